Source: an optimization exercise on an open RTL-to-GDS flow (aim: small area, a short achievable clock period and few clock cycles). Production flows keep margins and buffers that such runs may drop.
At most, simulation tests tie the RTL to the original design; equivalence was not proved.
The runs stand in the order in which they began. Some may have run side by side, so a run need not build on the results above it, and the first need not be the original design.
Not every run is shown, and edits may drop behaviour that the tests do not exercise.
The RTL of runs 2 to 4, 6 to 13, 17, 20 and 21 was laid out without a check of its function.
Power figures rest on the tool's default switching activity, not on a simulated workload.

==> design/flow/design.v <==
`timescale 1ns / 1ps
module seq_core(
    input 		rst,    
    input		clk,
    output reg [(10)-1:0] pc,
    input  [(16)-1:0] instruction,
    output reg read,   
    output reg write,  
    output reg[(10)-1:0]	address,
    input wire[(32)-1:0]	data_in,
    output reg[(32)-1:0] data_out,
    output halted   
);
reg [(32)-1:0] reg_block [0:(8)-1];
wire [(32)-1:0] mem_buff = data_in;
assign halted = (instruction[15:9] == (7'b1111111));
always @(posedge clk) begin
    if (1'b0 == rst) begin
        pc <= 1'd0;
        reg_block[0] <= 0;
        reg_block[1] <= 0;
        reg_block[2] <= 0;
        reg_block[3] <= 0;
        reg_block[4] <= 0;
        reg_block[5] <= 0;
        reg_block[6] <= 0;
        reg_block[7] <= 0;
    end
    else begin    
        if (instruction[15:9] != (7'b1111111)) begin
            pc <= pc + 10'd1;
        end
        casex(instruction[15:9])
        (7'b0000000):       ;
        (7'b0000001):       reg_block[instruction[8:6]] <= reg_block[instruction[5:3]] + reg_block[instruction[2:0]];
        (7'b0000010):      reg_block[instruction[8:6]] <= reg_block[instruction[5:3]] + reg_block[instruction[2:0]];
        (7'b0000011):       reg_block[instruction[8:6]] <= reg_block[instruction[5:3]] - reg_block[instruction[2:0]];
        (7'b0000100):      reg_block[instruction[8:6]] <= reg_block[instruction[5:3]] - reg_block[instruction[2:0]];
        (7'b0000101):       reg_block[instruction[8:6]] <= reg_block[instruction[5:3]] & reg_block[instruction[2:0]];
        (7'b0000110):        reg_block[instruction[8:6]] <= reg_block[instruction[5:3]] | reg_block[instruction[2:0]];
        (7'b0000111):       reg_block[instruction[8:6]] <= reg_block[instruction[5:3]] ^ reg_block[instruction[2:0]];
        (7'b0001000):      reg_block[instruction[8:6]] <= ~(reg_block[instruction[5:3]] & reg_block[instruction[2:0]]);
        (7'b0001001):       reg_block[instruction[8:6]] <= ~(reg_block[instruction[5:3]] | reg_block[instruction[2:0]]);
        (7'b0001010):      reg_block[instruction[8:6]] <= ~(reg_block[instruction[5:3]] ^ reg_block[instruction[2:0]]);
        (7'b0001011):    reg_block[instruction[8:6]] <= reg_block[instruction[8:6]] >> instruction[5:0];
        (7'b0001100):   reg_block[instruction[8:6]] <= $signed(reg_block[instruction[8:6]]) >>> instruction[5:0]; 
        (7'b0001101):    reg_block[instruction[8:6]] <= reg_block[instruction[8:6]] << instruction[5:0];
        (7'b0101xxx):       pc <= reg_block[instruction[2:0]];
        (7'b0110xxx):      pc <= pc + instruction[5:0];
        (7'b0111xxx):   case (instruction[11:9])
                        (3'b000): if (1'b1 == reg_block[instruction[8:6]][(32)-1]) begin
                            pc <= reg_block[instruction[2:0]];
                            end
                        (3'b001): if (1'b0 == reg_block[instruction[8:6]][(32)-1]) begin
                            pc <= reg_block[instruction[2:0]];
                            end
                        (3'b010): if (reg_block[instruction[8:6]] == 0) begin
                            pc <= reg_block[instruction[2:0]];
                            end
                        (3'b011): if (reg_block[instruction[8:6]] != 0) begin
                             pc <= reg_block[instruction[2:0]];
                             end            
                    endcase
        (7'b1000xxx):  case (instruction[11:9])
                        (3'b000): if (1'b1 == reg_block[instruction[8:6]][(32)-1]) begin
                            pc <= pc + instruction[5:0];
                            end
                        (3'b001): if (1'b0 == reg_block[instruction[8:6]][(32)-1]) begin
                            pc <= pc + instruction[5:0];
                            end
                         (3'b010): if (reg_block[instruction[8:6]] == 0) begin
                             pc <= pc + instruction[5:0];
                             end
                         (3'b011): if (reg_block[instruction[8:6]] != 0) begin
                              pc <= pc + instruction[5:0];
                              end            
                    endcase
         (7'b00111xx):     reg_block[instruction[10:8]] <= mem_buff;
         (7'b01000xx):    begin
                    reg_block[instruction[10:8]] <= {reg_block[instruction[10:8]][(32) - 1:0], instruction[7:0]};
                    end
         (7'b1111111):     pc <= pc;
        endcase
    end
end
always @(*) begin 
    read     = (1'b0);
    write    = (1'b0);
    address  = reg_block[instruction[2:0]][(10) - 1:0];
    data_out = reg_block[instruction[2:0]];
    casex(instruction[15:9]) 
       (7'b00111xx): begin
              read    = (1'b1);
              write   = (1'b0);
              address = reg_block[instruction[2:0]][(10) - 1:0];
              end
       (7'b01001xx): begin
               read     = (1'b0);
               write    = (1'b1);
               address  = reg_block[instruction[10:8]][(10) - 1:0];
               data_out = reg_block[instruction[2:0]];
               end
    endcase
end
endmodule
==> design/flow/run.sh <==
#!/bin/bash
# synth_recipe.tcl (not shown) runs the flow's synth.tcl, then flattens the netlist and writes it again
# the make line also repeats each setting of config.mk as NAME=value (left out here)
make -C /OpenROAD-flow-scripts/flow DESIGN_CONFIG=/design/flow/config.mk WORK_HOME=/design/flow/orfs CLKGATE_MAP_FILE= SYNTH_SCRIPT=/design/flow/synth_recipe.tcl finish
==> design/flow/config.mk <==
export PLATFORM = sky130hd
export DESIGN_NAME = seq_core
export DESIGN_NICKNAME = seq_core
export VERILOG_FILES = /design/flow/design.v
export SDC_FILE = /design/flow/constraint.sdc
export NUM_CORES = 4
export LEC_CHECK = 0
export CAP_MARGIN = 20
export CORE_MARGIN = 2
export CORE_UTILIZATION = 40
export PLACE_DENSITY = 0.6
export SLEW_MARGIN = 20
==> design/flow/constraint.sdc <==
create_clock -name core_clock -period 8.5 [get_ports {clk}]
set_input_delay 1.7000 -clock core_clock [delete_from_list [all_inputs] [get_ports {clk}]]
set_output_delay 1.7000 -clock core_clock [all_outputs]
set_load 0.01 [all_outputs]
==> results of run 1 <==
## cells by family after synthesis
group	count (synthesis)
simple gates	1160
compound gates	880
mux	497
buf+inv	394
flops	266
fa+ha+maj	105
xor+xnor	42
## cells in the final DEF (no fill, tap or decap), drive strengths merged, types with 84 or more instances in the layout
master         netlist  routed
a21oi              228     228
buf                107     123
clkdlybuf4s50        0      93
edfxtp             256     256
ha                 102     102
inv                116     120
mux2i              194     194
mux4               242     242
nand2              307     307
nor2               523     523
nor3                84      84
o21ai              186     186
## flip-flops by register name (all words and copies together) (netlist names)
name	flops
reg_block	256
pc	10
## worst min path at each step
stage / endpoint / slack, ps / cells past startpoint / startpoint
5_1_grt: pc[4] / 640 / 1 / pc[4]
4_1_cts: pc[4] / 600 / 1 / pc[4]
6_report: pc[4] / 600 / 1 / pc[4]
3_5_place_dp: pc[4] / 580 / 1 / pc[4]
2_1_floorplan: pc[5] / 600 / 2 / pc[5]
3_3_place_gp: pc[4] / 590 / 1 / pc[4]
## routing by layer
layer  vias up  part of all wire  routed length [um]
met3       451              0.14               22070
li1      12780                 -                   -
met4        10             0.061                9344
met1     15430              0.38               57420
met5         -           0.00033                  51
met2      2666              0.42               63930
## final cells by class
type | instances | area (um^2) | share of cell area
Clock buffer | 39 | 890.9 | 0.02657
Sequential cell | 266 | 7888 | 0.2353
Multi-Input combinational cell | 2684 | 20860 | 0.6222
Antenna cell | 4 | 10.01 | 0.0002986
Tap cell | 969 | 1212 | 0.03616
Timing Repair Buffer | 216 | 1963 | 0.05855
Clock inverter | 22 | 262.8 | 0.007837
Inverter | 117 | 439.2 | 0.01310
## metrics by stage
| step | util | power [uW] |
|---|---|---|
| finish | 0.4481 | 5365 |
| global route | 0.4480 | 5498 |
| CTS | 0.4479 | 5259 |
| detailed placement | 0.4325 | 3741 |
| global placement | 0.4325 | 3754 |
| floorplan | - | 2898 |
## worst max-delay path, stage by stage
cell and delay (ps):
buf_6 330, mux4_2 560, mux2i_1 460, ha_1 300, inv_1 80, fa_1 440
nand2b_1 100, a221oi_1 140, o311ai_0 840, nand3b_1 330, mux2i_1 270, mux2i_1 210
a222oi_1 100, o21ai_0 590, a2111oi_0 350, nor2_1 710, nor2_1 80
## power by group through the flow
stage	registers, uW	logic (uW)	clock network [uW]
2_1_floorplan	1560	1340	0
3_3_place_gp	1590	2170	0
3_5_place_dp	1590	2150	0
4_1_cts	1560	2160	1530
5_1_grt	1570	2350	1580
6_report	1570	2280	1520
==> summary.md, run 1 <==
| Metric | Value |
|---|---|
| TritonCTS clock tree | `built` |
| Synth warn | `1` |
| Post-synth EDFFs | `~260` |
| Vias | `31340` |
| Slew headroom | `0.2247` |
| Layout area overhead | `10.52%` |
| Status | `finished clean` |
| Nets | `3474` |
| Fillers | `about 7300` |
| Fmax achieved | `between 100 and 150 MHz` |
| M3 GR Usage | `0.1269` |
| CP required | `slightly below 9000 ps` |
| Initial drt markers | `approximately 5600` |
| R2R setup slack | `between 2000 and 2500 ps` |
| Mux share of post-synthesis cell area | `0.2674` |
| First-pass GRT wire length | `215900 um` |
| Routability Congestion | `around 1.0` |
| HPWL after DPL | `approximately 110000 um` |
| Worst Hold Class | `reg -> reg` |
| Clock share of power | `0.284` |
| Reported max-cap violation count | `0` |
| Worst vdd rail ir drop | `0.1192 mV` |
| Largest family of logic cells by synthesized area | `multiplexers` |
| Drt pass-1 iters | `8` |
| Clock buffer depth | `3` |
| Layout cell share with drive strength beyond 1 | `0.1630` |
| Adder-cell share of the synthesized area | `0.04405` |
| CORE AREA | `between 0.07 and 0.08 mm^2` |
| Cell Int Power | `roughly 3200 uW` |
| Switching power | `approximately 2200 uW` |
| Setup_tns | `0 ps` |
| Most common cell in the netlist | `nor2_1` |
| Primary FF master, synth | `edfxtp_1` |
| Syn nets | `3499` |
| Cell area after layout | `roughly 0.034 mm^2` |
| Met2 GRT Util | `0.5546` |
| Die area | `just under 0.08 mm^2` |
| Avg Inst Size Synth | `roughly 9.1 um^2` |
| Largest net degree at the start of global routing | `80` |
| Combinational power share | `0.424` |
| Reg2Reg Capture Point | `reg_block[0][14]` |
| Non-filler cells, final | `4317` |
| Grt total ovfl | `0` |
| Ports | `between 100 and 150` |
| Die Ht | `around 280 um` |
| Vias in the first global route | `between 20000 and 30000` |
| Critical Path Source Type | `primary input` |
| Final wirelength | `around 150000 um` |
| Post-Synth XOR/XNOR Area | `0.01237` |
| Post-CTS sizing | `0` |
| Placed insts | `about 4300` |
| Row cnt | `100` |
| Reg-to-reg critical path startpoint | `reg_block[7][0]` |
| Final Setup Violations | `0` |
| Initial antenna violation count | `8` |
| CTS buffer count | `34` |
| Post-CTS setup buffers | `0` |
| Post-cts hold buffer count | `0` |
| Crit path arrival time | `roughly 7700 ps` |
| GRT Total Usage | `0.3822` |
| CP startpoint | `instruction[3]` |
| Period utilization | `0.8715` |
| Latest clock arrival within the worst-skew pair | `560 ps` |
| Worst-margin pin slew | `around 1200 ps` |
| Slew Limit Fails | `0` |
| CTS sink cnt | `around 270` |
| Post-synth cell types | `just over 100` |
| Post-synthesis cell count | `3344` |
| Die Wd | `approximately 280 um` |
| CP endpoint kind | `register` |
| Simple-gate share of the synthesized area | `0.1678` |
| CTS clock-pin slew for the worst setup and hold paths | `~60 ps` |
| Number of vias per cell | `about 7.3` |
| Reg2Reg Depth | `16` |
| Busiest layer in global routing | `met2` |
| Initial cell density of the core | `0.4055` |
| Synthesized area | `about 0.030 mm^2` |
| Synth top area cells | `edfxtp_1 25%, mux4_2 18%, nor2_1 6.4%` |
| Placed cell area | `~0.032 mm^2` |
| RSZ-0062 raised after global routing | `no` |
| Clock skew | `about 30 ps` |
| Pwr dens | `roughly 160 mW/mm^2` |
| Place WS | `885.2 ps` |
| Commonest cells post-synth | `521 x nor2_1, 307 x nand2_1, 256 x edfxtp_1` |
| Final ANT Viol Nets | `0` |
| Synth area leader | `edfxtp_1` |
| Worst Setup Slack, final | `roughly 1100 ps` |
| Minimum hold slack | `between 500 and 600 ps` |
| Flops & latches, synth | `approximately 270` |
| Post-route minimum period | `about 7400 ps` |
| Fin. Hold Viols | `0` |
| Wire per inst | `around 35 um` |
| # DRC | `0` |
| Switching Share | `0.4102` |
| Routing usage on met1 | `0.5081` |
| H-tree depth | `2` |
| Post-synthesis sequential area ratio | `0.2600` |
| Worst-path fanout max | `27` |
| LEAKAGE | `0.01255 uW` |
| Reg power frac | `0.292` |
| Worst Path Class, Setup | `in -> reg` |
| Post-synthesis compound-gate area fraction | `0.1936` |
| End point of the critical path | `reg_block[0][14]` |
| Root Buffer | `clkbuf_16` |
| Yosys top cell area share | `0.2534` |
| Post-synth ARST share | `0` |
| I/O Buffers | `between 100 and 150` |
==> inputs of run 2 (changes only) <==
==> design/flow/design.v (replaced) <==
`timescale 1ns / 1ps
module seq_core(
    input              rst,    
    input              clk,
    output reg [(10)-1:0] pc,
    input  [(16)-1:0] instruction,
    output             read,
    output             write,
    output [(10)-1:0] address,
    input  [(32)-1:0] data_in,
    output [(32)-1:0] data_out,
    output             halted
);
reg [31:0] rf [0:7];
reg [7:0]  rvalid;
reg [15:0] ir;
reg [9:0]  ir_pc;
reg        e_valid;
reg        e_pred;
reg [7:0]  a_sel, b_sel;    
reg [7:0]  wen;             
reg        e_store, e_load, e_halt;
wire [6:0] f_op = instruction[15:9];
wire f_load  = (f_op[6:2] == 5'b00111);
wire f_loadc = (f_op[6:2] == 5'b01000);
wire f_store = (f_op[6:2] == 5'b01001);
wire f_alu   = (f_op >= 7'd1) && (f_op <= 7'd10);
wire f_shift = (f_op >= 7'd11) && (f_op <= 7'd13);
wire f_jmp   = (f_op[6:3] == 4'b0101);
wire f_jc    = (f_op[6:3] == 4'b0111);
wire f_halt  = (f_op == 7'h7f);
reg [2:0] f_aidx;
always @(*) begin
    if (f_load)                f_aidx = instruction[2:0];
    else if (f_loadc | f_store) f_aidx = instruction[10:8];
    else if (f_alu)            f_aidx = instruction[5:3];
    else                       f_aidx = instruction[8:6];
end
wire [2:0] f_didx = (f_alu | f_shift) ? instruction[8:6] : instruction[10:8];
wire       f_we   = f_alu | f_shift | f_load | f_loadc;
wire [7:0] f_a1h = 8'd1 << f_aidx;
wire [7:0] f_b1h = 8'd1 << instruction[2:0];
wire [7:0] f_d1h = 8'd1 << f_didx;
wire [7:0] rvalid_next = rvalid | wen;
reg [9:0] f_tgt;
integer k;
always @(*) begin
    f_tgt = 10'd0;
    for (k = 0; k < 8; k = k + 1)
        f_tgt = f_tgt | ({10{f_b1h[k] & rvalid[k]}} & rf[k][9:0]);
end
wire f_hazard = |(f_b1h & wen);
wire f_pred   = (f_jmp | (f_jc & instruction[9] & ~instruction[11])) & ~f_hazard;
reg [31:0] A, B;
always @(*) begin
    A = 32'd0;
    B = 32'd0;
    for (k = 0; k < 8; k = k + 1) begin
        A = A | ({32{a_sel[k]}} & rf[k]);
        B = B | ({32{b_sel[k]}} & rf[k]);
    end
end
wire [6:0] e_op = ir[15:9];
wire e_arith = (e_op >= 7'd1) && (e_op <= 7'd4);
wire e_logic = (e_op >= 7'd5) && (e_op <= 7'd10);
wire e_shift = (e_op >= 7'd11) && (e_op <= 7'd13);
wire e_loadc = (e_op[6:2] == 5'b01000);
wire e_jmp   = (e_op[6:3] == 4'b0101);
wire e_jmpr  = (e_op[6:3] == 4'b0110);
wire e_jc    = (e_op[6:3] == 4'b0111);
wire e_jrc   = (e_op[6:3] == 4'b1000);
wire        sub = (e_op == 7'd3) || (e_op == 7'd4);
wire [31:0] sum = A + (B ^ {32{sub}}) + {31'd0, sub};
reg [31:0] lres;
always @(*) begin
    case (e_op)
        7'd5, 7'd8:  lres = A & B;
        7'd6, 7'd9:  lres = A | B;
        default:     lres = A ^ B;
    endcase
    if (e_op == 7'd8 || e_op == 7'd9 || e_op == 7'd10) lres = ~lres;
end
wire        sh_left  = (e_op == 7'd13);
wire        sh_fill  = (e_op == 7'd12) & A[31];
reg  [31:0] sh_in;
always @(*) for (k = 0; k < 32; k = k + 1) sh_in[k] = sh_left ? A[31-k] : A[k];
wire [63:0] sh_ext = {{32{sh_fill}}, sh_in};
wire [31:0] sh_r   = ir[5] ? {32{sh_fill}} : sh_ext[ir[4:0] +: 32];
reg  [31:0] sres;
always @(*) for (k = 0; k < 32; k = k + 1) sres[k] = sh_left ? sh_r[31-k] : sh_r[k];
reg [31:0] result;
always @(*) begin
    if (e_load)       result = data_in;
    else if (e_loadc) result = {A[23:0], ir[7:0]};
    else if (e_shift) result = sres;
    else if (e_logic) result = lres;
    else              result = sum;
end
reg cond;
always @(*) begin
    case (ir[11:9])
        3'b000:  cond = A[31];
        3'b001:  cond = ~A[31];
        3'b010:  cond = (A == 32'd0);
        3'b011:  cond = (A != 32'd0);
        default: cond = 1'b0;
    endcase
end
wire       taken    = e_jmp | e_jmpr | ((e_jc | e_jrc) & cond);
wire       redirect = e_valid & (taken ^ e_pred);
wire       e_rel    = e_jmpr | e_jrc;
wire [9:0] e_inc    = ir_pc + ((taken & e_rel) ? {4'd0, ir[5:0]} : 10'd1);
wire [9:0] r_tgt    = (taken & ~e_rel) ? B[9:0] : e_inc;
assign read     = e_load;
assign write    = e_store;
assign address  = A[9:0];
assign data_out = B;
assign halted   = e_halt;
always @(posedge clk) begin
    for (k = 0; k < 8; k = k + 1)
        if (wen[k]) rf[k] <= result;
end
always @(posedge clk) begin
    ir    <= instruction;
    ir_pc <= pc;
    a_sel <= f_a1h & rvalid_next;
    b_sel <= f_b1h & rvalid_next;
    if (1'b0 == rst) begin
        pc      <= 10'd0;
        rvalid  <= 8'd0;
        e_valid <= 1'b0;
        e_pred  <= 1'b0;
        wen     <= 8'd0;
        e_store <= 1'b0;
        e_load  <= 1'b0;
        e_halt  <= 1'b0;
    end else begin
        rvalid  <= rvalid_next;
        e_valid <= ~redirect;
        e_pred  <= f_pred;
        wen     <= (f_we & ~redirect) ? f_d1h : 8'd0;
        e_store <= f_store & ~redirect;
        e_load  <= f_load & ~redirect;
        e_halt  <= f_halt & ~redirect;
        if (redirect)    pc <= r_tgt;
        else if (f_halt) pc <= pc;
        else if (f_pred) pc <= f_tgt;
        else             pc <= pc + 10'd1;
    end
end
endmodule
==> run 2 against run 1 <==
  * Fmax is 18% higher
  * Still clean
  * Sequential share of layout area is 14 points higher
  * Non-clock buffer count is 48 lower
  * Combinational power is 74% lower
  * Register-to-register slack worse by 100 ps
  * Cell area is 28% lower
  * Routed wire length is 40% lower
  * Power is 29% lower
  * Sequential cell count is 62 higher
  * Final cell count is 34% lower
  * Worst hold slack worse by 180 ps
==> summary.md, run 2 <==
| Metric | Value |
|---|---|
| Routability Congestion | `approximately 1.0` |
| Die area | `approximately 0.055 mm^2` |
| LEAKAGE | `0.008346 uW` |
| Worst-margin pin slew | `between 1000 and 1500 ps` |
| Max FFs per register | `about 260` |
| # diodes | `0` |
| Post-synthesis cell count | `2086` |
| Clock buffer depth | `3` |
| Most common cell in the netlist | `a22oi_1` |
| Row cnt | `84` |
| Regs by FF count | `rf x256, ir x15` |
| Latest clock arrival within the worst-skew pair | `590 ps` |
| CP required | `between 8000 and 9000 ps` |
| CP max stage delay | `approximately 810 ps` |
| Synth area leader | `edfxtp_1` |
| Worst Hold Class | `reg -> reg` |
| HPWL after DPL | `about 63000 um` |
| Syn nets | `2239` |
| Die Ht | `between 200 and 250 um` |
| Drt pass-1 iters | `7` |
| Vias | `between 15000 and 20000` |
| Pwr dens | `around 160 mW/mm^2` |
| Initial antenna violation count | `1` |
| Biggest register | `rf` |
| Fin. Hold Viols | `0` |
| Grt total ovfl | `0` |
| GRT Total Usage | `0.3184` |
| Final Setup Violations | `0` |
| CP endpoint kind | `register` |
| Post-CTS sizing | `0` |
| H-tree depth | `1` |
| Critical Path Source Type | `register` |
| Post-synth ARST share | `0` |
| Worst vdd rail ir drop | `between 0.15 and 0.2 mV` |
| Post-cts hold buffer count | `0` |
| Critical path buffer and inverter count | `1` |
| Cell area after layout | `around 0.024 mm^2` |
| Layout cell share with drive strength beyond 1 | `0.1035` |
| Post-synthesis sequential area ratio | `0.4269` |
| Slew headroom | `0.1678` |
| Most frequent cells in the layout | `287 x a22oi_1, 256 x edfxtp_1, 162 x nor2_1` |
| Die Wd | `between 200 and 250 um` |
| Crit path arrival time | `about 6500 ps` |
| Area of the multi-input gates | `0.01136 mm^2` |
| Root Buffer | `clkbuf_16` |
| Fillers | `4827` |
| Largest net degree at the start of global routing | `between 40 and 50` |
| Yosys top cell area share | `0.3595` |
| RSZ-0062 raised after global routing | `no` |
| Ports | `approximately 110` |
| Worst Path Class, Setup | `reg -> reg` |
| Synth top area cells | `edfxtp_1 36%, a22oi_1 10%, dfxtp_1 6.7%` |
| CP max stage cell | `a221oi_1` |
| Avg Inst Size Synth | `between 10 and 15 um^2` |
| Slew Limit Fails | `0` |
| Crit-path cells | `buf_4, a22oi_1, nand4_1, xnor2_1, ha_1, a21oi_1, nand3b_1, o2111a_1, a31oi_1, o211ai_1, a311oi_1, o311ai_1, nor2_1, a2111oi_1, a221oi_1` |
| Vias in the first global route | `18830` |
| Clock skew | `21.34 ps` |
| Flops & latches, synth | `roughly 330` |
| CORE AREA | `approximately 0.053 mm^2` |
| Post-synth cell types | `85` |
| Number of vias per cell | `between 6 and 7` |
| Post-CTS setup buffers | `0` |
| Post-synth EDFFs | `256` |
| I/O Buffers | `roughly 100` |
| Setup_tns | `0 ps` |
| Most common cell after layout, fill and taps aside | `a22oi_1` |
| Synthesized area | `roughly 0.021 mm^2` |
| Status | `finished clean` |
| Worst-path fanout max | `19` |
| Wire per inst | `between 30 and 40 um` |
| Fmax achieved | `about 160 MHz` |
| Critical path's top delay family | `compound AO/OA/AOI/OAI gates` |
| CTS buffer count | `30` |
| CTS sink cnt | `328` |
| Post-route minimum period | `approximately 6300 ps` |
| Reported max-cap violation count | `0` |
| Placed cell area | `approximately 0.023 mm^2` |
| R2R setup slack | `around 2200 ps` |
| Final wirelength | `91750 um` |
| Nets | `roughly 2300` |
| First-pass GRT wire length | `~130000 um` |
| TritonCTS clock tree | `built` |
| Synth warn | `2` |
| # DRC | `0` |
| Primary FF master, synth | `edfxtp_1` |
| CTS clock-pin slew for the worst setup and hold paths | `roughly 70 ps` |
| Layout area overhead | `13.44%` |
| Final ANT Viol Nets | `0` |
| Commonest cells post-synth | `287 x a22oi_1, 256 x edfxtp_1, 163 x nor2_1` |
| Initial cell density of the core | `0.4053` |
| Period utilization | `0.7381` |
| Register area | `0.009140 mm^2` |
| Initial drt markers | `~3500` |
| Final core occ | `0.4598` |
## run 2: kinds of logic (layout without fill, tap and decap cells)
group,count (synthesis),count (layout),share of synthesized area
XOR/XNOR,96,96,0.03932
multiplexers,88,88,0.06424
AO/OA/AOI/OAI,715,715,0.2374
buffers and inverters,236,315,0.04552
AND/OR/NAND/NOR,520,520,0.1257
flip-flops,328,328,0.4269
adder cells (fa/ha/maj),103,103,0.06096
## run 2: power breakdown
part,internal (uW),switching [uW],leakage [uW],total [uW]
Combinational,199,385,0.00488,584
Clock,795,597,0.000500,1390
Sequential,1800,37.7,0.00296,1830
Total,2790,1020,0.00835,3810
## run 2: area by class of cell
cell class | count | area share
Multi-Input combinational cell | 1522 | 0.4685
Sequential cell | 328 | 0.3768
Timing Repair Buffer | 168 | 0.06272
Tap cell | 688 | 0.03548
Clock buffer | 38 | 0.03476
Inverter | 92 | 0.01423
Clock inverter | 17 | 0.007582
## run 2: per-layer routing
| layer | vias to the layer above | wire length, um | part of all wire | GRT usage |
|---|---|---|---|---|
| met5 | - | 0 | 0 | 0 |
| met4 | 0 | 5476 | 0.060 | 0.1579 |
| met3 | 331 | 11440 | 0.12 | 0.07727 |
| met2 | 1586 | 39790 | 0.43 | 0.4911 |
| met1 | 9666 | 35050 | 0.38 | 0.4190 |
| li1 | 8341 | - | - | - |
## run 2: path summary, 6_finish.rpt
check,from,end,depth (start not counted)
hold / removal,pc[7],ir_pc[7],0
setup reg to reg,b_sel[3],rf[1][30],15
setup / recovery,b_sel[3],rf[1][30],15
hold reg to reg,pc[7],ir_pc[7],0
## run 2: stage by stage
stage	total power, uW	setup WS (ps)	instances	hold WS, ps
floorplan	2176	3894	2086	400.8
global placement	2423	2672	2798	415.1
detailed placement	2425	2541	2798	420.1
CTS	3799	2476	2853	429.1
global route	3919	2075	2853	433.3
finish	3810	2226	2853	421.1
## run 2: worst reg2reg max path, stage by stage, from the launching register on
cell	delay, ps
dfxtp_1	560
buf_4	380
a22oi_1	260
nand4_1	620
xnor2_1	490
ha_1	370
a21oi_1	260
nand3b_1	150
o2111a_1	340
a31oi_1	410
o211ai_1	290
a311oi_1	560
o311ai_1	250
nor2_1	150
a2111oi_1	60
a221oi_1	810
==> inputs of run 3 (changes only) <==
--- a/design/flow/config.mk
+++ b/design/flow/config.mk
@@ -5,8 +5,10 @@
 export SDC_FILE = /design/flow/constraint.sdc
 export NUM_CORES = 4
 export LEC_CHECK = 0
+export ABC_CLOCK_PERIOD_IN_PS = 3000
 export CAP_MARGIN = 20
 export CORE_MARGIN = 2
 export CORE_UTILIZATION = 40
 export PLACE_DENSITY = 0.6
+export SETUP_SLACK_MARGIN = 5
 export SLEW_MARGIN = 20
==> run 3 against run 2 <==
  * Still clean on timing, DRC and antenna
  * Die area is the same
  * Global-route usage grew 5.8 points
  * Non-clock buffer count grew 356
  * Area after synthesis is the same
  * Cell area grew 28%
  * Critical path depth grew 5
  * Clock-buffer cell count grew 4
  * Routed wire length grew 21%
  * Largest cell class unchanged
==> summary.md, run 3 <==
| Metric | Value |
|---|---|
| RSZ-0062 raised after global routing | `yes` |
| Total power | `4203 uW` |
| GRT Total Usage | `0.3762` |
| Setup_tns | `0 ps` |
| Regs by FF count | `rf x256, ir x15` |
| CP endpoint kind | `register` |
| CTS buffer count | `34` |
| Synthesized area | `0.02139 mm^2` |
| Initial drt markers | `between 4000 and 5000` |
| Ports | `~110` |
| Worst Setup Slack, final | `3925 ps` |
| Period utilization | `0.5383` |
| Latest clock arrival within the worst-skew pair | `around 550 ps` |
| Commonest cells post-synth | `287 x a22oi_1, 256 x edfxtp_1, 163 x nor2_1` |
| CTS clock-pin slew for the worst setup and hold paths | `around 60 ps` |
| Final ANT Viol Nets | `0` |
| Wire per inst | `~34 um` |
| CP required | `approximately 8900 ps` |
| Layout cell share with drive strength beyond 1 | `0.4053` |
| Flops & latches, synth | `328` |
| LEAKAGE | `roughly 0.011 uW` |
| Initial antenna violation count | `3` |
| Yosys top cell area share | `0.3595` |
| Worst Path Class, Setup | `reg -> reg` |
| Largest net degree at the start of global routing | `35` |
| Syn nets | `about 2200` |
| Max FFs per register | `around 260` |
| Most frequent cells in the layout | `266 x buf_4, 256 x edfxtp_1, 152 x nor2_1` |
| Pwr dens | `135.5 mW/mm^2` |
| Slew Limit Fails | `0` |
| Drt pass-1 iters | `9` |
| Final wirelength | `around 110000 um` |
| Nets | `2656` |
| Crit path arrival time | `4990 ps` |
| Final Setup Violations | `0` |
| Fin. Hold Viols | `0` |
| Post-synthesis sequential area ratio | `0.4269` |
| Most common cell after layout, fill and taps aside | `buf_4` |
| # DRC | `0` |
| Vias | `22990` |
| Synth warn | `2` |
| Worst Hold Class | `reg -> reg` |
| Die Wd | `roughly 240 um` |
| Die area | `approximately 0.055 mm^2` |
| Register area | `just over 0.009 mm^2` |
| Avg Inst Size Synth | `roughly 10 um^2` |
| Worst-path fanout max | `8` |
| Root Buffer | `clkbuf_16` |
| CTS sink cnt | `328` |
| Number of vias per cell | `between 7 and 8` |
| Post-synth ARST share | `0` |
| Slew headroom | `0.1533` |
| Post-synth EDFFs | `around 260` |
| Area of the multi-input gates | `~0.014 mm^2` |
| Vias in the first global route | `21640` |
| Post-route minimum period | `4575 ps` |
| Routability Congestion | `between 1 and 1.5` |
| Post-cts hold buffer count | `0` |
| First-pass GRT wire length | `~150000 um` |
| Biggest register | `rf` |
| Clock skew | `between 30 and 40 ps` |
| Row cnt | `84` |
| Reported max-cap violation count | `0` |
| Most common cell in the netlist | `a22oi_1` |
| Critical Path Source Type | `register` |
| Synth top area cells | `edfxtp_1 36%, a22oi_1 10%, dfxtp_1 6.7%` |
| Worst vdd rail ir drop | `around 0.12 mV` |
| Post-synthesis cell count | `between 2000 and 2500` |
| I/O Buffers | `~100` |
| Place WS | `~3200 ps` |
| TritonCTS clock tree | `built` |
| Grt total ovfl | `0` |
| Synth area leader | `edfxtp_1` |
| Fmax achieved | `~220 MHz` |
| Primary FF master, synth | `edfxtp_1` |
| HPWL after DPL | `about 62000 um` |
| Post-synth cell types | `85` |
| Fillers | `just over 4000` |
| Clock buffer depth | `3` |
| Worst-margin pin slew | `1265 ps` |
| Layout area overhead | `44.99%` |
| H-tree depth | `2` |
| CORE AREA | `0.05276 mm^2` |
| Initial cell density of the core | `0.4053` |
| Status | `finished clean` |
| Die Ht | `between 200 and 250 um` |
==> run 3: cell counts after synthesis <==
Identical to the previous run, type by type.
==> run 3: cell type report <==
cell class                      count  share of cell area
Clock inverter                     20            0.006941
Multi-Input combinational cell   1523              0.4417
Inverter                           92             0.01324
Clock buffer                       42             0.03010
Tap cell                          688             0.02776
Antenna cell                        2           0.0001614
Timing Repair Buffer              524              0.1825
Sequential cell                   328              0.2976
==> run 3: where the power goes <==
| part | internal, uW | leakage, uW | switching [uW] |
|---|---|---|---|
| combinational | 342 | 0.00771 | 481 |
| clock | 883 | 0.000553 | 665 |
| sequential | 1790 | 0.00298 | 42.6 |
| total | 3010 | 0.0112 | 1190 |
==> run 3: worst max-delay path, cell delays in order, from the launching register on <==
cell	delay, ps
dfxtp_4	420
buf_12	180
a22oi_2	180
and4_4	310
clkinvlp_4	270
nor4_4	230
nand4_1	170
or3_4	420
nand3_4	110
a32oi_4	120
or3_1	350
ha_2	200
fa_2	360
a21oi_2	150
o21bai_1	90
a21o_1	200
a21oi_2	170
xor2_1	170
nor2_1	60
a21oi_1	170
a21oi_1	90
==> run 3: per-stage QoR <==
stage	util	cell area (um^2)	cells	hold slack, ps
after floorplan	-	21910	2086	400.8
after global placement	0.4423	23330	2786	409.2
after detailed placement	0.4423	23330	2786	405.9
after CTS	0.5580	29440	3137	415.4
after global routing	0.5876	31000	3217	424.4
final	0.5877	31010	3219	414.6
==> run 3: layer usage <==
layer,share of wire,vias to the layer above,track usage,routed length (um)
met5,0.00012,-,0,13
met4,0.089,2,0.2552,9880
met3,0.15,622,0.1221,16200
met2,0.42,2135,0.5683,47010
met1,0.34,11130,0.4584,37560
li1,-,9102,-,-
==> run 3: timing repair <==
action,4_1_cts,5_1_grt
buffers inserted,271,77
pin swaps,130,116
endpoints found under the setup margin,329,328
gates resized for setup,675,191
cloned,18,3
==> run 3: cell families (layout without fill, tap and decap cells) <==
kind of cell               count (synthesis)  in the layout  share of synthesized area
adders and majority gates                103            103                    0.06096
muxes                                     88             88                    0.06424
AOI/OAI and AO/OA                        715            715                     0.2374
xor gates and xnor gates                  96             96                    0.03932
other                                      0              2                          0
DFF                                      328            328                     0.4269
buffers and inverters                    236            678                    0.04552
and+or+nand+nor                          520            521                     0.1257
==> run 3: path summary, 6_finish.rpt <==
path,startpoint,end,slack [ps],depth (start not counted)
worst max register to register,a_sel[4],pc[6],3920,20
worst max-delay path,a_sel[4],pc[6],3920,20
worst min register to register,pc[9],ir_pc[9],410,0
worst min-delay path,pc[9],ir_pc[9],410,0
==> inputs of run 4 (changes only) <==
==> design/flow/design.v (replaced) <==
`timescale 1ns / 1ps
module seq_core(
    input              rst,    
    input              clk,
    output reg [(10)-1:0] pc,
    input  [(16)-1:0] instruction,
    output             read,
    output             write,
    output [(10)-1:0] address,
    input  [(32)-1:0] data_in,
    output [(32)-1:0] data_out,
    output             halted
);
integer k;
reg [31:0] rf [0:7];
reg [7:0]  rvalid;
reg [1:0]  bt_v;
reg [9:0]  bt_pc [0:1];
reg [9:0]  bt_tg [0:1];
reg        bt_victim;
reg        d_valid;
reg [9:0]  d_pc;
reg [1:0]  d_hit;
reg [15:0] d_ir;
reg        e_valid;
reg [9:0]  e_pc;
reg [1:0]  e_hit;
reg [7:0]  e_ir;
reg [2:0]  e_cc;
reg [31:0] A, B;
reg [7:0]  e_wen;
reg        e_halt, e_load, e_store, e_jmp, e_jmpr, e_jc, e_jrc;
reg        e_sub, e_and, e_or, e_inv, e_shl, e_shr, e_ashr;
reg        e_arith, e_logic, e_loadc;
reg        e_ntok, e_relok;    
reg        h_r;
reg        upd_r, upd_t;       
wire [31:0] sum  = A + (B ^ {32{e_sub}}) + {31'd0, e_sub};
wire [31:0] lres = {32{e_inv}} ^ (e_and ? (A & B) : e_or ? (A | B) : (A ^ B));
wire        sh_fill = e_ashr & A[31];
wire [63:0] sh_ext  = {{32{sh_fill}}, A};
wire [31:0] sh_r    = e_ir[5] ? {32{sh_fill}} : sh_ext[e_ir[4:0] +: 32];
reg  [31:0] sh_rev;
always @(*) for (k = 0; k < 32; k = k + 1) sh_rev[k] = sh_r[31-k];
wire [31:0] result = ({32{e_load}}  & data_in)
                   | ({32{e_loadc}} & {A[23:0], e_ir[7:0]})
                   | ({32{e_shr}}   & sh_r)
                   | ({32{e_shl}}   & sh_rev)
                   | ({32{e_logic}} & lres)
                   | ({32{e_arith}} & sum);
reg cond;
always @(*) begin
    case (e_cc)
        3'b000:  cond = A[31];
        3'b001:  cond = ~A[31];
        3'b010:  cond = (A == 32'd0);
        3'b011:  cond = (A != 32'd0);
        default: cond = 1'b0;
    endcase
end
wire       e_rel    = e_jmpr | e_jrc;
wire       taken    = e_jmp | e_jmpr | ((e_jc | e_jrc) & cond);
wire [9:0] e_pc1    = e_pc + 10'd1;
wire [9:0] e_pcrel  = e_pc + {4'd0, e_ir[5:0]};
wire [9:0] e_tgt    = e_rel ? e_pcrel : B[9:0];
wire       ok_t     = e_rel ? e_relok : (d_pc == B[9:0]);
wire       redirect = e_valid & (taken ? ~ok_t : ~e_ntok);
wire [9:0] r_tgt    = taken ? e_tgt : e_pc1;
wire       stop     = h_r | (e_valid & e_halt);
assign read     = e_valid & e_load;
assign write    = e_valid & e_store;
assign address  = A[9:0];
assign data_out = B;
assign halted   = stop;
wire [6:0] op      = d_ir[15:9];
wire       i_load  = (op[6:2] == 5'b00111);
wire       i_loadc = (op[6:2] == 5'b01000);
wire       i_store = (op[6:2] == 5'b01001);
wire       i_alu   = (op >= 7'd1) && (op <= 7'd10);
wire       i_shift = (op >= 7'd11) && (op <= 7'd13);
reg [2:0] aidx;
always @(*) begin
    if (i_load)                 aidx = d_ir[2:0];
    else if (i_loadc | i_store) aidx = d_ir[10:8];
    else if (i_alu)             aidx = d_ir[5:3];
    else                        aidx = d_ir[8:6];
end
wire [2:0] didx = (i_alu | i_shift) ? d_ir[8:6] : d_ir[10:8];
wire       we   = i_alu | i_shift | i_load | i_loadc;
wire [7:0] a1h  = (8'd1 << aidx) & rvalid;
wire [7:0] b1h  = (8'd1 << d_ir[2:0]) & rvalid;
wire       abyp = |((8'd1 << aidx) & e_wen);
wire       bbyp = |((8'd1 << d_ir[2:0]) & e_wen);
reg [31:0] ra, rb;
always @(*) begin
    ra = 32'd0;
    rb = 32'd0;
    for (k = 0; k < 8; k = k + 1) begin
        ra = ra | ({32{a1h[k]}} & rf[k]);
        rb = rb | ({32{b1h[k]}} & rf[k]);
    end
end
wire        i_shl = (op == 7'd13);
wire [31:0] a_in  = abyp ? result : ra;
reg  [31:0] a_rev;
always @(*) for (k = 0; k < 32; k = k + 1) a_rev[k] = a_in[31-k];
wire        go    = d_valid & ~redirect & ~stop;
wire       hit0   = bt_v[0] & (bt_pc[0] == pc);
wire       hit1   = bt_v[1] & (bt_pc[1] == pc);
wire [9:0] pc_inc = pc + 10'd1;
always @(posedge clk) begin
    for (k = 0; k < 8; k = k + 1)
        if (e_wen[k]) rf[k] <= result;
end
always @(posedge clk) begin
    d_pc    <= pc;
    d_hit   <= {hit1 & ~hit0, hit0};
    d_ir    <= instruction;
    if (~redirect) begin
        e_pc  <= d_pc;
        e_hit <= d_hit;
    end
    e_ntok  <= (pc == d_pc + 10'd1);
    e_relok <= (pc == d_pc + {4'd0, d_ir[5:0]});
    e_ir    <= d_ir[7:0];
    e_cc    <= d_ir[11:9];
    A       <= i_shl ? a_rev : a_in;
    B       <= bbyp ? result : rb;
    e_halt  <= (op == 7'h7f);
    e_load  <= i_load;
    e_store <= i_store;
    e_jmp   <= (op[6:3] == 4'b0101);
    e_jmpr  <= (op[6:3] == 4'b0110);
    e_jc    <= (op[6:3] == 4'b0111);
    e_jrc   <= (op[6:3] == 4'b1000);
    e_sub   <= (op == 7'd3) | (op == 7'd4);
    e_and   <= (op == 7'd5) | (op == 7'd8);
    e_or    <= (op == 7'd6) | (op == 7'd9);
    e_inv   <= (op == 7'd8) | (op == 7'd9) | (op == 7'd10);
    e_shl   <= i_shl;
    e_shr   <= (op == 7'd11) | (op == 7'd12);
    e_ashr  <= (op == 7'd12);
    e_arith <= (op >= 7'd1) && (op <= 7'd4);
    e_logic <= (op >= 7'd5) && (op <= 7'd10);
    e_loadc <= i_loadc;
    if (1'b0 == rst) begin
        pc        <= 10'd0;
        rvalid    <= 8'd0;
        bt_v      <= 2'd0;
        bt_victim <= 1'b0;
        d_valid   <= 1'b0;
        e_valid   <= 1'b0;
        e_wen     <= 8'd0;
        h_r       <= 1'b0;
        upd_r     <= 1'b0;
    end else begin
        rvalid  <= rvalid | e_wen;
        h_r     <= stop;
        d_valid <= ~redirect;
        e_valid <= go;
        e_wen   <= (go & we) ? (8'd1 << didx) : 8'd0;
        if (redirect)  pc <= r_tgt;
        else if (hit0) pc <= bt_tg[0];
        else if (hit1) pc <= bt_tg[1];
        else           pc <= pc_inc;
        upd_r <= redirect;
        upd_t <= taken;
        if (upd_r) begin
            if (upd_t) begin
                if (e_hit[0] | (~e_hit[1] & ~bt_victim)) begin
                    bt_v[0] <= 1'b1; bt_pc[0] <= e_pc; bt_tg[0] <= pc;
                end else begin
                    bt_v[1] <= 1'b1; bt_pc[1] <= e_pc; bt_tg[1] <= pc;
                end
                if (e_hit == 2'b00) bt_victim <= ~bt_victim;
            end else begin
                if (e_hit[0]) bt_v[0] <= 1'b0;
                if (e_hit[1]) bt_v[1] <= 1'b0;
            end
        end
    end
end
endmodule
--- a/design/flow/config.mk
+++ b/design/flow/config.mk
@@ -5,7 +5,6 @@
 export SDC_FILE = /design/flow/constraint.sdc
 export NUM_CORES = 4
 export LEC_CHECK = 0
-export ABC_CLOCK_PERIOD_IN_PS = 3000
 export CAP_MARGIN = 20
 export CORE_MARGIN = 2
 export CORE_UTILIZATION = 40
==> run 4 against run 3 <==
  * Synthesized cell count rose by 27%
  * Critical endpoint is now A[30]
  * Power rose by 43%
  * Still clean
  * Clock power rose by 53%
  * Area after synthesis rose by 29%
  * Core utilization fell by 11 points
==> summary.md, run 4 <==
| Metric | Value |
|---|---|
| Ports | `105` |
| Post-synth ARST share | `0` |
| Worst Path Class, Setup | `reg -> reg` |
| Largest net degree at the start of global routing | `65` |
| # diodes | `0` |
| I/O Buffers | `around 100` |
| CP endpoint kind | `register` |
| Most common cell after layout, fill and taps aside | `edfxtp_1` |
| Setup_tns | `0 ps` |
| Layout area overhead | `19.57%` |
| CTS clock-pin slew for the worst setup and hold paths | `~70 ps` |
| Critical path's top delay family | `compound AO/OA/AOI/OAI gates` |
| Wire per inst | `30.31 um` |
| CP max stage delay | `about 380 ps` |
| Reported max-cap violation count | `0` |
| Post-synth cell types | `96` |
| Nets | `around 2900` |
| First-pass GRT wire length | `between 150000 and 200000 um` |
| Fin. Hold Viols | `0` |
| Critical path buffer and inverter count | `2` |
| Most common cell in the netlist | `edfxtp_1` |
| CTS buffer count | `~50` |
| Drt pass-1 iters | `6` |
| Number of vias per cell | `approximately 6.7` |
| Pwr dens | `183.2 mW/mm^2` |
| Slew Limit Fails | `0` |
| Final ANT Viol Nets | `0` |
| Critical Path Source Type | `register` |
| Reg2Reg Capture Point | `A[30]` |
| LEAKAGE | `0.01205 uW` |
| CORE AREA | `around 0.068 mm^2` |
| Yosys top cell area share | `0.3373` |
| Initial antenna violation count | `4` |
| Post-route minimum period | `roughly 3500 ps` |
| Initial drt markers | `between 3000 and 4000` |
| Crit path arrival time | `4040 ps` |
| Met3 wire len | `12890 um` |
| Fillers | `just over 6000` |
| Initial cell density of the core | `0.4025` |
| Met1 wire length | `about 42000 um` |
| HPWL after DPL | `between 60000 and 70000 um` |
| Met2 wire len | `49560 um` |
| Biggest register | `rf` |
| Die Ht | `between 200 and 300 um` |
| Primary FF master, synth | `edfxtp_1` |
| Minimum hold slack | `roughly 400 ps` |
| Placed cell area | `0.02926 mm^2` |
| Die Wd | `~270 um` |
| Crit-path cells | `bufbuf_16, xor2_1, ha_1, a21oi_1, o21ai_0, a21oi_2, a31oi_4, buf_12, a2111oi_4, nor3_1, a211oi_4, a21oi_1, mux2_2` |
| Clock skew | `between 20 and 30 ps` |
| Grt total ovfl | `0` |
| Vias | `roughly 24000` |
| Post-synthesis sequential area ratio | `0.4501` |
| GRT Total Usage | `0.3061` |
| CP max stage cell | `dfxtp_4` |
| Post-cts hold buffer count | `0` |
| End point of the critical path | `A[30]` |
| Most frequent cells in the layout | `309 x edfxtp_1, 163 x nand2_1, 155 x a21oi_1` |
| Row cnt | `96` |
| Final wirelength | `111300 um` |
| Final Setup Violations | `0` |
| Worst-path fanout max | `16` |
| Final core occ | `0.4813` |
| RSZ-0062 raised after global routing | `yes` |
| Fmax achieved | `roughly 280 MHz` |
| Worst Setup Slack, final | `a little under 5000 ps` |
| Cell area after layout | `0.03290 mm^2` |
| Reg2Reg Depth | `13` |
| Commonest cells post-synth | `309 x edfxtp_1, 170 x a21oi_1, 168 x nand2_1` |
| Syn nets | `2817` |
| Period utilization | `0.4173` |
| Regs by FF count | `rf x256, A x32, B x32` |
| Place WS | `3174 ps` |
| DR top layer | `met5` |
| Max FFs per register | `~260` |
| Latest clock arrival within the worst-skew pair | `between 600 and 700 ps` |
| Synth area leader | `edfxtp_1` |
| Root Buffer | `clkbuf_16` |
| # DRC | `0` |
| Synth warn | `4` |
| H-tree depth | `2` |
| Synthesized area | `around 0.028 mm^2` |
| Worst-margin pin slew | `around 1100 ps` |
| Post-synthesis cell count | `around 2700` |
| Clock buffer depth | `3` |
| Avg Inst Size Synth | `10.36 um^2` |
| Layout cell share with drive strength beyond 1 | `0.1839` |
| CTS sink cnt | `464` |
| Die area | `0.07089 mm^2` |
| Worst vdd rail ir drop | `between 0.15 and 0.2 mV` |
| Vias in the first global route | `approximately 24000` |
| Worst Hold Class | `reg -> reg` |
| Slew headroom | `0.2668` |
| Routability Congestion | `between 0.9 and 1` |
| R2R setup slack | `~5000 ps` |
| Hold path startpoint | `d_ir[3]` |
| CP required | `approximately 9000 ps` |
| Post-synth EDFFs | `309` |
| Cell mode on critical path | `a21oi_1` |
| Reg-to-reg critical path startpoint | `e_sub` |
| Synth top area cells | `edfxtp_1 34%, dfxtp_1 11%, ha_1 5.0%` |
| Flops & latches, synth | `around 460` |
| Crit. path cell count | `13` |
| Status | `finished clean` |
| CP startpoint | `e_sub` |
| TritonCTS clock tree | `built` |
[run 4: cell types whose count changed in the layout (fill, tap and decap cells not counted), moves of 41 or more]
cell | previous run | this run
a21oi_1 | 65 | 155
a22o_1 | 8 | 50
a22oi_2 | 142 | 1
buf_4 | 266 | 105
buf_6 | 90 | 7
clkdlybuf4s50_1 | 54 | 104
dfxtp_1 | 39 | 91
edfxtp_1 | 256 | 309
inv_1 | 69 | 124
mux2_2 | 7 | 52
nand2_1 | 111 | 163
nand3_1 | 27 | 93
xor2_1 | 26 | 67
[run 4: timing repair]
item,4_1_cts,5_1_grt
pin swaps,26,32
resized for setup,157,65
setup endpoints to repair,327,170
gates cloned,15,1
setup buffers,42,33
endpoints found under the hold margin,0,0
[run 4: how the worst min path moves through the flow]
| stage | to | slack (ps) | cells past startpoint |
|---|---|---|---|
| 2_1_floorplan | e_cc[0] | 330 | 0 |
| 3_3_place_gp | e_hit[0] | 390 | 0 |
| 3_5_place_dp | e_hit[0] | 390 | 0 |
| 4_1_cts | e_hit[0] | 400 | 0 |
| 5_1_grt | e_ir[3] | 420 | 0 |
| 6_report | e_ir[3] | 400 | 0 |
[run 4: cells by family after synthesis]
family,Yosys count,share of synthesized area
AO/OA/AOI/OAI,765,0.2017
XOR/XNOR,151,0.04807
adder cells (fa/ha/maj),112,0.05176
buffers and inverters,334,0.05057
flip-flops,464,0.4501
multiplexers,141,0.07190
AND/OR/NAND/NOR,688,0.1259
[run 4: routing by layer]
layer	vias up	GRT usage
met5	-	0
met2	1777	0.4801
met4	2	0.1579
met1	11880	0.3991
met3	423	0.06349
li1	10380	-
[run 4: layout make-up]
class                           count  area (um^2)  area share
Tap cell                          882         1104     0.03355
Clock inverter                     35        446.7     0.01358
Multi-Input combinational cell   1864        14490      0.4405
Sequential cell                   464        12500      0.3801
Clock buffer                       57         1350     0.04104
Timing Repair Buffer              242         2516     0.07649
Inverter                          128        484.2     0.01472
[run 4: power breakdown]
part           internal (uW)  switching (uW)
registers               2480             187
clock network           1420             951
logic                    434             554
[run 4: through the flow]
stage / power (uW) / instances
after floorplan: 3207 / 2655
after global placement: 3536 / 3488
after detailed placement: 3552 / 3489
after CTS: 5991 / 3638
after global routing: 6207 / 3672
final: 6027 / 3672
==> inputs of run 5 (changes only) <==
--- a/design/flow/design.v
+++ b/design/flow/design.v
@@ -21,7 +21,13 @@
 reg        d_valid;
 reg [9:0]  d_pc;
 reg [1:0]  d_hit;
-reg [15:0] d_ir;
+reg [11:0] d_ir;
+reg [7:0]  d_asel, d_bsel;    
+reg        d_abyp, d_bbyp;    
+reg [7:0]  d_wen;             
+reg        d_halt, d_load, d_store, d_jmp, d_jmpr, d_jc, d_jrc;
+reg        d_sub, d_and, d_or, d_inv, d_shl, d_shr, d_ashr;
+reg        d_arith, d_logic, d_loadc;
 reg        e_valid;
 reg [9:0]  e_pc;
 reg [1:0]  e_hit;
@@ -32,8 +38,8 @@
 reg        e_halt, e_load, e_store, e_jmp, e_jmpr, e_jc, e_jrc;
 reg        e_sub, e_and, e_or, e_inv, e_shl, e_shr, e_ashr;
 reg        e_arith, e_logic, e_loadc;
+reg        h_r;
 reg        e_ntok, e_relok;    
-reg        h_r;
 reg        upd_r, upd_t;       
 wire [31:0] sum  = A + (B ^ {32{e_sub}}) + {31'd0, e_sub};
 wire [31:0] lres = {32{e_inv}} ^ (e_and ? (A & B) : e_or ? (A | B) : (A ^ B));
@@ -72,39 +78,37 @@
 assign address  = A[9:0];
 assign data_out = B;
 assign halted   = stop;
-wire [6:0] op      = d_ir[15:9];
-wire       i_load  = (op[6:2] == 5'b00111);
-wire       i_loadc = (op[6:2] == 5'b01000);
-wire       i_store = (op[6:2] == 5'b01001);
-wire       i_alu   = (op >= 7'd1) && (op <= 7'd10);
-wire       i_shift = (op >= 7'd11) && (op <= 7'd13);
-reg [2:0] aidx;
-always @(*) begin
-    if (i_load)                 aidx = d_ir[2:0];
-    else if (i_loadc | i_store) aidx = d_ir[10:8];
-    else if (i_alu)             aidx = d_ir[5:3];
-    else                        aidx = d_ir[8:6];
-end
-wire [2:0] didx = (i_alu | i_shift) ? d_ir[8:6] : d_ir[10:8];
-wire       we   = i_alu | i_shift | i_load | i_loadc;
-wire [7:0] a1h  = (8'd1 << aidx) & rvalid;
-wire [7:0] b1h  = (8'd1 << d_ir[2:0]) & rvalid;
-wire       abyp = |((8'd1 << aidx) & e_wen);
-wire       bbyp = |((8'd1 << d_ir[2:0]) & e_wen);
 reg [31:0] ra, rb;
 always @(*) begin
     ra = 32'd0;
     rb = 32'd0;
     for (k = 0; k < 8; k = k + 1) begin
-        ra = ra | ({32{a1h[k]}} & rf[k]);
-        rb = rb | ({32{b1h[k]}} & rf[k]);
+        ra = ra | ({32{d_asel[k]}} & rf[k]);
+        rb = rb | ({32{d_bsel[k]}} & rf[k]);
     end
 end
-wire        i_shl = (op == 7'd13);
-wire [31:0] a_in  = abyp ? result : ra;
+wire [31:0] a_in = d_abyp ? result : ra;
 reg  [31:0] a_rev;
 always @(*) for (k = 0; k < 32; k = k + 1) a_rev[k] = a_in[31-k];
-wire        go    = d_valid & ~redirect & ~stop;
+wire [6:0] f_op    = instruction[15:9];
+wire       f_load  = (f_op[6:2] == 5'b00111);
+wire       f_loadc = (f_op[6:2] == 5'b01000);
+wire       f_store = (f_op[6:2] == 5'b01001);
+wire       f_alu   = (f_op >= 7'd1) && (f_op <= 7'd10);
+wire       f_shift = (f_op >= 7'd11) && (f_op <= 7'd13);
+reg [2:0] f_aidx;
+always @(*) begin
+    if (f_load)                 f_aidx = instruction[2:0];
+    else if (f_loadc | f_store) f_aidx = instruction[10:8];
+    else if (f_alu)             f_aidx = instruction[5:3];
+    else                        f_aidx = instruction[8:6];
+end
+wire [2:0] f_didx = (f_alu | f_shift) ? instruction[8:6] : instruction[10:8];
+wire       f_we   = f_alu | f_shift | f_load | f_loadc;
+wire [7:0] f_a1h  = 8'd1 << f_aidx;
+wire [7:0] f_b1h  = 8'd1 << instruction[2:0];
+wire [7:0] f_d1h  = f_we ? (8'd1 << f_didx) : 8'd0;
+wire [7:0] rv_d   = rvalid | e_wen;
 wire       hit0   = bt_v[0] & (bt_pc[0] == pc);
 wire       hit1   = bt_v[1] & (bt_pc[1] == pc);
 wire [9:0] pc_inc = pc + 10'd1;
@@ -115,7 +119,29 @@
 always @(posedge clk) begin
     d_pc    <= pc;
     d_hit   <= {hit1 & ~hit0, hit0};
-    d_ir    <= instruction;
+    d_ir    <= instruction[11:0];
+    d_asel  <= f_a1h & rv_d;
+    d_bsel  <= f_b1h & rv_d;
+    d_abyp  <= d_valid & |(f_a1h & d_wen);
+    d_bbyp  <= d_valid & |(f_b1h & d_wen);
+    d_wen   <= f_d1h;
+    d_halt  <= (f_op == 7'h7f);
+    d_load  <= f_load;
+    d_store <= f_store;
+    d_jmp   <= (f_op[6:3] == 4'b0101);
+    d_jmpr  <= (f_op[6:3] == 4'b0110);
+    d_jc    <= (f_op[6:3] == 4'b0111);
+    d_jrc   <= (f_op[6:3] == 4'b1000);
+    d_sub   <= (f_op == 7'd3) | (f_op == 7'd4);
+    d_and   <= (f_op == 7'd5) | (f_op == 7'd8);
+    d_or    <= (f_op == 7'd6) | (f_op == 7'd9);
+    d_inv   <= (f_op == 7'd8) | (f_op == 7'd9) | (f_op == 7'd10);
+    d_shl   <= (f_op == 7'd13);
+    d_shr   <= (f_op == 7'd11) | (f_op == 7'd12);
+    d_ashr  <= (f_op == 7'd12);
+    d_arith <= (f_op >= 7'd1) && (f_op <= 7'd4);
+    d_logic <= (f_op >= 7'd5) && (f_op <= 7'd10);
+    d_loadc <= f_loadc;
     if (~redirect) begin
         e_pc  <= d_pc;
         e_hit <= d_hit;
@@ -124,25 +150,25 @@
     e_relok <= (pc == d_pc + {4'd0, d_ir[5:0]});
     e_ir    <= d_ir[7:0];
     e_cc    <= d_ir[11:9];
-    A       <= i_shl ? a_rev : a_in;
-    B       <= bbyp ? result : rb;
-    e_halt  <= (op == 7'h7f);
-    e_load  <= i_load;
-    e_store <= i_store;
-    e_jmp   <= (op[6:3] == 4'b0101);
-    e_jmpr  <= (op[6:3] == 4'b0110);
-    e_jc    <= (op[6:3] == 4'b0111);
-    e_jrc   <= (op[6:3] == 4'b1000);
-    e_sub   <= (op == 7'd3) | (op == 7'd4);
-    e_and   <= (op == 7'd5) | (op == 7'd8);
-    e_or    <= (op == 7'd6) | (op == 7'd9);
-    e_inv   <= (op == 7'd8) | (op == 7'd9) | (op == 7'd10);
-    e_shl   <= i_shl;
-    e_shr   <= (op == 7'd11) | (op == 7'd12);
-    e_ashr  <= (op == 7'd12);
-    e_arith <= (op >= 7'd1) && (op <= 7'd4);
-    e_logic <= (op >= 7'd5) && (op <= 7'd10);
-    e_loadc <= i_loadc;
+    A       <= d_shl ? a_rev : a_in;
+    B       <= d_bbyp ? result : rb;
+    e_halt  <= d_halt;
+    e_load  <= d_load;
+    e_store <= d_store;
+    e_jmp   <= d_jmp;
+    e_jmpr  <= d_jmpr;
+    e_jc    <= d_jc;
+    e_jrc   <= d_jrc;
+    e_sub   <= d_sub;
+    e_and   <= d_and;
+    e_or    <= d_or;
+    e_inv   <= d_inv;
+    e_shl   <= d_shl;
+    e_shr   <= d_shr;
+    e_ashr  <= d_ashr;
+    e_arith <= d_arith;
+    e_logic <= d_logic;
+    e_loadc <= d_loadc;
     if (1'b0 == rst) begin
         pc        <= 10'd0;
         rvalid    <= 8'd0;
@@ -154,11 +180,11 @@
         h_r       <= 1'b0;
         upd_r     <= 1'b0;
     end else begin
-        rvalid  <= rvalid | e_wen;
+        rvalid  <= rv_d;
         h_r     <= stop;
         d_valid <= ~redirect;
-        e_valid <= go;
-        e_wen   <= (go & we) ? (8'd1 << didx) : 8'd0;
+        e_valid <= d_valid & ~redirect & ~stop;
+        e_wen   <= (d_valid & ~redirect & ~stop) ? d_wen : 8'd0;
         if (redirect)  pc <= r_tgt;
         else if (hit0) pc <= bt_tg[0];
         else if (hit1) pc <= bt_tg[1];
==> run 5 against run 4 <==
  * Power is 6.2% lower
  * Die area is 0.34% higher
  * Fmax is 0.71% higher
  * Register-to-register slack better by 20 ps
  * Clock skew is 3.5 ps lower
  * Sequential cell count is 38 higher
  * Sequential share of layout area is 3.3 points higher
  * Via count is 5.1% lower
==> summary.md, run 5 <==
| Metric | Value |
|---|---|
| Latest clock arrival within the worst-skew pair | `610 ps` |
| Largest net degree at the start of global routing | `between 60 and 70` |
| Post-synthesis sequential area ratio | `0.4761` |
| Initial cell density of the core | `0.4032` |
| Post-route minimum period | `about 3500 ps` |
| Pwr dens | `176.4 mW/mm^2` |
| Vias | `between 20000 and 25000` |
| CP required | `approximately 8800 ps` |
| LEAKAGE | `0.01171 uW` |
| Die Ht | `about 270 um` |
| CP endpoint kind | `register` |
| Drt pass-1 iters | `9` |
| Final ANT Viol Nets | `0` |
| Root Buffer | `clkbuf_16` |
| Setup_tns | `0 ps` |
| Syn nets | `about 2700` |
| Crit path arrival time | `3810 ps` |
| Most frequent cells in the layout | `309 x edfxtp_1, 163 x a22oi_1, 145 x nor2_1` |
| CTS clock-pin slew for the worst setup and hold paths | `60 ps` |
| Biggest register | `rf` |
| TritonCTS clock tree | `built` |
| Ports | `between 100 and 150` |
| Worst-path fanout max | `8` |
| Slew Limit Fails | `0` |
| Flops & latches, synth | `around 500` |
| Reg-to-reg critical path startpoint | `e_sub` |
| Worst Path Class, Setup | `in -> reg` |
| Worst vdd rail ir drop | `approximately 0.14 mV` |
| Vias in the first global route | `around 23000` |
| Post-synth ARST share | `0` |
| CTS sink cnt | `between 500 and 600` |
| Initial drt markers | `approximately 2700` |
| Routability Congestion | `around 1` |
| Layout area overhead | `16.09%` |
| Clock skew | `~24 ps` |
| End point of the critical path | `rf[1][7]` |
| Critical Path Source Type | `primary input` |
| Synth top area cells | `edfxtp_1 34%, dfxtp_1 14%, ha_1 4.9%` |
| Synth warn | `4` |
| Place WS | `3973 ps` |
| First-pass GRT wire length | `between 150000 and 200000 um` |
| Wire per inst | `slightly below 30 um` |
| Final Setup Violations | `0` |
| Die area | `approximately 0.071 mm^2` |
| Placed insts | `roughly 3400` |
| Reg2Reg Depth | `11` |
| # diodes | `0` |
| Fmax achieved | `approximately 280 MHz` |
| Die Wd | `266.7 um` |
| Grt total ovfl | `0` |
| H-tree depth | `2` |
| Max FFs per register | `256` |
| Initial antenna violation count | `1` |
| R2R setup slack | `between 4000 and 5000 ps` |
| HPWL after DPL | `between 60000 and 70000 um` |
| CORE AREA | `~0.07 mm^2` |
| Fin. Hold Viols | `0` |
| Clock buffer depth | `3` |
| Most common cell after layout, fill and taps aside | `edfxtp_1` |
| CTS buffer count | `about 50` |
| Row cnt | `96` |
| Layout cell share with drive strength beyond 1 | `0.1454` |
| Synthesized area | `0.02761 mm^2` |
| Post-synth cell types | `85` |
| Regs by FF count | `rf x256, A x32, B x32` |
| Status | `finished clean` |
| Worst Setup Slack, final | `between 4000 and 5000 ps` |
| Most common cell in the netlist | `edfxtp_1` |
| Worst-margin pin slew | `1002 ps` |
| I/O Buffers | `roughly 100` |
| CP startpoint | `data_in[7]` |
| RSZ-0062 raised after global routing | `yes` |
| Non-filler cells, final | `~3600` |
| Primary FF master, synth | `edfxtp_1` |
| Period utilization | `0.4143` |
| Post-synth EDFFs | `309` |
| Worst Hold Class | `reg -> reg` |
| Avg Inst Size Synth | `~11 um^2` |
| GRT Total Usage | `0.2852` |
| # DRC | `0` |
| Nets | `2795` |
| Reported max-cap violation count | `0` |
| Synth area leader | `edfxtp_1` |
| Reg2Reg Capture Point | `rf[2][29]` |
| Number of vias per cell | `~6.5` |
| Post-synthesis cell count | `2573` |
| Slew headroom | `0.3320` |
| Commonest cells post-synth | `309 x edfxtp_1, 193 x dfxtp_1, 163 x a22oi_1` |
| Yosys top cell area share | `0.3361` |
| Total power | `around 5700 uW` |
| Final wirelength | `roughly 100000 um` |
run 5: final cells by class:
class / count / area, um^2
fillers: 6229 / 36420
multi-input cells: 1752 / 13650
flip-flops and latches: 502 / 13250
repair buffers: 194 / 1797
clock buffers: 72 / 1501
well taps: 882 / 1104
inverters: 132 / 499.2
clock inverters: 23 / 240.2
run 5: worst max-delay path, stage by stage:
cell and delay (ps):
clkdlybuf4s50_1 410, a222oi_1 720, nand2_1 180, a221oi_2 530, inv_1 270
run 5: worst min-delay path by stage:
stage               startpoint       to  slack (ps)  cells past startpoint
finish                d_ir[11]  e_cc[2]         320                      0
global route             d_inv    e_inv         320                      0
CTS                   d_ir[11]  e_cc[2]         320                      0
detailed placement       d_inv    e_inv         310                      0
global placement       d_store  e_store         310                      0
floorplan                d_and    e_and         310                      0
run 5: cell families after synthesis:
family | after synthesis | share of synthesized area
and+or+nand+nor | 585 | 0.1044
xor gates and xnor gates | 154 | 0.04886
AOI/OAI and AO/OA | 754 | 0.1991
muxes | 147 | 0.07374
buffers and inverters | 319 | 0.04632
adders and majority gates | 112 | 0.05158
DFF | 502 | 0.4761
run 5: per-layer routing:
metal	track usage	vias up	share of wire	routed length [um]
met5	0	-	0.00012	12
met2	0.4529	1535	0.46	47440
met4	0.1408	2	0.050	5232
met3	0.05628	326	0.11	10920
li1	-	10010	-	-
met1	0.3718	11340	0.39	40230
run 5: timing repair:
action | CTS | global route
buffers inserted | 22 | 11
hold buffers | 0 | 0
gates cloned | 1 | 0
pin swaps | 18 | 19
endpoints found under the setup margin | 377 | 198
endpoints found under the hold margin | 0 | 0
resized for setup | 112 | 57
run 5: metrics by stage:
step	util	hold WS, ps	area [um^2]
floorplan	-	309.6	27650
detailed placement	0.4299	312.0	29440
global route	0.4681	321.2	32050
global placement	0.4299	314.0	29440
CTS	0.4640	317.8	31770
finish	0.4681	318.3	32050
run 5: where the power goes:
part           total [uW]  switching [uW]  internal, uW
logic                 588             329           259
clock network        2300             962          1330
registers            2770             127          2640
Testbench counts for the RTL of run 5, summed over its fixed seeds: cycles 20,787.
==> inputs of run 6 (changes only) <==
==> design/flow/design.v (replaced) <==
`timescale 1ns / 1ps
module seq_core(
    input              rst,    
    input              clk,
    output reg [(10)-1:0] pc,
    input  [(16)-1:0] instruction,
    output             read,
    output             write,
    output [(10)-1:0] address,
    input  [(32)-1:0] data_in,
    output [(32)-1:0] data_out,
    output             halted
);
reg [31:0] rf [0:7];
reg [7:0]  rvalid;
reg [15:0] ir;
reg [9:0]  ir_pc1;           
reg [9:0]  ir_rel;           
reg        e_valid;
reg        e_pred;
reg [7:0]  a_sel, b_sel;    
reg [7:0]  wen;             
reg        e_store, e_load, e_halt;
wire [6:0] f_op = instruction[15:9];
wire f_load  = (f_op[6:2] == 5'b00111);
wire f_loadc = (f_op[6:2] == 5'b01000);
wire f_store = (f_op[6:2] == 5'b01001);
wire f_alu   = (f_op >= 7'd1) && (f_op <= 7'd10);
wire f_shift = (f_op >= 7'd11) && (f_op <= 7'd13);
wire f_jmp   = (f_op[6:3] == 4'b0101);
wire f_jc    = (f_op[6:3] == 4'b0111);
wire f_halt  = (f_op == 7'h7f);
reg [2:0] f_aidx;
always @(*) begin
    if (f_load)                f_aidx = instruction[2:0];
    else if (f_loadc | f_store) f_aidx = instruction[10:8];
    else if (f_alu)            f_aidx = instruction[5:3];
    else                       f_aidx = instruction[8:6];
end
wire [2:0] f_didx = (f_alu | f_shift) ? instruction[8:6] : instruction[10:8];
wire       f_we   = f_alu | f_shift | f_load | f_loadc;
wire [7:0] f_a1h = 8'd1 << f_aidx;
wire [7:0] f_b1h = 8'd1 << instruction[2:0];
wire [7:0] f_d1h = 8'd1 << f_didx;
wire [7:0] rvalid_next = rvalid | wen;
reg [9:0] f_tgt;
integer k;
always @(*) begin
    f_tgt = 10'd0;
    for (k = 0; k < 8; k = k + 1)
        f_tgt = f_tgt | ({10{f_b1h[k] & rvalid[k]}} & rf[k][9:0]);
end
wire f_hazard = |(f_b1h & wen);
wire f_pred   = (f_jmp | (f_jc & instruction[9] & ~instruction[11])) & ~f_hazard;
reg [31:0] A, B;
always @(*) begin
    A = 32'd0;
    B = 32'd0;
    for (k = 0; k < 8; k = k + 1) begin
        A = A | ({32{a_sel[k]}} & rf[k]);
        B = B | ({32{b_sel[k]}} & rf[k]);
    end
end
reg c_sub, c_and, c_or, c_inv, c_left, c_ashr;
reg r_arith, r_logic, r_shift, r_loadc;
reg e_jmp, e_jmpr, e_jc, e_jrc;
wire [31:0] sum = A + (B ^ {32{c_sub}}) + {31'd0, c_sub};
wire [31:0] lres = {32{c_inv}} ^ (c_and ? (A & B) : c_or ? (A | B) : (A ^ B));
wire        sh_fill  = c_ashr & A[31];
reg  [31:0] sh_in;
always @(*) for (k = 0; k < 32; k = k + 1) sh_in[k] = c_left ? A[31-k] : A[k];
wire [63:0] sh_ext = {{32{sh_fill}}, sh_in};
wire [31:0] sh_r   = ir[5] ? {32{sh_fill}} : sh_ext[ir[4:0] +: 32];
reg  [31:0] sres;
always @(*) for (k = 0; k < 32; k = k + 1) sres[k] = c_left ? sh_r[31-k] : sh_r[k];
wire [31:0] result = ({32{e_load}}  & data_in)
                   | ({32{r_loadc}} & {A[23:0], ir[7:0]})
                   | ({32{r_shift}} & sres)
                   | ({32{r_logic}} & lres)
                   | ({32{r_arith}} & sum);
reg cond;
always @(*) begin
    case (ir[11:9])
        3'b000:  cond = A[31];
        3'b001:  cond = ~A[31];
        3'b010:  cond = (A == 32'd0);
        3'b011:  cond = (A != 32'd0);
        default: cond = 1'b0;
    endcase
end
wire       taken    = e_jmp | e_jmpr | ((e_jc | e_jrc) & cond);
wire       redirect = e_valid & (taken ^ e_pred);
wire       e_rel    = e_jmpr | e_jrc;
wire [9:0] r_tgt    = ~taken ? ir_pc1 : e_rel ? ir_rel : B[9:0];
assign read     = e_load;
assign write    = e_store;
assign address  = A[9:0];
assign data_out = B;
assign halted   = e_halt;
wire [9:0] pc_inc = pc + 10'd1;
always @(posedge clk) begin
    for (k = 0; k < 8; k = k + 1)
        if (wen[k]) rf[k] <= result;
end
always @(posedge clk) begin
    ir    <= instruction;
    ir_pc1 <= pc_inc;
    c_sub   <= (f_op == 7'd3) | (f_op == 7'd4);
    c_and   <= (f_op == 7'd5) | (f_op == 7'd8);
    c_or    <= (f_op == 7'd6) | (f_op == 7'd9);
    c_inv   <= (f_op == 7'd8) | (f_op == 7'd9) | (f_op == 7'd10);
    c_left  <= (f_op == 7'd13);
    c_ashr  <= (f_op == 7'd12);
    r_arith <= (f_op >= 7'd1) && (f_op <= 7'd4);
    r_logic <= (f_op >= 7'd5) && (f_op <= 7'd10);
    r_shift <= f_shift;
    r_loadc <= f_loadc;
    e_jmp   <= f_jmp;
    e_jmpr  <= (f_op[6:3] == 4'b0110);
    e_jc    <= f_jc;
    e_jrc   <= (f_op[6:3] == 4'b1000);
    ir_rel <= pc + {4'd0, instruction[5:0]};
    a_sel <= f_a1h & rvalid_next;
    b_sel <= f_b1h & rvalid_next;
    if (1'b0 == rst) begin
        pc      <= 10'd0;
        rvalid  <= 8'd0;
        e_valid <= 1'b0;
        e_pred  <= 1'b0;
        wen     <= 8'd0;
        e_store <= 1'b0;
        e_load  <= 1'b0;
        e_halt  <= 1'b0;
    end else begin
        rvalid  <= rvalid_next;
        e_valid <= ~redirect;
        e_pred  <= f_pred;
        wen     <= (f_we & ~redirect) ? f_d1h : 8'd0;
        e_store <= f_store & ~redirect;
        e_load  <= f_load & ~redirect;
        e_halt  <= f_halt & ~redirect;
        if (redirect)    pc <= r_tgt;
        else if (f_halt) pc <= pc;
        else if (f_pred) pc <= f_tgt;
        else             pc <= pc_inc;
    end
end
endmodule
--- a/design/flow/config.mk
+++ b/design/flow/config.mk
@@ -9,5 +9,5 @@
 export CORE_MARGIN = 2
 export CORE_UTILIZATION = 40
 export PLACE_DENSITY = 0.6
-export SETUP_SLACK_MARGIN = 5
+export SETUP_SLACK_MARGIN = 4.5
 export SLEW_MARGIN = 20
==> run 6 against run 5 <==
  * Sequential share of layout area is 5.6 points lower
  * Cell area is 16% lower
  * First-iteration DRC count is 25% higher
  * Clock power is 32% lower
  * Synthesized cell count is 18% lower
  * Routed wire length is 9.3% lower
  * Critical endpoint is now data_out[4]
  * Highest routed layer unchanged
==> summary.md, run 6 <==
| Metric | Value |
|---|---|
| Initial antenna violation count | `2` |
| HPWL after DPL | `roughly 61000 um` |
| Drt pass-1 iters | `8` |
| Cell area after layout | `roughly 0.027 mm^2` |
| CP endpoint kind | `output port` |
| LEAKAGE | `a little over 0.01 uW` |
| Post-synth cell types | `75` |
| Root Buffer | `clkbuf_16` |
| Worst vdd rail ir drop | `between 0.1 and 0.15 mV` |
| Period utilization | `0.4795` |
| Flops & latches, synth | `roughly 350` |
| Placed cell area | `approximately 0.023 mm^2` |
| Reg power frac | `0.486` |
| CTS buffer count | `36` |
| Layout cell share with drive strength beyond 1 | `0.1991` |
| Wire per inst | `30.77 um` |
| Initial cell density of the core | `0.4022` |
| Regs by FF count | `rf x256, ir x11` |
| Pwr dens | `~140 mW/mm^2` |
| Post-route minimum period | `slightly above 4000 ps` |
| Die area | `about 0.056 mm^2` |
| Number of vias per cell | `6.783` |
| Switching Share | `0.2544` |
| Largest net degree at the start of global routing | `65` |
| Fillers | `~4900` |
| Post-synth EDFFs | `~260` |
| TritonCTS clock tree | `built` |
| Combinational power share | `0.106` |
| Synth area leader | `edfxtp_1` |
| Routability Congestion | `between 0.9 and 1` |
| Critical path buffer and inverter count | `3` |
| Clock buffer depth | `3` |
| Yosys top cell area share | `0.3565` |
| Initial drt markers | `around 3400` |
| H-tree depth | `2` |
| Post-synth ARST share | `0` |
| Latest clock arrival within the worst-skew pair | `580 ps` |
| # DRC | `0` |
| Vias in the first global route | `19420` |
| Worst-margin pin slew | `between 1000 and 1500 ps` |
| Die Ht | `roughly 240 um` |
| Crit path arrival time | `about 2400 ps` |
| GRT Total Usage | `0.3213` |
| Primary FF master, synth | `edfxtp_1` |
| # diodes | `0` |
| Slew headroom | `0.3103` |
| CP max stage delay | `~560 ps` |
| Worst Path Class, Setup | `reg -> out` |
| Cell Int Power | `roughly 2900 uW` |
| Worst Setup Slack, final | `roughly 4400 ps` |
| Syn nets | `roughly 2300` |
| Clock skew | `29.18 ps` |
| Max FFs per register | `about 260` |
| Switching power | `around 1000 uW` |
| Most common cell in the netlist | `a22oi_1` |
| I/O Buffers | `104` |
| Critical Path Source Type | `register` |
| Worst Hold Class | `reg -> reg` |
| Fmax achieved | `245.3 MHz` |
| CP max stage cell | `clkdlybuf4s50_1` |
| First-pass GRT wire length | `approximately 130000 um` |
| Post-cts hold buffer count | `0` |
| Area of the multi-input gates | `about 0.012 mm^2` |
| Final wirelength | `~94000 um` |
| CORE AREA | `0.05360 mm^2` |
| Crit-path cells | `buf_12, a22oi_2, nand4_1, buf_4, clkdlybuf4s50_1` |
| Synthesized area | `between 0.02 and 0.025 mm^2` |
| Final ANT Viol Nets | `0` |
| Layout area overhead | `24.44%` |
| Most frequent cells in the layout | `271 x a22oi_1, 256 x edfxtp_1, 201 x buf_4` |
| Biggest register | `rf` |
| Final Setup Violations | `0` |
| Avg Inst Size Synth | `10.23 um^2` |
| Post-synthesis cell count | `around 2100` |
| Post-synthesis sequential area ratio | `0.4420` |
| CTS sink cnt | `348` |
| CTS clock-pin slew for the worst setup and hold paths | `around 60 ps` |
| Reported max-cap violation count | `0` |
| Synth top area cells | `edfxtp_1 36%, a22oi_1 10%, dfxtp_1 8.5%` |
| RSZ-0062 raised after global routing | `yes` |
| Critical path's top delay family | `buffers and inverters` |
| Minimum hold slack | `497.3 ps` |
| Most common cell after layout, fill and taps aside | `a22oi_1` |
| Synth warn | `2` |
| Commonest cells post-synth | `288 x a22oi_1, 256 x edfxtp_1, 139 x nor2_1` |
| Ports | `between 100 and 150` |
| Slew Limit Fails | `0` |
| Vias | `around 21000` |
| Nets | `roughly 2500` |
| Grt total ovfl | `0` |
| Place WS | `roughly 3100 ps` |
| Total power | `between 3000 and 4000 uW` |
| Register area | `0.009588 mm^2` |
| Status | `finished clean` |
| Worst-path fanout max | `16` |
| CP required | `about 6800 ps` |
| Die Wd | `approximately 240 um` |
| Row cnt | `85` |
| Clock share of power | `0.409` |
| Fin. Hold Viols | `0` |
| Setup_tns | `0 ps` |
run 6: cell types whose count changed after synthesis, moves of 20 or more:
cell / change
and2_1: -23
o22ai_1: +34
dfxtp_1: -101
xnor2_1: -36
a221oi_1: -45
a22o_1: -20
a22oi_1: +125
edfxtp_1: -53
inv_1: -21
clkbuf_1: -40
a21oi_1: -63
nand3_1: -36
mux2i_1: -25
run 6: worst paths after layout:
check | from | to | slack, ps | depth (start not counted)
max | b_sel[4] | data_out[4] | 4420 | 5
min | pc[0] | ir_pc1[0] | 500 | 1
max reg2reg | a_sel[2] | rf[7][22] | 4440 | 18
min reg2reg | pc[0] | ir_pc1[0] | 500 | 1
run 6: kinds of logic (layout without fill, tap and decap cells):
logic type                 after synthesis  after routing  share of synthesized area
adders and majority gates              103            103                    0.06047
xor gates and xnor gates               104            104                    0.04225
AOI/OAI and AO/OA                      711            711                     0.2382
buffers and inverters                  258            516                    0.04643
muxes                                   92             92                    0.05739
DFF                                    348            348                     0.4420
and+or+nand+nor                        492            492                     0.1133
run 6: worst register-to-register path, cell delays in order (launching register included):
cell and delay [ps]:
dfxtp_4 370, buf_12 140, buf_4 150, a22oi_2 170
nand4_1 270, buf_4 230, buf_4 130, ha_4 230
a21o_4 240, o21ai_0 230, nor4b_2 300, buf_4 210
o211ai_1 110, buf_4 170, buf_4 120, nand2_1 60
xor2_1 140, o21ai_0 90, a221o_2 410
run 6: cell type report:
class                      instances  share of cell area
clock buffer                      42             0.03479
clock inverter                    22            0.007415
inverter                         110             0.01548
multi-input combinational       1502              0.4296
sequential                       348              0.3573
tap                              696             0.03246
timing repair buffer             342              0.1229
run 6: power by group through the flow:
stage / logic [uW] / clock network, uW / registers (uW)
4_1_cts: 377 / 1580 / 1860
6_report: 404 / 1560 / 1860
3_5_place_dp: 357 / 0 / 1900
2_1_floorplan: 217 / 0 / 1890
5_1_grt: 424 / 1650 / 1860
3_3_place_gp: 355 / 0 / 1900
run 6: per-stage QoR:
stage,utilization,cells
detailed placement,0.4352,2812
finish,0.5006,3062
global route,0.5006,3062
CTS,0.4840,3005
global placement,0.4351,2811
floorplan,-,2108
run 6: what timing repair did:
item,CTS,global route
endpoints found under the setup margin,329,253
setup buffers,128,54
resized for setup,112,100
pin swaps,53,41
cloned,1,3
run 6: per-layer routing:
metal / up-vias / global-route usage / wire (um) / share of wire
li1: 8722 / - / - / -
met1: 10090 / 0.4262 / 35290 / 0.37
met2: 1594 / 0.4948 / 41160 / 0.44
met3: 357 / 0.08016 / 11990 / 0.13
met4: 4 / 0.1473 / 5757 / 0.061
met5: - / 0 / 29 / 0.00031
==> inputs of run 7 (changes only) <==
==> design/flow/design.v (replaced) <==
`timescale 1ns / 1ps
module seq_core(
    input              rst,    
    input              clk,
    output reg [(10)-1:0] pc,
    input  [(16)-1:0] instruction,
    output             read,
    output             write,
    output [(10)-1:0] address,
    input  [(32)-1:0] data_in,
    output [(32)-1:0] data_out,
    output             halted
);
integer k;
reg [31:0] rf [0:7];
reg [7:0]  rvalid;
reg [1:0]  bt_v;
reg [9:0]  bt_pc [0:1];
reg [9:0]  bt_tg [0:1];
reg        bt_victim;
reg        d_valid;
reg [9:0]  d_pc;
reg [1:0]  d_hit;
reg [15:0] d_ir;
reg        e_valid;
reg [9:0]  e_pc;
reg [1:0]  e_hit;
reg [7:0]  e_ir;
reg [2:0]  e_cc;
reg [31:0] A, Bx;
reg [7:0]  e_wen;
reg        e_halt, e_load, e_store, e_jmp, e_jmpr, e_jc, e_jrc;
reg        e_sub, e_and, e_or, e_inv, e_shl, e_shr, e_ashr;
reg        e_arith, e_logic, e_loadc;
reg        e_ntok, e_relok;    
reg        h_r;
reg        upd_r, upd_t;       
reg  [31:0] sum;
reg  [31:0] pp, gg;
integer j;
always @(*) begin
    pp = A ^ Bx;
    gg = A & Bx;
    gg[0] = gg[0] | (pp[0] & e_sub);
    for (k = 0; k < 5; k = k + 1)
        for (j = 0; j < 32; j = j + 1)
            if (j & (1 << k)) begin
                gg[j] = gg[j] | (pp[j] & gg[((j >> k) << k) - 1]);
                pp[j] = pp[j] & pp[((j >> k) << k) - 1];
            end
    sum = A ^ Bx ^ {gg[30:0], e_sub};
end
wire [31:0] B    = Bx;    
wire [31:0] lres = {32{e_inv}} ^ (e_and ? (A & B) : e_or ? (A | B) : (A ^ B));
wire        sh_fill = e_ashr & A[31];
wire [63:0] sh_ext  = {{32{sh_fill}}, A};
wire [31:0] sh_r    = e_ir[5] ? {32{sh_fill}} : sh_ext[e_ir[4:0] +: 32];
reg  [31:0] sh_rev;
always @(*) for (k = 0; k < 32; k = k + 1) sh_rev[k] = sh_r[31-k];
wire [31:0] result = ({32{e_load}}  & data_in)
                   | ({32{e_loadc}} & {A[23:0], e_ir[7:0]})
                   | ({32{e_shr}}   & sh_r)
                   | ({32{e_shl}}   & sh_rev)
                   | ({32{e_logic}} & lres)
                   | ({32{e_arith}} & sum);
reg cond;
always @(*) begin
    case (e_cc)
        3'b000:  cond = A[31];
        3'b001:  cond = ~A[31];
        3'b010:  cond = (A == 32'd0);
        3'b011:  cond = (A != 32'd0);
        default: cond = 1'b0;
    endcase
end
wire       e_rel    = e_jmpr | e_jrc;
wire       taken    = e_jmp | e_jmpr | ((e_jc | e_jrc) & cond);
wire [9:0] e_pc1    = e_pc + 10'd1;
wire [9:0] e_pcrel  = e_pc + {4'd0, e_ir[5:0]};
wire [9:0] e_tgt    = e_rel ? e_pcrel : B[9:0];
wire       ok_t     = e_rel ? e_relok : (d_pc == B[9:0]);
wire       redirect = e_valid & (taken ? ~ok_t : ~e_ntok);
wire [9:0] r_tgt    = taken ? e_tgt : e_pc1;
wire       stop     = h_r | (e_valid & e_halt);
assign read     = e_valid & e_load;
assign write    = e_valid & e_store;
assign address  = A[9:0];
assign data_out = B;
assign halted   = stop;
wire [6:0] op      = d_ir[15:9];
wire       i_load  = (op[6:2] == 5'b00111);
wire       i_loadc = (op[6:2] == 5'b01000);
wire       i_store = (op[6:2] == 5'b01001);
wire       i_alu   = (op >= 7'd1) && (op <= 7'd10);
wire       i_shift = (op >= 7'd11) && (op <= 7'd13);
reg [2:0] aidx;
always @(*) begin
    if (i_load)                 aidx = d_ir[2:0];
    else if (i_loadc | i_store) aidx = d_ir[10:8];
    else if (i_alu)             aidx = d_ir[5:3];
    else                        aidx = d_ir[8:6];
end
wire [2:0] didx = (i_alu | i_shift) ? d_ir[8:6] : d_ir[10:8];
wire       we   = i_alu | i_shift | i_load | i_loadc;
wire [7:0] a1h  = (8'd1 << aidx) & rvalid;
wire [7:0] b1h  = (8'd1 << d_ir[2:0]) & rvalid;
wire       abyp = |((8'd1 << aidx) & e_wen);
wire       bbyp = |((8'd1 << d_ir[2:0]) & e_wen);
reg [31:0] ra, rb;
always @(*) begin
    ra = 32'd0;
    rb = 32'd0;
    for (k = 0; k < 8; k = k + 1) begin
        ra = ra | ({32{a1h[k]}} & rf[k]);
        rb = rb | ({32{b1h[k]}} & rf[k]);
    end
end
wire        i_shl = (op == 7'd13);
wire        i_sub = (op == 7'd3) | (op == 7'd4);
wire [31:0] a_in  = abyp ? result : ra;
reg  [31:0] a_rev;
always @(*) for (k = 0; k < 32; k = k + 1) a_rev[k] = a_in[31-k];
wire        go    = d_valid & ~redirect & ~stop;
wire       hit0   = bt_v[0] & (bt_pc[0] == pc);
wire       hit1   = bt_v[1] & (bt_pc[1] == pc);
wire [9:0] pc_inc = pc + 10'd1;
always @(posedge clk) begin
    for (k = 0; k < 8; k = k + 1)
        if (e_wen[k]) rf[k] <= result;
end
always @(posedge clk) begin
    d_pc    <= pc;
    d_hit   <= {hit1 & ~hit0, hit0};
    d_ir    <= instruction;
    if (~redirect) begin
        e_pc  <= d_pc;
        e_hit <= d_hit;
    end
    e_ntok  <= (pc == d_pc + 10'd1);
    e_relok <= (pc == d_pc + {4'd0, d_ir[5:0]});
    e_ir    <= d_ir[7:0];
    e_cc    <= d_ir[11:9];
    A       <= i_shl ? a_rev : a_in;
    Bx      <= (bbyp ? result : rb) ^ {32{i_sub}};
    e_halt  <= (op == 7'h7f);
    e_load  <= i_load;
    e_store <= i_store;
    e_jmp   <= (op[6:3] == 4'b0101);
    e_jmpr  <= (op[6:3] == 4'b0110);
    e_jc    <= (op[6:3] == 4'b0111);
    e_jrc   <= (op[6:3] == 4'b1000);
    e_sub   <= i_sub;
    e_and   <= (op == 7'd5) | (op == 7'd8);
    e_or    <= (op == 7'd6) | (op == 7'd9);
    e_inv   <= (op == 7'd8) | (op == 7'd9) | (op == 7'd10);
    e_shl   <= i_shl;
    e_shr   <= (op == 7'd11) | (op == 7'd12);
    e_ashr  <= (op == 7'd12);
    e_arith <= (op >= 7'd1) && (op <= 7'd4);
    e_logic <= (op >= 7'd5) && (op <= 7'd10);
    e_loadc <= i_loadc;
    if (1'b0 == rst) begin
        pc        <= 10'd0;
        rvalid    <= 8'd0;
        bt_v      <= 2'd0;
        bt_victim <= 1'b0;
        d_valid   <= 1'b0;
        e_valid   <= 1'b0;
        e_wen     <= 8'd0;
        h_r       <= 1'b0;
        upd_r     <= 1'b0;
    end else begin
        rvalid  <= rvalid | e_wen;
        h_r     <= stop;
        d_valid <= ~redirect;
        e_valid <= go;
        e_wen   <= (go & we) ? (8'd1 << didx) : 8'd0;
        if (redirect)  pc <= r_tgt;
        else if (hit0) pc <= bt_tg[0];
        else if (hit1) pc <= bt_tg[1];
        else           pc <= pc_inc;
        upd_r <= redirect;
        upd_t <= taken;
        if (upd_r) begin
            if (upd_t) begin
                if (e_hit[0] | (~e_hit[1] & ~bt_victim)) begin
                    bt_v[0] <= 1'b1; bt_pc[0] <= e_pc; bt_tg[0] <= pc;
                end else begin
                    bt_v[1] <= 1'b1; bt_pc[1] <= e_pc; bt_tg[1] <= pc;
                end
                if (e_hit == 2'b00) bt_victim <= ~bt_victim;
            end else begin
                if (e_hit[0]) bt_v[0] <= 1'b0;
                if (e_hit[1]) bt_v[1] <= 1'b0;
            end
        end
    end
end
endmodule
--- a/design/flow/config.mk
+++ b/design/flow/config.mk
@@ -9,5 +9,5 @@
 export CORE_MARGIN = 2
 export CORE_UTILIZATION = 40
 export PLACE_DENSITY = 0.6
-export SETUP_SLACK_MARGIN = 4.5
+export SETUP_SLACK_MARGIN = 5
 export SLEW_MARGIN = 20
==> run 7 against run 6 <==
  * Global-route usage decreased by 1.1 points
  * Die area increased by 23%
  * Clock skew grew 9.0 ps
  * Via count increased by 16%
  * Power is 54% higher
  * Clock-buffer cell count rose by 31
  * Worst setup slack better by 230 ps
  * Routed wire length rose by 18%
  * Register-to-register slack improved by 210 ps
  * Core utilization is 0.49 points lower
  * Largest cell class unchanged
==> summary.md, run 7 <==
| Metric | Value |
|---|---|
| CP required | `9020 ps` |
| Die area | `between 0.06 and 0.07 mm^2` |
| Worst Path Class, Setup | `reg -> reg` |
| Row cnt | `94` |
| Slew headroom | `0.2537` |
| Die Wd | `between 200 and 300 um` |
| Nets | `2845` |
| Ports | `105` |
| Layout cell share with drive strength beyond 1 | `0.2021` |
| Synth area leader | `edfxtp_1` |
| Adder-cell share of the synthesized area | `0.04300` |
| Latest clock arrival within the worst-skew pair | `640 ps` |
| Synth warn | `4` |
| Most common cell in the netlist | `edfxtp_1` |
| RSZ-0062 raised after global routing | `yes` |
| Worst-path fanout max | `2` |
| CP endpoint kind | `register` |
| Reg-to-reg critical path startpoint | `A[0]` |
| Layout area overhead | `22.45%` |
| Flops & latches, synth | `464` |
| Root Buffer | `clkbuf_16` |
| HPWL after DPL | `71370 um` |
| Period utilization | `0.4529` |
| # DRC | `0` |
| Largest family of logic cells by synthesized area | `compound AO/OA/AOI/OAI gates` |
| Simple-gate share of the synthesized area | `0.1211` |
| Post-synthesis compound-gate area fraction | `0.2036` |
| Setup_tns | `0 ps` |
| Cell area after layout | `between 0.03 and 0.04 mm^2` |
| Fmax achieved | `259.8 MHz` |
| CTS buffer count | `51` |
| Placed cell area | `between 0.02 and 0.03 mm^2` |
| Syn nets | `between 2000 and 3000` |
| Post-synth ARST share | `0` |
| LEAKAGE | `0.01188 uW` |
| Yosys top cell area share | `0.3474` |
| Vias | `around 24000` |
| Post-synthesis sequential area ratio | `0.4636` |
| Minimum hold slack | `roughly 410 ps` |
| Clock buffer depth | `3` |
| Post-synthesis cell count | `between 2000 and 3000` |
| Drt pass-1 iters | `8` |
| Vias in the first global route | `approximately 23000` |
| Commonest cells post-synth | `309 x edfxtp_1, 169 x nor2_1, 163 x nand2_1` |
| Critical Path Source Type | `register` |
| Pwr dens | `~180 mW/mm^2` |
| # diodes | `0` |
| Primary FF master, synth | `edfxtp_1` |
| Clock skew | `~38 ps` |
| Regs by FF count | `rf x256, A x32, Bx x32` |
| Slew Limit Fails | `0` |
| Initial antenna violation count | `1` |
| Die Ht | `262.4 um` |
| Largest net degree at the start of global routing | `65` |
| CP startpoint | `A[0]` |
| TritonCTS clock tree | `built` |
| Mux share of post-synthesis cell area | `0.06867` |
| Synthesized area | `0.02671 mm^2` |
| Post-Synth XOR/XNOR Area | `0.04919` |
| Crit path arrival time | `4370 ps` |
| Final Setup Violations | `0` |
| H-tree depth | `2` |
| I/O Buffers | `around 100` |
| Grt total ovfl | `0` |
| Final ANT Viol Nets | `0` |
| Worst-margin pin slew | `between 1000 and 1500 ps` |
| Max FFs per register | `256` |
| Biggest register | `rf` |
| Number of vias per cell | `approximately 6.6` |
| First-pass GRT wire length | `between 150000 and 200000 um` |
| Routability Congestion | `1.012` |
| Post-route minimum period | `3850 ps` |
| Status | `finished clean` |
| Initial cell density of the core | `0.4048` |
| Wire per inst | `about 31 um` |
| Post-synth cell types | `90` |
| Fin. Hold Viols | `0` |
| Synth top area cells | `edfxtp_1 35%, dfxtp_1 12%, ha_1 3.7%` |
| GRT Total Usage | `0.3100` |
| CTS sink cnt | `approximately 460` |
| Final wirelength | `about 110000 um` |
| Reported max-cap violation count | `0` |
| Initial drt markers | `3650` |
| Most common cell after layout, fill and taps aside | `edfxtp_1` |
| Hold path startpoint | `d_hit[0]` |
| CORE AREA | `about 0.066 mm^2` |
| Avg Inst Size Synth | `a little over 10 um^2` |
| CTS clock-pin slew for the worst setup and hold paths | `~60 ps` |
| Post-synth EDFFs | `between 300 and 400` |
| Most frequent cells in the layout | `309 x edfxtp_1, 161 x nor2_1, 160 x nand2_1` |
| Worst Hold Class | `reg -> reg` |
| Worst vdd rail ir drop | `between 0.15 and 0.2 mV` |
| Fillers | `around 5900` |
==> run 7: cell count changes after synthesis, sizes merged, moves of 22 or more <==
cell,previous run,this run
nor2,139,170
xnor2,52,109
nand3,28,97
o22ai,47,17
a22o,9,50
edfxtp,256,309
nand4,69,39
dfxtp,92,155
a22oi,294,114
nand2,117,163
o21ai,73,101
a21oi,83,125
ha,101,79
clkbuf,105,142
==> run 7: per-stage QoR <==
| stage | cells | power (uW) | setup WS (ps) | utilization |
|---|---|---|---|---|
| 6_report | 3615 | 5891 | 4650 | 0.4957 |
| 2_1_floorplan | 2586 | 3138 | 5035 | - |
| 4_1_cts | 3561 | 5809 | 4794 | 0.4784 |
| 3_3_place_gp | 3427 | 3471 | 3391 | 0.4335 |
| 3_5_place_dp | 3428 | 3479 | 3453 | 0.4337 |
| 5_1_grt | 3615 | 6065 | 4613 | 0.4957 |
==> run 7: final cells by class <==
cell class | count | area, um^2 | area share
clock buffers | 73 | 1486 | 0.04545
inverters | 133 | 514.2 | 0.01572
flip-flops and latches | 464 | 12490 | 0.3818
clock inverters | 23 | 259.0 | 0.007919
repair buffers | 270 | 2699 | 0.08252
multi-input cells | 1788 | 14180 | 0.4335
well taps | 864 | 1081 | 0.03305
==> run 7: layer usage <==
metal / up-vias / wire (um) / share of wire / GRT usage
li1: 10130 / - / - / -
met1: 11720 / 41930 / 0.38 / 0.4019
met2: 1804 / 49720 / 0.45 / 0.4808
met3: 378 / 13660 / 0.12 / 0.07787
met4: 0 / 6329 / 0.057 / 0.1586
met5: - / 0 / 0 / 0
==> run 7: where the power goes <==
| part | total [uW] | internal, uW | switching [uW] |
|---|---|---|---|
| Clock | 2280 | 1320 | 959 |
| Combinational | 1000 | 426 | 575 |
| Sequential | 2610 | 2470 | 141 |
| Total | 5890 | 4220 | 1680 |
==> run 7: kinds of logic (layout without fill, tap and decap cells) <==
family | count (synthesis) | count (layout)
AOI/OAI and AO/OA | 751 | 751
muxes | 132 | 132
adders and majority gates | 87 | 87
xor gates and xnor gates | 150 | 150
DFF | 464 | 464
buffers and inverters | 334 | 499
and+or+nand+nor | 668 | 668
==> run 7: path summary, 6_finish.rpt <==
path | end | slack (ps) | cells after the start
min | e_hit[0] | 410 | 0
max | A[23] | 4650 | 14
min reg2reg | e_hit[0] | 410 | 0
max reg2reg | A[23] | 4650 | 14
==> run 7: critical path: stages, from the launching register on <==
cell,delay (ps)
dfxtp_4,350
fa_2,200
inv_2,50
fa_2,340
nand2b_4,170
a21oi_4,140
nand2b_4,150
a21o_1,120
a21o_1,130
fa_2,440
a222oi_1,730
o2111ai_4,340
nor2_2,220
a41oi_2,70
mux2_4,290
==> run 7: repair_timing <==
action                     CTS  global route
pin swaps                   43            63
setup endpoints to repair  339           188
gates resized for setup    216           145
cloned                       3             4
setup buffers               34            50
hold buffers                 0             0
==> inputs of run 8 (changes only) <==
==> design/flow/design.v (replaced) <==
`timescale 1ns / 1ps
module seq_core(
    input              rst,    
    input              clk,
    output reg [(10)-1:0] pc,
    input  [(16)-1:0] instruction,
    output             read,
    output             write,
    output [(10)-1:0] address,
    input  [(32)-1:0] data_in,
    output [(32)-1:0] data_out,
    output             halted
);
reg [31:0] rf [0:7];
reg [7:0]  rvalid;
reg [15:0] ir;
reg [9:0]  ir_pc1;           
reg        e_valid;
reg        e_pred;
reg [7:0]  a_sel, b_sel;    
reg [7:0]  wen;             
reg        e_store, e_load, e_halt;
wire [6:0] f_op = instruction[15:9];
wire f_load  = (f_op[6:2] == 5'b00111);
wire f_loadc = (f_op[6:2] == 5'b01000);
wire f_store = (f_op[6:2] == 5'b01001);
wire f_alu   = (f_op >= 7'd1) && (f_op <= 7'd10);
wire f_shift = (f_op >= 7'd11) && (f_op <= 7'd13);
wire f_jmp   = (f_op[6:3] == 4'b0101);
wire f_jc    = (f_op[6:3] == 4'b0111);
wire f_halt  = (f_op == 7'h7f);
reg [2:0] f_aidx;
always @(*) begin
    if (f_load)                f_aidx = instruction[2:0];
    else if (f_loadc | f_store) f_aidx = instruction[10:8];
    else if (f_alu)            f_aidx = instruction[5:3];
    else                       f_aidx = instruction[8:6];
end
wire [2:0] f_didx = (f_alu | f_shift) ? instruction[8:6] : instruction[10:8];
wire       f_we   = f_alu | f_shift | f_load | f_loadc;
wire [7:0] f_a1h = 8'd1 << f_aidx;
wire [7:0] f_b1h = 8'd1 << instruction[2:0];
wire [7:0] f_d1h = 8'd1 << f_didx;
wire [7:0] rvalid_next = rvalid | wen;
reg [9:0] f_tgt;
integer k;
always @(*) begin
    f_tgt = 10'd0;
    for (k = 0; k < 8; k = k + 1)
        f_tgt = f_tgt | ({10{f_b1h[k] & rvalid[k]}} & rf[k][9:0]);
end
wire f_hazard = |(f_b1h & wen);
wire f_pred   = (f_jmp | (f_jc & instruction[9] & ~instruction[11])) & ~f_hazard;
reg [31:0] A, B;
always @(*) begin
    A = 32'd0;
    B = 32'd0;
    for (k = 0; k < 8; k = k + 1) begin
        A = A | ({32{a_sel[k]}} & rf[k]);
        B = B | ({32{b_sel[k]}} & rf[k]);
    end
end
reg c_sub, c_left, c_ashr;
reg r_arith, r_shift, r_loadc;
reg e_jmp, e_jmpr, e_jc, e_jrc;
wire [31:0] sum = A + (B ^ {32{c_sub}}) + {31'd0, c_sub};
reg [3:0]  lut;
reg [31:0] lres;
always @(*) for (k = 0; k < 32; k = k + 1) lres[k] = lut[{A[k], B[k]}];
wire        sh_fill  = c_ashr & A[31];
reg  [31:0] sh_in;
always @(*) for (k = 0; k < 32; k = k + 1) sh_in[k] = c_left ? A[31-k] : A[k];
wire [63:0] sh_ext = {{32{sh_fill}}, sh_in};
wire [31:0] sh_r   = ir[5] ? {32{sh_fill}} : sh_ext[ir[4:0] +: 32];
reg  [31:0] sres;
always @(*) for (k = 0; k < 32; k = k + 1) sres[k] = c_left ? sh_r[31-k] : sh_r[k];
wire [31:0] result = ({32{e_load}}  & data_in)
                   | ({32{r_loadc}} & {A[23:0], ir[7:0]})
                   | ({32{r_shift}} & sres)
                   | lres
                   | ({32{r_arith}} & sum);
reg cond;
always @(*) begin
    case (ir[11:9])
        3'b000:  cond = A[31];
        3'b001:  cond = ~A[31];
        3'b010:  cond = (A == 32'd0);
        3'b011:  cond = (A != 32'd0);
        default: cond = 1'b0;
    endcase
end
wire       taken    = e_jmp | e_jmpr | ((e_jc | e_jrc) & cond);
wire       redirect = e_valid & (taken ^ e_pred);
wire       e_rel    = e_jmpr | e_jrc;
wire [9:0] ir_rel   = ir_pc1 + {4'd0, ir[5:0]} - 10'd1;
wire [9:0] r_tgt    = ~taken ? ir_pc1 : e_rel ? ir_rel : B[9:0];
assign read     = e_load;
assign write    = e_store;
assign address  = A[9:0];
assign data_out = B;
assign halted   = e_halt;
wire [9:0] pc_inc = pc + 10'd1;
always @(posedge clk) begin
    for (k = 0; k < 8; k = k + 1)
        if (wen[k]) rf[k] <= result;
end
always @(posedge clk) begin
    ir    <= instruction;
    ir_pc1 <= pc_inc;
    c_sub   <= (f_op == 7'd3) | (f_op == 7'd4);
    case (f_op)
        7'd5:    lut <= 4'b1000;    
        7'd6:    lut <= 4'b1110;    
        7'd7:    lut <= 4'b0110;    
        7'd8:    lut <= 4'b0111;    
        7'd9:    lut <= 4'b0001;    
        7'd10:   lut <= 4'b1001;    
        default: lut <= 4'b0000;
    endcase
    c_left  <= (f_op == 7'd13);
    c_ashr  <= (f_op == 7'd12);
    r_arith <= (f_op >= 7'd1) && (f_op <= 7'd4);
    r_shift <= f_shift;
    r_loadc <= f_loadc;
    e_jmp   <= f_jmp;
    e_jmpr  <= (f_op[6:3] == 4'b0110);
    e_jc    <= f_jc;
    e_jrc   <= (f_op[6:3] == 4'b1000);
    a_sel <= f_a1h & rvalid_next;
    b_sel <= f_b1h & rvalid_next;
    if (1'b0 == rst) begin
        pc      <= 10'd0;
        rvalid  <= 8'd0;
        e_valid <= 1'b0;
        e_pred  <= 1'b0;
        wen     <= 8'd0;
        e_store <= 1'b0;
        e_load  <= 1'b0;
        e_halt  <= 1'b0;
    end else begin
        rvalid  <= rvalid_next;
        e_valid <= ~redirect;
        e_pred  <= f_pred;
        wen     <= (f_we & ~redirect) ? f_d1h : 8'd0;
        e_store <= f_store & ~redirect;
        e_load  <= f_load & ~redirect;
        e_halt  <= f_halt & ~redirect;
        if (redirect)    pc <= r_tgt;
        else if (f_halt) pc <= pc;
        else if (f_pred) pc <= f_tgt;
        else             pc <= pc_inc;
    end
end
endmodule
--- a/design/flow/config.mk
+++ b/design/flow/config.mk
@@ -9,5 +9,5 @@
 export CORE_MARGIN = 2
 export CORE_UTILIZATION = 40
 export PLACE_DENSITY = 0.6
-export SETUP_SLACK_MARGIN = 5
+export SETUP_SLACK_MARGIN = 4.5
 export SLEW_MARGIN = 20
==> run 8 against run 7 <==
  * Largest power group unchanged
  * Fmax decreased by 8.8%
  * Power fell by 29%
  * Critical path depth is 2 higher
==> summary.md, run 8 <==
| Metric | Value |
|---|---|
| Avg Inst Size Synth | `between 10 and 15 um^2` |
| Hold EP | `pc[1]` |
| Period utilization | `0.4964` |
| Status | `finished clean` |
| Post-synth cell types | `73` |
| Synth warn | `2` |
| Synthesized area | `0.02061 mm^2` |
| Critical Path Source Type | `register` |
| Drt pass-1 iters | `9` |
| First-pass GRT wire length | `roughly 130000 um` |
| Post-route minimum period | `approximately 4200 ps` |
| CTS clock-pin slew for the worst setup and hold paths | `~60 ps` |
| Routability Congestion | `between 0.9 and 1` |
| CORE AREA | `slightly above 0.05 mm^2` |
| Flops & latches, synth | `337` |
| Slew Limit Fails | `0` |
| Syn nets | `2036` |
| CTS buffer count | `36` |
| Post-synthesis compound-gate area fraction | `0.2308` |
| Non-filler cells, final | `2856` |
| Root Buffer | `clkbuf_16` |
| Synth area leader | `edfxtp_1` |
| Final Setup Violations | `0` |
| Most common cell after layout, fill and taps aside | `a22oi_1` |
| Slew headroom | `0.2940` |
| CP endpoint kind | `register` |
| Setup_tns | `0 ps` |
| Wire per inst | `around 31 um` |
| Number of vias per cell | `7.021` |
| Row cnt | `83` |
| Die area | `roughly 0.053 mm^2` |
| Initial cell density of the core | `0.4034` |
| Primary FF master, synth | `edfxtp_1` |
| Clock buffer depth | `3` |
| Worst Hold Class | `reg -> reg` |
| Vias | `20050` |
| Synth top area cells | `edfxtp_1 37%, a22oi_1 11%, dfxtp_1 7.9%` |
| Placed insts | `roughly 2600` |
| Reg-to-reg critical path startpoint | `b_sel[4]` |
| Post-synth EDFFs | `roughly 260` |
| Fmax achieved | `237.0 MHz` |
| Nets | `2245` |
| Reg2Reg Capture Point | `rf[5][29]` |
| RSZ-0062 raised after global routing | `yes` |
| Post-cts hold buffer count | `0` |
| Reg2Reg Depth | `16` |
| Simple-gate share of the synthesized area | `0.1233` |
| HPWL after DPL | `slightly below 60000 um` |
| Die Wd | `roughly 230 um` |
| Layout area overhead | `26.28%` |
| Grt total ovfl | `0` |
| Ports | `between 100 and 150` |
| Regs by FF count | `rf x256, ir x11` |
| Fin. Hold Viols | `0` |
| Hold Crit Depth | `2` |
| Yosys top cell area share | `0.3729` |
| Final core occ | `0.5095` |
| GRT Total Usage | `0.3191` |
| Worst Path Class, Setup | `reg -> reg` |
| Die Ht | `231.0 um` |
| Crit path arrival time | `roughly 4500 ps` |
| H-tree depth | `2` |
| Post-Synth XOR/XNOR Area | `0.04334` |
| Most common cell in the netlist | `a22oi_1` |
| Pwr dens | `160.0 mW/mm^2` |
| Initial drt markers | `3625` |
| Largest family of logic cells by synthesized area | `compound AO/OA/AOI/OAI gates` |
| Worst-margin pin slew | `1045 ps` |
| # diodes | `0` |
| I/O Buffers | `between 100 and 150` |
| Adder-cell share of the synthesized area | `0.02926` |
| Mux share of post-synthesis cell area | `0.08109` |
| Most frequent cells in the layout | `291 x a22oi_1, 256 x edfxtp_1, 160 x buf_4` |
| Latest clock arrival within the worst-skew pair | `560 ps` |
| CP required | `just under 9000 ps` |
| Post-synth ARST share | `0` |
| Largest net degree at the start of global routing | `35` |
| Post-synthesis cell count | `~1900` |
| Worst-path fanout max | `13` |
| Clock skew | `between 20 and 30 ps` |
| Initial antenna violation count | `2` |
| Worst vdd rail ir drop | `between 0.1 and 0.15 mV` |
| R2R setup slack | `between 4000 and 5000 ps` |
| TritonCTS clock tree | `built` |
| Final ANT Viol Nets | `0` |
| Post-synthesis sequential area ratio | `0.4516` |
| Layout cell share with drive strength beyond 1 | `0.2224` |
| # DRC | `0` |
| Commonest cells post-synth | `308 x a22oi_1, 256 x edfxtp_1, 122 x nor2_1` |
| CTS sink cnt | `about 340` |
| Reported max-cap violation count | `0` |
| Final wirelength | `between 80000 and 90000 um` |
| Max FFs per register | `256` |
| Hold path startpoint | `ir_pc1[1]` |
| LEAKAGE | `0.009434 uW` |
| Vias in the first global route | `roughly 18000` |
| Biggest register | `rf` |
[run 8: routing by layer]
metal / GRT usage / up-vias / share of wire
met1: 0.4345 / 9728 / 0.38
met2: 0.4998 / 1753 / 0.44
met4: 0.1278 / 4 / 0.053
li1: - / 8199 / -
met5: 0 / - / 0.00030
met3: 0.06299 / 367 / 0.13
[run 8: how the worst max path moves through the flow]
stage	startpoint	end	slack (ps)	cells after the start
finish	b_sel[4]	rf[5][29]	4280	16
global route	b_sel[0]	rf[5][29]	4190	16
CTS	a_sel[0]	rf[2][19]	4440	13
detailed placement	b_sel[6]	rf[4][30]	2920	14
global placement	instruction[0]	pc[2]	2510	9
floorplan	b_sel[2]	rf[0][31]	4540	15
[run 8: report_power, final]
group	switching, uW	leakage (uW)	internal [uW]
combinational	387	0.00577	246
sequential	30.3	0.00305	1820
clock	665	0.000616	1010
[run 8: critical path: stages (launching register included)]
cell and delay (ps):
dfxtp_4 370, buf_12 160, a22oi_1 190, nand4_1 280, xor2_1 290, ha_2 340
buf_6 130, buf_6 110, a2111oi_4 340, o21ai_1 130, a31oi_2 280, a31oi_4 170
a31o_4 300, a211oi_4 370, o21a_1 180, o211ai_1 90, buf_4 200
[run 8: layout make-up]
class,instances,area [um^2]
clock buffers,46,1023
clock inverters,20,246.5
fillers,4517,25060
inverters,63,265.3
multi-input cells,1404,11260
flip-flops and latches,337,9369
well taps,680,850.8
repair buffers,306,3010
[run 8: kinds of logic after synthesis]
| family | count (synthesis) |
|---|---|
| AO/OA/AOI/OAI | 662 |
| flip-flops | 337 |
| adder cells (fa/ha/maj) | 47 |
| multiplexers | 111 |
| AND/OR/NAND/NOR | 482 |
| buffers and inverters | 198 |
| XOR/XNOR | 102 |
[run 8: stage by stage]
step	power (uW)	hold WS (ps)	worst slack [ps]	instance area (um^2)
global route	4283	514.8	4190	26030
detailed placement	2431	472.9	2919	22350
finish	4164	486.9	4281	26030
CTS	4130	488.7	4437	25240
floorplan	2216	447.6	4540	20630
global placement	2426	467.2	2513	22330
[run 8: timing repair]
item,4_1_cts,5_1_grt
cloned,4,3
setup endpoints to repair,321,254
gates resized for setup,169,92
pin swaps,62,49
hold endpoints to repair,0,0
buffers inserted,111,37
==> inputs of run 9 (changes only) <==
==> design/flow/flow/run.sh (new file) <==
#!/bin/bash
# The standard ORFS layout; the port buffers are plain buffers instead of
# the default delay-cell buffers, so I/O paths are not slowed by them.
set -euo pipefail
bash standard.sh 'BUFFER_PORTS_ARGS=-buffer_cell sky130_fd_sc_hd__buf_2' finish > standard.log 2>&1
==> design/flow/standard.sh (new file) <==
#!/bin/bash
# synth_recipe.tcl (not shown) runs the flow's synth.tcl, then flattens the netlist and writes it again
# the make line also repeats each setting of config.mk as NAME=value (left out here)
make -C /OpenROAD-flow-scripts/flow DESIGN_CONFIG=/design/flow/config.mk WORK_HOME=/design/flow/orfs CLKGATE_MAP_FILE= SYNTH_SCRIPT=/design/flow/synth_recipe.tcl "${@:-finish}"
removed: design/flow/run.sh
==> run 9 against run 8 <==
  * Highest routed layer is now met4
  * Critical path depth increased by 3
  * Final cell count down 1.9%
  * Worst setup slack improved by 25 ps
  * Sequential power hardly changed
  * Clock skew decreased by 0.99 ps
  * Sequential cell count stayed put
  * Global-route usage down 0.27 points
  * First-iteration DRC count increased by 2.6%
  * Via count is 1.2% lower
==> summary.md, run 9 <==
| Metric | Value |
|---|---|
| Status | `finished clean` |
| Row cnt | `83` |
| Fillers | `4619` |
| CORE AREA | `roughly 0.05 mm^2` |
| Met2 GRT Util | `0.4873` |
| CTS buffer count | `38` |
| Synth warn | `2` |
| # DRC | `0` |
| Worst Path Class, Setup | `reg -> reg` |
| Final ANT Viol Nets | `0` |
| Synth area leader | `edfxtp_1` |
| LEAKAGE | `between 0.009 and 0.01 uW` |
| Final core occ | `0.4864` |
| Period utilization | `0.4935` |
| Synth top area cells | `edfxtp_1 37%, a22oi_1 11%, dfxtp_1 7.9%` |
| Busiest layer in global routing | `met2` |
| Grt total ovfl | `0` |
| Layout cell share with drive strength beyond 1 | `0.2454` |
| Regs by FF count | `rf x256, ir x11` |
| Largest net degree at the start of global routing | `36` |
| Most frequent cells in the layout | `299 x a22oi_1, 256 x edfxtp_1, 118 x nor2_1` |
| GRT Total Usage | `0.3164` |
| Clock skew | `~27 ps` |
| Biggest register | `rf` |
| Crit path arrival time | `4600 ps` |
| Commonest cells post-synth | `308 x a22oi_1, 256 x edfxtp_1, 122 x nor2_1` |
| Post-synth EDFFs | `approximately 260` |
| Pwr dens | `162.5 mW/mm^2` |
| Initial antenna violation count | `3` |
| # diodes | `0` |
| Reg2Reg Capture Point | `rf[2][28]` |
| Initial drt markers | `between 3000 and 4000` |
| Hold EP | `pc[0]` |
| Drt pass-1 iters | `7` |
| HPWL after DPL | `slightly below 60000 um` |
| Crit-path cells | `buf_12, buf_12, a22oi_2, nand4_1, xor2_1, ha_1, nor2b_4, o31a_1, nor3_2, o31ai_2, buf_4, a221oi_4, buf_6, o31ai_4, buf_6, a311o_1, a211o_1, o211ai_1, buf_4` |
| Post-synthesis cell count | `a little under 2000` |
| Final Setup Violations | `0` |
| RSZ-0062 raised after global routing | `yes` |
| M3 GR Usage | `0.07333` |
| Post-synthesis sequential area ratio | `0.4516` |
| Area of the multi-input gates | `0.01123 mm^2` |
| Die Wd | `roughly 230 um` |
| Setup_tns | `0 ps` |
| CTS clock-pin slew for the worst setup and hold paths | `about 60 ps` |
| CP max stage cell | `ha_1` |
| Post-route minimum period | `about 4200 ps` |
| Primary FF master, synth | `edfxtp_1` |
| Initial cell density of the core | `0.4034` |
| Die Ht | `roughly 230 um` |
| Post-synth cell types | `between 70 and 80` |
| Nets | `approximately 2200` |
| Avg Inst Size Synth | `10.63 um^2` |
| Routability Congestion | `between 0.9 and 1` |
| Final wirelength | `around 90000 um` |
| Reported max-cap violation count | `0` |
| Clock buffer depth | `3` |
| Routing usage on met1 | `0.4281` |
| Slew Limit Fails | `0` |
| Yosys top cell area share | `0.3729` |
| Layout area overhead | `20.56%` |
| R2R setup slack | `approximately 4300 ps` |
| Placed cell area | `between 0.02 and 0.025 mm^2` |
| Wire per inst | `~32 um` |
| Number of vias per cell | `between 7 and 8` |
| Hold Crit Depth | `2` |
| Most common cell in the netlist | `a22oi_1` |
| CP required | `between 8000 and 9000 ps` |
| TritonCTS clock tree | `built` |
| Vias in the first global route | `between 15000 and 20000` |
| Slew headroom | `0.2297` |
| Worst Hold Class | `reg -> reg` |
| Worst vdd rail ir drop | `0.1254 mV` |
| Syn nets | `between 2000 and 2500` |
| Latest clock arrival within the worst-skew pair | `570 ps` |
| CP endpoint kind | `register` |
| First-pass GRT wire length | `124400 um` |
| Post-synth ARST share | `0` |
| Fin. Hold Viols | `0` |
| Synthesized area | `about 0.021 mm^2` |
| Cell area after layout | `around 0.025 mm^2` |
| Ports | `about 110` |
| Register area | `approximately 0.0094 mm^2` |
| Reg2Reg Depth | `19` |
| Worst-path fanout max | `8` |
| Worst-margin pin slew | `1151 ps` |
| Critical Path Source Type | `register` |
| H-tree depth | `2` |
| Max FFs per register | `between 200 and 300` |
| Most common cell after layout, fill and taps aside | `a22oi_1` |
| I/O Buffers | `~100` |
| Hold path startpoint | `ir_pc1[0]` |
| CP max stage delay | `370 ps` |
| Vias | `~20000` |
| Flops & latches, synth | `337` |
| Root Buffer | `clkbuf_16` |
| Die area | `0.05337 mm^2` |
| Reg-to-reg critical path startpoint | `b_sel[3]` |
| CTS sink cnt | `between 300 and 400` |
| Fmax achieved | `238.4 MHz` |
-- run 9: cell counts after synthesis --
No cell type changed its count.
-- run 9: worst max path at each step --
stage	startpoint	endpoint	cells after the start
floorplan	b_sel[2]	rf[0][31]	15
global placement	instruction[0]	pc[5]	9
detailed placement	a_sel[1]	rf[6][28]	13
CTS	a_sel[6]	rf[4][17]	10
global route	b_sel[3]	rf[4][28]	19
finish	b_sel[3]	rf[2][28]	19
-- run 9: worst max-delay path, delay by kind of cell (launching register included) --
kind / cells / cell delay (ps)
fa+ha+maj: 1 / 370
xor+xnor: 1 / 210
simple gates: 3 / 580
buf+inv: 6 / 930
flops: 1 / 350
compound gates: 8 / 1600
-- run 9: area by class of cell --
| class | instances | area share |
|---|---|---|
| sequential | 337 | 0.3772 |
| clock inverter | 18 | 0.005941 |
| tap | 680 | 0.03423 |
| inverter | 63 | 0.01037 |
| timing repair buffer | 251 | 0.07849 |
| clock buffer | 50 | 0.04174 |
| multi-input combinational | 1404 | 0.4520 |
-- run 9: metrics by stage --
stage          setup WS (ps)  total power, uW  hold WS, ps  std cells
2_1_floorplan           4540             2216        447.6       1939
3_3_place_gp            3199             2405        471.5       2628
3_5_place_dp            3078             2410        477.2       2629
4_1_cts                 4311             4007        493.6       2742
5_1_grt                 4232             4157        506.4       2803
6_report                4305             4038        493.3       2803
-- run 9: logic make-up after synthesis --
group | Yosys count | share of synthesized area
muxes | 111 | 0.08109
xor gates and xnor gates | 102 | 0.04334
and+or+nand+nor | 482 | 0.1233
AOI/OAI and AO/OA | 662 | 0.2308
DFF | 337 | 0.4516
buffers and inverters | 198 | 0.04061
adders and majority gates | 47 | 0.02926
-- run 9: power by group --
group | leakage, uW | total, uW | internal [uW] | switching [uW]
registers | 0.00305 | 1860 | 1820 | 33.1
logic | 0.00540 | 594 | 213 | 381
clock network | 0.000582 | 1590 | 921 | 667
-- run 9: what timing repair did --
action                                  in CTS  in global routing
setup buffers                               45                 52
endpoints found under the setup margin     312                256
resized for setup                          115                 90
cloned                                       0                  9
hold buffers                                 0                  0
pin swaps                                   35                 51
-- run 9: layer usage --
layer,routed length (um),vias to the layer above
met1,33330,9694
met4,5263,0
met2,39170,1663
li1,-,8086
met3,11650,364
met5,0,-
==> inputs of run 10 (changes only) <==
==> design/flow/design.v (replaced) <==
`timescale 1ns / 1ps
module seq_core(
    input              rst,    
    input              clk,
    output reg [(10)-1:0] pc,
    input  [(16)-1:0] instruction,
    output             read,
    output             write,
    output [(10)-1:0] address,
    input  [(32)-1:0] data_in,
    output [(32)-1:0] data_out,
    output             halted
);
integer k;
reg [31:0] rf [0:7];
reg [7:0]  rvalid;
reg        e_valid;
reg        e_pred;             
reg [9:0]  e_pc1;              
reg [7:0]  e_ir;
reg [2:0]  e_cc;
reg [31:0] A, B;
reg [7:0]  e_wen;              
reg        e_halt, e_load, e_store, e_jmp, e_jmpr, e_jc, e_jrc;
reg        e_sub, e_shl, e_shr, e_ashr, e_arith, e_loadc;
reg [3:0]  e_lut;              
reg        h_r;
wire [31:0] sum = A + (B ^ {32{e_sub}}) + {31'd0, e_sub};
reg  [31:0] lres;
always @(*) for (k = 0; k < 32; k = k + 1) lres[k] = e_lut[{A[k], B[k]}];
reg  [31:0] sh_in;
always @(*) for (k = 0; k < 32; k = k + 1) sh_in[k] = e_shl ? A[31-k] : A[k];
wire        sh_fill = e_ashr & A[31];
wire [63:0] sh_ext  = {{32{sh_fill}}, sh_in};
wire [31:0] sh_r    = e_ir[5] ? {32{sh_fill}} : sh_ext[e_ir[4:0] +: 32];
reg  [31:0] sh_rev;
always @(*) for (k = 0; k < 32; k = k + 1) sh_rev[k] = sh_r[31-k];
wire [31:0] result = ({32{e_load}}  & data_in)
                   | ({32{e_loadc}} & {A[23:0], e_ir[7:0]})
                   | ({32{e_shr}}   & sh_r)
                   | ({32{e_shl}}   & sh_rev)
                   | lres
                   | ({32{e_arith}} & sum);
reg cond;
always @(*) begin
    case (e_cc)
        3'b000:  cond = A[31];
        3'b001:  cond = ~A[31];
        3'b010:  cond = (A == 32'd0);
        3'b011:  cond = (A != 32'd0);
        default: cond = 1'b0;
    endcase
end
wire       e_rel    = e_jmpr | e_jrc;
wire       taken    = e_jmp | e_jmpr | ((e_jc | e_jrc) & cond);
wire       redirect = e_valid & (taken ^ e_pred);
wire [9:0] e_pcrel  = e_pc1 + {4'd0, e_ir[5:0]} - 10'd1;
wire [9:0] r_tgt    = ~taken ? e_pc1 : e_rel ? e_pcrel : B[9:0];
wire       stop     = h_r | (e_valid & e_halt);
assign read     = e_valid & e_load;
assign write    = e_valid & e_store;
assign address  = A[9:0];
assign data_out = B;
assign halted   = stop;
wire [6:0] op      = instruction[15:9];
wire       i_load  = (op[6:2] == 5'b00111);
wire       i_loadc = (op[6:2] == 5'b01000);
wire       i_store = (op[6:2] == 5'b01001);
wire       i_alu   = (op >= 7'd1) && (op <= 7'd10);
wire       i_shift = (op >= 7'd11) && (op <= 7'd13);
wire       i_jmp   = (op[6:3] == 4'b0101);
wire       i_jc    = (op[6:3] == 4'b0111);
wire       i_shl   = (op == 7'd13);
wire       i_r86 = i_shift | (op[6:3] == 4'b0111) | (op[6:3] == 4'b1000);
wire [7:0] a1h   = ({8{i_load}}           & (8'd1 << instruction[2:0]))
                 | ({8{i_loadc | i_store}} & (8'd1 << instruction[10:8]))
                 | ({8{i_alu}}            & (8'd1 << instruction[5:3]))
                 | ({8{i_r86}}            & (8'd1 << instruction[8:6]));
wire [2:0] didx = (i_alu | i_shift) ? instruction[8:6] : instruction[10:8];
wire       we   = i_alu | i_shift | i_load | i_loadc;
wire [7:0] b1h  = 8'd1 << instruction[2:0];
wire       abyp = |(a1h & e_wen);
wire       bbyp = |(b1h & e_wen);
reg [31:0] ra, rb;
always @(*) begin
    ra = 32'd0;
    rb = 32'd0;
    for (k = 0; k < 8; k = k + 1) begin
        ra = ra | ({32{a1h[k] & rvalid[k]}} & rf[k]);
        rb = rb | ({32{b1h[k] & rvalid[k]}} & rf[k]);
    end
end
wire [31:0] a_in = abyp ? result : ra;
wire       f_pred = (i_jmp | (i_jc & instruction[9] & ~instruction[11])) & ~bbyp;
wire       go     = ~redirect & ~stop;
wire [9:0] pc_inc = pc + 10'd1;
always @(posedge clk) begin
    for (k = 0; k < 8; k = k + 1)
        if (e_wen[k]) rf[k] <= result;
end
always @(posedge clk) begin
    e_pc1   <= pc_inc;
    e_ir    <= instruction[7:0];
    e_cc    <= instruction[11:9];
    A       <= a_in;
    B       <= bbyp ? result : rb;
    e_pred  <= f_pred;
    e_halt  <= (op == 7'h7f);
    e_load  <= i_load;
    e_store <= i_store;
    e_jmp   <= i_jmp;
    e_jmpr  <= (op[6:3] == 4'b0110);
    e_jc    <= i_jc;
    e_jrc   <= (op[6:3] == 4'b1000);
    e_sub   <= (op == 7'd3) | (op == 7'd4);
    e_shl   <= i_shl;
    e_shr   <= (op == 7'd11) | (op == 7'd12);
    e_ashr  <= (op == 7'd12);
    e_arith <= (op >= 7'd1) && (op <= 7'd4);
    e_loadc <= i_loadc;
    case (op)
        7'd5:    e_lut <= 4'b1000;    
        7'd6:    e_lut <= 4'b1110;    
        7'd7:    e_lut <= 4'b0110;    
        7'd8:    e_lut <= 4'b0111;    
        7'd9:    e_lut <= 4'b0001;    
        7'd10:   e_lut <= 4'b1001;    
        default: e_lut <= 4'b0000;
    endcase
    if (1'b0 == rst) begin
        pc      <= 10'd0;
        rvalid  <= 8'd0;
        e_valid <= 1'b0;
        e_wen   <= 8'd0;
        h_r     <= 1'b0;
    end else begin
        rvalid  <= rvalid | e_wen;
        h_r     <= stop;
        e_valid <= go;
        e_wen   <= (go & we) ? (8'd1 << didx) : 8'd0;
        if (redirect)    pc <= r_tgt;
        else if (f_pred) pc <= rb[9:0];
        else             pc <= pc_inc;
    end
end
endmodule
==> design/flow/run.sh (new file) <==
#!/bin/bash
# synth_recipe.tcl (not shown) runs the flow's synth.tcl, then flattens the netlist and writes it again
# the make line also repeats each setting of config.mk as NAME=value (left out here)
make -C /OpenROAD-flow-scripts/flow DESIGN_CONFIG=/design/flow/config.mk WORK_HOME=/design/flow/orfs CLKGATE_MAP_FILE= SYNTH_SCRIPT=/design/flow/synth_recipe.tcl finish
--- a/design/flow/config.mk
+++ b/design/flow/config.mk
@@ -9,5 +9,5 @@
 export CORE_MARGIN = 2
 export CORE_UTILIZATION = 40
 export PLACE_DENSITY = 0.6
-export SETUP_SLACK_MARGIN = 4.5
+export SETUP_SLACK_MARGIN = 5
 export SLEW_MARGIN = 20
removed: design/flow/flow/run.sh
removed: design/flow/standard.sh
==> run 10 against run 9 <==
  * Sequential share of layout area shrank 0.71 points
  * Via count grew 4.9%
  * Sequential cell count grew 49
  * Critical path depth shrank 5
  * First-iteration DRC count shrank 18%
  * Worst hold slack lost 7.4 ps
  * Non-clock buffer count shrank 7
  * Combinational power shrank 41%
  * Critical endpoint is now rf[0][24]
  * Largest power group unchanged
  * Cell area grew 12%
  * Largest cell class unchanged
  * Still clean
  * Power grew 2.3%
  * Fmax grew 14%
==> summary.md, run 10 <==
| Metric | Value |
|---|---|
| # DRC | `0` |
| Vias | `20770` |
| Synth warn | `2` |
| CTS sink cnt | `just under 400` |
| Post-synthesis cell count | `between 2000 and 2500` |
| Nets | `approximately 2400` |
| GRT Total Usage | `0.3119` |
| LEAKAGE | `around 0.01 uW` |
| Worst vdd rail ir drop | `around 0.12 mV` |
| Number of vias per cell | `approximately 6.7` |
| Post-synth EDFFs | `between 200 and 300` |
| Die Ht | `243.1 um` |
| Post-synth cell types | `between 90 and 100` |
| Final Setup Violations | `0` |
| Vias in the first global route | `20000` |
| H-tree depth | `2` |
| Fin. Hold Viols | `0` |
| Clock buffer depth | `3` |
| Routability Congestion | `0.9968` |
| Placed cell area | `~0.025 mm^2` |
| Die area | `a little under 0.06 mm^2` |
| I/O Buffers | `around 100` |
| Final wirelength | `96520 um` |
| Die Wd | `between 200 and 250 um` |
| CTS buffer count | `a little over 40` |
| CORE AREA | `0.05650 mm^2` |
| Flops & latches, synth | `around 390` |
| HPWL after DPL | `around 60000 um` |
| Latest clock arrival within the worst-skew pair | `580 ps` |
| Layout cell share with drive strength beyond 1 | `0.2162` |
| Layout area overhead | `21.91%` |
| CP required | `around 8800 ps` |
| TritonCTS clock tree | `built` |
| Crit path arrival time | `about 4000 ps` |
| Post-synthesis sequential area ratio | `0.4500` |
| Initial drt markers | `3035` |
| Synth top area cells | `edfxtp_1 34%, dfxtp_1 11%, a22oi_1 4.6%` |
| Avg Inst Size Synth | `between 10 and 15 um^2` |
| Status | `finished clean` |
| Post-route minimum period | `approximately 3700 ps` |
| Worst-path fanout max | `8` |
| Routing usage on met1 | `0.4139` |
| Synth area leader | `edfxtp_1` |
| Wire per inst | `31.17 um` |
| Largest net degree at the start of global routing | `70` |
| Worst Path Class, Setup | `reg -> reg` |
| Max FFs per register | `between 200 and 300` |
| Fmax achieved | `between 200 and 300 MHz` |
| Minimum hold slack | `roughly 490 ps` |
| Pwr dens | `about 150 mW/mm^2` |
| Period utilization | `0.4334` |
| Most common cell after layout, fill and taps aside | `edfxtp_1` |
| Syn nets | `about 2300` |
| Worst-margin pin slew | `997.6 ps` |
| Met2 GRT Util | `0.4867` |
| Most common cell in the netlist | `edfxtp_1` |
| Row cnt | `87` |
| Reported max-cap violation count | `0` |
| # diodes | `0` |
| Root Buffer | `clkbuf_16` |
| Biggest register | `rf` |
| CTS clock-pin slew for the worst setup and hold paths | `around 80 ps` |
| Drt pass-1 iters | `11` |
| Final ANT Viol Nets | `0` |
| Initial cell density of the core | `0.4048` |
| First-pass GRT wire length | `between 100000 and 150000 um` |
| Post-synth ARST share | `0` |
| Clock skew | `~33 ps` |
| RSZ-0062 raised after global routing | `yes` |
| Final core occ | `0.4935` |
| Worst Hold Class | `reg -> reg` |
| M3 GR Usage | `0.05838` |
| Slew Limit Fails | `0` |
| Critical Path Source Type | `register` |
| Busiest layer in global routing | `met2` |
| Cell area after layout | `0.02788 mm^2` |
| Yosys top cell area share | `0.3362` |
| Grt total ovfl | `0` |
| Most frequent cells in the layout | `256 x edfxtp_1, 124 x nor2_1, 123 x a22oi_1` |
| Synthesized area | `between 0.02 and 0.025 mm^2` |
| Regs by FF count | `rf x256, A x32, B x32` |
| CP endpoint kind | `register` |
| Slew headroom | `0.3339` |
| Primary FF master, synth | `edfxtp_1` |
| Setup_tns | `0 ps` |
| Ports | `about 110` |
| Commonest cells post-synth | `256 x edfxtp_1, 146 x a21oi_1, 140 x a22oi_1` |
| Initial antenna violation count | `2` |
## run 10: repair_timing
action,in CTS,in global routing
buffers inserted,53,22
pin swaps,36,50
gates resized for setup,214,152
cloned,5,1
hold buffers,0,0
endpoints found under the setup margin,304,244
## run 10: cell type report
class | instances | area (um^2)
Inverter | 83 | 340.3
Clock inverter | 18 | 157.7
Fill cell | 5027 | 28620
Sequential cell | 386 | 10320
Timing Repair Buffer | 244 | 2540
Tap cell | 756 | 945.9
Multi-Input combinational cell | 1553 | 12460
Clock buffer | 56 | 1114
## run 10: report_power, final
| part | total (uW) | internal [uW] | switching [uW] |
|---|---|---|---|
| Sequential | 2040 | 2020 | 24.6 |
| Clock | 1740 | 984 | 758 |
| Combinational | 349 | 134 | 215 |
| Total | 4130 | 3130 | 998 |
## run 10: per-layer routing
layer  wire (um)  share of wire
met2       43250           0.45
met3        9311          0.096
met4        5278          0.055
met1       38660           0.40
met5          17        0.00018
## run 10: path summary, 6_finish.rpt
kind	start	endpoint	slack (ps)	cells past startpoint
setup / recovery	e_sub	rf[0][24]	4820	14
hold / removal	pc[0]	e_pc1[0]	490	1
setup reg to reg	e_sub	rf[0][24]	4820	14
hold reg to reg	pc[0]	e_pc1[0]	490	1
## run 10: cell families (layout without fill, tap and decap cells)
logic type      after synthesis  after routing  share of synthesized area
compound gates              724            724                     0.2342
buf+inv                     259            401                    0.04717
fa+ha+maj                    47             47                    0.02637
xor+xnor                     68             68                    0.02605
mux                         178            178                    0.09980
flops                       386            386                     0.4500
simple gates                536            536                     0.1164
## run 10: through the flow
stage,power [uW],cells,worst slack [ps]
6_report,4132,3096,4816
5_1_grt,4240,3096,4766
4_1_cts,4127,3073,4907
3_5_place_dp,2392,2941,2808
3_3_place_gp,2388,2941,2868
2_1_floorplan,2265,2198,4764
## run 10: worst max-delay path: stages, from the launching register on
cell,delay [ps]
dfxtp_4,370
buf_12,140
buf_8,130
xor2_1,140
ha_1,370
nor2b_4,200
o2111ai_4,190
a2111oi_4,450
o21ai_2,110
o31a_1,340
buf_6,140
xnor2_4,150
a221oi_4,300
buf_6,180
clkinvlp_4,150
==> inputs of run 11 (changes only) <==
==> design/flow/flow/run.sh (new file) <==
#!/bin/bash
# The standard ORFS layout; the port buffers are plain buffers instead of
# the default delay-cell buffers, so I/O paths are not slowed by them.
set -euo pipefail
bash standard.sh 'BUFFER_PORTS_ARGS=-buffer_cell sky130_fd_sc_hd__buf_2' finish > standard.log 2>&1
==> design/flow/standard.sh (new file) <==
#!/bin/bash
# synth_recipe.tcl (not shown) runs the flow's synth.tcl, then flattens the netlist and writes it again
# the make line also repeats each setting of config.mk as NAME=value (left out here)
make -C /OpenROAD-flow-scripts/flow DESIGN_CONFIG=/design/flow/config.mk WORK_HOME=/design/flow/orfs CLKGATE_MAP_FILE= SYNTH_SCRIPT=/design/flow/synth_recipe.tcl "${@:-finish}"
removed: design/flow/run.sh
==> run 11 against run 10 <==
  * Worst setup slack better by 4.0 ps
  * Critical endpoint is now A[1]
  * Critical path depth is 1 lower
  * Non-clock buffer count is 3 lower
  * Core utilization is 0.92 points lower
  * Critical path type is now in -> reg
  * Register-to-register slack better by 150 ps
  * Die area stayed put
  * Combinational power is 3% lower
  * Fmax is 0.11% higher
  * Via count is 0.45% lower
==> summary.md, run 11 <==
| Metric | Value |
|---|---|
| Status | `finished clean` |
| Most frequent cells in the layout | `256 x edfxtp_1, 135 x a22oi_1, 124 x nor2_1` |
| Yosys top cell area share | `0.3362` |
| I/O Buffers | `between 100 and 150` |
| Pwr dens | `between 150 and 200 mW/mm^2` |
| Routability Congestion | `~1.0` |
| Reg power frac | `0.496` |
| Mux share of post-synthesis cell area | `0.09980` |
| Post-Synth XOR/XNOR Area | `0.02605` |
| Regs by FF count | `rf x256, A x32, B x32` |
| Grt total ovfl | `0` |
| Wire per inst | `31.30 um` |
| Initial drt markers | `a little under 3000` |
| Fmax achieved | `271.8 MHz` |
| Switching Share | `0.2402` |
| Die area | `approximately 0.059 mm^2` |
| CP required | `between 8000 and 9000 ps` |
| Syn nets | `2295` |
| Initial cell density of the core | `0.4048` |
| Non-filler cells, final | `3088` |
| Adder-cell share of the synthesized area | `0.02637` |
| Synthesized area | `about 0.023 mm^2` |
| Final wirelength | `96650 um` |
| CTS buffer count | `39` |
| Simple-gate share of the synthesized area | `0.1164` |
| GRT Total Usage | `0.3148` |
| Reported max-cap violation count | `0` |
| CP endpoint kind | `register` |
| Die Wd | `~240 um` |
| Commonest cells post-synth | `256 x edfxtp_1, 146 x a21oi_1, 140 x a22oi_1` |
| Nets | `approximately 2400` |
| Switching power | `between 900 and 1000 uW` |
| Fin. Hold Viols | `0` |
| Number of vias per cell | `between 6 and 7` |
| Placed insts | `2939` |
| Largest net degree at the start of global routing | `65` |
| Ports | `~110` |
| Vias in the first global route | `between 15000 and 20000` |
| Synth area leader | `edfxtp_1` |
| Flops & latches, synth | `between 300 and 400` |
| Vias | `just over 20000` |
| Place WS | `just under 4000 ps` |
| Post-synth cell types | `91` |
| Post-synthesis cell count | `between 2000 and 2500` |
| CORE AREA | `between 0.05 and 0.06 mm^2` |
| Row cnt | `a little under 90` |
| Post-cts hold buffer count | `0` |
| First-pass GRT wire length | `137000 um` |
| Hold Crit Depth | `1` |
| Primary FF master, synth | `edfxtp_1` |
| Final Setup Violations | `0` |
| Synth warn | `2` |
| Initial antenna violation count | `0` |
| Layout area overhead | `19.65%` |
| Clock share of power | `0.422` |
| Final ANT Viol Nets | `0` |
| CTS sink cnt | `386` |
| Worst vdd rail ir drop | `approximately 0.14 mV` |
| Worst Setup Slack, final | `just under 5000 ps` |
| Combinational power share | `0.082` |
| # DRC | `0` |
| Worst Hold Class | `reg -> reg` |
| Post-synth ARST share | `0` |
| Critical Path Source Type | `primary input` |
| Slew headroom | `0.3459` |
| Die Ht | `243.1 um` |
| Period utilization | `0.4329` |
| # diodes | `0` |
| Post-synthesis compound-gate area fraction | `0.2342` |
| Synth top area cells | `edfxtp_1 34%, dfxtp_1 11%, a22oi_1 4.6%` |
| RSZ-0062 raised after global routing | `yes` |
| Largest family of logic cells by synthesized area | `compound AO/OA/AOI/OAI gates` |
| Setup_tns | `0 ps` |
| Reg2Reg Depth | `9` |
| LEAKAGE | `about 0.0099 uW` |
| Crit path arrival time | `4140 ps` |
| Latest clock arrival within the worst-skew pair | `slightly below 600 ps` |
| Most common cell after layout, fill and taps aside | `edfxtp_1` |
| Worst-margin pin slew | `972.1 ps` |
| Layout cell share with drive strength beyond 1 | `0.2479` |
| Worst-path fanout max | `8` |
| Avg Inst Size Synth | `about 10 um^2` |
| Worst Path Class, Setup | `in -> reg` |
| Max FFs per register | `256` |
| Cell Int Power | `3121 uW` |
| Most common cell in the netlist | `edfxtp_1` |
| Clock buffer depth | `3` |
| Post-synthesis sequential area ratio | `0.4500` |
| TritonCTS clock tree | `built` |
| Final core occ | `0.4843` |
| Root Buffer | `clkbuf_16` |
| H-tree depth | `2` |
| CTS clock-pin slew for the worst setup and hold paths | `about 60 ps` |
| Biggest register | `rf` |
| Drt pass-1 iters | `6` |
| Slew Limit Fails | `0` |
| HPWL after DPL | `approximately 61000 um` |
| Clock skew | `between 20 and 30 ps` |
| Post-synth EDFFs | `roughly 260` |
| Post-route minimum period | `around 3700 ps` |
## run 11: area by class of cell
class	instances	area, um^2
Clock buffer	52	1065
Clock inverter	17	210.2
Fill cell	5176	29140
Inverter	83	346.6
Multi-Input combinational cell	1553	12420
Sequential cell	386	10320
Tap cell	756	945.9
Timing Repair Buffer	241	2056
## run 11: metrics by stage
| step | hold WS [ps] | power (uW) | cell area [um^2] |
|---|---|---|---|
| finish | 479.1 | 4107 | 27360 |
| global route | 508.6 | 4222 | 27360 |
| CTS | 476.3 | 4106 | 26640 |
| detailed placement | 458.1 | 2375 | 24080 |
| global placement | 457.9 | 2372 | 24080 |
| floorplan | 441.6 | 2265 | 23010 |
## run 11: cell families after synthesis
logic type,count (synthesis)
xor gates and xnor gates,68
buffers and inverters,259
and+or+nand+nor,536
AOI/OAI and AO/OA,724
DFF,386
muxes,178
adders and majority gates,47
## run 11: power by group through the flow
stage	sequential (uW)	combinational, uW	clock (uW)
after global routing	2040	360	1820
after CTS	2040	318	1750
after floorplan	2070	191	0
final	2040	337	1730
after global placement	2080	294	0
after detailed placement	2080	298	0
## run 11: metal layers
layer	GRT usage	wire, um	up-vias
met1	0.4234	39520	10280
met2	0.4882	43450	1330
li1	-	-	8820
met3	0.06535	9176	244
met4	0.1429	4509	0
met5	0	0	-
## run 11: what timing repair did
item / in CTS / in global routing
cloned: 8 / 0
resized for setup: 155 / 115
endpoints found under the hold margin: 0 / 0
buffers inserted: 47 / 25
endpoints found under the setup margin: 331 / 232
pin swaps: 51 / 56
## run 11: path summary, 6_finish.rpt
check	startpoint	end	slack [ps]
worst min-delay path	pc[0]	e_pc1[0]	480
worst max register to register	B[0]	rf[1][12]	4970
worst min register to register	pc[0]	e_pc1[0]	480
worst max-delay path	instruction[12]	A[1]	4820
## run 11: worst max-delay path, cell delays in order
cell and delay, ps:
buf_16 110, nor4_4 250, buf_4 180, buf_12 100, a2111oi_4 30, buf_4 170, and3_4 150, a221o_4 420
buf_6 160, buf_16 150, a222oi_1 330, nand3_1 110, mux2_2 270
==> inputs of run 12 (changes only) <==
==> design/flow/flow/run.sh (replaced) <==
#!/bin/bash
# The standard ORFS layout, with plain buffers on the ports instead of the
# default delay-cell buffers, and a clock tree of clkbuf_8 without dummy loads.
set -euo pipefail
bash standard.sh 'BUFFER_PORTS_ARGS=-buffer_cell sky130_fd_sc_hd__buf_2' \
  'CTS_ARGS=-sink_clustering_enable -repair_clock_nets -dont_use_dummy_load -buf_list sky130_fd_sc_hd__clkbuf_8' \
  finish > standard.log 2>&1
==> run 12 against run 11 <==
  * Still clean
  * Critical path depth stayed put
  * Area after synthesis did not move
  * Final cell count is 0.87% lower
  * Routed wire length decreased by 0.67%
  * Clock skew up 87 ps
  * Power down 11%
  * Core utilization down 1.6 points
  * Via count down 1.1%
  * Largest power group unchanged
  * Highest routed layer is now met5
==> summary.md, run 12 <==
| Metric | Value |
|---|---|
| Status | `finished clean` |
| Worst Hold Class | `reg -> reg` |
| Reg2Reg Capture Point | `rf[7][13]` |
| Total power | `between 3000 and 4000 uW` |
| Setup_tns | `0 ps` |
| CP max stage delay | `just over 300 ps` |
| I/O Buffers | `about 100` |
| H-tree depth | `2` |
| CORE AREA | `between 0.05 and 0.06 mm^2` |
| Primary FF master, synth | `edfxtp_1` |
| Die Wd | `243.1 um` |
| Most common cell after layout, fill and taps aside | `edfxtp_1` |
| Worst Path Class, Setup | `in -> reg` |
| Hold path startpoint | `pc[0]` |
| Layout area overhead | `15.75%` |
| CP max stage cell | `a221o_1` |
| Reg2Reg Depth | `8` |
| Biggest register | `rf` |
| Clock buffer depth | `3` |
| Worst vdd rail ir drop | `slightly below 0.1 mV` |
| Synth top area cells | `edfxtp_1 34%, dfxtp_1 11%, a22oi_1 4.6%` |
| Commonest cells post-synth | `256 x edfxtp_1, 146 x a21oi_1, 140 x a22oi_1` |
| Post-synth cell types | `a little over 90` |
| Hold Crit Depth | `1` |
| DR top layer | `met5` |
| Reg-to-reg critical path startpoint | `A[9]` |
| Drt pass-1 iters | `7` |
| Worst-margin pin slew | `985.5 ps` |
| Regs by FF count | `rf x256, A x32, B x32` |
| LEAKAGE | `0.009690 uW` |
| CTS clock-pin slew for the worst setup and hold paths | `about 60 ps` |
| Cell area after layout | `between 0.02 and 0.03 mm^2` |
| Vias | `~20000` |
| Final wirelength | `96000 um` |
| TritonCTS clock tree | `built` |
| Layout cell share with drive strength beyond 1 | `0.2283` |
| Critical path's top delay family | `compound AO/OA/AOI/OAI gates` |
| Most frequent cells in the layout | `256 x edfxtp_1, 138 x a22oi_1, 124 x nor2_1` |
| Crit path arrival time | `4040 ps` |
| Met2 wire len | `between 40000 and 50000 um` |
| Synth warn | `2` |
| Met1 wire length | `38830 um` |
| Critical Path Source Type | `primary input` |
| Fmax achieved | `roughly 280 MHz` |
| Root Buffer | `clkbuf_8` |
| # DRC | `0` |
| CP endpoint kind | `register` |
| Synthesized area | `around 0.023 mm^2` |
| Placed insts | `roughly 2900` |
| CP required | `between 8000 and 9000 ps` |
| Final Setup Violations | `0` |
| Initial cell density of the core | `0.4048` |
| Post-route minimum period | `~3600 ps` |
| Ports | `105` |
| Reported max-cap violation count | `0` |
| Post-synth ARST share | `0` |
| First-pass GRT wire length | `about 140000 um` |
| CTS buffer count | `60` |
| Die area | `0.05910 mm^2` |
| Slew headroom | `0.3369` |
| Grt total ovfl | `0` |
| Die Ht | `approximately 240 um` |
| Initial antenna violation count | `2` |
| Row cnt | `87` |
| Vias in the first global route | `between 15000 and 20000` |
| Non-filler cells, final | `~3100` |
| Crit-path cells | `buf_12, nor4_4, buf_4, a2111oi_4, buf_4, buf_6, and3_1, a221o_1, buf_12, a222oi_1, inv_1, a211oi_2, mux2i_2` |
| Worst-path fanout max | `32` |
| Nets | `around 2400` |
| Post-synth EDFFs | `256` |
| R2R setup slack | `between 4000 and 5000 ps` |
| Critical path buffer and inverter count | `6` |
| GRT Total Usage | `0.3105` |
| Yosys top cell area share | `0.3362` |
| Fin. Hold Viols | `0` |
| Largest net degree at the start of global routing | `65` |
| Post-synthesis cell count | `roughly 2200` |
| Syn nets | `2295` |
| Wire per inst | `approximately 31 um` |
| Routability Congestion | `1.011` |
| Post-cts hold buffer count | `0` |
| HPWL after DPL | `between 60000 and 70000 um` |
| Slew Limit Fails | `0` |
| Placed cell area | `0.02408 mm^2` |
| Fillers | `approximately 5200` |
| Latest clock arrival within the worst-skew pair | `700 ps` |
| Most common cell in the netlist | `edfxtp_1` |
| Final core occ | `0.4685` |
| Hold EP | `e_pc1[0]` |
| Avg Inst Size Synth | `~10 um^2` |
| Post-synthesis sequential area ratio | `0.4500` |
| Pwr dens | `137.5 mW/mm^2` |
| Clock skew | `approximately 120 ps` |
| Synth area leader | `edfxtp_1` |
| Final ANT Viol Nets | `0` |
| Number of vias per cell | `6.680` |
| Met3 wire len | `about 9600 um` |
| CTS sink cnt | `approximately 390` |
| Period utilization | `0.4187` |
| Initial drt markers | `~3000` |
| RSZ-0062 raised after global routing | `yes` |
| Max FFs per register | `roughly 260` |
| Flops & latches, synth | `386` |
-- run 12: logic make-up (layout without fill, tap and decap cells) --
kind of cell / Yosys count / count (layout) / synth area share
multiplexers: 178 / 178 / 0.09980
buffers and inverters: 259 / 365 / 0.04717
adder cells (fa/ha/maj): 47 / 47 / 0.02637
other: 0 / 1 / 0
XOR/XNOR: 68 / 68 / 0.02605
flip-flops: 386 / 386 / 0.4500
AND/OR/NAND/NOR: 536 / 536 / 0.1164
AO/OA/AOI/OAI: 724 / 724 / 0.2342
-- run 12: repair_timing --
| action | CTS | global route |
|---|---|---|
| gates resized for setup | 115 | 95 |
| setup buffers | 31 | 19 |
| setup endpoints to repair | 335 | 234 |
| pin swaps | 21 | 38 |
| cloned | 5 | 6 |
-- run 12: worst max-delay path by stage --
stage	from	to	slack (ps)	cells past startpoint
6_report	instruction[9]	A[21]	4940	13
5_1_grt	instruction[9]	A[21]	4830	13
4_1_cts	instruction[9]	A[1]	4970	13
3_5_place_dp	instruction[14]	A[3]	3890	10
3_3_place_gp	instruction[12]	A[3]	3860	10
2_1_floorplan	instruction[15]	A[7]	4760	10
-- run 12: layout make-up --
class / instances / area, um^2 / share of cell area
antenna: 1 / 2.502 / 0.00009454
clock buffer: 60 / 825.8 / 0.03120
inverter: 83 / 327.8 / 0.01239
multi-input combinational: 1553 / 12110 / 0.4574
sequential: 386 / 10320 / 0.3899
tap: 756 / 945.9 / 0.03574
timing repair buffer: 222 / 1939 / 0.07327
-- run 12: metal layers --
| layer | track usage | up-vias |
|---|---|---|
| met1 | 0.4125 | 10100 |
| met4 | 0.1465 | 2 |
| met3 | 0.06690 | 266 |
| li1 | - | 8793 |
| met2 | 0.4829 | 1283 |
| met5 | 0 | - |
-- run 12: through the flow --
step / hold slack, ps / worst slack [ps]
after global placement: 457.9 / 3859
final: 468.9 / 4941
after floorplan: 441.6 / 4764
after global routing: 505.3 / 4833
after CTS: 473.8 / 4971
after detailed placement: 458.1 / 3893
-- run 12: worst reg2reg max path, delay by kind of cell (launching register included) --
family | cells | cell delay (ps)
AOI/OAI and AO/OA | 3 | 1030
and+or+nand+nor | 2 | 600
adders and majority gates | 1 | 360
DFF | 1 | 810
xor gates and xnor gates | 1 | 220
buffers and inverters | 1 | 220
-- run 12: report_power, final --
group          switching, uW  leakage [uW]  internal, uW
clock                    654      0.000431           617
sequential              23.4       0.00343          2020
combinational            211       0.00583           116
total                    889       0.00969          2750
==> inputs of run 13 (changes only) <==
==> design/flow/flow/run.sh (replaced) <==
#!/bin/bash
# The standard ORFS layout; the port buffers are plain buffers instead of
# the default delay-cell buffers, so I/O paths are not slowed by them.
set -euo pipefail
bash standard.sh 'BUFFER_PORTS_ARGS=-buffer_cell sky130_fd_sc_hd__buf_2' finish > standard.log 2>&1
--- a/design/flow/config.mk
+++ b/design/flow/config.mk
@@ -7,7 +7,7 @@
 export LEC_CHECK = 0
 export CAP_MARGIN = 20
 export CORE_MARGIN = 2
-export CORE_UTILIZATION = 40
-export PLACE_DENSITY = 0.6
+export CORE_UTILIZATION = 60
+export PLACE_DENSITY = 0.75
 export SETUP_SLACK_MARGIN = 5
 export SLEW_MARGIN = 20
==> run 13 against run 12 <==
  * Final cell count decreased by 6.8%
  * Cell area increased by 2.9%
  * Clock power increased by 33%
  * Combinational power increased by 3%
  * Register-to-register slack got worse by 150 ps
  * Sequential share of layout area decreased by 1.1 points
  * Critical endpoint is now A[29]
  * Via count increased by 6.0%
  * Synthesized cell count unchanged
  * Critical path type unchanged
  * Clock-buffer cell count decreased by 8
  * First-iteration DRC count increased by 26%
  * Worst setup slack got worse by 170 ps
  * Power increased by 12%
  * Still clean
==> summary.md, run 13 <==
| Metric | Value |
|---|---|
| Fmax achieved | `between 200 and 300 MHz` |
| HPWL after DPL | `around 57000 um` |
| Cell area after layout | `0.02724 mm^2` |
| Regs by FF count | `rf x256, A x32, B x32` |
| Met2 wire len | `around 40000 um` |
| Commonest cells post-synth | `256 x edfxtp_1, 146 x a21oi_1, 140 x a22oi_1` |
| GRT Total Usage | `0.4646` |
| Synthesized area | `roughly 0.023 mm^2` |
| Drt pass-1 iters | `10` |
| CORE AREA | `around 0.038 mm^2` |
| CP endpoint kind | `register` |
| Critical path's top delay family | `compound AO/OA/AOI/OAI gates` |
| Layout area overhead | `19.12%` |
| Routability Congestion | `1.009` |
| Slew Limit Fails | `0` |
| Crit-path cells | `buf_12, nor4_4, buf_4, a2111oi_4, buf_4, and3_4, a221o_2, buf_12, buf_6, a222oi_1, nand3_1, a21oi_2, mux2i_1` |
| Setup_tns | `0 ps` |
| Worst-margin pin slew | `between 1000 and 1500 ps` |
| Flops & latches, synth | `around 390` |
| Post-synth EDFFs | `about 260` |
| Initial drt markers | `roughly 3800` |
| Post-synthesis sequential area ratio | `0.4500` |
| Reported max-cap violation count | `0` |
| Primary FF master, synth | `edfxtp_1` |
| Post-synth ARST share | `0` |
| Final wirelength | `between 90000 and 100000 um` |
| Row cnt | `71` |
| Latest clock arrival within the worst-skew pair | `approximately 570 ps` |
| Avg Inst Size Synth | `roughly 10 um^2` |
| Die area | `0.03969 mm^2` |
| Met1 wire length | `roughly 34000 um` |
| Crit path arrival time | `between 4000 and 5000 ps` |
| Status | `finished clean` |
| Place WS | `roughly 4000 ps` |
| TritonCTS clock tree | `built` |
| Biggest register | `rf` |
| Vias in the first global route | `slightly above 20000` |
| Max FFs per register | `256` |
| Yosys top cell area share | `0.3362` |
| Critical Path Source Type | `primary input` |
| Most common cell in the netlist | `edfxtp_1` |
| Most frequent cells in the layout | `256 x edfxtp_1, 124 x nor2_1, 117 x nand2_1` |
| Post-synthesis cell count | `about 2200` |
| Initial antenna violation count | `7` |
| Post-cts hold buffer count | `0` |
| CTS buffer count | `39` |
| Fillers | `~2600` |
| CTS clock-pin slew for the worst setup and hold paths | `around 60 ps` |
| Synth top area cells | `edfxtp_1 34%, dfxtp_1 11%, a22oi_1 4.6%` |
| Nets | `between 2000 and 2500` |
| Initial cell density of the core | `0.6085` |
| Clock buffer depth | `3` |
| Most common cell after layout, fill and taps aside | `edfxtp_1` |
| Wire per inst | `approximately 33 um` |
| Layout cell share with drive strength beyond 1 | `0.2603` |
| Post-route minimum period | `about 3700 ps` |
| CP required | `roughly 8900 ps` |
| Final Setup Violations | `0` |
| Worst Hold Class | `reg -> reg` |
| Pwr dens | `149.3 mW/mm^2` |
| Root Buffer | `clkbuf_16` |
| # DRC | `0` |
| First-pass GRT wire length | `about 130000 um` |
| Die Wd | `199.2 um` |
| Worst-path fanout max | `6` |
| Worst vdd rail ir drop | `roughly 0.23 mV` |
| Syn nets | `2295` |
| Synth area leader | `edfxtp_1` |
| Vias | `~22000` |
| CP max stage cell | `a221o_2` |
| Clock skew | `26.84 ps` |
| Number of vias per cell | `7.596` |
| Met3 wire len | `roughly 14000 um` |
| Worst Setup Slack, final | `roughly 4800 ps` |
| CP max stage delay | `between 300 and 400 ps` |
| CTS sink cnt | `~390` |
| Largest net degree at the start of global routing | `65` |
| RSZ-0062 raised after global routing | `yes` |
| Ports | `105` |
| Slew headroom | `0.3078` |
| Period utilization | `0.4382` |
| DR top layer | `met5` |
| I/O Buffers | `around 100` |
| Grt total ovfl | `0` |
| H-tree depth | `2` |
| Post-synth cell types | `91` |
| Die Ht | `between 150 and 200 um` |
| Placed cell area | `~0.024 mm^2` |
| Synth warn | `2` |
| Critical path buffer and inverter count | `5` |
| Final ANT Viol Nets | `0` |
| LEAKAGE | `0.01010 uW` |
| Worst Path Class, Setup | `in -> reg` |
| Fin. Hold Viols | `0` |
-- run 13: final timing paths --
path | start | endpoint | slack [ps] | depth (start not counted)
setup / recovery | instruction[9] | A[29] | 4780 | 13
hold / removal | pc[9] | e_pc1[9] | 510 | 1
setup reg to reg | e_sub | rf[0][21] | 4840 | 12
hold reg to reg | pc[9] | e_pc1[9] | 510 | 1
-- run 13: metal layers --
metal / vias up / global-route usage
met5: - / 0
met2: 2017 / 0.6801
li1: 8851 / -
met1: 10290 / 0.6307
met3: 498 / 0.1370
met4: 20 / 0.2294
-- run 13: cells by family after synthesis --
kind of cell,Yosys count,synth area share
AND/OR/NAND/NOR,536,0.1164
XOR/XNOR,68,0.02605
adder cells (fa/ha/maj),47,0.02637
AO/OA/AOI/OAI,724,0.2342
multiplexers,178,0.09980
buffers and inverters,259,0.04717
flip-flops,386,0.4500
-- run 13: area by class of cell --
cell class,count,area [um^2],area share
sequential,386,10320,0.3788
inverter,83,341.6,0.01254
timing repair buffer,248,2215,0.08130
clock inverter,18,162.7,0.005972
antenna,2,5.005,0.0001837
clock buffer,52,1076,0.03950
multi-input combinational,1553,12480,0.4582
tap,511,639.4,0.02347
-- run 13: what timing repair did --
action	CTS	global route
gates resized for setup	163	139
pin swaps	48	61
gates cloned	10	3
setup endpoints to repair	323	270
hold endpoints to repair	0	0
setup buffers	42	37
-- run 13: per-stage QoR --
| stage | instances | power, uW | utilization | hold slack, ps |
|---|---|---|---|---|
| after floorplan | 2198 | 2265 | - | 441.6 |
| after global placement | 2689 | 2361 | 0.6316 | 467.2 |
| after detailed placement | 2689 | 2369 | 0.6316 | 481.1 |
| after CTS | 2811 | 4025 | 0.6992 | 502.0 |
| after global routing | 2853 | 4152 | 0.7249 | 527.3 |
| final | 2853 | 4066 | 0.7249 | 511.5 |
-- run 13: where the power goes --
group          internal (uW)  switching, uW  leakage [uW]
clock                    957            731      0.000610
sequential              2010           26.0       0.00343
combinational            122            216       0.00607
total                   3090            972        0.0101
==> inputs of run 14 (changes only) <==
--- a/design/flow/design.v
+++ b/design/flow/design.v
@@ -59,7 +59,7 @@
 wire       stop     = h_r | (e_valid & e_halt);
 assign read     = e_valid & e_load;
 assign write    = e_valid & e_store;
-assign address  = A[9:0];
+assign address  = e_load ? B[9:0] : A[9:0];
 assign data_out = B;
 assign halted   = stop;
 wire [6:0] op      = instruction[15:9];
@@ -71,16 +71,19 @@
 wire       i_jmp   = (op[6:3] == 4'b0101);
 wire       i_jc    = (op[6:3] == 4'b0111);
 wire       i_shl   = (op == 7'd13);
-wire       i_r86 = i_shift | (op[6:3] == 4'b0111) | (op[6:3] == 4'b1000);
-wire [7:0] a1h   = ({8{i_load}}           & (8'd1 << instruction[2:0]))
-                 | ({8{i_loadc | i_store}} & (8'd1 << instruction[10:8]))
-                 | ({8{i_alu}}            & (8'd1 << instruction[5:3]))
-                 | ({8{i_r86}}            & (8'd1 << instruction[8:6]));
+wire       a_108 = (op[6:4] == 3'b010);
+wire       a_53  = (op[6:4] == 3'b000) & (~op[3] | (~op[2] & ~(op[1] & op[0])));
+wire       a_86  = ~a_108 & ~a_53;
+wire [7:0] a1h   = ({8{a_108}} & (8'd1 << instruction[10:8]))
+                 | ({8{a_53}}  & (8'd1 << instruction[5:3]))
+                 | ({8{a_86}}  & (8'd1 << instruction[8:6]));
 wire [2:0] didx = (i_alu | i_shift) ? instruction[8:6] : instruction[10:8];
 wire       we   = i_alu | i_shift | i_load | i_loadc;
 wire [7:0] b1h  = 8'd1 << instruction[2:0];
-wire       abyp = |(a1h & e_wen);
-wire       bbyp = |(b1h & e_wen);
+wire       abyp = (a_108 & e_wen[instruction[10:8]])
+                | (a_53  & e_wen[instruction[5:3]])
+                | (a_86  & e_wen[instruction[8:6]]);
+wire       bbyp = e_wen[instruction[2:0]];
 reg [31:0] ra, rb;
 always @(*) begin
     ra = 32'd0;
==> design/flow/flow/run.sh (replaced) <==
#!/bin/bash
# The standard ORFS layout, with plain buffers on the ports instead of the
# default delay-cell buffers, and a clock tree of clkbuf_8 without dummy loads.
set -euo pipefail
bash standard.sh 'BUFFER_PORTS_ARGS=-buffer_cell sky130_fd_sc_hd__buf_2' \
  'CTS_ARGS=-sink_clustering_enable -repair_clock_nets -dont_use_dummy_load -buf_list sky130_fd_sc_hd__clkbuf_8' \
  finish > standard.log 2>&1
--- a/design/flow/config.mk
+++ b/design/flow/config.mk
@@ -7,7 +7,7 @@
 export LEC_CHECK = 0
 export CAP_MARGIN = 20
 export CORE_MARGIN = 2
-export CORE_UTILIZATION = 60
-export PLACE_DENSITY = 0.75
+export CORE_UTILIZATION = 40
+export PLACE_DENSITY = 0.6
 export SETUP_SLACK_MARGIN = 5
 export SLEW_MARGIN = 20
==> run 14 against run 13 <==
  * Still clean on timing, DRC and antenna
  * Combinational power grew 6.2%
  * Synthesized cell count is 2.3% lower
  * Die area increased by 46%
  * Worst setup slack gained 180 ps
  * Clock skew grew 48 ps
  * Final cell count grew 4.0%
  * Cell area fell by 6.1%
  * Sequential power about the same
  * Largest power group unchanged
==> summary.md, run 14 <==
| Metric | Value |
|---|---|
| Post-synthesis sequential area ratio | `0.4589` |
| Most common cell after layout, fill and taps aside | `edfxtp_1` |
| Worst Path Class, Setup | `reg -> reg` |
| Drt pass-1 iters | `7` |
| CP required | `a little under 9000 ps` |
| Final wirelength | `slightly below 90000 um` |
| Post-cts hold buffer count | `0` |
| Post-synth cell types | `78` |
| Commonest cells post-synth | `256 x edfxtp_1, 206 x a22oi_1, 140 x nand2_1` |
| Critical Path Source Type | `register` |
| Period utilization | `0.4166` |
| Largest net degree at the start of global routing | `65` |
| HPWL after DPL | `roughly 55000 um` |
| CORE AREA | `0.05531 mm^2` |
| Synth top area cells | `edfxtp_1 34%, dfxtp_1 12%, a22oi_1 6.9%` |
| CP max stage cell | `dfxtp_4` |
| H-tree depth | `2` |
| Synth warn | `2` |
| Crit-path cells | `buf_8, buf_4, xor2_4, fa_2, a21o_1, a311o_1, nand2_2, o211ai_1, buf_4, a311oi_4, xnor2_2, a221oi_2, buf_4, clkinvlp_4` |
| Critical path buffer and inverter count | `5` |
| Final ANT Viol Nets | `0` |
| Slew Limit Fails | `0` |
| Hold EP | `rvalid[0]` |
| Nets | `approximately 2300` |
| Reg2Reg Capture Point | `rf[2][30]` |
| Clock buffer depth | `3` |
| Hold path startpoint | `rvalid[0]` |
| Regs by FF count | `rf x256, A x32, B x32` |
| Syn nets | `approximately 2200` |
| Reg-to-reg critical path startpoint | `e_sub` |
| Post-synthesis cell count | `2147` |
| Layout cell share with drive strength beyond 1 | `0.2087` |
| Flops & latches, synth | `roughly 390` |
| Placed insts | `between 2000 and 3000` |
| Area of the multi-input gates | `roughly 0.012 mm^2` |
| Hold Crit Depth | `1` |
| Initial drt markers | `2492` |
| Number of vias per cell | `approximately 6.7` |
| Pwr dens | `roughly 140 mW/mm^2` |
| Row cnt | `86` |
| Final Setup Violations | `0` |
| Wire per inst | `slightly below 30 um` |
| Die area | `0.05797 mm^2` |
| Grt total ovfl | `0` |
| Post-synth ARST share | `0` |
| Ports | `roughly 110` |
| Crit path arrival time | `between 3000 and 4000 ps` |
| Vias in the first global route | `between 15000 and 20000` |
| Clock skew | `74.55 ps` |
| Root Buffer | `clkbuf_8` |
| CTS buffer count | `a little over 60` |
| Non-filler cells, final | `around 3000` |
| GRT Total Usage | `0.2957` |
| Slew headroom | `0.2918` |
| I/O Buffers | `about 100` |
| LEAKAGE | `between 0.009 and 0.01 uW` |
| Cell mode on critical path | `buf_4` |
| Worst Hold Class | `reg -> reg` |
| Initial cell density of the core | `0.4054` |
| Primary FF master, synth | `edfxtp_1` |
| # DRC | `0` |
| Max FFs per register | `roughly 260` |
| Die Ht | `roughly 240 um` |
| Biggest register | `rf` |
| Yosys top cell area share | `0.3428` |
| Initial antenna violation count | `3` |
| Die Wd | `approximately 240 um` |
| TritonCTS clock tree | `built` |
| Status | `finished clean` |
| CP endpoint kind | `register` |
| RSZ-0062 raised after global routing | `yes` |
| CTS sink cnt | `a little under 400` |
| Worst-margin pin slew | `1062 ps` |
| Cell area after layout | `about 0.026 mm^2` |
| Register area | `0.01032 mm^2` |
| Avg Inst Size Synth | `10.44 um^2` |
| Synthesized area | `about 0.022 mm^2` |
| Setup_tns | `0 ps` |
| Latest clock arrival within the worst-skew pair | `680 ps` |
| Layout area overhead | `14.02%` |
| Routability Congestion | `between 0.9 and 1` |
| Final core occ | `0.4623` |
| CP max stage delay | `410 ps` |
| Synth area leader | `edfxtp_1` |
| Vias | `about 20000` |
| Critical path's top delay family | `compound AO/OA/AOI/OAI gates` |
| Post-synth EDFFs | `roughly 260` |
| Placed cell area | `~0.024 mm^2` |
| Worst-path fanout max | `8` |
| Reg2Reg Depth | `14` |
| Most frequent cells in the layout | `256 x edfxtp_1, 206 x a22oi_1, 138 x nand2_1` |
| Worst vdd rail ir drop | `0.09998 mV` |
| R2R setup slack | `roughly 5000 ps` |
| Most common cell in the netlist | `edfxtp_1` |
| First-pass GRT wire length | `~130000 um` |
| Fmax achieved | `between 200 and 300 MHz` |
| CTS clock-pin slew for the worst setup and hold paths | `~50 ps` |
| Fin. Hold Viols | `0` |
| Fillers | `just over 5000` |
| Post-route minimum period | `around 3500 ps` |
| Reported max-cap violation count | `0` |
run 14: cell types whose count changed after synthesis, sizes merged, moves of 12 or more:
cell	previous run	this run
nand3	77	64
nor2	129	104
nor3	27	43
buf	60	41
a211oi	52	34
mux2	40	59
a22oi	141	206
a222oi	34	3
nand2	120	140
clkbuf	116	134
nand2b	20	8
mux2i	102	85
run 14: layer usage:
metal	routed length [um]	global-route usage	up-vias
met2	39790	0.4665	1343
li1	-	-	8502
met3	9903	0.06954	292
met4	4531	0.1560	0
met1	33900	0.3781	9714
met5	0	0	-
run 14: worst max path at each step:
stage	from	endpoint	slack (ps)	cells past startpoint
3_5_place_dp	instruction[0]	pc[6]	3490	8
5_1_grt	e_sub	rf[4][26]	4920	12
6_report	e_sub	rf[2][30]	4960	14
3_3_place_gp	instruction[0]	pc[6]	3570	8
4_1_cts	e_sub	rf[0][31]	4990	10
2_1_floorplan	instruction[10]	A[8]	4940	10
run 14: what timing repair did:
item,4_1_cts,5_1_grt
gates resized for setup,65,71
setup endpoints to repair,327,196
setup buffers,12,12
pin swaps,8,7
gates cloned,3,0
run 14: cells by family after synthesis:
| kind of cell | share of synthesized area |
|---|---|
| muxes | 0.1128 |
| DFF | 0.4589 |
| xor gates and xnor gates | 0.02773 |
| and+or+nand+nor | 0.1093 |
| buffers and inverters | 0.04369 |
| AOI/OAI and AO/OA | 0.2207 |
| adders and majority gates | 0.02690 |
run 14: area by class of cell:
class | count | area share
Inverter | 78 | 0.01238
Sequential cell | 386 | 0.4036
Multi-Input combinational cell | 1509 | 0.4623
Tap cell | 748 | 0.03661
Clock buffer | 61 | 0.03284
Antenna cell | 2 | 0.0001958
Timing Repair Buffer | 184 | 0.05207
run 14: power by group:
part | leakage, uW | switching [uW] | internal (uW)
Clock | 0.000439 | 666 | 626
Combinational | 0.00569 | 229 | 128
Sequential | 0.00343 | 32.2 | 2020
Total | 0.00955 | 927 | 2780
run 14: through the flow:
step                setup WS (ps)  total power (uW)  hold WS [ps]
floorplan                    4940              2295         434.3
global route                 4920              3810         499.6
finish                       4959              3704         485.5
detailed placement           3485              2419         473.4
CTS                          4990              3701         485.2
global placement             3571              2413         466.3
Testbench counts for the RTL of run 14, summed over its fixed seeds: cycles 19,978.
==> inputs of run 15 (changes only) <==
==> design/flow/flow/run.sh (replaced) <==
#!/bin/bash
# The standard ORFS layout, with plain buf_2 port buffers instead of the
# default delay-cell buffers, a clock tree of clkbuf_8 without dummy loads,
# and timing repair aiming 5.25 ns below the clock period.
set -euo pipefail
bash standard.sh 'BUFFER_PORTS_ARGS=-buffer_cell sky130_fd_sc_hd__buf_2' \
  'CTS_ARGS=-sink_clustering_enable -repair_clock_nets -dont_use_dummy_load -buf_list sky130_fd_sc_hd__clkbuf_8' \
  SETUP_SLACK_MARGIN=5.25 finish > standard.log 2>&1
--- a/design/flow/config.mk
+++ b/design/flow/config.mk
@@ -9,5 +9,4 @@
 export CORE_MARGIN = 2
 export CORE_UTILIZATION = 40
 export PLACE_DENSITY = 0.6
-export SETUP_SLACK_MARGIN = 5
 export SLEW_MARGIN = 20
==> run 15 against run 14 <==
  * Sequential power about the same
  * Register-to-register slack got worse by 20 ps
  * Combinational power grew 21%
  * Area after synthesis unchanged
  * Fmax down 0.66%
  * Sequential share of layout area decreased by 4.2 points
  * Largest power group unchanged
==> summary.md, run 15 <==
| Metric | Value |
|---|---|
| Status | `finished clean` |
| Initial drt markers | `between 2000 and 3000` |
| Clock share of power | `0.333` |
| Combinational power share | `0.116` |
| Final wirelength | `approximately 97000 um` |
| Grt total ovfl | `0` |
| Row cnt | `86` |
| Fin. Hold Viols | `0` |
| Worst vdd rail ir drop | `0.1318 mV` |
| Max FFs per register | `~260` |
| Regs by FF count | `rf x256, A x32, B x32` |
| CP required | `8850 ps` |
| Switching power | `938.2 uW` |
| Worst Hold Class | `reg -> reg` |
| CTS sink cnt | `386` |
| Fmax achieved | `280.5 MHz` |
| Vias in the first global route | `between 15000 and 20000` |
| Most common cell in the netlist | `edfxtp_1` |
| # DRC | `0` |
| Synth warn | `2` |
| Biggest register | `rf` |
| Slew headroom | `0.3501` |
| Post-synthesis cell count | `between 2000 and 2500` |
| Critical Path Source Type | `register` |
| Die area | `about 0.058 mm^2` |
| TritonCTS clock tree | `built` |
| Commonest cells post-synth | `256 x edfxtp_1, 206 x a22oi_1, 140 x nand2_1` |
| Reg power frac | `0.551` |
| Synth area leader | `edfxtp_1` |
| Reported max-cap violation count | `0` |
| Worst-path fanout max | `8` |
| Vias | `20770` |
| Most common cell after layout, fill and taps aside | `edfxtp_1` |
| Clock skew | `just under 100 ps` |
| Avg Inst Size Synth | `around 10 um^2` |
| First-pass GRT wire length | `between 100000 and 150000 um` |
| Post-synth cell types | `slightly below 80` |
| Largest net degree at the start of global routing | `65` |
| Crit path arrival time | `between 3000 and 4000 ps` |
| CP endpoint kind | `register` |
| Worst Setup Slack, final | `between 4000 and 5000 ps` |
| Initial antenna violation count | `1` |
| Period utilization | `0.4194` |
| Total power | `around 3700 uW` |
| Initial cell density of the core | `0.4054` |
| I/O Buffers | `around 100` |
| Wire per inst | `31.33 um` |
| Ports | `roughly 110` |
| Post-synth EDFFs | `256` |
| Yosys top cell area share | `0.3428` |
| HPWL after DPL | `57290 um` |
| Post-synthesis sequential area ratio | `0.4589` |
| Clock buffer depth | `3` |
| Final ANT Viol Nets | `0` |
| Routability Congestion | `1.055` |
| Final core occ | `0.5168` |
| H-tree depth | `2` |
| Die Wd | `240.8 um` |
| Post-route minimum period | `~3600 ps` |
| Slew Limit Fails | `0` |
| Worst Path Class, Setup | `reg -> reg` |
| CORE AREA | `approximately 0.055 mm^2` |
| Minimum hold slack | `between 400 and 500 ps` |
| Setup_tns | `0 ps` |
| Nets | `2452` |
| Place WS | `between 3000 and 4000 ps` |
| Syn nets | `between 2000 and 2500` |
| Most frequent cells in the layout | `256 x edfxtp_1, 184 x a22oi_1, 132 x nand2_1` |
| Die Ht | `~240 um` |
| Synth top area cells | `edfxtp_1 34%, dfxtp_1 12%, a22oi_1 6.9%` |
| LEAKAGE | `0.01064 uW` |
| Number of vias per cell | `6.696` |
| Post-synth ARST share | `0` |
| CTS clock-pin slew for the worst setup and hold paths | `about 70 ps` |
| Cell Int Power | `~2800 uW` |
| Synthesized area | `roughly 0.022 mm^2` |
| Drt pass-1 iters | `8` |
| Primary FF master, synth | `edfxtp_1` |
| Flops & latches, synth | `about 390` |
| RSZ-0062 raised after global routing | `yes` |
| Layout area overhead | `27.48%` |
| Pwr dens | `approximately 130 mW/mm^2` |
| CTS buffer count | `58` |
| Worst-margin pin slew | `between 900 and 1000 ps` |
| Switching Share | `0.2512` |
| GRT Total Usage | `0.3209` |
| Final Setup Violations | `0` |
| Layout cell share with drive strength beyond 1 | `0.3192` |
| Latest clock arrival within the worst-skew pair | `~650 ps` |
| Root Buffer | `clkbuf_8` |
==> run 15: changes by cell type in the layout (fill, tap and decap cells not counted), moves of 11 or more <==
cell and delta:
buf_4 +60, buf_6 +45, buf_12 +36, a21oi_1 -26, a22oi_1 -22, a22oi_2 +22, mux2_4 +20, a21oi_2 +19
mux2_2 -17, buf_2 -16, nor3_1 -12, ha_1 -11
==> run 15: timing repair <==
item                                    in CTS  in global routing
setup buffers                               92                 54
gates cloned                                17                  7
hold buffers                                 0                  0
endpoints found under the setup margin     350                284
pin swaps                                   82                 79
resized for setup                          299                154
==> run 15: cell type report <==
cell class                      instances  area, um^2
Inverter                               78       349.1
Sequential cell                       386       10340
Multi-Input combinational cell       1512       12860
Fill cell                            4909       26720
Tap cell                              748       935.9
Timing Repair Buffer                  319        3292
Clock buffer                           58       798.3
Antenna cell                            1       2.502
==> run 15: final timing paths <==
check | startpoint | endpoint | slack (ps) | depth (start not counted)
worst max-delay path | e_sub | rf[2][30] | 4940 | 13
worst max register to register | e_sub | rf[2][30] | 4940 | 13
worst min-delay path | rvalid[7] | rvalid[7] | 490 | 1
worst min register to register | rvalid[7] | rvalid[7] | 490 | 1
==> run 15: routing by layer <==
metal  track usage  vias up  part of all wire
met5             0        -                 0
met4        0.1828        0             0.064
met3       0.06348      347              0.10
met2        0.4985     1394              0.45
met1        0.4192    10250              0.38
li1              -     8783                 -
==> run 15: kinds of logic (layout without fill, tap and decap cells) <==
| kind of cell | after synthesis | after routing | synth area share |
|---|---|---|---|
| compound gates | 699 | 701 | 0.2207 |
| simple gates | 502 | 502 | 0.1093 |
| flops | 386 | 386 | 0.4589 |
| buf+inv | 253 | 455 | 0.04369 |
| mux | 189 | 191 | 0.1128 |
| xor+xnor | 71 | 71 | 0.02773 |
| fa+ha+maj | 47 | 47 | 0.02690 |
| other cells | 0 | 1 | 0 |
==> run 15: power groups by stage <==
stage,logic (uW),clock network (uW),registers [uW]
global route,456,1330,2060
detailed placement,326,0,2090
global placement,322,0,2090
finish,434,1240,2060
floorplan,219,0,2080
CTS,394,1260,2050
==> run 15: critical path, cell delays in order (launching register included) <==
cell and delay (ps):
dfxtp_4 400, buf_16 160, mux2_4 280, fa_2 350, a21o_1 180, a311o_2 460, nand2_4 100, o211ai_1 90
buf_4 180, a311oi_4 320, xnor2_2 110, a221oi_2 290, buf_4 220, clkinvlp_4 160
==> run 15: stage by stage <==
stage          instance area (um^2)  instances
4_1_cts                       27320       3040
5_1_grt                       28580       3102
2_1_floorplan                 22910       2147
6_report                      28580       3102
3_3_place_gp                  23900       2873
3_5_place_dp                  23900       2873
==> inputs of run 16 (changes only) <==
==> design/flow/flow/run.sh (replaced) <==
#!/bin/bash
# The standard ORFS layout, with plain buf_2 port buffers instead of the
# default delay-cell buffers, and a clock tree of clkbuf_16 with sink
# clusters of up to 20 flip-flops and no dummy loads.
set -euo pipefail
bash standard.sh 'BUFFER_PORTS_ARGS=-buffer_cell sky130_fd_sc_hd__buf_2' \
  'CTS_ARGS=-sink_clustering_enable -repair_clock_nets -dont_use_dummy_load -buf_list sky130_fd_sc_hd__clkbuf_16 -sink_clustering_size 20 -sink_clustering_max_diameter 150' \
  finish > standard.log 2>&1
--- a/design/flow/config.mk
+++ b/design/flow/config.mk
@@ -9,4 +9,5 @@
 export CORE_MARGIN = 2
 export CORE_UTILIZATION = 40
 export PLACE_DENSITY = 0.6
+export SETUP_SLACK_MARGIN = 5
 export SLEW_MARGIN = 20
==> run 16 against run 15 <==
  * Clock power fell by 13%
  * Combinational power fell by 15%
  * Sequential share of layout area rose by 3.9 points
  * Power fell by 6.5%
  * Still clean on timing, DRC and antenna
  * Routed wire length fell by 7.8%
  * First-iteration DRC count fell by 9.9%
  * Critical path type unchanged
  * Clock-buffer cell count fell by 35
  * Worst hold slack improved by 2.6 ps
  * Critical path depth did not move
  * Largest cell class unchanged
  * Final cell count fell by 4.6%
==> summary.md, run 16 <==
| Metric | Value |
|---|---|
| Status | `finished clean` |
| Post-synth ARST share | `0` |
| Max FFs per register | `about 260` |
| Biggest register | `rf` |
| Post-synthesis sequential area ratio | `0.4589` |
| Number of vias per cell | `roughly 6.7` |
| Final ANT Viol Nets | `0` |
| Grt total ovfl | `0` |
| Worst Path Class, Setup | `reg -> reg` |
| Latest clock arrival within the worst-skew pair | `570 ps` |
| Drt pass-1 iters | `6` |
| Die Ht | `around 240 um` |
| Synthesized area | `roughly 0.022 mm^2` |
| Largest net degree at the start of global routing | `65` |
| Post-synth EDFFs | `between 200 and 300` |
| Avg Inst Size Synth | `approximately 10 um^2` |
| CP endpoint kind | `register` |
| Cell Int Power | `between 2000 and 3000 uW` |
| GRT Total Usage | `0.2916` |
| Pwr dens | `between 100 and 150 mW/mm^2` |
| Synth area leader | `edfxtp_1` |
| Root Buffer | `clkbuf_16` |
| Worst Setup Slack, final | `4843 ps` |
| Layout cell share with drive strength beyond 1 | `0.2149` |
| Clock skew | `39.77 ps` |
| Final core occ | `0.4652` |
| CTS sink cnt | `386` |
| Yosys top cell area share | `0.3428` |
| Initial antenna violation count | `3` |
| Worst Hold Class | `reg -> reg` |
| Post-cts hold buffer count | `0` |
| # DRC | `0` |
| Layout area overhead | `14.75%` |
| CORE AREA | `0.05531 mm^2` |
| Period utilization | `0.4302` |
| Switching power | `860.7 uW` |
| H-tree depth | `1` |
| Worst-path fanout max | `8` |
| Total power | `roughly 3500 uW` |
| Nets | `between 2000 and 2500` |
| Post-synth cell types | `78` |
| Clock buffer depth | `3` |
| Wire per inst | `slightly above 30 um` |
| Die area | `about 0.058 mm^2` |
| Most common cell after layout, fill and taps aside | `edfxtp_1` |
| Fin. Hold Viols | `0` |
| Clock share of power | `0.308` |
| Post-synthesis cell count | `approximately 2100` |
| Fmax achieved | `around 270 MHz` |
| TritonCTS clock tree | `built` |
| Regs by FF count | `rf x256, A x32, B x32` |
| Critical Path Source Type | `register` |
| Vias in the first global route | `between 15000 and 20000` |
| Worst vdd rail ir drop | `~0.13 mV` |
| Combinational power share | `0.105` |
| Row cnt | `86` |
| Worst-margin pin slew | `1151 ps` |
| Synth top area cells | `edfxtp_1 34%, dfxtp_1 12%, a22oi_1 6.9%` |
| Most common cell in the netlist | `edfxtp_1` |
| LEAKAGE | `between 0.009 and 0.01 uW` |
| HPWL after DPL | `55360 um` |
| Commonest cells post-synth | `256 x edfxtp_1, 206 x a22oi_1, 140 x nand2_1` |
| CP required | `between 8000 and 9000 ps` |
| Reported max-cap violation count | `0` |
| Slew headroom | `0.2330` |
| RSZ-0062 raised after global routing | `yes` |
| Place WS | `roughly 3500 ps` |
| Die Wd | `roughly 240 um` |
| CTS clock-pin slew for the worst setup and hold paths | `100 ps` |
| Vias | `19910` |
| Reg power frac | `0.587` |
| Switching Share | `0.2464` |
| Most frequent cells in the layout | `256 x edfxtp_1, 204 x a22oi_1, 139 x nand2_1` |
| Primary FF master, synth | `edfxtp_1` |
| Crit path arrival time | `just under 4000 ps` |
| Post-route minimum period | `3657 ps` |
| Setup_tns | `0 ps` |
| Non-filler cells, final | `between 2000 and 3000` |
| Syn nets | `roughly 2200` |
| Final Setup Violations | `0` |
| Initial drt markers | `around 2600` |
| Placed insts | `roughly 2900` |
| First-pass GRT wire length | `about 120000 um` |
| Slew Limit Fails | `0` |
| I/O Buffers | `104` |
| Ports | `~110` |
| Synth warn | `2` |
| Final wirelength | `around 90000 um` |
| Initial cell density of the core | `0.4054` |
| Flops & latches, synth | `a little under 400` |
| Routability Congestion | `0.9707` |
| CTS buffer count | `23` |
run 16: cell counts after synthesis:
Identical to the previous run, type by type.
run 16: stage by stage:
| step | hold WS (ps) | instance area, um^2 |
|---|---|---|
| 6_report | 492.3 | 25730 |
| 4_1_cts | 493.3 | 24980 |
| 5_1_grt | 508.6 | 25720 |
| 3_3_place_gp | 466.3 | 23840 |
| 2_1_floorplan | 434.3 | 22650 |
| 3_5_place_dp | 473.4 | 23840 |
run 16: cell families after synthesis:
kind of cell,count (synthesis),share of synthesized area
AO/OA/AOI/OAI,699,0.2207
AND/OR/NAND/NOR,502,0.1093
flip-flops,386,0.4589
buffers and inverters,253,0.04369
multiplexers,189,0.1128
XOR/XNOR,71,0.02773
adder cells (fa/ha/maj),47,0.02690
run 16: layer usage:
layer / GRT usage / wire [um]
met1: 0.3806 / 34310
met2: 0.4672 / 40540
met5: 0 / 0
met3: 0.05696 / 9955
met4: 0.1386 / 4757
run 16: layout make-up:
type / instances / area, um^2
Fill cell: 5151 / 29580
Inverter: 78 / 326.6
Sequential cell: 386 / 10320
Antenna cell: 5 / 12.51
Multi-Input combinational cell: 1510 / 11950
Tap cell: 748 / 935.9
Clock buffer: 23 / 575.6
Timing Repair Buffer: 209 / 1617
run 16: critical path, stage by stage, from the launching register on:
cell and delay [ps]:
dfxtp_4 380, buf_12 150, mux2_4 280, fa_2 340, a21o_1 220, a311o_1 420
nand2_2 130, o211ai_1 110, buf_4 180, a311oi_4 320, xnor2_2 150, a221oi_2 300
buf_4 220, clkinvlp_4 150
run 16: worst paths after layout:
path | cells past startpoint | startpoint | slack (ps) | endpoint
min reg2reg | 1 | rvalid[0] | 490 | rvalid[0]
min | 1 | rvalid[0] | 490 | rvalid[0]
max reg2reg | 13 | e_sub | 4840 | rf[6][30]
max | 13 | e_sub | 4840 | rf[6][30]
run 16: power groups by stage:
| stage | registers, uW | logic [uW] | clock network, uW |
|---|---|---|---|
| finish | 2050 | 368 | 1080 |
| global route | 2050 | 390 | 1150 |
| CTS | 2050 | 340 | 1090 |
| detailed placement | 2090 | 327 | 0 |
| global placement | 2090 | 322 | 0 |
| floorplan | 2080 | 215 | 0 |
run 16: repair_timing:
item	CTS	global route
setup buffers	21	27
cloned	0	5
gates resized for setup	80	89
hold endpoints to repair	0	0
endpoints found under the setup margin	341	224
pin swaps	14	28
==> inputs of run 17 (changes only) <==
--- a/design/flow/design.v
+++ b/design/flow/design.v
@@ -29,8 +29,8 @@
 reg  [31:0] lres;
 always @(*) for (k = 0; k < 32; k = k + 1) lres[k] = e_lut[{A[k], B[k]}];
 reg  [31:0] sh_in;
-always @(*) for (k = 0; k < 32; k = k + 1) sh_in[k] = e_shl ? A[31-k] : A[k];
-wire        sh_fill = e_ashr & A[31];
+always @(*) for (k = 0; k < 32; k = k + 1) sh_in[k] = e_shl ? B[31-k] : B[k];
+wire        sh_fill = e_ashr & B[31];
 wire [63:0] sh_ext  = {{32{sh_fill}}, sh_in};
 wire [31:0] sh_r    = e_ir[5] ? {32{sh_fill}} : sh_ext[e_ir[4:0] +: 32];
 reg  [31:0] sh_rev;
@@ -72,18 +72,19 @@
 wire       i_jc    = (op[6:3] == 4'b0111);
 wire       i_shl   = (op == 7'd13);
 wire       a_108 = (op[6:4] == 3'b010);
-wire       a_53  = (op[6:4] == 3'b000) & (~op[3] | (~op[2] & ~(op[1] & op[0])));
-wire       a_86  = ~a_108 & ~a_53;
+wire       a_86  = (op[6:4] == 3'b011) | (op[6:4] == 3'b100);
+wire       a_53  = ~a_108 & ~a_86;
 wire [7:0] a1h   = ({8{a_108}} & (8'd1 << instruction[10:8]))
                  | ({8{a_53}}  & (8'd1 << instruction[5:3]))
                  | ({8{a_86}}  & (8'd1 << instruction[8:6]));
+wire       b_86  = i_shift;
 wire [2:0] didx = (i_alu | i_shift) ? instruction[8:6] : instruction[10:8];
 wire       we   = i_alu | i_shift | i_load | i_loadc;
-wire [7:0] b1h  = 8'd1 << instruction[2:0];
+wire [7:0] b1h  = b_86 ? (8'd1 << instruction[8:6]) : (8'd1 << instruction[2:0]);
 wire       abyp = (a_108 & e_wen[instruction[10:8]])
                 | (a_53  & e_wen[instruction[5:3]])
                 | (a_86  & e_wen[instruction[8:6]]);
-wire       bbyp = e_wen[instruction[2:0]];
+wire       bbyp = b_86 ? e_wen[instruction[8:6]] : e_wen[instruction[2:0]];
 reg [31:0] ra, rb;
 always @(*) begin
     ra = 32'd0;
==> design/flow/flow/run.sh (replaced) <==
#!/bin/bash
# The standard ORFS layout, with plain buffers on the ports instead of the
# default delay-cell buffers, and a clock tree of clkbuf_8 without dummy loads.
set -euo pipefail
bash standard.sh 'BUFFER_PORTS_ARGS=-buffer_cell sky130_fd_sc_hd__buf_2' \
  'CTS_ARGS=-sink_clustering_enable -repair_clock_nets -dont_use_dummy_load -buf_list sky130_fd_sc_hd__clkbuf_8' \
  finish > standard.log 2>&1
==> run 17 against run 16 <==
  * Still clean
  * Highest routed layer unchanged
  * Die area up 2.0%
  * Power up 15%
  * Cell area up 5.1%
  * Core utilization up 1.4 points
  * Routed wire length up 6.9%
  * Clock-buffer cell count up 36
  * Largest power group unchanged
  * Critical path depth unchanged
==> summary.md, run 17 <==
| Metric | Value |
|---|---|
| Worst vdd rail ir drop | `0.1003 mV` |
| H-tree depth | `2` |
| Status | `finished clean` |
| Latest clock arrival within the worst-skew pair | `around 660 ps` |
| Syn nets | `approximately 2400` |
| Reported max-cap violation count | `0` |
| Hold Crit Depth | `2` |
| Post-synth cell types | `86` |
| Largest family of logic cells by synthesized area | `compound AO/OA/AOI/OAI gates` |
| Slew Limit Fails | `0` |
| Most common cell after layout, fill and taps aside | `edfxtp_1` |
| Worst Hold Class | `reg -> reg` |
| Worst Path Class, Setup | `reg -> reg` |
| Final wirelength | `roughly 96000 um` |
| Fin. Hold Viols | `0` |
| Synth top area cells | `edfxtp_1 34%, dfxtp_1 11%, a22oi_1 8.0%` |
| CORE AREA | `about 0.056 mm^2` |
| Primary FF master, synth | `edfxtp_1` |
| # DRC | `0` |
| Die Ht | `around 240 um` |
| I/O Buffers | `104` |
| Ports | `~110` |
| Post-cts hold buffer count | `0` |
| Avg Inst Size Synth | `approximately 10 um^2` |
| Post-synthesis sequential area ratio | `0.4496` |
| Yosys top cell area share | `0.3359` |
| Grt total ovfl | `0` |
| Busiest layer in global routing | `met2` |
| Die area | `0.05914 mm^2` |
| First-pass GRT wire length | `135600 um` |
| Placed insts | `between 2000 and 3000` |
| Mux share of post-synthesis cell area | `0.1015` |
| Fillers | `between 5000 and 6000` |
| Switching power | `1109 uW` |
| Flops & latches, synth | `a little under 400` |
| Post-route minimum period | `3547 ps` |
| Wire per inst | `~31 um` |
| Biggest register | `rf` |
| Post-synthesis compound-gate area fraction | `0.2257` |
| Vias in the first global route | `20120` |
| Synth warn | `2` |
| Routability Congestion | `around 1` |
| Layout area overhead | `18.22%` |
| Critical Path Source Type | `register` |
| Met2 GRT Util | `0.4790` |
| CTS buffer count | `59` |
| Post-synth ARST share | `0` |
| Row cnt | `87` |
| Combinational power share | `0.152` |
| Final Setup Violations | `0` |
| HPWL after DPL | `approximately 62000 um` |
| Vias | `21070` |
| Synth area leader | `edfxtp_1` |
| Pwr dens | `roughly 150 mW/mm^2` |
| Initial antenna violation count | `1` |
| Crit path arrival time | `about 4000 ps` |
| Die Wd | `~240 um` |
| CTS clock-pin slew for the worst setup and hold paths | `about 60 ps` |
| LEAKAGE | `approximately 0.01 uW` |
| Root Buffer | `clkbuf_8` |
| CP endpoint kind | `register` |
| Initial cell density of the core | `0.4051` |
| Commonest cells post-synth | `256 x edfxtp_1, 244 x a22oi_1, 173 x nand2_1` |
| CP required | `a little under 9000 ps` |
| Largest net degree at the start of global routing | `65` |
| Post-Synth XOR/XNOR Area | `0.02602` |
| Post-synth EDFFs | `roughly 260` |
| Period utilization | `0.4173` |
| Simple-gate share of the synthesized area | `0.1253` |
| Switching Share | `0.2766` |
| Regs by FF count | `rf x256, A x32, B x32` |
| Clock skew | `36.92 ps` |
| Drt pass-1 iters | `5` |
| Nets | `around 2500` |
| Most common cell in the netlist | `edfxtp_1` |
| Synthesized area | `0.02289 mm^2` |
| Clock buffer depth | `3` |
| Non-filler cells, final | `~3100` |
| Worst-path fanout max | `10` |
| Initial drt markers | `~2800` |
| Number of vias per cell | `around 6.7` |
| GRT Total Usage | `0.3086` |
| Max FFs per register | `between 200 and 300` |
| Reg power frac | `0.538` |
| Layout cell share with drive strength beyond 1 | `0.2386` |
| TritonCTS clock tree | `built` |
| Adder-cell share of the synthesized area | `0.02635` |
| Final ANT Viol Nets | `0` |
| Worst-margin pin slew | `~1200 ps` |
| R2R setup slack | `between 4000 and 5000 ps` |
| Slew headroom | `0.1966` |
| M3 GR Usage | `0.05816` |
| CTS sink cnt | `about 390` |
| RSZ-0062 raised after global routing | `yes` |
| Most frequent cells in the layout | `256 x edfxtp_1, 233 x a22oi_1, 171 x nand2_1` |
| Reg2Reg Depth | `13` |
| Setup_tns | `0 ps` |
| Clock share of power | `0.309` |
| Post-synthesis cell count | `~2300` |
| Routing usage on met1 | `0.4018` |
| Fmax achieved | `281.9 MHz` |
| Cell Int Power | `2901 uW` |
[run 17: changes by cell type in the layout (fill, tap and decap cells not counted), sizes merged, moves of 15 or more]
cell    change
mux2       -15
nand3      -22
a221oi     -20
a22oi      +38
o22ai      +16
nor2       +24
a22o       -26
nand2      +33
buf        +17
clkbuf     +37
[run 17: worst max-delay path, cell delays in order, from the launching register on]
cell,delay (ps)
dfxtp_4,350
buf_12,140
buf_4,190
xor2_1,150
ha_1,380
nand4_1,200
or3_4,430
a21boi_2,190
o41ai_2,260
o21ai_2,130
xnor2_2,190
a221oi_4,300
buf_6,180
clkinvlp_4,140
[run 17: area by class of cell]
type / count / area, um^2 / share of cell area
Antenna cell: 2 / 5.005 / 0.0001850
Sequential cell: 386 / 10350 / 0.3827
Tap cell: 756 / 945.9 / 0.03496
Inverter: 78 / 309.0 / 0.01142
Clock buffer: 59 / 812.0 / 0.03001
Multi-Input combinational cell: 1610 / 12640 / 0.4671
Timing Repair Buffer: 231 / 1992 / 0.07363
[run 17: metal layers]
layer | part of all wire | vias up
met3 | 0.11 | 365
met5 | 0 | -
met2 | 0.45 | 1506
li1 | - | 8951
met4 | 0.062 | 0
met1 | 0.37 | 10250
[run 17: metrics by stage]
step                      utilization  cell area, um^2  total power [uW]  hold slack (ps)  setup slack [ps]
after floorplan                     -            23100              2495            434.9              4898
after global placement         0.4275            24150              2706            452.7              3531
after detailed placement       0.4275            24150              2711            458.1              3464
after CTS                      0.4619            26090              3971            474.9              4857
after global routing           0.4788            27050              4140            520.7              4805
final                          0.4789            27050              4010            472.4              4953
[run 17: power groups by stage]
stage	Sequential, uW	Combinational (uW)	Clock, uW
2_1_floorplan	2150	348	0
3_3_place_gp	2190	517	0
3_5_place_dp	2190	522	0
4_1_cts	2150	559	1260
5_1_grt	2160	646	1340
6_report	2160	611	1240
[run 17: timing repair]
action | in CTS | in global routing
setup buffers | 28 | 43
cloned | 8 | 4
resized for setup | 150 | 130
setup endpoints to repair | 341 | 207
pin swaps | 17 | 35
[run 17: path summary, 6_finish.rpt]
kind	from	end
setup reg to reg	e_sub	rf[2][29]
hold / removal	h_r	h_r
hold reg to reg	h_r	h_r
setup / recovery	e_sub	rf[2][29]
[run 17: cell families after synthesis]
group / after synthesis
xor+xnor: 68
simple gates: 586
buf+inv: 262
compound gates: 739
flops: 386
fa+ha+maj: 47
mux: 167
==> inputs of run 18 (changes only) <==
--- a/design/flow/design.v
+++ b/design/flow/design.v
@@ -29,8 +29,8 @@
 reg  [31:0] lres;
 always @(*) for (k = 0; k < 32; k = k + 1) lres[k] = e_lut[{A[k], B[k]}];
 reg  [31:0] sh_in;
-always @(*) for (k = 0; k < 32; k = k + 1) sh_in[k] = e_shl ? B[31-k] : B[k];
-wire        sh_fill = e_ashr & B[31];
+always @(*) for (k = 0; k < 32; k = k + 1) sh_in[k] = e_shl ? A[31-k] : A[k];
+wire        sh_fill = e_ashr & A[31];
 wire [63:0] sh_ext  = {{32{sh_fill}}, sh_in};
 wire [31:0] sh_r    = e_ir[5] ? {32{sh_fill}} : sh_ext[e_ir[4:0] +: 32];
 reg  [31:0] sh_rev;
@@ -72,19 +72,18 @@
 wire       i_jc    = (op[6:3] == 4'b0111);
 wire       i_shl   = (op == 7'd13);
 wire       a_108 = (op[6:4] == 3'b010);
-wire       a_86  = (op[6:4] == 3'b011) | (op[6:4] == 3'b100);
-wire       a_53  = ~a_108 & ~a_86;
+wire       a_53  = (op[6:4] == 3'b000) & (~op[3] | (~op[2] & ~(op[1] & op[0])));
+wire       a_86  = ~a_108 & ~a_53;
 wire [7:0] a1h   = ({8{a_108}} & (8'd1 << instruction[10:8]))
                  | ({8{a_53}}  & (8'd1 << instruction[5:3]))
                  | ({8{a_86}}  & (8'd1 << instruction[8:6]));
-wire       b_86  = i_shift;
 wire [2:0] didx = (i_alu | i_shift) ? instruction[8:6] : instruction[10:8];
 wire       we   = i_alu | i_shift | i_load | i_loadc;
-wire [7:0] b1h  = b_86 ? (8'd1 << instruction[8:6]) : (8'd1 << instruction[2:0]);
+wire [7:0] b1h  = 8'd1 << instruction[2:0];
 wire       abyp = (a_108 & e_wen[instruction[10:8]])
                 | (a_53  & e_wen[instruction[5:3]])
                 | (a_86  & e_wen[instruction[8:6]]);
-wire       bbyp = b_86 ? e_wen[instruction[8:6]] : e_wen[instruction[2:0]];
+wire       bbyp = e_wen[instruction[2:0]];
 reg [31:0] ra, rb;
 always @(*) begin
     ra = 32'd0;
--- a/design/flow/config.mk
+++ b/design/flow/config.mk
@@ -7,7 +7,7 @@
 export LEC_CHECK = 0
 export CAP_MARGIN = 20
 export CORE_MARGIN = 2
-export CORE_UTILIZATION = 40
-export PLACE_DENSITY = 0.6
+export CORE_UTILIZATION = 50
+export PLACE_DENSITY = 0.65
 export SETUP_SLACK_MARGIN = 5
 export SLEW_MARGIN = 20
==> run 18 against run 17 <==
  * Still clean
  * Combinational power is 41% lower
  * Clock-buffer cell count is 2 higher
  * First-iteration DRC count is 2.8% higher
  * Die area is 21% lower
  * Critical path depth is 3 lower
  * Routed wire length is 11% lower
  * Final cell count is 9.7% lower
  * Synthesized cell count is 4.8% lower
  * Core utilization is 9.8 points higher
  * Worst hold slack hardly changed
  * Power is 8.2% lower
  * Largest cell class unchanged
==> summary.md, run 18 <==
| Metric | Value |
|---|---|
| Status | `finished clean` |
| Cell area after layout | `0.02551 mm^2` |
| Final ANT Viol Nets | `0` |
| Die Ht | `around 220 um` |
| Post-synthesis sequential area ratio | `0.4589` |
| Reported max-cap violation count | `0` |
| Avg Inst Size Synth | `approximately 10 um^2` |
| Slew headroom | `0.3379` |
| Regs by FF count | `rf x256, A x32, B x32` |
| CORE AREA | `roughly 0.044 mm^2` |
| Biggest register | `rf` |
| RSZ-0062 raised after global routing | `yes` |
| Post-synth cell types | `between 70 and 80` |
| Max FFs per register | `about 260` |
| Worst Hold Class | `reg -> reg` |
| Worst-path fanout max | `10` |
| Ports | `105` |
| Initial cell density of the core | `0.5071` |
| R2R setup slack | `5000 ps` |
| Largest net degree at the start of global routing | `65` |
| H-tree depth | `2` |
| Row cnt | `77` |
| Synth warn | `2` |
| Place WS | `approximately 3500 ps` |
| Vias in the first global route | `approximately 19000` |
| Fillers | `3795` |
| Total power | `around 3700 uW` |
| CP required | `a little under 9000 ps` |
| Most common cell after layout, fill and taps aside | `edfxtp_1` |
| Latest clock arrival within the worst-skew pair | `around 660 ps` |
| Fin. Hold Viols | `0` |
| GRT Total Usage | `0.3542` |
| TritonCTS clock tree | `built` |
| Final wirelength | `approximately 85000 um` |
| Initial antenna violation count | `0` |
| Primary FF master, synth | `edfxtp_1` |
| Die area | `about 0.047 mm^2` |
| Period utilization | `0.4120` |
| Crit path arrival time | `about 3800 ps` |
| Post-cts hold buffer count | `0` |
| Synth top area cells | `edfxtp_1 34%, dfxtp_1 12%, a22oi_1 6.9%` |
| CP endpoint kind | `register` |
| First-pass GRT wire length | `about 120000 um` |
| Routability Congestion | `around 1.0` |
| Critical Path Source Type | `register` |
| Initial drt markers | `between 2000 and 3000` |
| I/O Buffers | `between 100 and 150` |
| Critical path buffer and inverter count | `3` |
| LEAKAGE | `slightly below 0.01 uW` |
| Post-route minimum period | `approximately 3500 ps` |
| Post-synth ARST share | `0` |
| CP max stage cell | `mux4_2` |
| Worst Setup Slack, final | `roughly 5000 ps` |
| Slew Limit Fails | `0` |
| Placed cell area | `roughly 0.024 mm^2` |
| Yosys top cell area share | `0.3428` |
| Worst-margin pin slew | `989.5 ps` |
| Synthesized area | `between 0.02 and 0.025 mm^2` |
| Number of vias per cell | `between 7 and 8` |
| Clock skew | `around 42 ps` |
| Wire per inst | `30.25 um` |
| Most frequent cells in the layout | `256 x edfxtp_1, 206 x a22oi_1, 139 x nand2_1` |
| Grt total ovfl | `0` |
| Worst Path Class, Setup | `reg -> reg` |
| Syn nets | `between 2000 and 2500` |
| Layout cell share with drive strength beyond 1 | `0.2170` |
| CTS sink cnt | `about 390` |
| Pwr dens | `between 100 and 150 mW/mm^2` |
| Setup_tns | `0 ps` |
| Drt pass-1 iters | `6` |
| Worst vdd rail ir drop | `roughly 0.12 mV` |
| Fmax achieved | `about 290 MHz` |
| Most common cell in the netlist | `edfxtp_1` |
| Vias | `approximately 20000` |
| Synth area leader | `edfxtp_1` |
| CTS clock-pin slew for the worst setup and hold paths | `about 60 ps` |
| Nets | `2325` |
| Critical path's top delay family | `multiplexers` |
| Flops & latches, synth | `386` |
| CP max stage delay | `around 550 ps` |
| Commonest cells post-synth | `256 x edfxtp_1, 206 x a22oi_1, 140 x nand2_1` |
| Post-synth EDFFs | `between 200 and 300` |
| Post-synthesis cell count | `2147` |
| Die Wd | `roughly 220 um` |
| Final Setup Violations | `0` |
| # DRC | `0` |
| Crit-path cells | `buf_12, buf_12, mux4_2, mux2i_1, mux2_2, mux2i_1, a21oi_1, o211ai_1, a21oi_1, inv_1` |
| # diodes | `0` |
| HPWL after DPL | `~54000 um` |
| Layout area overhead | `13.79%` |
| CTS buffer count | `between 60 and 70` |
| Root Buffer | `clkbuf_8` |
| Clock buffer depth | `3` |
-- run 18: changes by cell type after synthesis, sizes merged, moves of 16 or more --
cell	before	now
nor2	128	104
nand3	42	64
a22oi	244	206
nand2	173	140
o22ai	20	4
a22o	3	29
a221oi	36	56
-- run 18: stage by stage --
stage,hold slack (ps),instances,utilization
after floorplan,434.3,2147,-
after global placement,464.0,2716,0.5337
after detailed placement,464.7,2717,0.5338
after CTS,476.1,2796,0.5660
after global routing,509.1,2818,0.5770
final,472.8,2818,0.5770
-- run 18: cells by family after synthesis --
family,share of synthesized area
AOI/OAI and AO/OA,0.2207
and+or+nand+nor,0.1093
DFF,0.4589
buffers and inverters,0.04369
muxes,0.1128
xor gates and xnor gates,0.02773
adders and majority gates,0.02690
-- run 18: layout make-up --
cell class	count	area (um^2)	share of cell area
inverter	78	305.3	0.01197
timing repair buffer	190	1429	0.05600
clock buffer	61	839.6	0.03291
multi-input combinational	1511	11870	0.4650
tap	592	740.7	0.02903
sequential	386	10330	0.4051
-- run 18: worst reg2reg max path: stages (launching register included) --
cell	delay, ps
dfxtp_4	400
buf_12	180
buf_12	140
mux4_2	550
mux2i_1	340
mux2_2	250
mux2i_1	70
a21oi_1	380
o211ai_1	200
a21oi_1	460
inv_1	250
-- run 18: where the power goes --
part / leakage [uW] / switching [uW] / internal, uW
registers: 0.00343 / 34.8 / 2020
clock network: 0.000439 / 641 / 626
logic: 0.00575 / 225 / 134
total: 0.00963 / 900 / 2780
-- run 18: repair_timing --
action	in CTS	in global routing
gates resized for setup	83	61
pin swaps	6	19
setup buffers	17	18
gates cloned	1	4
endpoints found under the setup margin	339	212
-- run 18: path summary, 6_finish.rpt --
check            start         to  cells past startpoint
min          rvalid[6]  rvalid[6]                      1
min reg2reg  rvalid[6]  rvalid[6]                      1
max            e_ir[0]  rf[2][18]                     10
max reg2reg    e_ir[0]  rf[2][18]                     10
-- run 18: routing by layer --
metal	up-vias	routed length, um	global-route usage
li1	8515	-	-
met1	9782	33290	0.4778
met2	1424	37620	0.5383
met3	300	9412	0.07019
met4	0	4911	0.1936
met5	-	0	0
Testbench counts for the RTL of run 18, summed over its fixed seeds: cycles 19,978.
==> inputs of run 19 (changes only) <==
--- a/design/flow/config.mk
+++ b/design/flow/config.mk
@@ -8,6 +8,6 @@
 export CAP_MARGIN = 20
 export CORE_MARGIN = 2
 export CORE_UTILIZATION = 50
-export PLACE_DENSITY = 0.65
+export PLACE_DENSITY = 0.75
 export SETUP_SLACK_MARGIN = 5
 export SLEW_MARGIN = 20
==> run 19 against run 18 <==
  * Final cell count is 0.67% lower
  * Sequential cell count unchanged
  * Global-route usage fell by 0.60 points
  * First-iteration DRC count up 11%
==> summary.md, run 19 <==
| Metric | Value |
|---|---|
| Status | `finished clean` |
| Worst vdd rail ir drop | `approximately 0.12 mV` |
| First-pass GRT wire length | `around 120000 um` |
| Non-filler cells, final | `between 2000 and 3000` |
| Yosys top cell area share | `0.3428` |
| Fmax achieved | `278.8 MHz` |
| Max FFs per register | `roughly 260` |
| Biggest register | `rf` |
| Latest clock arrival within the worst-skew pair | `roughly 660 ps` |
| CP max stage cell | `dfxtp_1` |
| Fin. Hold Viols | `0` |
| Syn nets | `roughly 2200` |
| Clock skew | `approximately 37 ps` |
| Worst Path Class, Setup | `reg -> reg` |
| Die Wd | `~220 um` |
| Ports | `between 100 and 150` |
| Slew Limit Fails | `0` |
| Final Setup Violations | `0` |
| Largest net degree at the start of global routing | `between 60 and 70` |
| Wire per inst | `about 30 um` |
| Synth top area cells | `edfxtp_1 34%, dfxtp_1 12%, a22oi_1 6.9%` |
| Critical Path Source Type | `register` |
| Most common cell after layout, fill and taps aside | `edfxtp_1` |
| CP max stage delay | `560 ps` |
| Most common cell in the netlist | `edfxtp_1` |
| Vias in the first global route | `19250` |
| I/O Buffers | `104` |
| Post-synthesis cell count | `between 2000 and 2500` |
| Place WS | `around 3600 ps` |
| Nets | `2306` |
| Root Buffer | `clkbuf_8` |
| Synthesized area | `0.02242 mm^2` |
| Crit path arrival time | `3960 ps` |
| Initial antenna violation count | `2` |
| Number of vias per cell | `7.232` |
| TritonCTS clock tree | `built` |
| Setup_tns | `0 ps` |
| Initial cell density of the core | `0.5071` |
| Placed insts | `roughly 2700` |
| Layout cell share with drive strength beyond 1 | `0.2039` |
| H-tree depth | `2` |
| HPWL after DPL | `approximately 54000 um` |
| Synth area leader | `edfxtp_1` |
| Commonest cells post-synth | `256 x edfxtp_1, 206 x a22oi_1, 140 x nand2_1` |
| # diodes | `0` |
| Regs by FF count | `rf x256, A x32, B x32` |
| CTS sink cnt | `a little under 400` |
| Flops & latches, synth | `386` |
| Initial drt markers | `between 3000 and 4000` |
| Avg Inst Size Synth | `10.44 um^2` |
| Worst-margin pin slew | `~990 ps` |
| GRT Total Usage | `0.3483` |
| CP required | `8870 ps` |
| Pwr dens | `~140 mW/mm^2` |
| Worst Setup Slack, final | `between 4000 and 5000 ps` |
| Grt total ovfl | `0` |
| Routability Congestion | `1.044` |
| Drt pass-1 iters | `6` |
| Post-synth ARST share | `0` |
| CORE AREA | `0.04422 mm^2` |
| Die area | `about 0.047 mm^2` |
| Slew headroom | `0.3423` |
| Post-synthesis sequential area ratio | `0.4589` |
| Vias | `approximately 20000` |
| Reported max-cap violation count | `0` |
| # DRC | `0` |
| RSZ-0062 raised after global routing | `yes` |
| CTS buffer count | `59` |
| CTS clock-pin slew for the worst setup and hold paths | `~60 ps` |
| Final wirelength | `between 80000 and 90000 um` |
| CP endpoint kind | `register` |
| Post-synth cell types | `78` |
| Synth warn | `2` |
| Worst Hold Class | `reg -> reg` |
| Die Ht | `about 220 um` |
| Minimum hold slack | `a little under 500 ps` |
| Post-cts hold buffer count | `0` |
| Post-route minimum period | `about 3600 ps` |
| Final ANT Viol Nets | `0` |
| Primary FF master, synth | `edfxtp_1` |
| Most frequent cells in the layout | `256 x edfxtp_1, 206 x a22oi_1, 140 x nand2_1` |
| Worst-path fanout max | `8` |
| Period utilization | `0.4220` |
| LEAKAGE | `roughly 0.0095 uW` |
| Clock buffer depth | `3` |
| Row cnt | `77` |
| Layout area overhead | `12.83%` |
| Crit-path cells | `xor2_1, ha_1, a21o_1, a31o_2, o2111ai_2, a21oi_1, o21ai_1, xnor2_1, a221oi_1, buf_4, inv_1` |
| Post-synth EDFFs | `~260` |
-- run 19: cell types whose count changed in the layout (fill, tap and decap cells not counted), sizes merged --
cell	before	now
bufbuf	1	2
buf	185	167
a21boi	11	12
mux2	61	59
clkbuf	65	64
-- run 19: final timing paths --
| check | slack, ps | startpoint | cells past startpoint | to |
|---|---|---|---|---|
| worst max-delay path | 4910 | B[6] | 11 | rf[2][19] |
| worst min-delay path | 480 | rvalid[6] | 1 | rvalid[6] |
| worst max register to register | 4910 | B[6] | 11 | rf[2][19] |
| worst min register to register | 480 | rvalid[6] | 1 | rvalid[6] |
-- run 19: cells by family after synthesis --
logic type               share of synthesized area
multiplexers                                0.1128
flip-flops                                  0.4589
AND/OR/NAND/NOR                             0.1093
AO/OA/AOI/OAI                               0.2207
XOR/XNOR                                   0.02773
buffers and inverters                      0.04369
adder cells (fa/ha/maj)                    0.02690
-- run 19: through the flow --
step	cell area (um^2)	util	power, uW
after floorplan	22650	-	2295
after global placement	23560	0.5328	2405
after detailed placement	23560	0.5328	2411
after CTS	24880	0.5625	3648
after global routing	25300	0.5721	3768
final	25300	0.5721	3662
-- run 19: worst max-delay path, delay by kind of cell (launching register included) --
family,cells,cell delay [ps]
flip-flops,1,560
XOR/XNOR,2,310
AO/OA/AOI/OAI,6,1760
buffers and inverters,2,360
adder cells (fa/ha/maj),1,310
-- run 19: final cells by class --
cell class	instances	area [um^2]
Fill cell	3640	18920
Multi-Input combinational cell	1510	11800
Sequential cell	386	10320
Timing Repair Buffer	174	1316
Clock buffer	59	812.0
Tap cell	592	740.7
Inverter	78	307.8
-- run 19: layer usage --
layer	track usage	routed length (um)	vias to the layer above
li1	-	-	8464
met1	0.4537	31230	9759
met2	0.5268	37100	1647
met3	0.08020	10440	370
met4	0.2166	5607	2
met5	0	33	-
-- run 19: power by group --
part / total (uW) / leakage [uW] / internal (uW) / switching, uW
clock network: 1250 / 0.000424 / 607 / 641
registers: 2060 / 0.00343 / 2020 / 35.7
logic: 356 / 0.00568 / 131 / 226
total: 3660 / 0.00953 / 2760 / 902
-- run 19: repair_timing --
item	CTS	global route
resized for setup	63	69
pin swaps	2	18
setup buffers	8	10
setup endpoints to repair	330	183
gates cloned	3	4
==> inputs of run 20 (changes only) <==
--- a/design/flow/design.v
+++ b/design/flow/design.v
@@ -23,7 +23,9 @@
 reg [7:0]  e_wen;              
 reg        e_halt, e_load, e_store, e_jmp, e_jmpr, e_jc, e_jrc;
 reg        e_sub, e_shl, e_shr, e_ashr, e_arith, e_loadc;
-reg [3:0]  e_lut;              
+reg [3:0]  e_lut;
+reg [3:0]  e_sa0, e_sa1;        
+reg        e_sbig;              
 reg        h_r;
 wire [31:0] sum = A + (B ^ {32{e_sub}}) + {31'd0, e_sub};
 reg  [31:0] lres;
@@ -31,8 +33,23 @@
 reg  [31:0] sh_in;
 always @(*) for (k = 0; k < 32; k = k + 1) sh_in[k] = e_shl ? A[31-k] : A[k];
 wire        sh_fill = e_ashr & A[31];
-wire [63:0] sh_ext  = {{32{sh_fill}}, sh_in};
-wire [31:0] sh_r    = e_ir[5] ? {32{sh_fill}} : sh_ext[e_ir[4:0] +: 32];
+reg  [31:0] s1, s2, sh_r;
+always @(*) begin
+    for (k = 0; k < 32; k = k + 1) begin
+        s1[k] = (e_sa0[0] & sh_in[k])
+              | (e_sa0[1] & (k + 1 < 32 ? sh_in[(k + 1) % 32] : sh_fill))
+              | (e_sa0[2] & (k + 2 < 32 ? sh_in[(k + 2) % 32] : sh_fill))
+              | (e_sa0[3] & (k + 3 < 32 ? sh_in[(k + 3) % 32] : sh_fill));
+    end
+    for (k = 0; k < 32; k = k + 1) begin
+        s2[k] = (e_sa1[0] & s1[k])
+              | (e_sa1[1] & (k + 4  < 32 ? s1[(k + 4)  % 32] : sh_fill))
+              | (e_sa1[2] & (k + 8  < 32 ? s1[(k + 8)  % 32] : sh_fill))
+              | (e_sa1[3] & (k + 12 < 32 ? s1[(k + 12) % 32] : sh_fill));
+    end
+    for (k = 0; k < 32; k = k + 1)
+        sh_r[k] = e_sbig ? sh_fill : e_ir[4] ? (k + 16 < 32 ? s2[(k + 16) % 32] : sh_fill) : s2[k];
+end
 reg  [31:0] sh_rev;
 always @(*) for (k = 0; k < 32; k = k + 1) sh_rev[k] = sh_r[31-k];
 wire [31:0] result = ({32{e_load}}  & data_in)
@@ -105,6 +122,9 @@
     e_pc1   <= pc_inc;
     e_ir    <= instruction[7:0];
     e_cc    <= instruction[11:9];
+    e_sa0   <= 4'd1 << instruction[1:0];
+    e_sa1   <= 4'd1 << instruction[3:2];
+    e_sbig  <= instruction[5];
     A       <= a_in;
     B       <= bbyp ? result : rb;
     e_pred  <= f_pred;
--- a/design/flow/config.mk
+++ b/design/flow/config.mk
@@ -8,6 +8,6 @@
 export CAP_MARGIN = 20
 export CORE_MARGIN = 2
 export CORE_UTILIZATION = 50
-export PLACE_DENSITY = 0.75
+export PLACE_DENSITY = 0.65
 export SETUP_SLACK_MARGIN = 5
 export SLEW_MARGIN = 20
==> run 20 against run 19 <==
  * Still clean on timing, DRC and antenna
  * Fmax rose by 1.3%
  * Clock skew rose by 26 ps
  * Area after synthesis rose by 0.42%
  * Clock power barely moved
  * Core utilization rose by 0.88 points
  * Power rose by 1.8%
  * Critical path depth fell by 3
  * Largest power group unchanged
==> summary.md, run 20 <==
| Metric | Value |
|---|---|
| Most frequent cells in the layout | `256 x edfxtp_1, 245 x a22oi_1, 175 x a21oi_1` |
| Synth warn | `2` |
| Largest net degree at the start of global routing | `65` |
| Max FFs per register | `around 260` |
| Initial antenna violation count | `0` |
| Clock buffer depth | `3` |
| Fin. Hold Viols | `0` |
| Number of vias per cell | `between 7 and 8` |
| First-pass GRT wire length | `between 100000 and 150000 um` |
| Worst-path fanout max | `15` |
| LEAKAGE | `a little under 0.01 uW` |
| TritonCTS clock tree | `built` |
| Most common cell in the netlist | `edfxtp_1` |
| Nets | `approximately 2400` |
| Synthesized area | `0.02252 mm^2` |
| Post-synthesis sequential area ratio | `0.4641` |
| Final ANT Viol Nets | `0` |
| Vias | `20580` |
| Status | `finished clean` |
| Layout cell share with drive strength beyond 1 | `0.2117` |
| CTS sink cnt | `394` |
| Worst vdd rail ir drop | `about 0.17 mV` |
| Worst Hold Class | `reg -> reg` |
| Non-filler cells, final | `~2900` |
| I/O Buffers | `104` |
| GRT Total Usage | `0.3742` |
| Worst Path Class, Setup | `reg -> reg` |
| Die area | `about 0.047 mm^2` |
| Post-synthesis cell count | `between 2000 and 2500` |
| Slew headroom | `0.3913` |
| Fmax achieved | `approximately 280 MHz` |
| Post-route minimum period | `3542 ps` |
| Period utilization | `0.4167` |
| Routability Congestion | `1.002` |
| H-tree depth | `2` |
| Drt pass-1 iters | `8` |
| Clock skew | `a little over 60 ps` |
| # diodes | `0` |
| Post-synth EDFFs | `between 200 and 300` |
| Wire per inst | `between 30 and 40 um` |
| Crit path arrival time | `3990 ps` |
| Synth top area cells | `edfxtp_1 34%, dfxtp_1 12%, a22oi_1 8.5%` |
| Reported max-cap violation count | `0` |
| Synth area leader | `edfxtp_1` |
| Post-cts hold buffer count | `0` |
| Die Wd | `216.2 um` |
| Flops & latches, synth | `~390` |
| Worst-margin pin slew | `about 900 ps` |
| Pwr dens | `roughly 140 mW/mm^2` |
| Slew Limit Fails | `0` |
| Commonest cells post-synth | `256 x edfxtp_1, 254 x a22oi_1, 189 x a21oi_1` |
| Ports | `105` |
| Latest clock arrival within the worst-skew pair | `670 ps` |
| CTS clock-pin slew for the worst setup and hold paths | `roughly 60 ps` |
| Most common cell after layout, fill and taps aside | `edfxtp_1` |
| Die Ht | `216.2 um` |
| Yosys top cell area share | `0.3414` |
| # DRC | `0` |
| HPWL after DPL | `between 50000 and 60000 um` |
| Post-synth cell types | `87` |
| Root Buffer | `clkbuf_8` |
| Row cnt | `a little under 80` |
| CP endpoint kind | `register` |
| Final Setup Violations | `0` |
| Initial drt markers | `roughly 3000` |
| Placed insts | `about 2800` |
| Regs by FF count | `rf x256, A x32, B x32` |
| CP required | `8940 ps` |
| Avg Inst Size Synth | `about 10 um^2` |
| CTS buffer count | `60` |
| Biggest register | `rf` |
| Primary FF master, synth | `edfxtp_1` |
| Layout area overhead | `14.33%` |
| RSZ-0062 raised after global routing | `yes` |
| CORE AREA | `roughly 0.044 mm^2` |
| Syn nets | `2312` |
| Grt total ovfl | `0` |
| Critical Path Source Type | `register` |
| Final wirelength | `91280 um` |
| Setup_tns | `0 ps` |
| Vias in the first global route | `approximately 20000` |
| Initial cell density of the core | `0.5081` |
| Post-synth ARST share | `0` |
==> run 20: timing repair <==
item                       in CTS  in global routing
setup endpoints to repair     334                247
resized for setup              95                 89
hold endpoints to repair        0                  0
setup buffers                   9                 31
cloned                          3                  5
pin swaps                       9                 28
==> run 20: cell type report <==
| cell class | instances | area [um^2] |
|---|---|---|
| Clock buffer | 60 | 825.8 |
| Inverter | 77 | 295.3 |
| Multi-Input combinational cell | 1569 | 11790 |
| Sequential cell | 394 | 10490 |
| Timing Repair Buffer | 200 | 1604 |
| Tap cell | 592 | 740.7 |
| Fill cell | 3796 | 18570 |
==> run 20: path summary, 6_finish.rpt <==
check	from	to	slack, ps	depth (start not counted)
max	e_sa1[3]	rf[7][14]	4960	8
min reg2reg	pc[9]	e_pc1[9]	490	1
min	pc[9]	e_pc1[9]	490	1
max reg2reg	e_sa1[3]	rf[7][14]	4960	8
==> run 20: logic make-up after synthesis <==
| group | Yosys count | synth area share |
|---|---|---|
| compound gates | 820 | 0.2611 |
| xor+xnor | 69 | 0.02684 |
| fa+ha+maj | 47 | 0.02678 |
| buf+inv | 252 | 0.04407 |
| flops | 394 | 0.4641 |
| mux | 130 | 0.06702 |
| simple gates | 503 | 0.1101 |
==> run 20: through the flow <==
step	setup slack (ps)	hold slack, ps	power [uW]	utilization	area, um^2
6_report	4958	486.3	3729	0.5809	25740
5_1_grt	4916	494.7	3850	0.5809	25740
4_1_cts	4923	481.5	3721	0.5642	25010
3_5_place_dp	3439	464.8	2453	0.5313	23550
3_3_place_gp	3561	458.0	2450	0.5313	23550
2_1_floorplan	4848	441.3	2326	-	22690
==> run 20: critical path: stages (launching register included) <==
cell	delay [ps]
dfxtp_1	910
clkinv_2	450
a31oi_1	600
nor3_2	200
a22o_1	270
a21oi_1	310
a211o_1	240
a21oi_2	100
inv_1	240
==> run 20: metal layers <==
metal | up-vias | routed length (um) | GRT usage
li1 | 8786 | - | -
met1 | 9993 | 35830 | 0.5064
met2 | 1464 | 39040 | 0.5465
met3 | 336 | 10540 | 0.09825
met4 | 0 | 5869 | 0.2064
met5 | - | 0 | 0
==> run 20: power breakdown <==
group	switching, uW	internal (uW)
Sequential	34.9	2060
Clock	652	618
Combinational	239	124
Total	925	2800
==> inputs of run 21 (changes only) <==
--- a/design/flow/design.v
+++ b/design/flow/design.v
@@ -101,16 +101,18 @@
                 | (a_53  & e_wen[instruction[5:3]])
                 | (a_86  & e_wen[instruction[8:6]]);
 wire       bbyp = e_wen[instruction[2:0]];
-reg [31:0] ra, rb;
+wire [7:0] rmask = rvalid & ~e_wen;
+reg [31:0] ra, rf_b;
 always @(*) begin
-    ra = 32'd0;
-    rb = 32'd0;
+    ra   = {32{abyp}} & result;
+    rf_b = 32'd0;
     for (k = 0; k < 8; k = k + 1) begin
-        ra = ra | ({32{a1h[k] & rvalid[k]}} & rf[k]);
-        rb = rb | ({32{b1h[k] & rvalid[k]}} & rf[k]);
+        ra   = ra   | ({32{a1h[k] & rmask[k]}} & rf[k]);
+        rf_b = rf_b | ({32{b1h[k] & rmask[k]}} & rf[k]);
     end
 end
-wire [31:0] a_in = abyp ? result : ra;
+wire [31:0] rb = rf_b | ({32{bbyp}} & result);
+wire [31:0] a_in = ra;
 wire       f_pred = (i_jmp | (i_jc & instruction[9] & ~instruction[11])) & ~bbyp;
 wire       go     = ~redirect & ~stop;
 wire [9:0] pc_inc = pc + 10'd1;
@@ -126,7 +128,7 @@
     e_sa1   <= 4'd1 << instruction[3:2];
     e_sbig  <= instruction[5];
     A       <= a_in;
-    B       <= bbyp ? result : rb;
+    B       <= rb;
     e_pred  <= f_pred;
     e_halt  <= (op == 7'h7f);
     e_load  <= i_load;
@@ -162,7 +164,7 @@
         e_valid <= go;
         e_wen   <= (go & we) ? (8'd1 << didx) : 8'd0;
         if (redirect)    pc <= r_tgt;
-        else if (f_pred) pc <= rb[9:0];
+        else if (f_pred) pc <= rf_b[9:0];
         else             pc <= pc_inc;
     end
 end
==> run 21 against run 20 <==
  * Non-clock buffer count up 15
  * Routed wire length is 2.3% lower
  * Critical path depth grew 2
  * Critical path type unchanged
  * Largest cell class unchanged
==> summary.md, run 21 <==
| Metric | Value |
|---|---|
| Nets | `approximately 2400` |
| Post-route minimum period | `approximately 3500 ps` |
| Latest clock arrival within the worst-skew pair | `~670 ps` |
| Most common cell in the netlist | `edfxtp_1` |
| Synth area leader | `edfxtp_1` |
| Post-cts hold buffer count | `0` |
| # DRC | `0` |
| LEAKAGE | `0.009457 uW` |
| Setup_tns | `0 ps` |
| Die Wd | `215.8 um` |
| Worst-margin pin slew | `946.9 ps` |
| Flops & latches, synth | `about 390` |
| Worst Hold Class | `reg -> reg` |
| Clock skew | `about 82 ps` |
| Post-synth ARST share | `0` |
| Pwr dens | `around 140 mW/mm^2` |
| GRT Total Usage | `0.3705` |
| Biggest register | `rf` |
| Worst vdd rail ir drop | `about 0.25 mV` |
| Worst Path Class, Setup | `reg -> reg` |
| Crit path arrival time | `between 4000 and 5000 ps` |
| Placed insts | `roughly 2700` |
| Layout cell share with drive strength beyond 1 | `0.2234` |
| RSZ-0062 raised after global routing | `yes` |
| Post-synthesis cell count | `2154` |
| I/O Buffers | `between 100 and 150` |
| Fillers | `3771` |
| Syn nets | `approximately 2300` |
| HPWL after DPL | `58580 um` |
| Initial antenna violation count | `1` |
| Final Setup Violations | `0` |
| Yosys top cell area share | `0.3429` |
| Die area | `~0.047 mm^2` |
| Max FFs per register | `about 260` |
| Worst-path fanout max | `16` |
| Commonest cells post-synth | `256 x edfxtp_1, 170 x a22oi_1, 163 x a21oi_1` |
| Most frequent cells in the layout | `256 x edfxtp_1, 167 x a22oi_1, 143 x a21oi_1` |
| Period utilization | `0.4115` |
| H-tree depth | `2` |
| Slew headroom | `0.3659` |
| Layout area overhead | `15.03%` |
| TritonCTS clock tree | `built` |
| Die Ht | `215.8 um` |
| Final wirelength | `between 80000 and 90000 um` |
| Post-synth cell types | `88` |
| Synth warn | `2` |
| Fin. Hold Viols | `0` |
| CP endpoint kind | `register` |
| Post-synthesis sequential area ratio | `0.4661` |
| Status | `finished clean` |
| Regs by FF count | `rf x256, A x32, B x32` |
| Initial drt markers | `roughly 3400` |
| Vias in the first global route | `between 15000 and 20000` |
| Most common cell after layout, fill and taps aside | `edfxtp_1` |
| Root Buffer | `clkbuf_8` |
| First-pass GRT wire length | `between 100000 and 150000 um` |
| Primary FF master, synth | `edfxtp_1` |
| Ports | `approximately 110` |
| Final ANT Viol Nets | `0` |
| Reported max-cap violation count | `0` |
| Fmax achieved | `~290 MHz` |
| CTS clock-pin slew for the worst setup and hold paths | `around 60 ps` |
| CTS buffer count | `59` |
| CTS sink cnt | `~390` |
| Post-synth EDFFs | `256` |
| CORE AREA | `around 0.044 mm^2` |
| Row cnt | `slightly below 80` |
| Final core occ | `0.5832` |
| CP required | `between 9000 and 10000 ps` |
| Non-filler cells, final | `~2900` |
| Largest net degree at the start of global routing | `65` |
| Routability Congestion | `1.033` |
| Number of vias per cell | `approximately 7.2` |
| Slew Limit Fails | `0` |
| Avg Inst Size Synth | `10.41 um^2` |
| Vias | `around 21000` |
| Drt pass-1 iters | `9` |
| Initial cell density of the core | `0.5070` |
| Clock buffer depth | `3` |
| Wire per inst | `31.25 um` |
| Synth top area cells | `edfxtp_1 34%, dfxtp_1 12%, a22oi_1 5.7%` |
| Grt total ovfl | `0` |
| Synthesized area | `~0.022 mm^2` |
| Critical Path Source Type | `register` |
[run 21: cell type report]
type,count,area (um^2),area share
timing repair buffer,215,1594,0.06181
clock buffer,59,812.0,0.03148
multi-input combinational,1522,11870,0.4603
sequential,394,10490,0.4069
antenna,1,2.502,0.00009703
tap,592,740.7,0.02872
inverter,71,275.3,0.01067
[run 21: kinds of logic after synthesis]
| kind of cell | Yosys count | synth area share |
|---|---|---|
| flops | 394 | 0.4661 |
| xor+xnor | 69 | 0.02695 |
| buf+inv | 238 | 0.04152 |
| compound gates | 826 | 0.2719 |
| fa+ha+maj | 47 | 0.02690 |
| mux | 119 | 0.06289 |
| simple gates | 461 | 0.1038 |
[run 21: power by group]
group,internal [uW],switching (uW)
Combinational,107,206
Clock,608,648
Sequential,2060,26.8
Total,2770,881
[run 21: critical path, cell delays in order (launching register included)]
cell,delay [ps]
dfxtp_2,420
nor4_2,590
nand4_1,360
o31ai_2,410
xor2_1,150
a211oi_2,240
buf_4,270
xor2_1,380
o21ai_0,180
buf_4,210
o221ai_1,150
[run 21: metrics by stage]
stage                     hold slack [ps]  setup WS [ps]  area, um^2  power (uW)
after global placement              433.0           3952       23640        2396
after detailed placement            445.5           3944       23640        2399
after floorplan                     420.1           4962       22610        2290
after CTS                           460.2           4947       25130        3646
after global routing                480.4           4933       25790        3765
final                               457.7           5002       25790        3651
[run 21: final timing paths]
kind | startpoint | endpoint | slack [ps] | cells after the start
max | A[1] | pc[9] | 5000 | 10
min | rvalid[0] | rvalid[0] | 460 | 1
max reg2reg | A[1] | pc[9] | 5000 | 10
min reg2reg | rvalid[0] | rvalid[0] | 460 | 1
[run 21: what timing repair did]
| item | in CTS | in global routing |
|---|---|---|
| pin swaps | 17 | 43 |
| resized for setup | 100 | 91 |
| cloned | 2 | 3 |
| buffers inserted | 23 | 27 |
| setup endpoints to repair | 329 | 231 |
[run 21: per-layer routing]
metal | wire (um) | vias up | global-route usage
met5 | 0 | - | 0
met4 | 4351 | 0 | 0.1648
met3 | 10470 | 313 | 0.08104
met2 | 39530 | 1504 | 0.5660
met1 | 34840 | 10010 | 0.5066
li1 | - | 8738 | -

[re-timing with driven ports]
No port has a modelled driver above. Below, the same layouts with a new extraction and two added sets of constraints.
Step 1 sets driving cells, clkbuf_16 on the clock port and buf_2 on the other inputs (assumed; they add their load-dependent delay and slew).
Step 2 also shifts input and output timing later by t, the mid clock arrival at the registers, as if the neighbouring blocks saw the same clock.
a / b / c = no drivers / after step 1 / after step 2; a / b = the first two.
run | t, ns | slack for setup (ns) | worst hold slack (ns) | worst setup path at the end
run 1 | 0.609 | 1.092 / 1.118 / 0.509 | 0.600 / 0.600 / 0.600 | input to register
run 2 | 0.635 | 2.226 / 2.226 / 2.226 | 0.421 / 0.421 / 0.421 | register to register
run 3 | 0.591 | 3.925 / 3.925 / 3.915 | 0.415 / 0.415 / 0.415 | input to register
run 4 | 0.670 | 4.953 / 4.953 / 4.439 | 0.400 / 0.400 / 0.400 | input to register
run 5 | 0.667 | 4.978 / 4.952 / 4.350 | 0.318 / 0.318 / 0.318 | input to register
run 6 | 0.625 | 4.424 / 4.366 / 3.892 | 0.497 / 0.497 / 0.497 | input to register
run 7 | 0.680 | 4.650 / 4.650 / 4.378 | 0.415 / 0.415 / 0.415 | input to register
run 8 | 0.607 | 4.281 / 4.281 / 4.068 | 0.487 / 0.487 / 0.487 | input to register
run 9 | 0.619 | 4.305 / 4.305 / 4.043 | 0.493 / 0.493 / 0.493 | input to register
run 10 | 0.629 | 4.816 / 4.816 / 4.297 | 0.486 / 0.486 / 0.486 | input to register
run 11 | 0.629 | 4.820 / 4.820 / 4.191 | 0.479 / 0.479 / 0.479 | input to register
run 12 | 0.699 | 4.941 / 4.951 / 4.252 | 0.469 / 0.469 / 0.469 | input to register
run 13 | 0.613 | 4.776 / 4.777 / 4.165 | 0.512 / 0.512 / 0.512 | input to register
run 14 | 0.701 | 4.959 / 4.959 / 4.342 | 0.485 / 0.485 / 0.485 | input to register
run 15 | 0.661 | 4.935 / 4.935 / 4.544 | 0.490 / 0.490 / 0.490 | input to register
run 16 | 0.610 | 4.843 / 4.843 / 4.441 | 0.492 / 0.492 / 0.492 | input to register
run 17 | 0.688 | 4.953 / 4.953 / 4.282 | 0.472 / 0.472 / 0.472 | input to register
run 18 | 0.694 | 4.998 / 4.998 / 4.343 | 0.473 / 0.473 / 0.473 | input to register
run 19 | 0.701 | 4.913 / 4.913 / 4.321 | 0.481 / 0.481 / 0.481 | input to register
run 20 | 0.694 | 4.958 / 4.958 / 4.338 | 0.486 / 0.486 / 0.486 | input to register
run 21 | 0.685 | 5.002 / 4.974 / 4.356 | 0.458 / 0.458 / 0.458 | input to register
After both steps setup and hold are still met in every run listed. The setup slack of run 12, which loses most, moves by +0.010 ns with the drivers and by -0.689 ns with both steps.
